Source: an optimization exercise on an open RTL-to-GDS flow (aim: small area, a short achievable clock period and few clock cycles per item). Production flows keep margins and buffers that such runs may drop.
In this exercise RTL edits were held to simulation tests only and were not proved equivalent to the original.
Runs are listed by start time; runs that overlapped did not see each other's results, and the first one shown may already differ from the original design.
Not every run is shown, and edits may drop behaviour that the tests do not exercise.
No activity file was given, so power comes from the tool's default toggle rates.

### design/flow/run.sh
#!/bin/bash
# synth_recipe.tcl (not shown) runs the flow's synth.tcl, then flattens the netlist and writes it again
# the make line also repeats each setting of config.mk as NAME=value (left out here)
make -C /OpenROAD-flow-scripts/flow DESIGN_CONFIG=/design/flow/config.mk WORK_HOME=/design/flow/orfs CLKGATE_MAP_FILE= SYNTH_SCRIPT=/design/flow/synth_recipe.tcl finish
### design/flow/config.mk
export PLATFORM = sky130hd
export DESIGN_NAME = full_conn
export DESIGN_NICKNAME = full_conn
export VERILOG_FILES = /design/flow/design.v
export SDC_FILE = /design/flow/constraint.sdc
export NUM_CORES = 4
export LEC_CHECK = 0
export CAP_MARGIN = 20
export CORE_MARGIN = 2
export CORE_UTILIZATION = 45
export SLEW_MARGIN = 20
### design/flow/constraint.sdc
create_clock -name core_clock -period 15.0 [get_ports {clk}]
set_input_delay 3.0000 -clock core_clock [delete_from_list [all_inputs] [get_ports {clk}]]
set_output_delay 3.0000 -clock core_clock [all_outputs]
set_load 0.01 [all_outputs]
### design/flow/design.v
module full_conn
#
(
  parameter DATA_WIDTH = 32,
  parameter ADDR_WIDTH = 18
)
(
  input clk,
  input srstn,
  input enable,
  input dram_valid,
  input [DATA_WIDTH - 1:0] data_in,
  output [DATA_WIDTH - 1:0] data_out,
  output reg [ADDR_WIDTH - 1:0] addr_in,
  output [ADDR_WIDTH - 1:0] addr_out,
  output dram_en_wr,
  output dram_en_rd,
  output wire done
);
localparam [2:0] S_IDLE = 3'd0, S_B2 = 3'd1, S_BIAS = 3'd2, S_LOOP = 3'd3,
                 S_PAD = 3'd4, S_L2 = 3'd5, S_TAIL = 3'd6;
localparam [2:0] R_NONE = 3'd0, R_B2 = 3'd1, R_B1 = 3'd2, R_X = 3'd3,
                 R_W1 = 3'd4, R_W2 = 3'd5, R_W2H = 3'd6;
reg [2:0] st, st_n;
reg [3:0] c9, c9_n;      
reg [3:0] c10, c10_n;    
reg [2:0] wn, wn_n;      
reg [3:0] blk, blk_n;    
reg [2:0] xx, xy;        
reg [3:0] xz;
reg [15:0] wptr;         
reg [15:0] w2p;          
reg [2:0] nx;            
reg rd_en;
reg wr_en;
reg [3:0] wj;
reg done_r;
wire lasti = ~(|{xz, xy, xx});    
always @(*) begin
  st_n = st; c9_n = c9; c10_n = c10; wn_n = wn; blk_n = blk;
  nx = R_NONE;
  case (st)
    S_IDLE: if (enable) begin st_n = S_B2; c10_n = 4'd0; blk_n = 4'd0; nx = R_B2; end
    S_B2:
      if (c10 == 4'd9) begin st_n = S_BIAS; c9_n = 4'd0; nx = R_B1; end
      else begin c10_n = c10 + 4'd1; nx = R_B2; end
    S_BIAS:
      if (c9 == 4'd7) begin st_n = S_LOOP; c9_n = 4'd8; nx = R_X; end
      else begin c9_n = c9 + 4'd1; nx = R_B1; end
    S_LOOP:
      if (c9 == 4'd8) begin c9_n = 4'd0; nx = R_W1; end
      else if (c9 == 4'd7) begin
        if (lasti) begin st_n = S_PAD; c9_n = 4'd0; end
        else begin c9_n = 4'd8; nx = R_X; end
      end
      else begin c9_n = c9 + 4'd1; nx = R_W1; end
    S_PAD:
      if (c9 == 4'd1) begin st_n = S_L2; c10_n = 4'd0; wn_n = 3'd0; nx = R_W2H; end
      else c9_n = 4'd1;
    S_L2:
      if (c10 == 4'd9) begin
        c10_n = 4'd0;
        if (wn == 3'd7) begin
          if (blk == 4'd14) begin st_n = S_TAIL; c10_n = 4'd14; end
          else begin st_n = S_BIAS; blk_n = blk + 4'd1; c9_n = 4'd0; nx = R_B1; end
        end
        else begin wn_n = wn + 3'd1; nx = R_W2H; end
      end
      else begin c10_n = c10 + 4'd1; nx = R_W2; end
    S_TAIL:
      if (c10 == 4'd9) st_n = S_IDLE;
      else c10_n = c10 + 4'd1;
    default: st_n = S_IDLE;
  endcase
end
wire relu_en = (st == S_TAIL) & ~(c10[3] & c10[2]);
always @(posedge clk) begin
  if (~srstn) st <= S_IDLE;
  else st <= st_n;
  c9 <= c9_n;
  c10 <= c10_n;
  wn <= wn_n;
  blk <= blk_n;
end
always @(posedge clk) begin
  if (st == S_IDLE) begin
    xx <= 3'd0; xy <= 3'd0; xz <= 4'd0;
  end
  else if (nx == R_X) begin
    if (xx == 3'd4) begin
      xx <= 3'd0;
      if (xy == 3'd4) begin
        xy <= 3'd0;
        xz <= xz + 4'd1;
      end
      else xy <= xy + 3'd1;
    end
    else xx <= xx + 3'd1;
  end
end
always @(posedge clk) begin
  if (st == S_IDLE) wptr <= 16'd0;
  else if (nx == R_W1)
    wptr <= wptr + ((c9_n[2:0] != 3'd7) ? 16'd400 : (lasti ? 16'd1 : 16'd62737));
end
always @(posedge clk) begin
  if (st == S_IDLE) w2p <= 16'd50000;
  else if (nx == R_W2 || nx == R_W2H)
    w2p <= w2p + ((c10_n == 4'd9) ? 16'd64457 : 16'd120);
end
always @(posedge clk) begin
  case (nx)
    R_B2: addr_in <= {2'b00, 12'd3200, c10_n};
    R_B1: addr_in <= {2'b00, 9'd375, blk_n, c9_n[2:0]};
    R_X:  addr_in <= {2'b01, 2'b00, xz, 2'b00, xy, 2'b00, xx};
    R_W1: addr_in <= {2'b00, wptr};
    default: addr_in <= {2'b00, w2p};
  endcase
end
reg tg_x1, tg_x2, tg_b1_1, tg_b1_2, tg_b2_1, tg_b2_2, tg_h, tg_h1;
reg tg_w1_1, tg_w1_2, tg_w1_3, tg_w1_4;
reg tg_w2_1, tg_w2_2, tg_w2_3, tg_w2_4;
reg tg_x, tg_b1, tg_b2, tg_w1, tg_w2;
always @(posedge clk) begin
  if (~srstn) begin
    rd_en <= 1'b0;
    tg_x <= 1'b0; tg_b1 <= 1'b0; tg_b2 <= 1'b0; tg_w1 <= 1'b0; tg_w2 <= 1'b0; tg_h <= 1'b0;
    tg_x1 <= 1'b0; tg_x2 <= 1'b0; tg_b1_1 <= 1'b0; tg_b1_2 <= 1'b0;
    tg_b2_1 <= 1'b0; tg_b2_2 <= 1'b0; tg_h1 <= 1'b0;
    tg_w1_1 <= 1'b0; tg_w1_2 <= 1'b0; tg_w1_3 <= 1'b0; tg_w1_4 <= 1'b0;
    tg_w2_1 <= 1'b0; tg_w2_2 <= 1'b0; tg_w2_3 <= 1'b0; tg_w2_4 <= 1'b0;
    wr_en <= 1'b0;
    done_r <= 1'b0;
  end
  else begin
    rd_en <= (nx != R_NONE);
    tg_x <= (nx == R_X);
    tg_b1 <= (nx == R_B1);
    tg_b2 <= (nx == R_B2);
    tg_w1 <= (nx == R_W1);
    tg_w2 <= (nx == R_W2) | (nx == R_W2H);
    tg_h <= (nx == R_W2H);
    tg_x1 <= tg_x; tg_x2 <= tg_x1;
    tg_b1_1 <= tg_b1; tg_b1_2 <= tg_b1_1;
    tg_b2_1 <= tg_b2; tg_b2_2 <= tg_b2_1;
    tg_h1 <= tg_h;
    tg_w1_1 <= tg_w1; tg_w1_2 <= tg_w1_1; tg_w1_3 <= tg_w1_2; tg_w1_4 <= tg_w1_3;
    tg_w2_1 <= tg_w2; tg_w2_2 <= tg_w2_1; tg_w2_3 <= tg_w2_2; tg_w2_4 <= tg_w2_3;
    wr_en <= relu_en;
    done_r <= (st == S_TAIL) & (c10 == 4'd8);
  end
end
always @(posedge clk) wj <= c10;
assign dram_en_rd = rd_en;
assign dram_en_wr = wr_en;
assign done = done_r;
assign addr_out = {1'b1, 13'd0, wj};
reg [31:0] d;
always @(posedge clk) d <= data_in;
reg [31:0] kr0, kr1, kr2, kr3, kr4, kr5, kr6, kr7, kr8;
reg [31:0] yr0, yr1, yr2, yr3, yr4, yr5, yr6, yr7, yr8, yr9;
wire [31:0] opsrc = tg_x2 ? d : (kr6 & {32{~kr6[31]}});
wire [32:0] opx = {opsrc, 1'b0};
reg [15:0] b_one, b_two, b_neg;
integer bi;
always @(posedge clk) begin
  if (tg_x2 | tg_h1) begin
    for (bi = 0; bi < 16; bi = bi + 1) begin
      b_one[bi] <= opx[2*bi+1] ^ opx[2*bi];
      b_two[bi] <= (opx[2*bi+2] & ~opx[2*bi+1] & ~opx[2*bi]) | (~opx[2*bi+2] & opx[2*bi+1] & opx[2*bi]);
      b_neg[bi] <= opx[2*bi+2];
    end
  end
end
wire [31:0] a = d;
wire [31:0] t_r1, t_r2;
wire pp_0_0;
assign pp_0_0 = (b_one[0] & a[0]) ^ b_neg[0];
wire pp_0_1;
assign pp_0_1 = ((b_one[0] & a[1]) | (b_two[0] & a[0])) ^ b_neg[0];
wire pp_0_2;
assign pp_0_2 = ((b_one[0] & a[2]) | (b_two[0] & a[1])) ^ b_neg[0];
wire pp_0_3;
assign pp_0_3 = ((b_one[0] & a[3]) | (b_two[0] & a[2])) ^ b_neg[0];
wire pp_0_4;
assign pp_0_4 = ((b_one[0] & a[4]) | (b_two[0] & a[3])) ^ b_neg[0];
wire pp_0_5;
assign pp_0_5 = ((b_one[0] & a[5]) | (b_two[0] & a[4])) ^ b_neg[0];
wire pp_0_6;
assign pp_0_6 = ((b_one[0] & a[6]) | (b_two[0] & a[5])) ^ b_neg[0];
wire pp_0_7;
assign pp_0_7 = ((b_one[0] & a[7]) | (b_two[0] & a[6])) ^ b_neg[0];
wire pp_0_8;
assign pp_0_8 = ((b_one[0] & a[8]) | (b_two[0] & a[7])) ^ b_neg[0];
wire pp_0_9;
assign pp_0_9 = ((b_one[0] & a[9]) | (b_two[0] & a[8])) ^ b_neg[0];
wire pp_0_10;
assign pp_0_10 = ((b_one[0] & a[10]) | (b_two[0] & a[9])) ^ b_neg[0];
wire pp_0_11;
assign pp_0_11 = ((b_one[0] & a[11]) | (b_two[0] & a[10])) ^ b_neg[0];
wire pp_0_12;
assign pp_0_12 = ((b_one[0] & a[12]) | (b_two[0] & a[11])) ^ b_neg[0];
wire pp_0_13;
assign pp_0_13 = ((b_one[0] & a[13]) | (b_two[0] & a[12])) ^ b_neg[0];
wire pp_0_14;
assign pp_0_14 = ((b_one[0] & a[14]) | (b_two[0] & a[13])) ^ b_neg[0];
wire pp_0_15;
assign pp_0_15 = ((b_one[0] & a[15]) | (b_two[0] & a[14])) ^ b_neg[0];
wire pp_0_16;
assign pp_0_16 = ((b_one[0] & a[16]) | (b_two[0] & a[15])) ^ b_neg[0];
wire pp_0_17;
assign pp_0_17 = ((b_one[0] & a[17]) | (b_two[0] & a[16])) ^ b_neg[0];
wire pp_0_18;
assign pp_0_18 = ((b_one[0] & a[18]) | (b_two[0] & a[17])) ^ b_neg[0];
wire pp_0_19;
assign pp_0_19 = ((b_one[0] & a[19]) | (b_two[0] & a[18])) ^ b_neg[0];
wire pp_0_20;
assign pp_0_20 = ((b_one[0] & a[20]) | (b_two[0] & a[19])) ^ b_neg[0];
wire pp_0_21;
assign pp_0_21 = ((b_one[0] & a[21]) | (b_two[0] & a[20])) ^ b_neg[0];
wire pp_0_22;
assign pp_0_22 = ((b_one[0] & a[22]) | (b_two[0] & a[21])) ^ b_neg[0];
wire pp_0_23;
assign pp_0_23 = ((b_one[0] & a[23]) | (b_two[0] & a[22])) ^ b_neg[0];
wire pp_0_24;
assign pp_0_24 = ((b_one[0] & a[24]) | (b_two[0] & a[23])) ^ b_neg[0];
wire pp_0_25;
assign pp_0_25 = ((b_one[0] & a[25]) | (b_two[0] & a[24])) ^ b_neg[0];
wire pp_0_26;
assign pp_0_26 = ((b_one[0] & a[26]) | (b_two[0] & a[25])) ^ b_neg[0];
wire pp_0_27;
assign pp_0_27 = ((b_one[0] & a[27]) | (b_two[0] & a[26])) ^ b_neg[0];
wire pp_0_28;
assign pp_0_28 = ((b_one[0] & a[28]) | (b_two[0] & a[27])) ^ b_neg[0];
wire pp_0_29;
assign pp_0_29 = ((b_one[0] & a[29]) | (b_two[0] & a[28])) ^ b_neg[0];
wire pp_0_30;
assign pp_0_30 = ((b_one[0] & a[30]) | (b_two[0] & a[29])) ^ b_neg[0];
wire pp_0_31;
assign pp_0_31 = ((b_one[0] & a[31]) | (b_two[0] & a[30])) ^ b_neg[0];
wire pp_1_0;
assign pp_1_0 = (b_one[1] & a[0]) ^ b_neg[1];
wire pp_1_1;
assign pp_1_1 = ((b_one[1] & a[1]) | (b_two[1] & a[0])) ^ b_neg[1];
wire pp_1_2;
assign pp_1_2 = ((b_one[1] & a[2]) | (b_two[1] & a[1])) ^ b_neg[1];
wire pp_1_3;
assign pp_1_3 = ((b_one[1] & a[3]) | (b_two[1] & a[2])) ^ b_neg[1];
wire pp_1_4;
assign pp_1_4 = ((b_one[1] & a[4]) | (b_two[1] & a[3])) ^ b_neg[1];
wire pp_1_5;
assign pp_1_5 = ((b_one[1] & a[5]) | (b_two[1] & a[4])) ^ b_neg[1];
wire pp_1_6;
assign pp_1_6 = ((b_one[1] & a[6]) | (b_two[1] & a[5])) ^ b_neg[1];
wire pp_1_7;
assign pp_1_7 = ((b_one[1] & a[7]) | (b_two[1] & a[6])) ^ b_neg[1];
wire pp_1_8;
assign pp_1_8 = ((b_one[1] & a[8]) | (b_two[1] & a[7])) ^ b_neg[1];
wire pp_1_9;
assign pp_1_9 = ((b_one[1] & a[9]) | (b_two[1] & a[8])) ^ b_neg[1];
wire pp_1_10;
assign pp_1_10 = ((b_one[1] & a[10]) | (b_two[1] & a[9])) ^ b_neg[1];
wire pp_1_11;
assign pp_1_11 = ((b_one[1] & a[11]) | (b_two[1] & a[10])) ^ b_neg[1];
wire pp_1_12;
assign pp_1_12 = ((b_one[1] & a[12]) | (b_two[1] & a[11])) ^ b_neg[1];
wire pp_1_13;
assign pp_1_13 = ((b_one[1] & a[13]) | (b_two[1] & a[12])) ^ b_neg[1];
wire pp_1_14;
assign pp_1_14 = ((b_one[1] & a[14]) | (b_two[1] & a[13])) ^ b_neg[1];
wire pp_1_15;
assign pp_1_15 = ((b_one[1] & a[15]) | (b_two[1] & a[14])) ^ b_neg[1];
wire pp_1_16;
assign pp_1_16 = ((b_one[1] & a[16]) | (b_two[1] & a[15])) ^ b_neg[1];
wire pp_1_17;
assign pp_1_17 = ((b_one[1] & a[17]) | (b_two[1] & a[16])) ^ b_neg[1];
wire pp_1_18;
assign pp_1_18 = ((b_one[1] & a[18]) | (b_two[1] & a[17])) ^ b_neg[1];
wire pp_1_19;
assign pp_1_19 = ((b_one[1] & a[19]) | (b_two[1] & a[18])) ^ b_neg[1];
wire pp_1_20;
assign pp_1_20 = ((b_one[1] & a[20]) | (b_two[1] & a[19])) ^ b_neg[1];
wire pp_1_21;
assign pp_1_21 = ((b_one[1] & a[21]) | (b_two[1] & a[20])) ^ b_neg[1];
wire pp_1_22;
assign pp_1_22 = ((b_one[1] & a[22]) | (b_two[1] & a[21])) ^ b_neg[1];
wire pp_1_23;
assign pp_1_23 = ((b_one[1] & a[23]) | (b_two[1] & a[22])) ^ b_neg[1];
wire pp_1_24;
assign pp_1_24 = ((b_one[1] & a[24]) | (b_two[1] & a[23])) ^ b_neg[1];
wire pp_1_25;
assign pp_1_25 = ((b_one[1] & a[25]) | (b_two[1] & a[24])) ^ b_neg[1];
wire pp_1_26;
assign pp_1_26 = ((b_one[1] & a[26]) | (b_two[1] & a[25])) ^ b_neg[1];
wire pp_1_27;
assign pp_1_27 = ((b_one[1] & a[27]) | (b_two[1] & a[26])) ^ b_neg[1];
wire pp_1_28;
assign pp_1_28 = ((b_one[1] & a[28]) | (b_two[1] & a[27])) ^ b_neg[1];
wire pp_1_29;
assign pp_1_29 = ((b_one[1] & a[29]) | (b_two[1] & a[28])) ^ b_neg[1];
wire pp_2_0;
assign pp_2_0 = (b_one[2] & a[0]) ^ b_neg[2];
wire pp_2_1;
assign pp_2_1 = ((b_one[2] & a[1]) | (b_two[2] & a[0])) ^ b_neg[2];
wire pp_2_2;
assign pp_2_2 = ((b_one[2] & a[2]) | (b_two[2] & a[1])) ^ b_neg[2];
wire pp_2_3;
assign pp_2_3 = ((b_one[2] & a[3]) | (b_two[2] & a[2])) ^ b_neg[2];
wire pp_2_4;
assign pp_2_4 = ((b_one[2] & a[4]) | (b_two[2] & a[3])) ^ b_neg[2];
wire pp_2_5;
assign pp_2_5 = ((b_one[2] & a[5]) | (b_two[2] & a[4])) ^ b_neg[2];
wire pp_2_6;
assign pp_2_6 = ((b_one[2] & a[6]) | (b_two[2] & a[5])) ^ b_neg[2];
wire pp_2_7;
assign pp_2_7 = ((b_one[2] & a[7]) | (b_two[2] & a[6])) ^ b_neg[2];
wire pp_2_8;
assign pp_2_8 = ((b_one[2] & a[8]) | (b_two[2] & a[7])) ^ b_neg[2];
wire pp_2_9;
assign pp_2_9 = ((b_one[2] & a[9]) | (b_two[2] & a[8])) ^ b_neg[2];
wire pp_2_10;
assign pp_2_10 = ((b_one[2] & a[10]) | (b_two[2] & a[9])) ^ b_neg[2];
wire pp_2_11;
assign pp_2_11 = ((b_one[2] & a[11]) | (b_two[2] & a[10])) ^ b_neg[2];
wire pp_2_12;
assign pp_2_12 = ((b_one[2] & a[12]) | (b_two[2] & a[11])) ^ b_neg[2];
wire pp_2_13;
assign pp_2_13 = ((b_one[2] & a[13]) | (b_two[2] & a[12])) ^ b_neg[2];
wire pp_2_14;
assign pp_2_14 = ((b_one[2] & a[14]) | (b_two[2] & a[13])) ^ b_neg[2];
wire pp_2_15;
assign pp_2_15 = ((b_one[2] & a[15]) | (b_two[2] & a[14])) ^ b_neg[2];
wire pp_2_16;
assign pp_2_16 = ((b_one[2] & a[16]) | (b_two[2] & a[15])) ^ b_neg[2];
wire pp_2_17;
assign pp_2_17 = ((b_one[2] & a[17]) | (b_two[2] & a[16])) ^ b_neg[2];
wire pp_2_18;
assign pp_2_18 = ((b_one[2] & a[18]) | (b_two[2] & a[17])) ^ b_neg[2];
wire pp_2_19;
assign pp_2_19 = ((b_one[2] & a[19]) | (b_two[2] & a[18])) ^ b_neg[2];
wire pp_2_20;
assign pp_2_20 = ((b_one[2] & a[20]) | (b_two[2] & a[19])) ^ b_neg[2];
wire pp_2_21;
assign pp_2_21 = ((b_one[2] & a[21]) | (b_two[2] & a[20])) ^ b_neg[2];
wire pp_2_22;
assign pp_2_22 = ((b_one[2] & a[22]) | (b_two[2] & a[21])) ^ b_neg[2];
wire pp_2_23;
assign pp_2_23 = ((b_one[2] & a[23]) | (b_two[2] & a[22])) ^ b_neg[2];
wire pp_2_24;
assign pp_2_24 = ((b_one[2] & a[24]) | (b_two[2] & a[23])) ^ b_neg[2];
wire pp_2_25;
assign pp_2_25 = ((b_one[2] & a[25]) | (b_two[2] & a[24])) ^ b_neg[2];
wire pp_2_26;
assign pp_2_26 = ((b_one[2] & a[26]) | (b_two[2] & a[25])) ^ b_neg[2];
wire pp_2_27;
assign pp_2_27 = ((b_one[2] & a[27]) | (b_two[2] & a[26])) ^ b_neg[2];
wire pp_3_0;
assign pp_3_0 = (b_one[3] & a[0]) ^ b_neg[3];
wire pp_3_1;
assign pp_3_1 = ((b_one[3] & a[1]) | (b_two[3] & a[0])) ^ b_neg[3];
wire pp_3_2;
assign pp_3_2 = ((b_one[3] & a[2]) | (b_two[3] & a[1])) ^ b_neg[3];
wire pp_3_3;
assign pp_3_3 = ((b_one[3] & a[3]) | (b_two[3] & a[2])) ^ b_neg[3];
wire pp_3_4;
assign pp_3_4 = ((b_one[3] & a[4]) | (b_two[3] & a[3])) ^ b_neg[3];
wire pp_3_5;
assign pp_3_5 = ((b_one[3] & a[5]) | (b_two[3] & a[4])) ^ b_neg[3];
wire pp_3_6;
assign pp_3_6 = ((b_one[3] & a[6]) | (b_two[3] & a[5])) ^ b_neg[3];
wire pp_3_7;
assign pp_3_7 = ((b_one[3] & a[7]) | (b_two[3] & a[6])) ^ b_neg[3];
wire pp_3_8;
assign pp_3_8 = ((b_one[3] & a[8]) | (b_two[3] & a[7])) ^ b_neg[3];
wire pp_3_9;
assign pp_3_9 = ((b_one[3] & a[9]) | (b_two[3] & a[8])) ^ b_neg[3];
wire pp_3_10;
assign pp_3_10 = ((b_one[3] & a[10]) | (b_two[3] & a[9])) ^ b_neg[3];
wire pp_3_11;
assign pp_3_11 = ((b_one[3] & a[11]) | (b_two[3] & a[10])) ^ b_neg[3];
wire pp_3_12;
assign pp_3_12 = ((b_one[3] & a[12]) | (b_two[3] & a[11])) ^ b_neg[3];
wire pp_3_13;
assign pp_3_13 = ((b_one[3] & a[13]) | (b_two[3] & a[12])) ^ b_neg[3];
wire pp_3_14;
assign pp_3_14 = ((b_one[3] & a[14]) | (b_two[3] & a[13])) ^ b_neg[3];
wire pp_3_15;
assign pp_3_15 = ((b_one[3] & a[15]) | (b_two[3] & a[14])) ^ b_neg[3];
wire pp_3_16;
assign pp_3_16 = ((b_one[3] & a[16]) | (b_two[3] & a[15])) ^ b_neg[3];
wire pp_3_17;
assign pp_3_17 = ((b_one[3] & a[17]) | (b_two[3] & a[16])) ^ b_neg[3];
wire pp_3_18;
assign pp_3_18 = ((b_one[3] & a[18]) | (b_two[3] & a[17])) ^ b_neg[3];
wire pp_3_19;
assign pp_3_19 = ((b_one[3] & a[19]) | (b_two[3] & a[18])) ^ b_neg[3];
wire pp_3_20;
assign pp_3_20 = ((b_one[3] & a[20]) | (b_two[3] & a[19])) ^ b_neg[3];
wire pp_3_21;
assign pp_3_21 = ((b_one[3] & a[21]) | (b_two[3] & a[20])) ^ b_neg[3];
wire pp_3_22;
assign pp_3_22 = ((b_one[3] & a[22]) | (b_two[3] & a[21])) ^ b_neg[3];
wire pp_3_23;
assign pp_3_23 = ((b_one[3] & a[23]) | (b_two[3] & a[22])) ^ b_neg[3];
wire pp_3_24;
assign pp_3_24 = ((b_one[3] & a[24]) | (b_two[3] & a[23])) ^ b_neg[3];
wire pp_3_25;
assign pp_3_25 = ((b_one[3] & a[25]) | (b_two[3] & a[24])) ^ b_neg[3];
wire pp_4_0;
assign pp_4_0 = (b_one[4] & a[0]) ^ b_neg[4];
wire pp_4_1;
assign pp_4_1 = ((b_one[4] & a[1]) | (b_two[4] & a[0])) ^ b_neg[4];
wire pp_4_2;
assign pp_4_2 = ((b_one[4] & a[2]) | (b_two[4] & a[1])) ^ b_neg[4];
wire pp_4_3;
assign pp_4_3 = ((b_one[4] & a[3]) | (b_two[4] & a[2])) ^ b_neg[4];
wire pp_4_4;
assign pp_4_4 = ((b_one[4] & a[4]) | (b_two[4] & a[3])) ^ b_neg[4];
wire pp_4_5;
assign pp_4_5 = ((b_one[4] & a[5]) | (b_two[4] & a[4])) ^ b_neg[4];
wire pp_4_6;
assign pp_4_6 = ((b_one[4] & a[6]) | (b_two[4] & a[5])) ^ b_neg[4];
wire pp_4_7;
assign pp_4_7 = ((b_one[4] & a[7]) | (b_two[4] & a[6])) ^ b_neg[4];
wire pp_4_8;
assign pp_4_8 = ((b_one[4] & a[8]) | (b_two[4] & a[7])) ^ b_neg[4];
wire pp_4_9;
assign pp_4_9 = ((b_one[4] & a[9]) | (b_two[4] & a[8])) ^ b_neg[4];
wire pp_4_10;
assign pp_4_10 = ((b_one[4] & a[10]) | (b_two[4] & a[9])) ^ b_neg[4];
wire pp_4_11;
assign pp_4_11 = ((b_one[4] & a[11]) | (b_two[4] & a[10])) ^ b_neg[4];
wire pp_4_12;
assign pp_4_12 = ((b_one[4] & a[12]) | (b_two[4] & a[11])) ^ b_neg[4];
wire pp_4_13;
assign pp_4_13 = ((b_one[4] & a[13]) | (b_two[4] & a[12])) ^ b_neg[4];
wire pp_4_14;
assign pp_4_14 = ((b_one[4] & a[14]) | (b_two[4] & a[13])) ^ b_neg[4];
wire pp_4_15;
assign pp_4_15 = ((b_one[4] & a[15]) | (b_two[4] & a[14])) ^ b_neg[4];
wire pp_4_16;
assign pp_4_16 = ((b_one[4] & a[16]) | (b_two[4] & a[15])) ^ b_neg[4];
wire pp_4_17;
assign pp_4_17 = ((b_one[4] & a[17]) | (b_two[4] & a[16])) ^ b_neg[4];
wire pp_4_18;
assign pp_4_18 = ((b_one[4] & a[18]) | (b_two[4] & a[17])) ^ b_neg[4];
wire pp_4_19;
assign pp_4_19 = ((b_one[4] & a[19]) | (b_two[4] & a[18])) ^ b_neg[4];
wire pp_4_20;
assign pp_4_20 = ((b_one[4] & a[20]) | (b_two[4] & a[19])) ^ b_neg[4];
wire pp_4_21;
assign pp_4_21 = ((b_one[4] & a[21]) | (b_two[4] & a[20])) ^ b_neg[4];
wire pp_4_22;
assign pp_4_22 = ((b_one[4] & a[22]) | (b_two[4] & a[21])) ^ b_neg[4];
wire pp_4_23;
assign pp_4_23 = ((b_one[4] & a[23]) | (b_two[4] & a[22])) ^ b_neg[4];
wire pp_5_0;
assign pp_5_0 = (b_one[5] & a[0]) ^ b_neg[5];
wire pp_5_1;
assign pp_5_1 = ((b_one[5] & a[1]) | (b_two[5] & a[0])) ^ b_neg[5];
wire pp_5_2;
assign pp_5_2 = ((b_one[5] & a[2]) | (b_two[5] & a[1])) ^ b_neg[5];
wire pp_5_3;
assign pp_5_3 = ((b_one[5] & a[3]) | (b_two[5] & a[2])) ^ b_neg[5];
wire pp_5_4;
assign pp_5_4 = ((b_one[5] & a[4]) | (b_two[5] & a[3])) ^ b_neg[5];
wire pp_5_5;
assign pp_5_5 = ((b_one[5] & a[5]) | (b_two[5] & a[4])) ^ b_neg[5];
wire pp_5_6;
assign pp_5_6 = ((b_one[5] & a[6]) | (b_two[5] & a[5])) ^ b_neg[5];
wire pp_5_7;
assign pp_5_7 = ((b_one[5] & a[7]) | (b_two[5] & a[6])) ^ b_neg[5];
wire pp_5_8;
assign pp_5_8 = ((b_one[5] & a[8]) | (b_two[5] & a[7])) ^ b_neg[5];
wire pp_5_9;
assign pp_5_9 = ((b_one[5] & a[9]) | (b_two[5] & a[8])) ^ b_neg[5];
wire pp_5_10;
assign pp_5_10 = ((b_one[5] & a[10]) | (b_two[5] & a[9])) ^ b_neg[5];
wire pp_5_11;
assign pp_5_11 = ((b_one[5] & a[11]) | (b_two[5] & a[10])) ^ b_neg[5];
wire pp_5_12;
assign pp_5_12 = ((b_one[5] & a[12]) | (b_two[5] & a[11])) ^ b_neg[5];
wire pp_5_13;
assign pp_5_13 = ((b_one[5] & a[13]) | (b_two[5] & a[12])) ^ b_neg[5];
wire pp_5_14;
assign pp_5_14 = ((b_one[5] & a[14]) | (b_two[5] & a[13])) ^ b_neg[5];
wire pp_5_15;
assign pp_5_15 = ((b_one[5] & a[15]) | (b_two[5] & a[14])) ^ b_neg[5];
wire pp_5_16;
assign pp_5_16 = ((b_one[5] & a[16]) | (b_two[5] & a[15])) ^ b_neg[5];
wire pp_5_17;
assign pp_5_17 = ((b_one[5] & a[17]) | (b_two[5] & a[16])) ^ b_neg[5];
wire pp_5_18;
assign pp_5_18 = ((b_one[5] & a[18]) | (b_two[5] & a[17])) ^ b_neg[5];
wire pp_5_19;
assign pp_5_19 = ((b_one[5] & a[19]) | (b_two[5] & a[18])) ^ b_neg[5];
wire pp_5_20;
assign pp_5_20 = ((b_one[5] & a[20]) | (b_two[5] & a[19])) ^ b_neg[5];
wire pp_5_21;
assign pp_5_21 = ((b_one[5] & a[21]) | (b_two[5] & a[20])) ^ b_neg[5];
wire pp_6_0;
assign pp_6_0 = (b_one[6] & a[0]) ^ b_neg[6];
wire pp_6_1;
assign pp_6_1 = ((b_one[6] & a[1]) | (b_two[6] & a[0])) ^ b_neg[6];
wire pp_6_2;
assign pp_6_2 = ((b_one[6] & a[2]) | (b_two[6] & a[1])) ^ b_neg[6];
wire pp_6_3;
assign pp_6_3 = ((b_one[6] & a[3]) | (b_two[6] & a[2])) ^ b_neg[6];
wire pp_6_4;
assign pp_6_4 = ((b_one[6] & a[4]) | (b_two[6] & a[3])) ^ b_neg[6];
wire pp_6_5;
assign pp_6_5 = ((b_one[6] & a[5]) | (b_two[6] & a[4])) ^ b_neg[6];
wire pp_6_6;
assign pp_6_6 = ((b_one[6] & a[6]) | (b_two[6] & a[5])) ^ b_neg[6];
wire pp_6_7;
assign pp_6_7 = ((b_one[6] & a[7]) | (b_two[6] & a[6])) ^ b_neg[6];
wire pp_6_8;
assign pp_6_8 = ((b_one[6] & a[8]) | (b_two[6] & a[7])) ^ b_neg[6];
wire pp_6_9;
assign pp_6_9 = ((b_one[6] & a[9]) | (b_two[6] & a[8])) ^ b_neg[6];
wire pp_6_10;
assign pp_6_10 = ((b_one[6] & a[10]) | (b_two[6] & a[9])) ^ b_neg[6];
wire pp_6_11;
assign pp_6_11 = ((b_one[6] & a[11]) | (b_two[6] & a[10])) ^ b_neg[6];
wire pp_6_12;
assign pp_6_12 = ((b_one[6] & a[12]) | (b_two[6] & a[11])) ^ b_neg[6];
wire pp_6_13;
assign pp_6_13 = ((b_one[6] & a[13]) | (b_two[6] & a[12])) ^ b_neg[6];
wire pp_6_14;
assign pp_6_14 = ((b_one[6] & a[14]) | (b_two[6] & a[13])) ^ b_neg[6];
wire pp_6_15;
assign pp_6_15 = ((b_one[6] & a[15]) | (b_two[6] & a[14])) ^ b_neg[6];
wire pp_6_16;
assign pp_6_16 = ((b_one[6] & a[16]) | (b_two[6] & a[15])) ^ b_neg[6];
wire pp_6_17;
assign pp_6_17 = ((b_one[6] & a[17]) | (b_two[6] & a[16])) ^ b_neg[6];
wire pp_6_18;
assign pp_6_18 = ((b_one[6] & a[18]) | (b_two[6] & a[17])) ^ b_neg[6];
wire pp_6_19;
assign pp_6_19 = ((b_one[6] & a[19]) | (b_two[6] & a[18])) ^ b_neg[6];
wire pp_7_0;
assign pp_7_0 = (b_one[7] & a[0]) ^ b_neg[7];
wire pp_7_1;
assign pp_7_1 = ((b_one[7] & a[1]) | (b_two[7] & a[0])) ^ b_neg[7];
wire pp_7_2;
assign pp_7_2 = ((b_one[7] & a[2]) | (b_two[7] & a[1])) ^ b_neg[7];
wire pp_7_3;
assign pp_7_3 = ((b_one[7] & a[3]) | (b_two[7] & a[2])) ^ b_neg[7];
wire pp_7_4;
assign pp_7_4 = ((b_one[7] & a[4]) | (b_two[7] & a[3])) ^ b_neg[7];
wire pp_7_5;
assign pp_7_5 = ((b_one[7] & a[5]) | (b_two[7] & a[4])) ^ b_neg[7];
wire pp_7_6;
assign pp_7_6 = ((b_one[7] & a[6]) | (b_two[7] & a[5])) ^ b_neg[7];
wire pp_7_7;
assign pp_7_7 = ((b_one[7] & a[7]) | (b_two[7] & a[6])) ^ b_neg[7];
wire pp_7_8;
assign pp_7_8 = ((b_one[7] & a[8]) | (b_two[7] & a[7])) ^ b_neg[7];
wire pp_7_9;
assign pp_7_9 = ((b_one[7] & a[9]) | (b_two[7] & a[8])) ^ b_neg[7];
wire pp_7_10;
assign pp_7_10 = ((b_one[7] & a[10]) | (b_two[7] & a[9])) ^ b_neg[7];
wire pp_7_11;
assign pp_7_11 = ((b_one[7] & a[11]) | (b_two[7] & a[10])) ^ b_neg[7];
wire pp_7_12;
assign pp_7_12 = ((b_one[7] & a[12]) | (b_two[7] & a[11])) ^ b_neg[7];
wire pp_7_13;
assign pp_7_13 = ((b_one[7] & a[13]) | (b_two[7] & a[12])) ^ b_neg[7];
wire pp_7_14;
assign pp_7_14 = ((b_one[7] & a[14]) | (b_two[7] & a[13])) ^ b_neg[7];
wire pp_7_15;
assign pp_7_15 = ((b_one[7] & a[15]) | (b_two[7] & a[14])) ^ b_neg[7];
wire pp_7_16;
assign pp_7_16 = ((b_one[7] & a[16]) | (b_two[7] & a[15])) ^ b_neg[7];
wire pp_7_17;
assign pp_7_17 = ((b_one[7] & a[17]) | (b_two[7] & a[16])) ^ b_neg[7];
wire pp_8_0;
assign pp_8_0 = (b_one[8] & a[0]) ^ b_neg[8];
wire pp_8_1;
assign pp_8_1 = ((b_one[8] & a[1]) | (b_two[8] & a[0])) ^ b_neg[8];
wire pp_8_2;
assign pp_8_2 = ((b_one[8] & a[2]) | (b_two[8] & a[1])) ^ b_neg[8];
wire pp_8_3;
assign pp_8_3 = ((b_one[8] & a[3]) | (b_two[8] & a[2])) ^ b_neg[8];
wire pp_8_4;
assign pp_8_4 = ((b_one[8] & a[4]) | (b_two[8] & a[3])) ^ b_neg[8];
wire pp_8_5;
assign pp_8_5 = ((b_one[8] & a[5]) | (b_two[8] & a[4])) ^ b_neg[8];
wire pp_8_6;
assign pp_8_6 = ((b_one[8] & a[6]) | (b_two[8] & a[5])) ^ b_neg[8];
wire pp_8_7;
assign pp_8_7 = ((b_one[8] & a[7]) | (b_two[8] & a[6])) ^ b_neg[8];
wire pp_8_8;
assign pp_8_8 = ((b_one[8] & a[8]) | (b_two[8] & a[7])) ^ b_neg[8];
wire pp_8_9;
assign pp_8_9 = ((b_one[8] & a[9]) | (b_two[8] & a[8])) ^ b_neg[8];
wire pp_8_10;
assign pp_8_10 = ((b_one[8] & a[10]) | (b_two[8] & a[9])) ^ b_neg[8];
wire pp_8_11;
assign pp_8_11 = ((b_one[8] & a[11]) | (b_two[8] & a[10])) ^ b_neg[8];
wire pp_8_12;
assign pp_8_12 = ((b_one[8] & a[12]) | (b_two[8] & a[11])) ^ b_neg[8];
wire pp_8_13;
assign pp_8_13 = ((b_one[8] & a[13]) | (b_two[8] & a[12])) ^ b_neg[8];
wire pp_8_14;
assign pp_8_14 = ((b_one[8] & a[14]) | (b_two[8] & a[13])) ^ b_neg[8];
wire pp_8_15;
assign pp_8_15 = ((b_one[8] & a[15]) | (b_two[8] & a[14])) ^ b_neg[8];
wire pp_9_0;
assign pp_9_0 = (b_one[9] & a[0]) ^ b_neg[9];
wire pp_9_1;
assign pp_9_1 = ((b_one[9] & a[1]) | (b_two[9] & a[0])) ^ b_neg[9];
wire pp_9_2;
assign pp_9_2 = ((b_one[9] & a[2]) | (b_two[9] & a[1])) ^ b_neg[9];
wire pp_9_3;
assign pp_9_3 = ((b_one[9] & a[3]) | (b_two[9] & a[2])) ^ b_neg[9];
wire pp_9_4;
assign pp_9_4 = ((b_one[9] & a[4]) | (b_two[9] & a[3])) ^ b_neg[9];
wire pp_9_5;
assign pp_9_5 = ((b_one[9] & a[5]) | (b_two[9] & a[4])) ^ b_neg[9];
wire pp_9_6;
assign pp_9_6 = ((b_one[9] & a[6]) | (b_two[9] & a[5])) ^ b_neg[9];
wire pp_9_7;
assign pp_9_7 = ((b_one[9] & a[7]) | (b_two[9] & a[6])) ^ b_neg[9];
wire pp_9_8;
assign pp_9_8 = ((b_one[9] & a[8]) | (b_two[9] & a[7])) ^ b_neg[9];
wire pp_9_9;
assign pp_9_9 = ((b_one[9] & a[9]) | (b_two[9] & a[8])) ^ b_neg[9];
wire pp_9_10;
assign pp_9_10 = ((b_one[9] & a[10]) | (b_two[9] & a[9])) ^ b_neg[9];
wire pp_9_11;
assign pp_9_11 = ((b_one[9] & a[11]) | (b_two[9] & a[10])) ^ b_neg[9];
wire pp_9_12;
assign pp_9_12 = ((b_one[9] & a[12]) | (b_two[9] & a[11])) ^ b_neg[9];
wire pp_9_13;
assign pp_9_13 = ((b_one[9] & a[13]) | (b_two[9] & a[12])) ^ b_neg[9];
wire pp_10_0;
assign pp_10_0 = (b_one[10] & a[0]) ^ b_neg[10];
wire pp_10_1;
assign pp_10_1 = ((b_one[10] & a[1]) | (b_two[10] & a[0])) ^ b_neg[10];
wire pp_10_2;
assign pp_10_2 = ((b_one[10] & a[2]) | (b_two[10] & a[1])) ^ b_neg[10];
wire pp_10_3;
assign pp_10_3 = ((b_one[10] & a[3]) | (b_two[10] & a[2])) ^ b_neg[10];
wire pp_10_4;
assign pp_10_4 = ((b_one[10] & a[4]) | (b_two[10] & a[3])) ^ b_neg[10];
wire pp_10_5;
assign pp_10_5 = ((b_one[10] & a[5]) | (b_two[10] & a[4])) ^ b_neg[10];
wire pp_10_6;
assign pp_10_6 = ((b_one[10] & a[6]) | (b_two[10] & a[5])) ^ b_neg[10];
wire pp_10_7;
assign pp_10_7 = ((b_one[10] & a[7]) | (b_two[10] & a[6])) ^ b_neg[10];
wire pp_10_8;
assign pp_10_8 = ((b_one[10] & a[8]) | (b_two[10] & a[7])) ^ b_neg[10];
wire pp_10_9;
assign pp_10_9 = ((b_one[10] & a[9]) | (b_two[10] & a[8])) ^ b_neg[10];
wire pp_10_10;
assign pp_10_10 = ((b_one[10] & a[10]) | (b_two[10] & a[9])) ^ b_neg[10];
wire pp_10_11;
assign pp_10_11 = ((b_one[10] & a[11]) | (b_two[10] & a[10])) ^ b_neg[10];
wire pp_11_0;
assign pp_11_0 = (b_one[11] & a[0]) ^ b_neg[11];
wire pp_11_1;
assign pp_11_1 = ((b_one[11] & a[1]) | (b_two[11] & a[0])) ^ b_neg[11];
wire pp_11_2;
assign pp_11_2 = ((b_one[11] & a[2]) | (b_two[11] & a[1])) ^ b_neg[11];
wire pp_11_3;
assign pp_11_3 = ((b_one[11] & a[3]) | (b_two[11] & a[2])) ^ b_neg[11];
wire pp_11_4;
assign pp_11_4 = ((b_one[11] & a[4]) | (b_two[11] & a[3])) ^ b_neg[11];
wire pp_11_5;
assign pp_11_5 = ((b_one[11] & a[5]) | (b_two[11] & a[4])) ^ b_neg[11];
wire pp_11_6;
assign pp_11_6 = ((b_one[11] & a[6]) | (b_two[11] & a[5])) ^ b_neg[11];
wire pp_11_7;
assign pp_11_7 = ((b_one[11] & a[7]) | (b_two[11] & a[6])) ^ b_neg[11];
wire pp_11_8;
assign pp_11_8 = ((b_one[11] & a[8]) | (b_two[11] & a[7])) ^ b_neg[11];
wire pp_11_9;
assign pp_11_9 = ((b_one[11] & a[9]) | (b_two[11] & a[8])) ^ b_neg[11];
wire pp_12_0;
assign pp_12_0 = (b_one[12] & a[0]) ^ b_neg[12];
wire pp_12_1;
assign pp_12_1 = ((b_one[12] & a[1]) | (b_two[12] & a[0])) ^ b_neg[12];
wire pp_12_2;
assign pp_12_2 = ((b_one[12] & a[2]) | (b_two[12] & a[1])) ^ b_neg[12];
wire pp_12_3;
assign pp_12_3 = ((b_one[12] & a[3]) | (b_two[12] & a[2])) ^ b_neg[12];
wire pp_12_4;
assign pp_12_4 = ((b_one[12] & a[4]) | (b_two[12] & a[3])) ^ b_neg[12];
wire pp_12_5;
assign pp_12_5 = ((b_one[12] & a[5]) | (b_two[12] & a[4])) ^ b_neg[12];
wire pp_12_6;
assign pp_12_6 = ((b_one[12] & a[6]) | (b_two[12] & a[5])) ^ b_neg[12];
wire pp_12_7;
assign pp_12_7 = ((b_one[12] & a[7]) | (b_two[12] & a[6])) ^ b_neg[12];
wire pp_13_0;
assign pp_13_0 = (b_one[13] & a[0]) ^ b_neg[13];
wire pp_13_1;
assign pp_13_1 = ((b_one[13] & a[1]) | (b_two[13] & a[0])) ^ b_neg[13];
wire pp_13_2;
assign pp_13_2 = ((b_one[13] & a[2]) | (b_two[13] & a[1])) ^ b_neg[13];
wire pp_13_3;
assign pp_13_3 = ((b_one[13] & a[3]) | (b_two[13] & a[2])) ^ b_neg[13];
wire pp_13_4;
assign pp_13_4 = ((b_one[13] & a[4]) | (b_two[13] & a[3])) ^ b_neg[13];
wire pp_13_5;
assign pp_13_5 = ((b_one[13] & a[5]) | (b_two[13] & a[4])) ^ b_neg[13];
wire pp_14_0;
assign pp_14_0 = (b_one[14] & a[0]) ^ b_neg[14];
wire pp_14_1;
assign pp_14_1 = ((b_one[14] & a[1]) | (b_two[14] & a[0])) ^ b_neg[14];
wire pp_14_2;
assign pp_14_2 = ((b_one[14] & a[2]) | (b_two[14] & a[1])) ^ b_neg[14];
wire pp_14_3;
assign pp_14_3 = ((b_one[14] & a[3]) | (b_two[14] & a[2])) ^ b_neg[14];
wire pp_15_0;
assign pp_15_0 = (b_one[15] & a[0]) ^ b_neg[15];
wire pp_15_1;
assign pp_15_1 = ((b_one[15] & a[1]) | (b_two[15] & a[0])) ^ b_neg[15];
wire hs1, hc2;
assign hs1 = b_neg[1] ^ pp_0_2;
assign hc2 = b_neg[1] & pp_0_2;
wire hs3, hc4;
assign hs3 = pp_0_3 ^ pp_1_1;
assign hc4 = pp_0_3 & pp_1_1;
wire fs5, fc6;
assign fs5 = b_neg[2] ^ pp_0_4 ^ pp_1_2;
assign fc6 = (b_neg[2] & pp_0_4) | (pp_1_2 & (b_neg[2] ^ pp_0_4));
wire hs7, hc8;
assign hs7 = pp_2_0 ^ hc4;
assign hc8 = pp_2_0 & hc4;
wire fs9, fc10;
assign fs9 = pp_0_5 ^ pp_1_3 ^ pp_2_1;
assign fc10 = (pp_0_5 & pp_1_3) | (pp_2_1 & (pp_0_5 ^ pp_1_3));
wire hs11, hc12;
assign hs11 = fc6 ^ hc8;
assign hc12 = fc6 & hc8;
wire fs13, fc14;
assign fs13 = b_neg[3] ^ pp_0_6 ^ pp_1_4;
assign fc14 = (b_neg[3] & pp_0_6) | (pp_1_4 & (b_neg[3] ^ pp_0_6));
wire fs15, fc16;
assign fs15 = pp_2_2 ^ pp_3_0 ^ fc10;
assign fc16 = (pp_2_2 & pp_3_0) | (fc10 & (pp_2_2 ^ pp_3_0));
wire hs17, hc18;
assign hs17 = fs13 ^ hc12;
assign hc18 = fs13 & hc12;
wire fs19, fc20;
assign fs19 = pp_0_7 ^ pp_1_5 ^ pp_2_3;
assign fc20 = (pp_0_7 & pp_1_5) | (pp_2_3 & (pp_0_7 ^ pp_1_5));
wire fs21, fc22;
assign fs21 = pp_3_1 ^ fc14 ^ fs19;
assign fc22 = (pp_3_1 & fc14) | (fs19 & (pp_3_1 ^ fc14));
wire hs23, hc24;
assign hs23 = fc16 ^ hc18;
assign hc24 = fc16 & hc18;
wire fs25, fc26;
assign fs25 = b_neg[4] ^ pp_0_8 ^ pp_1_6;
assign fc26 = (b_neg[4] & pp_0_8) | (pp_1_6 & (b_neg[4] ^ pp_0_8));
wire fs27, fc28;
assign fs27 = pp_2_4 ^ pp_3_2 ^ pp_4_0;
assign fc28 = (pp_2_4 & pp_3_2) | (pp_4_0 & (pp_2_4 ^ pp_3_2));
wire fs29, fc30;
assign fs29 = fc20 ^ fs25 ^ fs27;
assign fc30 = (fc20 & fs25) | (fs27 & (fc20 ^ fs25));
wire hs31, hc32;
assign hs31 = fc22 ^ fs29;
assign hc32 = fc22 & fs29;
wire fs33, fc34;
assign fs33 = pp_0_9 ^ pp_1_7 ^ pp_2_5;
assign fc34 = (pp_0_9 & pp_1_7) | (pp_2_5 & (pp_0_9 ^ pp_1_7));
wire fs35, fc36;
assign fs35 = pp_3_3 ^ pp_4_1 ^ fc26;
assign fc36 = (pp_3_3 & pp_4_1) | (fc26 & (pp_3_3 ^ pp_4_1));
wire fs37, fc38;
assign fs37 = fc28 ^ fs33 ^ fc30;
assign fc38 = (fc28 & fs33) | (fc30 & (fc28 ^ fs33));
wire hs39, hc40;
assign hs39 = fs35 ^ hc32;
assign hc40 = fs35 & hc32;
wire fs41, fc42;
assign fs41 = b_neg[5] ^ pp_0_10 ^ pp_1_8;
assign fc42 = (b_neg[5] & pp_0_10) | (pp_1_8 & (b_neg[5] ^ pp_0_10));
wire fs43, fc44;
assign fs43 = pp_2_6 ^ pp_3_4 ^ pp_4_2;
assign fc44 = (pp_2_6 & pp_3_4) | (pp_4_2 & (pp_2_6 ^ pp_3_4));
wire fs45, fc46;
assign fs45 = pp_5_0 ^ fc34 ^ fs41;
assign fc46 = (pp_5_0 & fc34) | (fs41 & (pp_5_0 ^ fc34));
wire fs47, fc48;
assign fs47 = fs43 ^ fc36 ^ fs45;
assign fc48 = (fs43 & fc36) | (fs45 & (fs43 ^ fc36));
wire hs49, hc50;
assign hs49 = fc38 ^ hc40;
assign hc50 = fc38 & hc40;
wire fs51, fc52;
assign fs51 = pp_0_11 ^ pp_1_9 ^ pp_2_7;
assign fc52 = (pp_0_11 & pp_1_9) | (pp_2_7 & (pp_0_11 ^ pp_1_9));
wire fs53, fc54;
assign fs53 = pp_3_5 ^ pp_4_3 ^ pp_5_1;
assign fc54 = (pp_3_5 & pp_4_3) | (pp_5_1 & (pp_3_5 ^ pp_4_3));
wire fs55, fc56;
assign fs55 = fc42 ^ fc44 ^ fs51;
assign fc56 = (fc42 & fc44) | (fs51 & (fc42 ^ fc44));
wire fs57, fc58;
assign fs57 = fs53 ^ fc46 ^ fs55;
assign fc58 = (fs53 & fc46) | (fs55 & (fs53 ^ fc46));
wire hs59, hc60;
assign hs59 = fc48 ^ fs57;
assign hc60 = fc48 & fs57;
wire fs61, fc62;
assign fs61 = b_neg[6] ^ pp_0_12 ^ pp_1_10;
assign fc62 = (b_neg[6] & pp_0_12) | (pp_1_10 & (b_neg[6] ^ pp_0_12));
wire fs63, fc64;
assign fs63 = pp_2_8 ^ pp_3_6 ^ pp_4_4;
assign fc64 = (pp_2_8 & pp_3_6) | (pp_4_4 & (pp_2_8 ^ pp_3_6));
wire fs65, fc66;
assign fs65 = pp_5_2 ^ pp_6_0 ^ fc52;
assign fc66 = (pp_5_2 & pp_6_0) | (fc52 & (pp_5_2 ^ pp_6_0));
wire fs67, fc68;
assign fs67 = fc54 ^ fs61 ^ fs63;
assign fc68 = (fc54 & fs61) | (fs63 & (fc54 ^ fs61));
wire fs69, fc70;
assign fs69 = fc56 ^ fs65 ^ fs67;
assign fc70 = (fc56 & fs65) | (fs67 & (fc56 ^ fs65));
wire hs71, hc72;
assign hs71 = fc58 ^ fs69;
assign hc72 = fc58 & fs69;
wire fs73, fc74;
assign fs73 = pp_0_13 ^ pp_1_11 ^ pp_2_9;
assign fc74 = (pp_0_13 & pp_1_11) | (pp_2_9 & (pp_0_13 ^ pp_1_11));
wire fs75, fc76;
assign fs75 = pp_3_7 ^ pp_4_5 ^ pp_5_3;
assign fc76 = (pp_3_7 & pp_4_5) | (pp_5_3 & (pp_3_7 ^ pp_4_5));
wire fs77, fc78;
assign fs77 = pp_6_1 ^ fc62 ^ fc64;
assign fc78 = (pp_6_1 & fc62) | (fc64 & (pp_6_1 ^ fc62));
wire fs79, fc80;
assign fs79 = fs73 ^ fs75 ^ fc66;
assign fc80 = (fs73 & fs75) | (fc66 & (fs73 ^ fs75));
wire fs81, fc82;
assign fs81 = fc68 ^ fs77 ^ fc70;
assign fc82 = (fc68 & fs77) | (fc70 & (fc68 ^ fs77));
wire hs83, hc84;
assign hs83 = fs79 ^ hc72;
assign hc84 = fs79 & hc72;
wire fs85, fc86;
assign fs85 = b_neg[7] ^ pp_0_14 ^ pp_1_12;
assign fc86 = (b_neg[7] & pp_0_14) | (pp_1_12 & (b_neg[7] ^ pp_0_14));
wire fs87, fc88;
assign fs87 = pp_2_10 ^ pp_3_8 ^ pp_4_6;
assign fc88 = (pp_2_10 & pp_3_8) | (pp_4_6 & (pp_2_10 ^ pp_3_8));
wire fs89, fc90;
assign fs89 = pp_5_4 ^ pp_6_2 ^ pp_7_0;
assign fc90 = (pp_5_4 & pp_6_2) | (pp_7_0 & (pp_5_4 ^ pp_6_2));
wire fs91, fc92;
assign fs91 = fc74 ^ fc76 ^ fs85;
assign fc92 = (fc74 & fc76) | (fs85 & (fc74 ^ fc76));
wire fs93, fc94;
assign fs93 = fs87 ^ fs89 ^ fc78;
assign fc94 = (fs87 & fs89) | (fc78 & (fs87 ^ fs89));
wire fs95, fc96;
assign fs95 = fs91 ^ fc80 ^ fs93;
assign fc96 = (fs91 & fc80) | (fs93 & (fs91 ^ fc80));
wire hs97, hc98;
assign hs97 = fc82 ^ hc84;
assign hc98 = fc82 & hc84;
wire fs99, fc100;
assign fs99 = pp_0_15 ^ pp_1_13 ^ pp_2_11;
assign fc100 = (pp_0_15 & pp_1_13) | (pp_2_11 & (pp_0_15 ^ pp_1_13));
wire fs101, fc102;
assign fs101 = pp_3_9 ^ pp_4_7 ^ pp_5_5;
assign fc102 = (pp_3_9 & pp_4_7) | (pp_5_5 & (pp_3_9 ^ pp_4_7));
wire fs103, fc104;
assign fs103 = pp_6_3 ^ pp_7_1 ^ fc86;
assign fc104 = (pp_6_3 & pp_7_1) | (fc86 & (pp_6_3 ^ pp_7_1));
wire fs105, fc106;
assign fs105 = fc88 ^ fc90 ^ fs99;
assign fc106 = (fc88 & fc90) | (fs99 & (fc88 ^ fc90));
wire fs107, fc108;
assign fs107 = fs101 ^ fc92 ^ fs103;
assign fc108 = (fs101 & fc92) | (fs103 & (fs101 ^ fc92));
wire fs109, fc110;
assign fs109 = fs105 ^ fc94 ^ fs107;
assign fc110 = (fs105 & fc94) | (fs107 & (fs105 ^ fc94));
wire hs111, hc112;
assign hs111 = fc96 ^ fs109;
assign hc112 = fc96 & fs109;
wire fs113, fc114;
assign fs113 = b_neg[8] ^ pp_0_16 ^ pp_1_14;
assign fc114 = (b_neg[8] & pp_0_16) | (pp_1_14 & (b_neg[8] ^ pp_0_16));
wire fs115, fc116;
assign fs115 = pp_2_12 ^ pp_3_10 ^ pp_4_8;
assign fc116 = (pp_2_12 & pp_3_10) | (pp_4_8 & (pp_2_12 ^ pp_3_10));
wire fs117, fc118;
assign fs117 = pp_5_6 ^ pp_6_4 ^ pp_7_2;
assign fc118 = (pp_5_6 & pp_6_4) | (pp_7_2 & (pp_5_6 ^ pp_6_4));
wire fs119, fc120;
assign fs119 = pp_8_0 ^ fc100 ^ fc102;
assign fc120 = (pp_8_0 & fc100) | (fc102 & (pp_8_0 ^ fc100));
wire fs121, fc122;
assign fs121 = fs113 ^ fs115 ^ fs117;
assign fc122 = (fs113 & fs115) | (fs117 & (fs113 ^ fs115));
wire fs123, fc124;
assign fs123 = fc104 ^ fc106 ^ fs119;
assign fc124 = (fc104 & fc106) | (fs119 & (fc104 ^ fc106));
wire fs125, fc126;
assign fs125 = fs121 ^ fc108 ^ fs123;
assign fc126 = (fs121 & fc108) | (fs123 & (fs121 ^ fc108));
wire hs127, hc128;
assign hs127 = fc110 ^ fs125;
assign hc128 = fc110 & fs125;
wire fs129, fc130;
assign fs129 = pp_0_17 ^ pp_1_15 ^ pp_2_13;
assign fc130 = (pp_0_17 & pp_1_15) | (pp_2_13 & (pp_0_17 ^ pp_1_15));
wire fs131, fc132;
assign fs131 = pp_3_11 ^ pp_4_9 ^ pp_5_7;
assign fc132 = (pp_3_11 & pp_4_9) | (pp_5_7 & (pp_3_11 ^ pp_4_9));
wire fs133, fc134;
assign fs133 = pp_6_5 ^ pp_7_3 ^ pp_8_1;
assign fc134 = (pp_6_5 & pp_7_3) | (pp_8_1 & (pp_6_5 ^ pp_7_3));
wire fs135, fc136;
assign fs135 = fc114 ^ fc116 ^ fc118;
assign fc136 = (fc114 & fc116) | (fc118 & (fc114 ^ fc116));
wire fs137, fc138;
assign fs137 = fs129 ^ fs131 ^ fs133;
assign fc138 = (fs129 & fs131) | (fs133 & (fs129 ^ fs131));
wire fs139, fc140;
assign fs139 = fc120 ^ fc122 ^ fs135;
assign fc140 = (fc120 & fc122) | (fs135 & (fc120 ^ fc122));
wire fs141, fc142;
assign fs141 = fs137 ^ fc124 ^ fs139;
assign fc142 = (fs137 & fc124) | (fs139 & (fs137 ^ fc124));
wire hs143, hc144;
assign hs143 = fc126 ^ fs141;
assign hc144 = fc126 & fs141;
wire fs145, fc146;
assign fs145 = b_neg[9] ^ pp_0_18 ^ pp_1_16;
assign fc146 = (b_neg[9] & pp_0_18) | (pp_1_16 & (b_neg[9] ^ pp_0_18));
wire fs147, fc148;
assign fs147 = pp_2_14 ^ pp_3_12 ^ pp_4_10;
assign fc148 = (pp_2_14 & pp_3_12) | (pp_4_10 & (pp_2_14 ^ pp_3_12));
wire fs149, fc150;
assign fs149 = pp_5_8 ^ pp_6_6 ^ pp_7_4;
assign fc150 = (pp_5_8 & pp_6_6) | (pp_7_4 & (pp_5_8 ^ pp_6_6));
wire fs151, fc152;
assign fs151 = pp_8_2 ^ pp_9_0 ^ fc130;
assign fc152 = (pp_8_2 & pp_9_0) | (fc130 & (pp_8_2 ^ pp_9_0));
wire fs153, fc154;
assign fs153 = fc132 ^ fc134 ^ fs145;
assign fc154 = (fc132 & fc134) | (fs145 & (fc132 ^ fc134));
wire fs155, fc156;
assign fs155 = fs147 ^ fs149 ^ fc136;
assign fc156 = (fs147 & fs149) | (fc136 & (fs147 ^ fs149));
wire fs157, fc158;
assign fs157 = fc138 ^ fs151 ^ fs153;
assign fc158 = (fc138 & fs151) | (fs153 & (fc138 ^ fs151));
wire fs159, fc160;
assign fs159 = fc140 ^ fs155 ^ fs157;
assign fc160 = (fc140 & fs155) | (fs157 & (fc140 ^ fs155));
wire hs161, hc162;
assign hs161 = fc142 ^ fs159;
assign hc162 = fc142 & fs159;
wire fs163, fc164;
assign fs163 = pp_0_19 ^ pp_1_17 ^ pp_2_15;
assign fc164 = (pp_0_19 & pp_1_17) | (pp_2_15 & (pp_0_19 ^ pp_1_17));
wire fs165, fc166;
assign fs165 = pp_3_13 ^ pp_4_11 ^ pp_5_9;
assign fc166 = (pp_3_13 & pp_4_11) | (pp_5_9 & (pp_3_13 ^ pp_4_11));
wire fs167, fc168;
assign fs167 = pp_6_7 ^ pp_7_5 ^ pp_8_3;
assign fc168 = (pp_6_7 & pp_7_5) | (pp_8_3 & (pp_6_7 ^ pp_7_5));
wire fs169, fc170;
assign fs169 = pp_9_1 ^ fc146 ^ fc148;
assign fc170 = (pp_9_1 & fc146) | (fc148 & (pp_9_1 ^ fc146));
wire fs171, fc172;
assign fs171 = fc150 ^ fs163 ^ fs165;
assign fc172 = (fc150 & fs163) | (fs165 & (fc150 ^ fs163));
wire fs173, fc174;
assign fs173 = fs167 ^ fc152 ^ fc154;
assign fc174 = (fs167 & fc152) | (fc154 & (fs167 ^ fc152));
wire fs175, fc176;
assign fs175 = fs169 ^ fs171 ^ fc156;
assign fc176 = (fs169 & fs171) | (fc156 & (fs169 ^ fs171));
wire fs177, fc178;
assign fs177 = fc158 ^ fs173 ^ fc160;
assign fc178 = (fc158 & fs173) | (fc160 & (fc158 ^ fs173));
wire hs179, hc180;
assign hs179 = fs175 ^ hc162;
assign hc180 = fs175 & hc162;
wire fs181, fc182;
assign fs181 = b_neg[10] ^ pp_0_20 ^ pp_1_18;
assign fc182 = (b_neg[10] & pp_0_20) | (pp_1_18 & (b_neg[10] ^ pp_0_20));
wire fs183, fc184;
assign fs183 = pp_2_16 ^ pp_3_14 ^ pp_4_12;
assign fc184 = (pp_2_16 & pp_3_14) | (pp_4_12 & (pp_2_16 ^ pp_3_14));
wire fs185, fc186;
assign fs185 = pp_5_10 ^ pp_6_8 ^ pp_7_6;
assign fc186 = (pp_5_10 & pp_6_8) | (pp_7_6 & (pp_5_10 ^ pp_6_8));
wire fs187, fc188;
assign fs187 = pp_8_4 ^ pp_9_2 ^ pp_10_0;
assign fc188 = (pp_8_4 & pp_9_2) | (pp_10_0 & (pp_8_4 ^ pp_9_2));
wire fs189, fc190;
assign fs189 = fc164 ^ fc166 ^ fc168;
assign fc190 = (fc164 & fc166) | (fc168 & (fc164 ^ fc166));
wire fs191, fc192;
assign fs191 = fs181 ^ fs183 ^ fs185;
assign fc192 = (fs181 & fs183) | (fs185 & (fs181 ^ fs183));
wire fs193, fc194;
assign fs193 = fs187 ^ fc170 ^ fc172;
assign fc194 = (fs187 & fc170) | (fc172 & (fs187 ^ fc170));
wire fs195, fc196;
assign fs195 = fs189 ^ fs191 ^ fc174;
assign fc196 = (fs189 & fs191) | (fc174 & (fs189 ^ fs191));
wire fs197, fc198;
assign fs197 = fs193 ^ fc176 ^ fs195;
assign fc198 = (fs193 & fc176) | (fs195 & (fs193 ^ fc176));
wire hs199, hc200;
assign hs199 = fc178 ^ hc180;
assign hc200 = fc178 & hc180;
wire fs201, fc202;
assign fs201 = pp_0_21 ^ pp_1_19 ^ pp_2_17;
assign fc202 = (pp_0_21 & pp_1_19) | (pp_2_17 & (pp_0_21 ^ pp_1_19));
wire fs203, fc204;
assign fs203 = pp_3_15 ^ pp_4_13 ^ pp_5_11;
assign fc204 = (pp_3_15 & pp_4_13) | (pp_5_11 & (pp_3_15 ^ pp_4_13));
wire fs205, fc206;
assign fs205 = pp_6_9 ^ pp_7_7 ^ pp_8_5;
assign fc206 = (pp_6_9 & pp_7_7) | (pp_8_5 & (pp_6_9 ^ pp_7_7));
wire fs207, fc208;
assign fs207 = pp_9_3 ^ pp_10_1 ^ fc182;
assign fc208 = (pp_9_3 & pp_10_1) | (fc182 & (pp_9_3 ^ pp_10_1));
wire fs209, fc210;
assign fs209 = fc184 ^ fc186 ^ fc188;
assign fc210 = (fc184 & fc186) | (fc188 & (fc184 ^ fc186));
wire fs211, fc212;
assign fs211 = fs201 ^ fs203 ^ fs205;
assign fc212 = (fs201 & fs203) | (fs205 & (fs201 ^ fs203));
wire fs213, fc214;
assign fs213 = fc190 ^ fc192 ^ fs207;
assign fc214 = (fc190 & fc192) | (fs207 & (fc190 ^ fc192));
wire fs215, fc216;
assign fs215 = fs209 ^ fs211 ^ fc194;
assign fc216 = (fs209 & fs211) | (fc194 & (fs209 ^ fs211));
wire fs217, fc218;
assign fs217 = fs213 ^ fc196 ^ fs215;
assign fc218 = (fs213 & fc196) | (fs215 & (fs213 ^ fc196));
wire hs219, hc220;
assign hs219 = fc198 ^ fs217;
assign hc220 = fc198 & fs217;
wire fs221, fc222;
assign fs221 = b_neg[11] ^ pp_0_22 ^ pp_1_20;
assign fc222 = (b_neg[11] & pp_0_22) | (pp_1_20 & (b_neg[11] ^ pp_0_22));
wire fs223, fc224;
assign fs223 = pp_2_18 ^ pp_3_16 ^ pp_4_14;
assign fc224 = (pp_2_18 & pp_3_16) | (pp_4_14 & (pp_2_18 ^ pp_3_16));
wire fs225, fc226;
assign fs225 = pp_5_12 ^ pp_6_10 ^ pp_7_8;
assign fc226 = (pp_5_12 & pp_6_10) | (pp_7_8 & (pp_5_12 ^ pp_6_10));
wire fs227, fc228;
assign fs227 = pp_8_6 ^ pp_9_4 ^ pp_10_2;
assign fc228 = (pp_8_6 & pp_9_4) | (pp_10_2 & (pp_8_6 ^ pp_9_4));
wire fs229, fc230;
assign fs229 = pp_11_0 ^ fc202 ^ fc204;
assign fc230 = (pp_11_0 & fc202) | (fc204 & (pp_11_0 ^ fc202));
wire fs231, fc232;
assign fs231 = fc206 ^ fs221 ^ fs223;
assign fc232 = (fc206 & fs221) | (fs223 & (fc206 ^ fs221));
wire fs233, fc234;
assign fs233 = fs225 ^ fs227 ^ fc208;
assign fc234 = (fs225 & fs227) | (fc208 & (fs225 ^ fs227));
wire fs235, fc236;
assign fs235 = fc210 ^ fc212 ^ fs229;
assign fc236 = (fc210 & fc212) | (fs229 & (fc210 ^ fc212));
wire fs237, fc238;
assign fs237 = fs231 ^ fc214 ^ fs233;
assign fc238 = (fs231 & fc214) | (fs233 & (fs231 ^ fc214));
wire fs239, fc240;
assign fs239 = fs235 ^ fc216 ^ fs237;
assign fc240 = (fs235 & fc216) | (fs237 & (fs235 ^ fc216));
wire hs241, hc242;
assign hs241 = fc218 ^ fs239;
assign hc242 = fc218 & fs239;
wire fs243, fc244;
assign fs243 = pp_0_23 ^ pp_1_21 ^ pp_2_19;
assign fc244 = (pp_0_23 & pp_1_21) | (pp_2_19 & (pp_0_23 ^ pp_1_21));
wire fs245, fc246;
assign fs245 = pp_3_17 ^ pp_4_15 ^ pp_5_13;
assign fc246 = (pp_3_17 & pp_4_15) | (pp_5_13 & (pp_3_17 ^ pp_4_15));
wire fs247, fc248;
assign fs247 = pp_6_11 ^ pp_7_9 ^ pp_8_7;
assign fc248 = (pp_6_11 & pp_7_9) | (pp_8_7 & (pp_6_11 ^ pp_7_9));
wire fs249, fc250;
assign fs249 = pp_9_5 ^ pp_10_3 ^ pp_11_1;
assign fc250 = (pp_9_5 & pp_10_3) | (pp_11_1 & (pp_9_5 ^ pp_10_3));
wire fs251, fc252;
assign fs251 = fc222 ^ fc224 ^ fc226;
assign fc252 = (fc222 & fc224) | (fc226 & (fc222 ^ fc224));
wire fs253, fc254;
assign fs253 = fc228 ^ fs243 ^ fs245;
assign fc254 = (fc228 & fs243) | (fs245 & (fc228 ^ fs243));
wire fs255, fc256;
assign fs255 = fs247 ^ fs249 ^ fc230;
assign fc256 = (fs247 & fs249) | (fc230 & (fs247 ^ fs249));
wire fs257, fc258;
assign fs257 = fc232 ^ fs251 ^ fs253;
assign fc258 = (fc232 & fs251) | (fs253 & (fc232 ^ fs251));
wire fs259, fc260;
assign fs259 = fc234 ^ fc236 ^ fs255;
assign fc260 = (fc234 & fc236) | (fs255 & (fc234 ^ fc236));
wire fs261, fc262;
assign fs261 = fs257 ^ fc238 ^ fs259;
assign fc262 = (fs257 & fc238) | (fs259 & (fs257 ^ fc238));
wire hs263, hc264;
assign hs263 = fc240 ^ fs261;
assign hc264 = fc240 & fs261;
wire fs265, fc266;
assign fs265 = b_neg[12] ^ pp_0_24 ^ pp_1_22;
assign fc266 = (b_neg[12] & pp_0_24) | (pp_1_22 & (b_neg[12] ^ pp_0_24));
wire fs267, fc268;
assign fs267 = pp_2_20 ^ pp_3_18 ^ pp_4_16;
assign fc268 = (pp_2_20 & pp_3_18) | (pp_4_16 & (pp_2_20 ^ pp_3_18));
wire fs269, fc270;
assign fs269 = pp_5_14 ^ pp_6_12 ^ pp_7_10;
assign fc270 = (pp_5_14 & pp_6_12) | (pp_7_10 & (pp_5_14 ^ pp_6_12));
wire fs271, fc272;
assign fs271 = pp_8_8 ^ pp_9_6 ^ pp_10_4;
assign fc272 = (pp_8_8 & pp_9_6) | (pp_10_4 & (pp_8_8 ^ pp_9_6));
wire fs273, fc274;
assign fs273 = pp_11_2 ^ pp_12_0 ^ fc244;
assign fc274 = (pp_11_2 & pp_12_0) | (fc244 & (pp_11_2 ^ pp_12_0));
wire fs275, fc276;
assign fs275 = fc246 ^ fc248 ^ fc250;
assign fc276 = (fc246 & fc248) | (fc250 & (fc246 ^ fc248));
wire fs277, fc278;
assign fs277 = fs265 ^ fs267 ^ fs269;
assign fc278 = (fs265 & fs267) | (fs269 & (fs265 ^ fs267));
wire fs279, fc280;
assign fs279 = fs271 ^ fc252 ^ fc254;
assign fc280 = (fs271 & fc252) | (fc254 & (fs271 ^ fc252));
wire fs281, fc282;
assign fs281 = fs273 ^ fs275 ^ fs277;
assign fc282 = (fs273 & fs275) | (fs277 & (fs273 ^ fs275));
wire fs283, fc284;
assign fs283 = fc256 ^ fc258 ^ fs279;
assign fc284 = (fc256 & fc258) | (fs279 & (fc256 ^ fc258));
wire fs285, fc286;
assign fs285 = fs281 ^ fc260 ^ fs283;
assign fc286 = (fs281 & fc260) | (fs283 & (fs281 ^ fc260));
wire hs287, hc288;
assign hs287 = fc262 ^ fs285;
assign hc288 = fc262 & fs285;
wire fs289, fc290;
assign fs289 = pp_0_25 ^ pp_1_23 ^ pp_2_21;
assign fc290 = (pp_0_25 & pp_1_23) | (pp_2_21 & (pp_0_25 ^ pp_1_23));
wire fs291, fc292;
assign fs291 = pp_3_19 ^ pp_4_17 ^ pp_5_15;
assign fc292 = (pp_3_19 & pp_4_17) | (pp_5_15 & (pp_3_19 ^ pp_4_17));
wire fs293, fc294;
assign fs293 = pp_6_13 ^ pp_7_11 ^ pp_8_9;
assign fc294 = (pp_6_13 & pp_7_11) | (pp_8_9 & (pp_6_13 ^ pp_7_11));
wire fs295, fc296;
assign fs295 = pp_9_7 ^ pp_10_5 ^ pp_11_3;
assign fc296 = (pp_9_7 & pp_10_5) | (pp_11_3 & (pp_9_7 ^ pp_10_5));
wire fs297, fc298;
assign fs297 = pp_12_1 ^ fc266 ^ fc268;
assign fc298 = (pp_12_1 & fc266) | (fc268 & (pp_12_1 ^ fc266));
wire fs299, fc300;
assign fs299 = fc270 ^ fc272 ^ fs289;
assign fc300 = (fc270 & fc272) | (fs289 & (fc270 ^ fc272));
wire fs301, fc302;
assign fs301 = fs291 ^ fs293 ^ fs295;
assign fc302 = (fs291 & fs293) | (fs295 & (fs291 ^ fs293));
wire fs303, fc304;
assign fs303 = fc274 ^ fc276 ^ fc278;
assign fc304 = (fc274 & fc276) | (fc278 & (fc274 ^ fc276));
wire fs305, fc306;
assign fs305 = fs297 ^ fs299 ^ fs301;
assign fc306 = (fs297 & fs299) | (fs301 & (fs297 ^ fs299));
wire fs307, fc308;
assign fs307 = fc280 ^ fc282 ^ fs303;
assign fc308 = (fc280 & fc282) | (fs303 & (fc280 ^ fc282));
wire fs309, fc310;
assign fs309 = fs305 ^ fc284 ^ fs307;
assign fc310 = (fs305 & fc284) | (fs307 & (fs305 ^ fc284));
wire hs311, hc312;
assign hs311 = fc286 ^ fs309;
assign hc312 = fc286 & fs309;
wire fs313, fc314;
assign fs313 = b_neg[13] ^ pp_0_26 ^ pp_1_24;
assign fc314 = (b_neg[13] & pp_0_26) | (pp_1_24 & (b_neg[13] ^ pp_0_26));
wire fs315, fc316;
assign fs315 = pp_2_22 ^ pp_3_20 ^ pp_4_18;
assign fc316 = (pp_2_22 & pp_3_20) | (pp_4_18 & (pp_2_22 ^ pp_3_20));
wire fs317, fc318;
assign fs317 = pp_5_16 ^ pp_6_14 ^ pp_7_12;
assign fc318 = (pp_5_16 & pp_6_14) | (pp_7_12 & (pp_5_16 ^ pp_6_14));
wire fs319, fc320;
assign fs319 = pp_8_10 ^ pp_9_8 ^ pp_10_6;
assign fc320 = (pp_8_10 & pp_9_8) | (pp_10_6 & (pp_8_10 ^ pp_9_8));
wire fs321, fc322;
assign fs321 = pp_11_4 ^ pp_12_2 ^ pp_13_0;
assign fc322 = (pp_11_4 & pp_12_2) | (pp_13_0 & (pp_11_4 ^ pp_12_2));
wire fs323, fc324;
assign fs323 = fc290 ^ fc292 ^ fc294;
assign fc324 = (fc290 & fc292) | (fc294 & (fc290 ^ fc292));
wire fs325, fc326;
assign fs325 = fc296 ^ fs313 ^ fs315;
assign fc326 = (fc296 & fs313) | (fs315 & (fc296 ^ fs313));
wire fs327, fc328;
assign fs327 = fs317 ^ fs319 ^ fs321;
assign fc328 = (fs317 & fs319) | (fs321 & (fs317 ^ fs319));
wire fs329, fc330;
assign fs329 = fc298 ^ fc300 ^ fc302;
assign fc330 = (fc298 & fc300) | (fc302 & (fc298 ^ fc300));
wire fs331, fc332;
assign fs331 = fs323 ^ fs325 ^ fs327;
assign fc332 = (fs323 & fs325) | (fs327 & (fs323 ^ fs325));
wire fs333, fc334;
assign fs333 = fc304 ^ fc306 ^ fs329;
assign fc334 = (fc304 & fc306) | (fs329 & (fc304 ^ fc306));
wire fs335, fc336;
assign fs335 = fs331 ^ fc308 ^ fs333;
assign fc336 = (fs331 & fc308) | (fs333 & (fs331 ^ fc308));
wire hs337, hc338;
assign hs337 = fc310 ^ fs335;
assign hc338 = fc310 & fs335;
wire fs339, fc340;
assign fs339 = pp_0_27 ^ pp_1_25 ^ pp_2_23;
assign fc340 = (pp_0_27 & pp_1_25) | (pp_2_23 & (pp_0_27 ^ pp_1_25));
wire fs341, fc342;
assign fs341 = pp_3_21 ^ pp_4_19 ^ pp_5_17;
assign fc342 = (pp_3_21 & pp_4_19) | (pp_5_17 & (pp_3_21 ^ pp_4_19));
wire fs343, fc344;
assign fs343 = pp_6_15 ^ pp_7_13 ^ pp_8_11;
assign fc344 = (pp_6_15 & pp_7_13) | (pp_8_11 & (pp_6_15 ^ pp_7_13));
wire fs345, fc346;
assign fs345 = pp_9_9 ^ pp_10_7 ^ pp_11_5;
assign fc346 = (pp_9_9 & pp_10_7) | (pp_11_5 & (pp_9_9 ^ pp_10_7));
wire fs347, fc348;
assign fs347 = pp_12_3 ^ pp_13_1 ^ fc314;
assign fc348 = (pp_12_3 & pp_13_1) | (fc314 & (pp_12_3 ^ pp_13_1));
wire fs349, fc350;
assign fs349 = fc316 ^ fc318 ^ fc320;
assign fc350 = (fc316 & fc318) | (fc320 & (fc316 ^ fc318));
wire fs351, fc352;
assign fs351 = fc322 ^ fs339 ^ fs341;
assign fc352 = (fc322 & fs339) | (fs341 & (fc322 ^ fs339));
wire fs353, fc354;
assign fs353 = fs343 ^ fs345 ^ fc324;
assign fc354 = (fs343 & fs345) | (fc324 & (fs343 ^ fs345));
wire fs355, fc356;
assign fs355 = fc326 ^ fc328 ^ fs347;
assign fc356 = (fc326 & fc328) | (fs347 & (fc326 ^ fc328));
wire fs357, fc358;
assign fs357 = fs349 ^ fs351 ^ fc330;
assign fc358 = (fs349 & fs351) | (fc330 & (fs349 ^ fs351));
wire fs359, fc360;
assign fs359 = fc332 ^ fs353 ^ fs355;
assign fc360 = (fc332 & fs353) | (fs355 & (fc332 ^ fs353));
wire fs361, fc362;
assign fs361 = fc334 ^ fs357 ^ fs359;
assign fc362 = (fc334 & fs357) | (fs359 & (fc334 ^ fs357));
wire hs363, hc364;
assign hs363 = fc336 ^ fs361;
assign hc364 = fc336 & fs361;
wire fs365, fc366;
assign fs365 = b_neg[14] ^ pp_0_28 ^ pp_1_26;
assign fc366 = (b_neg[14] & pp_0_28) | (pp_1_26 & (b_neg[14] ^ pp_0_28));
wire fs367, fc368;
assign fs367 = pp_2_24 ^ pp_3_22 ^ pp_4_20;
assign fc368 = (pp_2_24 & pp_3_22) | (pp_4_20 & (pp_2_24 ^ pp_3_22));
wire fs369, fc370;
assign fs369 = pp_5_18 ^ pp_6_16 ^ pp_7_14;
assign fc370 = (pp_5_18 & pp_6_16) | (pp_7_14 & (pp_5_18 ^ pp_6_16));
wire fs371, fc372;
assign fs371 = pp_8_12 ^ pp_9_10 ^ pp_10_8;
assign fc372 = (pp_8_12 & pp_9_10) | (pp_10_8 & (pp_8_12 ^ pp_9_10));
wire fs373, fc374;
assign fs373 = pp_11_6 ^ pp_12_4 ^ pp_13_2;
assign fc374 = (pp_11_6 & pp_12_4) | (pp_13_2 & (pp_11_6 ^ pp_12_4));
wire fs375, fc376;
assign fs375 = pp_14_0 ^ fc340 ^ fc342;
assign fc376 = (pp_14_0 & fc340) | (fc342 & (pp_14_0 ^ fc340));
wire fs377, fc378;
assign fs377 = fc344 ^ fc346 ^ fs365;
assign fc378 = (fc344 & fc346) | (fs365 & (fc344 ^ fc346));
wire fs379, fc380;
assign fs379 = fs367 ^ fs369 ^ fs371;
assign fc380 = (fs367 & fs369) | (fs371 & (fs367 ^ fs369));
wire fs381, fc382;
assign fs381 = fs373 ^ fc348 ^ fc350;
assign fc382 = (fs373 & fc348) | (fc350 & (fs373 ^ fc348));
wire fs383, fc384;
assign fs383 = fc352 ^ fs375 ^ fs377;
assign fc384 = (fc352 & fs375) | (fs377 & (fc352 ^ fs375));
wire fs385, fc386;
assign fs385 = fs379 ^ fc354 ^ fc356;
assign fc386 = (fs379 & fc354) | (fc356 & (fs379 ^ fc354));
wire fs387, fc388;
assign fs387 = fs381 ^ fs383 ^ fc358;
assign fc388 = (fs381 & fs383) | (fc358 & (fs381 ^ fs383));
wire fs389, fc390;
assign fs389 = fc360 ^ fs385 ^ fc362;
assign fc390 = (fc360 & fs385) | (fc362 & (fc360 ^ fs385));
wire hs391, hc392;
assign hs391 = fs387 ^ hc364;
assign hc392 = fs387 & hc364;
wire fs393, fc394;
assign fs393 = pp_0_29 ^ pp_1_27 ^ pp_2_25;
assign fc394 = (pp_0_29 & pp_1_27) | (pp_2_25 & (pp_0_29 ^ pp_1_27));
wire fs395, fc396;
assign fs395 = pp_3_23 ^ pp_4_21 ^ pp_5_19;
assign fc396 = (pp_3_23 & pp_4_21) | (pp_5_19 & (pp_3_23 ^ pp_4_21));
wire fs397, fc398;
assign fs397 = pp_6_17 ^ pp_7_15 ^ pp_8_13;
assign fc398 = (pp_6_17 & pp_7_15) | (pp_8_13 & (pp_6_17 ^ pp_7_15));
wire fs399, fc400;
assign fs399 = pp_9_11 ^ pp_10_9 ^ pp_11_7;
assign fc400 = (pp_9_11 & pp_10_9) | (pp_11_7 & (pp_9_11 ^ pp_10_9));
wire fs401, fc402;
assign fs401 = pp_12_5 ^ pp_13_3 ^ pp_14_1;
assign fc402 = (pp_12_5 & pp_13_3) | (pp_14_1 & (pp_12_5 ^ pp_13_3));
wire fs403, fc404;
assign fs403 = fc366 ^ fc368 ^ fc370;
assign fc404 = (fc366 & fc368) | (fc370 & (fc366 ^ fc368));
wire fs405, fc406;
assign fs405 = fc372 ^ fc374 ^ fs393;
assign fc406 = (fc372 & fc374) | (fs393 & (fc372 ^ fc374));
wire fs407, fc408;
assign fs407 = fs395 ^ fs397 ^ fs399;
assign fc408 = (fs395 & fs397) | (fs399 & (fs395 ^ fs397));
wire fs409, fc410;
assign fs409 = fs401 ^ fc376 ^ fc378;
assign fc410 = (fs401 & fc376) | (fc378 & (fs401 ^ fc376));
wire fs411, fc412;
assign fs411 = fc380 ^ fs403 ^ fs405;
assign fc412 = (fc380 & fs403) | (fs405 & (fc380 ^ fs403));
wire fs413, fc414;
assign fs413 = fs407 ^ fc382 ^ fc384;
assign fc414 = (fs407 & fc382) | (fc384 & (fs407 ^ fc382));
wire fs415, fc416;
assign fs415 = fs409 ^ fs411 ^ fc386;
assign fc416 = (fs409 & fs411) | (fc386 & (fs409 ^ fs411));
wire fs417, fc418;
assign fs417 = fs413 ^ fc388 ^ fs415;
assign fc418 = (fs413 & fc388) | (fs415 & (fs413 ^ fc388));
wire hs419, hc420;
assign hs419 = fc390 ^ hc392;
assign hc420 = fc390 & hc392;
wire fs421, fc422;
assign fs421 = b_neg[15] ^ pp_0_30 ^ pp_1_28;
assign fc422 = (b_neg[15] & pp_0_30) | (pp_1_28 & (b_neg[15] ^ pp_0_30));
wire fs423, fc424;
assign fs423 = pp_2_26 ^ pp_3_24 ^ pp_4_22;
assign fc424 = (pp_2_26 & pp_3_24) | (pp_4_22 & (pp_2_26 ^ pp_3_24));
wire fs425, fc426;
assign fs425 = pp_5_20 ^ pp_6_18 ^ pp_7_16;
assign fc426 = (pp_5_20 & pp_6_18) | (pp_7_16 & (pp_5_20 ^ pp_6_18));
wire fs427, fc428;
assign fs427 = pp_8_14 ^ pp_9_12 ^ pp_10_10;
assign fc428 = (pp_8_14 & pp_9_12) | (pp_10_10 & (pp_8_14 ^ pp_9_12));
wire fs429, fc430;
assign fs429 = pp_11_8 ^ pp_12_6 ^ pp_13_4;
assign fc430 = (pp_11_8 & pp_12_6) | (pp_13_4 & (pp_11_8 ^ pp_12_6));
wire fs431, fc432;
assign fs431 = pp_14_2 ^ pp_15_0 ^ fc394;
assign fc432 = (pp_14_2 & pp_15_0) | (fc394 & (pp_14_2 ^ pp_15_0));
wire fs433, fc434;
assign fs433 = fc396 ^ fc398 ^ fc400;
assign fc434 = (fc396 & fc398) | (fc400 & (fc396 ^ fc398));
wire fs435, fc436;
assign fs435 = fc402 ^ fs421 ^ fs423;
assign fc436 = (fc402 & fs421) | (fs423 & (fc402 ^ fs421));
wire fs437, fc438;
assign fs437 = fs425 ^ fs427 ^ fs429;
assign fc438 = (fs425 & fs427) | (fs429 & (fs425 ^ fs427));
wire fs439, fc440;
assign fs439 = fc404 ^ fc406 ^ fc408;
assign fc440 = (fc404 & fc406) | (fc408 & (fc404 ^ fc406));
wire fs441, fc442;
assign fs441 = fs431 ^ fs433 ^ fs435;
assign fc442 = (fs431 & fs433) | (fs435 & (fs431 ^ fs433));
wire fs443, fc444;
assign fs443 = fs437 ^ fc410 ^ fc412;
assign fc444 = (fs437 & fc410) | (fc412 & (fs437 ^ fc410));
wire fs445, fc446;
assign fs445 = fs439 ^ fs441 ^ fc414;
assign fc446 = (fs439 & fs441) | (fc414 & (fs439 ^ fs441));
wire fs447, fc448;
assign fs447 = fs443 ^ fc416 ^ fs445;
assign fc448 = (fs443 & fc416) | (fs445 & (fs443 ^ fc416));
wire hs449, hc450;
assign hs449 = fc418 ^ fs447;
assign hc450 = fc418 & fs447;
wire x451;
assign x451 = pp_0_31 ^ pp_1_29 ^ pp_2_27;
wire x452;
assign x452 = pp_3_25 ^ pp_4_23 ^ pp_5_21;
wire x453;
assign x453 = pp_6_19 ^ pp_7_17 ^ pp_8_15;
wire x454;
assign x454 = pp_9_13 ^ pp_10_11 ^ pp_11_9;
wire x455;
assign x455 = pp_12_7 ^ pp_13_5 ^ pp_14_3;
wire x456;
assign x456 = pp_15_1 ^ fc422 ^ fc424;
wire x457;
assign x457 = fc426 ^ fc428 ^ fc430;
wire x458;
assign x458 = x451 ^ x452 ^ x453;
wire x459;
assign x459 = x454 ^ x455 ^ fc432;
wire x460;
assign x460 = fc434 ^ fc436 ^ fc438;
wire x461;
assign x461 = x456 ^ x457 ^ x458;
wire x462;
assign x462 = fc440 ^ fc442 ^ x459;
wire x463;
assign x463 = x460 ^ x461 ^ fc444;
wire x464;
assign x464 = x462 ^ fc446 ^ x463;
wire x465;
assign x465 = fc448 ^ x464 ^ hc450;
assign t_r1 = {x465, hc420, fs417, fs389, hc338, hc312, hc288, hc264, hc242, hc220, hc200, fs197, fs177, hc144, hc128, hc112, hc98, fs95, fs81, hc60, hc50, fs47, fs37, hc24, fs21, fs15, fs9, fs5, hc2, pp_1_0, pp_0_1, pp_0_0};
assign t_r2 = {1'b0, hs449, hs419, hs391, hs363, hs337, hs311, hs287, hs263, hs241, hs219, hs199, hs179, hs161, hs143, hs127, hs111, hs97, hs83, hs71, hs59, hs49, hs39, hs31, hs23, hs17, hs11, hs7, hs3, hs1, 1'b0, b_neg[0]};
reg [31:0] r1, r2;
always @(posedge clk) begin
  r1 <= t_r1;
  r2 <= t_r2;
end
wire [31:0] psum = r1 + r2;
reg [15:0] p;
always @(posedge clk) p <= psum[31:16];
wire [31:0] pext = {{16{p[15]}}, p};
always @(posedge clk) begin
  kr0 <= kr8 + (pext & {32{tg_w1_4}});
  kr1 <= kr0; kr2 <= kr1; kr3 <= kr2; kr4 <= kr3; kr5 <= kr4; kr6 <= kr5;
  kr7 <= tg_b1_2 ? d : kr6;
  kr8 <= kr7;
end
always @(posedge clk) begin
  yr0 <= yr9 + (pext & {32{tg_w2_4}});
  yr1 <= yr0; yr2 <= yr1; yr3 <= yr2; yr4 <= yr3; yr5 <= yr4; yr6 <= yr5; yr7 <= yr6;
  yr8 <= tg_b2_2 ? d : (relu_en ? (yr7 & {32{~yr7[31]}}) : yr7);
  yr9 <= yr8;
end
assign data_out = yr8;
endmodule
==> flow_summary.yaml, run 1 <==
yosys:
  ys.warnings.count: 1
  async_flop_share_pct: 0
  yosys.area.top_type_share_pct: 44.5
  synth_flop_cell: "dfxtp_1"
  syn_area_mm2: 0.0369
  synth_edf_count: 52
  synthCells: 3264
  avgSynthCellArea_um2: 11.3
  synth_cell_types: 80
  ys_seq_area_share_pct: 48.7
  synth_top_area_cell: "dfxtp_1"
  synth_area_leaders: "dfxtp_1, fa_1, ha_1"
  synth-seq-cells: 871
cts:
  cts_buffer_depth: 3
  cts_htree_levels: 3
  clkLatencyLatePin_ps: 670
  cts_tree: "built"
  postCtsResizedCells: 0
  hold_buffers: 0
  clkTransAtPathRegs_ps: 60
  cts_buffers: 86
  cts_sinks: 871
  root_buffer: "clkbuf_16"
  cts_setup_buffers: 0
worst_setup_path:
  cp.required_ps: 15510
  r2r_start: "b_neg[8]$_DFFE_PP_"
  regToRegSetupSlack_ps: 9060
  endpoint_kind: "flip-flop"
  cp-start-kind: "input pin"
  crit_end: "w2p[14]$_SDFFE_PP1P_"
  arrival_ps: 7590
  critPathMaxFanout: 8
  startpoint: "enable"
  r2r-end: "r1[31]$_DFF_P_"
  reg2regPathDepth: 16
  worstSetupPathType: "in -> reg"
power:
  p_per_area_mw_per_mm2: 173
  vdd_drop_max_uv: 114
  leakage_uw: 0.0174
routing:
  viasPerCell: 5.48
  drt-total-wl_mm: 93.5
  drtIter0Drc: 1961
  dr.pass1.iters: 6
  drc: 0
  num_vias: 24300
  wl_per_cell_um: 21.1
  drtAntennaViolNets: 0
sta:
  worstMarginPinSlew_ps: 1030
  min_period_ps: 7080
  rsz0062_at_grt: "no"
  fin_setup_tns_ps: 0
  slew_violations: 0
  max_freq_mhz: 141
  hold_viol: 0
  max_slew_margin_pct: 31.2
  worst_clock_skew_ps: 62.0
  setup_viol: 0
  post-route-period-util_pct: 47.2
floorplan:
  die_y_um: 290
  core_mm2: 0.0808
  io_pins: 107
  initial_core_util_pct: 45.6
  rows: 104
  die_area_mm2: 0.0842
  die_w_um: 290
cells_and_area:
  fillCellCount: 7005
  area_delta_synth_final_pct: 13.2
  drive_above_1_share_pct: 7.33
  regArea_mm2: 0.0180
  stdcell_area_mm2: 0.0417
  num-nets-final: 3694
  multi_input_area_mm2: 0.0174
placement:
  portBuffers: 90
  globalplace.congestion: 0.896
  placed_cell_area_mm2: 0.0387
  post-dp-hpwl_mm: 61.6
global_route:
  grt_overflow_total: 0
  antenna_found_initial: 3
  grt_pass1_wl_mm: 146
  grt_max_degree: 65
  grtUsageTotal_pct: 22.1
  grt_pass1_vias: 25500
run:
  cap_violations: 0
status:
  status: "finished clean"
hold_path:
  min_path_type: "reg -> reg"
-- layout by cell type (no fill, tap or decap), drive strengths merged, types with 12 or more instances in the layout --
| cell type | instances |
|---|---|
| a211oi | 16 |
| a221o | 13 |
| o211ai | 13 |
| nor3b | 32 |
| o21bai | 12 |
| ha | 158 |
| mux2 | 32 |
| buf | 59 |
| o21ai | 89 |
| o21a | 17 |
| nor2 | 100 |
| dfxtp | 819 |
| nor2b | 21 |
| xor2 | 204 |
| inv | 177 |
| nand2 | 133 |
| nand4 | 13 |
| edfxtp | 52 |
| clkdlybuf4s50 | 90 |
| xnor2 | 207 |
| clkinv | 25 |
| clkbuf | 115 |
| nand2b | 14 |
| and2 | 54 |
| nand3 | 31 |
| a22oi | 260 |
| nor3 | 24 |
| fa | 198 |
| a21oi | 151 |
| and3 | 17 |
| a21o | 44 |
| a22o | 34 |
| conb | 15 |
| or3 | 22 |
-- per-stage QoR --
stage	setup WS [ps]	std cells	hold WS [ps]	util, %	power, uW
2_1_floorplan	8900	3277	310	-	4310
5_1_grt	7660	4429	289	51.6	7630
6_report	7920	4430	283	51.6	7210
3_5_place_dp	7250	4274	312	47.9	5040
3_3_place_gp	7340	4274	310	47.9	4990
4_1_cts	7950	4429	276	51.6	7280
-- worst min-delay path by stage --
stage | from | endpoint | slack [ps] | cells after the start
6_report | kr5[18]$_DFF_P_ | kr6[18]$_DFF_P_ | 280 | 0
5_1_grt | kr5[18]$_DFF_P_ | kr6[18]$_DFF_P_ | 290 | 0
4_1_cts | kr5[18]$_DFF_P_ | kr6[18]$_DFF_P_ | 280 | 0
3_5_place_dp | kr7[19]$_DFF_P_ | kr8[19]$_DFF_P_ | 310 | 0
3_3_place_gp | kr2[29]$_DFF_P_ | kr3[29]$_DFF_P_ | 310 | 0
2_1_floorplan | kr0[0]$_DFF_P_ | kr1[0]$_DFF_P_ | 310 | 0
-- area by class of cell --
cell class | instances | area share (%)
Sequential cell | 871 | 43.1
Multi-Input combinational cell | 2021 | 41.8
Clock buffer | 115 | 5.81
Timing Repair Buffer | 149 | 3.22
Tap cell | 1060 | 3.18
Inverter | 173 | 1.56
Clock inverter | 40 | 1.33
Antenna cell | 1 | 0.00600
-- cells in the mapped netlist (all sizes together), types with 6 or more instances --
library cell,count
edfxtp,52
nand3b,6
inv,170
buf,65
nand2,133
xnor2,207
fa,198
nor2b,21
mux2,32
ha,158
a211oi,16
mux2i,11
nand2b,14
a22o,34
nor3b,32
o21bai,12
a22oi,260
o211ai,13
or3,22
o21ai,89
nor2,100
nand4,13
a221o,13
o21a,17
and2,54
a31oi,11
a21o,44
a41oi,6
xor2,204
dfxtp,819
clkbuf,147
and3,17
a21oi,151
nand3,31
nor3,24
-- metal layers --
metal | track usage, % | up-vias | part of all wire (%)
met2 | 37.6 | 916 | 48
li1 | - | 11200 | -
met1 | 27.9 | 11900 | 42
met3 | 3.82 | 221 | 6.6
met4 | 8.31 | 2 | 3.6
met5 | 0 | - | 0.017
-- critical path: stages --
cell	delay, ps
clkdlybuf4s50_1	610
nor2_1	100
a21oi_1	160
o22ai_1	160
a221o_1	510
nand4bb_1	330
inv_1	280
ha_1	300
ha_1	210
a21oi_1	220
o21ai_0	160
a211o_1	320
a21oi_1	220
nor2b_1	100
o41ai_1	410
o21ai_0	210
xnor2_1	190
o21ai_0	90
-- cells by family after synthesis --
kind of cell | after synthesis | share of synthesized area [%]
multiplexers | 43 | 1.28
XOR/XNOR | 411 | 9.77
adder cells (fa/ha/maj) | 356 | 16.1
AO/OA/AOI/OAI | 715 | 13.3
other | 2 | 0.0204
flip-flops | 871 | 48.7
buffers and inverters | 385 | 4.12
AND/OR/NAND/NOR | 481 | 6.63
-- power by group --
part / switching (uW) / total, uW / internal [uW] / leakage, uW
Sequential: 171 / 2950 / 2780 / 0.00716
Combinational: 1140 / 2040 / 899 / 0.00877
Clock: 938 / 2220 / 1280 / 0.00144
Total: 2250 / 7210 / 4960 / 0.0174
Testbench counts, summed over its fixed seeds: cycles 664,480, items 12.
==> run 2: changes to the inputs <==
==> design/flow/design.v (replaced) <==
module full_conn
#
(
  parameter DATA_WIDTH = 32,
  parameter ADDR_WIDTH = 18
)
(
  input clk,
  input srstn,
  input enable,
  input dram_valid,
  input [DATA_WIDTH - 1:0] data_in,
  output [DATA_WIDTH - 1:0] data_out,
  output reg [ADDR_WIDTH - 1:0] addr_in,
  output [ADDR_WIDTH - 1:0] addr_out,
  output dram_en_wr,
  output dram_en_rd,
  output wire done
);
localparam [2:0] S_IDLE = 3'd0, S_B2 = 3'd1, S_BIAS = 3'd2, S_LOOP = 3'd3,
                 S_PAD = 3'd4, S_L2 = 3'd5, S_TAIL = 3'd6;
localparam [2:0] R_NONE = 3'd0, R_B2 = 3'd1, R_B1 = 3'd2, R_X = 3'd3,
                 R_W1 = 3'd4, R_W2 = 3'd5, R_W2H = 3'd6;
reg [2:0] st, st_n;
reg [2:0] ty, ty_n;
reg [3:0] c9, c9_n;      
reg [3:0] c10, c10_n;    
reg [2:0] wn, wn_n;      
reg [3:0] blk, blk_n;    
reg [2:0] xx, xy;        
reg [3:0] xz;
reg [15:0] wptr;         
reg [15:0] w2p;          
reg rd_en;
reg wr_en;
reg [3:0] wj;
reg done_r;
wire lasti = ~(|{xz, xy, xx});    
always @(*) begin
  st_n = st; c9_n = c9; c10_n = c10; wn_n = wn; blk_n = blk;
  ty_n = R_NONE;
  case (st)
    S_IDLE: if (enable) begin st_n = S_B2; c10_n = 4'd0; ty_n = R_B2; end
    S_B2:
      if (c10 == 4'd9) begin st_n = S_BIAS; c9_n = 4'd0; ty_n = R_B1; end
      else begin c10_n = c10 + 4'd1; ty_n = R_B2; end
    S_BIAS:
      if (c9 == 4'd7) begin st_n = S_LOOP; c9_n = 4'd8; ty_n = R_X; end
      else begin c9_n = c9 + 4'd1; ty_n = R_B1; end
    S_LOOP:
      if (c9 == 4'd8) begin c9_n = 4'd0; ty_n = R_W1; end
      else if (c9 == 4'd7) begin
        if (lasti) begin st_n = S_PAD; c9_n = 4'd0; end
        else begin c9_n = 4'd8; ty_n = R_X; end
      end
      else begin c9_n = c9 + 4'd1; ty_n = R_W1; end
    S_PAD:
      if (c9 == 4'd1) begin st_n = S_L2; c10_n = 4'd0; wn_n = 3'd0; ty_n = R_W2H; end
      else c9_n = 4'd1;
    S_L2:
      if (c10 == 4'd9) begin
        c10_n = 4'd0;
        if (wn == 3'd7) begin
          if (blk == 4'd14) begin st_n = S_TAIL; c10_n = 4'd13; end
          else begin st_n = S_BIAS; blk_n = blk + 4'd1; c9_n = 4'd0; ty_n = R_B1; end
        end
        else begin wn_n = wn + 3'd1; ty_n = R_W2H; end
      end
      else begin c10_n = c10 + 4'd1; ty_n = R_W2; end
    S_TAIL:
      if (c10 == 4'd9) st_n = S_IDLE;
      else c10_n = c10 + 4'd1;
    default: st_n = S_IDLE;
  endcase
end
wire relu_en = (st == S_TAIL) & ~(c10[3] & c10[2]);
always @(posedge clk) begin
  if (~srstn) begin
    st <= S_IDLE;
    ty <= R_NONE;
  end
  else begin
    st <= st_n;
    ty <= ty_n;
  end
  c9 <= c9_n;
  c10 <= c10_n;
  wn <= wn_n;
  if (st == S_IDLE) blk <= 4'd0;
  else blk <= blk_n;
end
always @(posedge clk) begin
  if (st == S_IDLE) begin
    xx <= 3'd0; xy <= 3'd0; xz <= 4'd0;
  end
  else if (ty == R_X) begin
    if (xx == 3'd4) begin
      xx <= 3'd0;
      if (xy == 3'd4) begin
        xy <= 3'd0;
        xz <= xz + 4'd1;
      end
      else xy <= xy + 3'd1;
    end
    else xx <= xx + 3'd1;
  end
end
always @(posedge clk) begin
  if (st == S_IDLE) wptr <= 16'd0;
  else if (ty == R_W1)
    wptr <= wptr + ((c9[2:0] != 3'd7) ? 16'd400 : (lasti ? 16'd1 : 16'd62737));
end
always @(posedge clk) begin
  if (st == S_IDLE) w2p <= 16'd50000;
  else if (ty == R_W2 || ty == R_W2H)
    w2p <= w2p + ((c10 == 4'd9) ? 16'd64457 : 16'd120);
end
always @(posedge clk) begin
  case (ty)
    R_B2: addr_in <= {2'b00, 12'd3200, c10};
    R_B1: addr_in <= {2'b00, 9'd375, blk, c9[2:0]};
    R_X:  addr_in <= {2'b01, 2'b00, xz, 2'b00, xy, 2'b00, xx};
    R_W1: addr_in <= {2'b00, wptr};
    default: addr_in <= {2'b00, w2p};
  endcase
end
reg tg_x1, tg_x2, tg_b1_1, tg_b1_2, tg_b2_1, tg_b2_2, tg_h, tg_h1;
reg tg_w1_1, tg_w1_2, tg_w1_3;
reg tg_w2_1, tg_w2_2, tg_w2_3;
reg tg_x, tg_b1, tg_b2, tg_w1, tg_w2;
always @(posedge clk) begin
  if (~srstn) begin
    rd_en <= 1'b0;
    tg_x <= 1'b0; tg_b1 <= 1'b0; tg_b2 <= 1'b0; tg_w1 <= 1'b0; tg_w2 <= 1'b0; tg_h <= 1'b0;
    tg_x1 <= 1'b0; tg_x2 <= 1'b0; tg_b1_1 <= 1'b0; tg_b1_2 <= 1'b0;
    tg_b2_1 <= 1'b0; tg_b2_2 <= 1'b0; tg_h1 <= 1'b0;
    tg_w1_1 <= 1'b0; tg_w1_2 <= 1'b0; tg_w1_3 <= 1'b0;
    tg_w2_1 <= 1'b0; tg_w2_2 <= 1'b0; tg_w2_3 <= 1'b0;
    wr_en <= 1'b0;
    done_r <= 1'b0;
  end
  else begin
    rd_en <= (ty != R_NONE);
    tg_x <= (ty == R_X);
    tg_b1 <= (ty == R_B1);
    tg_b2 <= (ty == R_B2);
    tg_w1 <= (ty == R_W1);
    tg_w2 <= (ty == R_W2) | (ty == R_W2H);
    tg_h <= (ty == R_W2H);
    tg_x1 <= tg_x; tg_x2 <= tg_x1;
    tg_b1_1 <= tg_b1; tg_b1_2 <= tg_b1_1;
    tg_b2_1 <= tg_b2; tg_b2_2 <= tg_b2_1;
    tg_h1 <= tg_h;
    tg_w1_1 <= tg_w1; tg_w1_2 <= tg_w1_1; tg_w1_3 <= tg_w1_2;
    tg_w2_1 <= tg_w2; tg_w2_2 <= tg_w2_1; tg_w2_3 <= tg_w2_2;
    wr_en <= relu_en;
    done_r <= (st == S_TAIL) & (c10 == 4'd8);
  end
end
always @(posedge clk) wj <= c10;
assign dram_en_rd = rd_en;
assign dram_en_wr = wr_en;
assign done = done_r;
assign addr_out = {1'b1, 13'd0, wj};
reg [31:0] d;
always @(posedge clk) d <= data_in;
reg [31:0] kr0, kr1, kr2, kr3, kr4, kr5, kr6, kr7, kr8;
reg [31:0] yr0, yr1, yr2, yr3, yr4, yr5, yr6, yr7, yr8, yr9;
wire [31:0] opsrc = tg_x2 ? d : (kr7 & {32{~kr7[31]}});
wire [32:0] opx = {opsrc, 1'b0};
reg [15:0] b_one, b_two, b_neg;
integer bi;
always @(posedge clk) begin
  if (tg_x2 | tg_h1) begin
    for (bi = 0; bi < 16; bi = bi + 1) begin
      b_one[bi] <= opx[2*bi+1] ^ opx[2*bi];
      b_two[bi] <= (opx[2*bi+2] & ~opx[2*bi+1] & ~opx[2*bi]) | (~opx[2*bi+2] & opx[2*bi+1] & opx[2*bi]);
      b_neg[bi] <= opx[2*bi+2];
    end
  end
end
wire [31:0] a = d;
wire [31:0] t_r1, t_r2;
wire pp_0_0;
assign pp_0_0 = (b_one[0] & a[0]) ^ b_neg[0];
wire pp_0_1;
assign pp_0_1 = ((b_one[0] & a[1]) | (b_two[0] & a[0])) ^ b_neg[0];
wire pp_0_2;
assign pp_0_2 = ((b_one[0] & a[2]) | (b_two[0] & a[1])) ^ b_neg[0];
wire pp_0_3;
assign pp_0_3 = ((b_one[0] & a[3]) | (b_two[0] & a[2])) ^ b_neg[0];
wire pp_0_4;
assign pp_0_4 = ((b_one[0] & a[4]) | (b_two[0] & a[3])) ^ b_neg[0];
wire pp_0_5;
assign pp_0_5 = ((b_one[0] & a[5]) | (b_two[0] & a[4])) ^ b_neg[0];
wire pp_0_6;
assign pp_0_6 = ((b_one[0] & a[6]) | (b_two[0] & a[5])) ^ b_neg[0];
wire pp_0_7;
assign pp_0_7 = ((b_one[0] & a[7]) | (b_two[0] & a[6])) ^ b_neg[0];
wire pp_0_8;
assign pp_0_8 = ((b_one[0] & a[8]) | (b_two[0] & a[7])) ^ b_neg[0];
wire pp_0_9;
assign pp_0_9 = ((b_one[0] & a[9]) | (b_two[0] & a[8])) ^ b_neg[0];
wire pp_0_10;
assign pp_0_10 = ((b_one[0] & a[10]) | (b_two[0] & a[9])) ^ b_neg[0];
wire pp_0_11;
assign pp_0_11 = ((b_one[0] & a[11]) | (b_two[0] & a[10])) ^ b_neg[0];
wire pp_0_12;
assign pp_0_12 = ((b_one[0] & a[12]) | (b_two[0] & a[11])) ^ b_neg[0];
wire pp_0_13;
assign pp_0_13 = ((b_one[0] & a[13]) | (b_two[0] & a[12])) ^ b_neg[0];
wire pp_0_14;
assign pp_0_14 = ((b_one[0] & a[14]) | (b_two[0] & a[13])) ^ b_neg[0];
wire pp_0_15;
assign pp_0_15 = ((b_one[0] & a[15]) | (b_two[0] & a[14])) ^ b_neg[0];
wire pp_0_16;
assign pp_0_16 = ((b_one[0] & a[16]) | (b_two[0] & a[15])) ^ b_neg[0];
wire pp_0_17;
assign pp_0_17 = ((b_one[0] & a[17]) | (b_two[0] & a[16])) ^ b_neg[0];
wire pp_0_18;
assign pp_0_18 = ((b_one[0] & a[18]) | (b_two[0] & a[17])) ^ b_neg[0];
wire pp_0_19;
assign pp_0_19 = ((b_one[0] & a[19]) | (b_two[0] & a[18])) ^ b_neg[0];
wire pp_0_20;
assign pp_0_20 = ((b_one[0] & a[20]) | (b_two[0] & a[19])) ^ b_neg[0];
wire pp_0_21;
assign pp_0_21 = ((b_one[0] & a[21]) | (b_two[0] & a[20])) ^ b_neg[0];
wire pp_0_22;
assign pp_0_22 = ((b_one[0] & a[22]) | (b_two[0] & a[21])) ^ b_neg[0];
wire pp_0_23;
assign pp_0_23 = ((b_one[0] & a[23]) | (b_two[0] & a[22])) ^ b_neg[0];
wire pp_0_24;
assign pp_0_24 = ((b_one[0] & a[24]) | (b_two[0] & a[23])) ^ b_neg[0];
wire pp_0_25;
assign pp_0_25 = ((b_one[0] & a[25]) | (b_two[0] & a[24])) ^ b_neg[0];
wire pp_0_26;
assign pp_0_26 = ((b_one[0] & a[26]) | (b_two[0] & a[25])) ^ b_neg[0];
wire pp_0_27;
assign pp_0_27 = ((b_one[0] & a[27]) | (b_two[0] & a[26])) ^ b_neg[0];
wire pp_0_28;
assign pp_0_28 = ((b_one[0] & a[28]) | (b_two[0] & a[27])) ^ b_neg[0];
wire pp_0_29;
assign pp_0_29 = ((b_one[0] & a[29]) | (b_two[0] & a[28])) ^ b_neg[0];
wire pp_0_30;
assign pp_0_30 = ((b_one[0] & a[30]) | (b_two[0] & a[29])) ^ b_neg[0];
wire pp_0_31;
assign pp_0_31 = ((b_one[0] & a[31]) | (b_two[0] & a[30])) ^ b_neg[0];
wire pp_1_0;
assign pp_1_0 = (b_one[1] & a[0]) ^ b_neg[1];
wire pp_1_1;
assign pp_1_1 = ((b_one[1] & a[1]) | (b_two[1] & a[0])) ^ b_neg[1];
wire pp_1_2;
assign pp_1_2 = ((b_one[1] & a[2]) | (b_two[1] & a[1])) ^ b_neg[1];
wire pp_1_3;
assign pp_1_3 = ((b_one[1] & a[3]) | (b_two[1] & a[2])) ^ b_neg[1];
wire pp_1_4;
assign pp_1_4 = ((b_one[1] & a[4]) | (b_two[1] & a[3])) ^ b_neg[1];
wire pp_1_5;
assign pp_1_5 = ((b_one[1] & a[5]) | (b_two[1] & a[4])) ^ b_neg[1];
wire pp_1_6;
assign pp_1_6 = ((b_one[1] & a[6]) | (b_two[1] & a[5])) ^ b_neg[1];
wire pp_1_7;
assign pp_1_7 = ((b_one[1] & a[7]) | (b_two[1] & a[6])) ^ b_neg[1];
wire pp_1_8;
assign pp_1_8 = ((b_one[1] & a[8]) | (b_two[1] & a[7])) ^ b_neg[1];
wire pp_1_9;
assign pp_1_9 = ((b_one[1] & a[9]) | (b_two[1] & a[8])) ^ b_neg[1];
wire pp_1_10;
assign pp_1_10 = ((b_one[1] & a[10]) | (b_two[1] & a[9])) ^ b_neg[1];
wire pp_1_11;
assign pp_1_11 = ((b_one[1] & a[11]) | (b_two[1] & a[10])) ^ b_neg[1];
wire pp_1_12;
assign pp_1_12 = ((b_one[1] & a[12]) | (b_two[1] & a[11])) ^ b_neg[1];
wire pp_1_13;
assign pp_1_13 = ((b_one[1] & a[13]) | (b_two[1] & a[12])) ^ b_neg[1];
wire pp_1_14;
assign pp_1_14 = ((b_one[1] & a[14]) | (b_two[1] & a[13])) ^ b_neg[1];
wire pp_1_15;
assign pp_1_15 = ((b_one[1] & a[15]) | (b_two[1] & a[14])) ^ b_neg[1];
wire pp_1_16;
assign pp_1_16 = ((b_one[1] & a[16]) | (b_two[1] & a[15])) ^ b_neg[1];
wire pp_1_17;
assign pp_1_17 = ((b_one[1] & a[17]) | (b_two[1] & a[16])) ^ b_neg[1];
wire pp_1_18;
assign pp_1_18 = ((b_one[1] & a[18]) | (b_two[1] & a[17])) ^ b_neg[1];
wire pp_1_19;
assign pp_1_19 = ((b_one[1] & a[19]) | (b_two[1] & a[18])) ^ b_neg[1];
wire pp_1_20;
assign pp_1_20 = ((b_one[1] & a[20]) | (b_two[1] & a[19])) ^ b_neg[1];
wire pp_1_21;
assign pp_1_21 = ((b_one[1] & a[21]) | (b_two[1] & a[20])) ^ b_neg[1];
wire pp_1_22;
assign pp_1_22 = ((b_one[1] & a[22]) | (b_two[1] & a[21])) ^ b_neg[1];
wire pp_1_23;
assign pp_1_23 = ((b_one[1] & a[23]) | (b_two[1] & a[22])) ^ b_neg[1];
wire pp_1_24;
assign pp_1_24 = ((b_one[1] & a[24]) | (b_two[1] & a[23])) ^ b_neg[1];
wire pp_1_25;
assign pp_1_25 = ((b_one[1] & a[25]) | (b_two[1] & a[24])) ^ b_neg[1];
wire pp_1_26;
assign pp_1_26 = ((b_one[1] & a[26]) | (b_two[1] & a[25])) ^ b_neg[1];
wire pp_1_27;
assign pp_1_27 = ((b_one[1] & a[27]) | (b_two[1] & a[26])) ^ b_neg[1];
wire pp_1_28;
assign pp_1_28 = ((b_one[1] & a[28]) | (b_two[1] & a[27])) ^ b_neg[1];
wire pp_1_29;
assign pp_1_29 = ((b_one[1] & a[29]) | (b_two[1] & a[28])) ^ b_neg[1];
wire pp_2_0;
assign pp_2_0 = (b_one[2] & a[0]) ^ b_neg[2];
wire pp_2_1;
assign pp_2_1 = ((b_one[2] & a[1]) | (b_two[2] & a[0])) ^ b_neg[2];
wire pp_2_2;
assign pp_2_2 = ((b_one[2] & a[2]) | (b_two[2] & a[1])) ^ b_neg[2];
wire pp_2_3;
assign pp_2_3 = ((b_one[2] & a[3]) | (b_two[2] & a[2])) ^ b_neg[2];
wire pp_2_4;
assign pp_2_4 = ((b_one[2] & a[4]) | (b_two[2] & a[3])) ^ b_neg[2];
wire pp_2_5;
assign pp_2_5 = ((b_one[2] & a[5]) | (b_two[2] & a[4])) ^ b_neg[2];
wire pp_2_6;
assign pp_2_6 = ((b_one[2] & a[6]) | (b_two[2] & a[5])) ^ b_neg[2];
wire pp_2_7;
assign pp_2_7 = ((b_one[2] & a[7]) | (b_two[2] & a[6])) ^ b_neg[2];
wire pp_2_8;
assign pp_2_8 = ((b_one[2] & a[8]) | (b_two[2] & a[7])) ^ b_neg[2];
wire pp_2_9;
assign pp_2_9 = ((b_one[2] & a[9]) | (b_two[2] & a[8])) ^ b_neg[2];
wire pp_2_10;
assign pp_2_10 = ((b_one[2] & a[10]) | (b_two[2] & a[9])) ^ b_neg[2];
wire pp_2_11;
assign pp_2_11 = ((b_one[2] & a[11]) | (b_two[2] & a[10])) ^ b_neg[2];
wire pp_2_12;
assign pp_2_12 = ((b_one[2] & a[12]) | (b_two[2] & a[11])) ^ b_neg[2];
wire pp_2_13;
assign pp_2_13 = ((b_one[2] & a[13]) | (b_two[2] & a[12])) ^ b_neg[2];
wire pp_2_14;
assign pp_2_14 = ((b_one[2] & a[14]) | (b_two[2] & a[13])) ^ b_neg[2];
wire pp_2_15;
assign pp_2_15 = ((b_one[2] & a[15]) | (b_two[2] & a[14])) ^ b_neg[2];
wire pp_2_16;
assign pp_2_16 = ((b_one[2] & a[16]) | (b_two[2] & a[15])) ^ b_neg[2];
wire pp_2_17;
assign pp_2_17 = ((b_one[2] & a[17]) | (b_two[2] & a[16])) ^ b_neg[2];
wire pp_2_18;
assign pp_2_18 = ((b_one[2] & a[18]) | (b_two[2] & a[17])) ^ b_neg[2];
wire pp_2_19;
assign pp_2_19 = ((b_one[2] & a[19]) | (b_two[2] & a[18])) ^ b_neg[2];
wire pp_2_20;
assign pp_2_20 = ((b_one[2] & a[20]) | (b_two[2] & a[19])) ^ b_neg[2];
wire pp_2_21;
assign pp_2_21 = ((b_one[2] & a[21]) | (b_two[2] & a[20])) ^ b_neg[2];
wire pp_2_22;
assign pp_2_22 = ((b_one[2] & a[22]) | (b_two[2] & a[21])) ^ b_neg[2];
wire pp_2_23;
assign pp_2_23 = ((b_one[2] & a[23]) | (b_two[2] & a[22])) ^ b_neg[2];
wire pp_2_24;
assign pp_2_24 = ((b_one[2] & a[24]) | (b_two[2] & a[23])) ^ b_neg[2];
wire pp_2_25;
assign pp_2_25 = ((b_one[2] & a[25]) | (b_two[2] & a[24])) ^ b_neg[2];
wire pp_2_26;
assign pp_2_26 = ((b_one[2] & a[26]) | (b_two[2] & a[25])) ^ b_neg[2];
wire pp_2_27;
assign pp_2_27 = ((b_one[2] & a[27]) | (b_two[2] & a[26])) ^ b_neg[2];
wire pp_3_0;
assign pp_3_0 = (b_one[3] & a[0]) ^ b_neg[3];
wire pp_3_1;
assign pp_3_1 = ((b_one[3] & a[1]) | (b_two[3] & a[0])) ^ b_neg[3];
wire pp_3_2;
assign pp_3_2 = ((b_one[3] & a[2]) | (b_two[3] & a[1])) ^ b_neg[3];
wire pp_3_3;
assign pp_3_3 = ((b_one[3] & a[3]) | (b_two[3] & a[2])) ^ b_neg[3];
wire pp_3_4;
assign pp_3_4 = ((b_one[3] & a[4]) | (b_two[3] & a[3])) ^ b_neg[3];
wire pp_3_5;
assign pp_3_5 = ((b_one[3] & a[5]) | (b_two[3] & a[4])) ^ b_neg[3];
wire pp_3_6;
assign pp_3_6 = ((b_one[3] & a[6]) | (b_two[3] & a[5])) ^ b_neg[3];
wire pp_3_7;
assign pp_3_7 = ((b_one[3] & a[7]) | (b_two[3] & a[6])) ^ b_neg[3];
wire pp_3_8;
assign pp_3_8 = ((b_one[3] & a[8]) | (b_two[3] & a[7])) ^ b_neg[3];
wire pp_3_9;
assign pp_3_9 = ((b_one[3] & a[9]) | (b_two[3] & a[8])) ^ b_neg[3];
wire pp_3_10;
assign pp_3_10 = ((b_one[3] & a[10]) | (b_two[3] & a[9])) ^ b_neg[3];
wire pp_3_11;
assign pp_3_11 = ((b_one[3] & a[11]) | (b_two[3] & a[10])) ^ b_neg[3];
wire pp_3_12;
assign pp_3_12 = ((b_one[3] & a[12]) | (b_two[3] & a[11])) ^ b_neg[3];
wire pp_3_13;
assign pp_3_13 = ((b_one[3] & a[13]) | (b_two[3] & a[12])) ^ b_neg[3];
wire pp_3_14;
assign pp_3_14 = ((b_one[3] & a[14]) | (b_two[3] & a[13])) ^ b_neg[3];
wire pp_3_15;
assign pp_3_15 = ((b_one[3] & a[15]) | (b_two[3] & a[14])) ^ b_neg[3];
wire pp_3_16;
assign pp_3_16 = ((b_one[3] & a[16]) | (b_two[3] & a[15])) ^ b_neg[3];
wire pp_3_17;
assign pp_3_17 = ((b_one[3] & a[17]) | (b_two[3] & a[16])) ^ b_neg[3];
wire pp_3_18;
assign pp_3_18 = ((b_one[3] & a[18]) | (b_two[3] & a[17])) ^ b_neg[3];
wire pp_3_19;
assign pp_3_19 = ((b_one[3] & a[19]) | (b_two[3] & a[18])) ^ b_neg[3];
wire pp_3_20;
assign pp_3_20 = ((b_one[3] & a[20]) | (b_two[3] & a[19])) ^ b_neg[3];
wire pp_3_21;
assign pp_3_21 = ((b_one[3] & a[21]) | (b_two[3] & a[20])) ^ b_neg[3];
wire pp_3_22;
assign pp_3_22 = ((b_one[3] & a[22]) | (b_two[3] & a[21])) ^ b_neg[3];
wire pp_3_23;
assign pp_3_23 = ((b_one[3] & a[23]) | (b_two[3] & a[22])) ^ b_neg[3];
wire pp_3_24;
assign pp_3_24 = ((b_one[3] & a[24]) | (b_two[3] & a[23])) ^ b_neg[3];
wire pp_3_25;
assign pp_3_25 = ((b_one[3] & a[25]) | (b_two[3] & a[24])) ^ b_neg[3];
wire pp_4_0;
assign pp_4_0 = (b_one[4] & a[0]) ^ b_neg[4];
wire pp_4_1;
assign pp_4_1 = ((b_one[4] & a[1]) | (b_two[4] & a[0])) ^ b_neg[4];
wire pp_4_2;
assign pp_4_2 = ((b_one[4] & a[2]) | (b_two[4] & a[1])) ^ b_neg[4];
wire pp_4_3;
assign pp_4_3 = ((b_one[4] & a[3]) | (b_two[4] & a[2])) ^ b_neg[4];
wire pp_4_4;
assign pp_4_4 = ((b_one[4] & a[4]) | (b_two[4] & a[3])) ^ b_neg[4];
wire pp_4_5;
assign pp_4_5 = ((b_one[4] & a[5]) | (b_two[4] & a[4])) ^ b_neg[4];
wire pp_4_6;
assign pp_4_6 = ((b_one[4] & a[6]) | (b_two[4] & a[5])) ^ b_neg[4];
wire pp_4_7;
assign pp_4_7 = ((b_one[4] & a[7]) | (b_two[4] & a[6])) ^ b_neg[4];
wire pp_4_8;
assign pp_4_8 = ((b_one[4] & a[8]) | (b_two[4] & a[7])) ^ b_neg[4];
wire pp_4_9;
assign pp_4_9 = ((b_one[4] & a[9]) | (b_two[4] & a[8])) ^ b_neg[4];
wire pp_4_10;
assign pp_4_10 = ((b_one[4] & a[10]) | (b_two[4] & a[9])) ^ b_neg[4];
wire pp_4_11;
assign pp_4_11 = ((b_one[4] & a[11]) | (b_two[4] & a[10])) ^ b_neg[4];
wire pp_4_12;
assign pp_4_12 = ((b_one[4] & a[12]) | (b_two[4] & a[11])) ^ b_neg[4];
wire pp_4_13;
assign pp_4_13 = ((b_one[4] & a[13]) | (b_two[4] & a[12])) ^ b_neg[4];
wire pp_4_14;
assign pp_4_14 = ((b_one[4] & a[14]) | (b_two[4] & a[13])) ^ b_neg[4];
wire pp_4_15;
assign pp_4_15 = ((b_one[4] & a[15]) | (b_two[4] & a[14])) ^ b_neg[4];
wire pp_4_16;
assign pp_4_16 = ((b_one[4] & a[16]) | (b_two[4] & a[15])) ^ b_neg[4];
wire pp_4_17;
assign pp_4_17 = ((b_one[4] & a[17]) | (b_two[4] & a[16])) ^ b_neg[4];
wire pp_4_18;
assign pp_4_18 = ((b_one[4] & a[18]) | (b_two[4] & a[17])) ^ b_neg[4];
wire pp_4_19;
assign pp_4_19 = ((b_one[4] & a[19]) | (b_two[4] & a[18])) ^ b_neg[4];
wire pp_4_20;
assign pp_4_20 = ((b_one[4] & a[20]) | (b_two[4] & a[19])) ^ b_neg[4];
wire pp_4_21;
assign pp_4_21 = ((b_one[4] & a[21]) | (b_two[4] & a[20])) ^ b_neg[4];
wire pp_4_22;
assign pp_4_22 = ((b_one[4] & a[22]) | (b_two[4] & a[21])) ^ b_neg[4];
wire pp_4_23;
assign pp_4_23 = ((b_one[4] & a[23]) | (b_two[4] & a[22])) ^ b_neg[4];
wire pp_5_0;
assign pp_5_0 = (b_one[5] & a[0]) ^ b_neg[5];
wire pp_5_1;
assign pp_5_1 = ((b_one[5] & a[1]) | (b_two[5] & a[0])) ^ b_neg[5];
wire pp_5_2;
assign pp_5_2 = ((b_one[5] & a[2]) | (b_two[5] & a[1])) ^ b_neg[5];
wire pp_5_3;
assign pp_5_3 = ((b_one[5] & a[3]) | (b_two[5] & a[2])) ^ b_neg[5];
wire pp_5_4;
assign pp_5_4 = ((b_one[5] & a[4]) | (b_two[5] & a[3])) ^ b_neg[5];
wire pp_5_5;
assign pp_5_5 = ((b_one[5] & a[5]) | (b_two[5] & a[4])) ^ b_neg[5];
wire pp_5_6;
assign pp_5_6 = ((b_one[5] & a[6]) | (b_two[5] & a[5])) ^ b_neg[5];
wire pp_5_7;
assign pp_5_7 = ((b_one[5] & a[7]) | (b_two[5] & a[6])) ^ b_neg[5];
wire pp_5_8;
assign pp_5_8 = ((b_one[5] & a[8]) | (b_two[5] & a[7])) ^ b_neg[5];
wire pp_5_9;
assign pp_5_9 = ((b_one[5] & a[9]) | (b_two[5] & a[8])) ^ b_neg[5];
wire pp_5_10;
assign pp_5_10 = ((b_one[5] & a[10]) | (b_two[5] & a[9])) ^ b_neg[5];
wire pp_5_11;
assign pp_5_11 = ((b_one[5] & a[11]) | (b_two[5] & a[10])) ^ b_neg[5];
wire pp_5_12;
assign pp_5_12 = ((b_one[5] & a[12]) | (b_two[5] & a[11])) ^ b_neg[5];
wire pp_5_13;
assign pp_5_13 = ((b_one[5] & a[13]) | (b_two[5] & a[12])) ^ b_neg[5];
wire pp_5_14;
assign pp_5_14 = ((b_one[5] & a[14]) | (b_two[5] & a[13])) ^ b_neg[5];
wire pp_5_15;
assign pp_5_15 = ((b_one[5] & a[15]) | (b_two[5] & a[14])) ^ b_neg[5];
wire pp_5_16;
assign pp_5_16 = ((b_one[5] & a[16]) | (b_two[5] & a[15])) ^ b_neg[5];
wire pp_5_17;
assign pp_5_17 = ((b_one[5] & a[17]) | (b_two[5] & a[16])) ^ b_neg[5];
wire pp_5_18;
assign pp_5_18 = ((b_one[5] & a[18]) | (b_two[5] & a[17])) ^ b_neg[5];
wire pp_5_19;
assign pp_5_19 = ((b_one[5] & a[19]) | (b_two[5] & a[18])) ^ b_neg[5];
wire pp_5_20;
assign pp_5_20 = ((b_one[5] & a[20]) | (b_two[5] & a[19])) ^ b_neg[5];
wire pp_5_21;
assign pp_5_21 = ((b_one[5] & a[21]) | (b_two[5] & a[20])) ^ b_neg[5];
wire pp_6_0;
assign pp_6_0 = (b_one[6] & a[0]) ^ b_neg[6];
wire pp_6_1;
assign pp_6_1 = ((b_one[6] & a[1]) | (b_two[6] & a[0])) ^ b_neg[6];
wire pp_6_2;
assign pp_6_2 = ((b_one[6] & a[2]) | (b_two[6] & a[1])) ^ b_neg[6];
wire pp_6_3;
assign pp_6_3 = ((b_one[6] & a[3]) | (b_two[6] & a[2])) ^ b_neg[6];
wire pp_6_4;
assign pp_6_4 = ((b_one[6] & a[4]) | (b_two[6] & a[3])) ^ b_neg[6];
wire pp_6_5;
assign pp_6_5 = ((b_one[6] & a[5]) | (b_two[6] & a[4])) ^ b_neg[6];
wire pp_6_6;
assign pp_6_6 = ((b_one[6] & a[6]) | (b_two[6] & a[5])) ^ b_neg[6];
wire pp_6_7;
assign pp_6_7 = ((b_one[6] & a[7]) | (b_two[6] & a[6])) ^ b_neg[6];
wire pp_6_8;
assign pp_6_8 = ((b_one[6] & a[8]) | (b_two[6] & a[7])) ^ b_neg[6];
wire pp_6_9;
assign pp_6_9 = ((b_one[6] & a[9]) | (b_two[6] & a[8])) ^ b_neg[6];
wire pp_6_10;
assign pp_6_10 = ((b_one[6] & a[10]) | (b_two[6] & a[9])) ^ b_neg[6];
wire pp_6_11;
assign pp_6_11 = ((b_one[6] & a[11]) | (b_two[6] & a[10])) ^ b_neg[6];
wire pp_6_12;
assign pp_6_12 = ((b_one[6] & a[12]) | (b_two[6] & a[11])) ^ b_neg[6];
wire pp_6_13;
assign pp_6_13 = ((b_one[6] & a[13]) | (b_two[6] & a[12])) ^ b_neg[6];
wire pp_6_14;
assign pp_6_14 = ((b_one[6] & a[14]) | (b_two[6] & a[13])) ^ b_neg[6];
wire pp_6_15;
assign pp_6_15 = ((b_one[6] & a[15]) | (b_two[6] & a[14])) ^ b_neg[6];
wire pp_6_16;
assign pp_6_16 = ((b_one[6] & a[16]) | (b_two[6] & a[15])) ^ b_neg[6];
wire pp_6_17;
assign pp_6_17 = ((b_one[6] & a[17]) | (b_two[6] & a[16])) ^ b_neg[6];
wire pp_6_18;
assign pp_6_18 = ((b_one[6] & a[18]) | (b_two[6] & a[17])) ^ b_neg[6];
wire pp_6_19;
assign pp_6_19 = ((b_one[6] & a[19]) | (b_two[6] & a[18])) ^ b_neg[6];
wire pp_7_0;
assign pp_7_0 = (b_one[7] & a[0]) ^ b_neg[7];
wire pp_7_1;
assign pp_7_1 = ((b_one[7] & a[1]) | (b_two[7] & a[0])) ^ b_neg[7];
wire pp_7_2;
assign pp_7_2 = ((b_one[7] & a[2]) | (b_two[7] & a[1])) ^ b_neg[7];
wire pp_7_3;
assign pp_7_3 = ((b_one[7] & a[3]) | (b_two[7] & a[2])) ^ b_neg[7];
wire pp_7_4;
assign pp_7_4 = ((b_one[7] & a[4]) | (b_two[7] & a[3])) ^ b_neg[7];
wire pp_7_5;
assign pp_7_5 = ((b_one[7] & a[5]) | (b_two[7] & a[4])) ^ b_neg[7];
wire pp_7_6;
assign pp_7_6 = ((b_one[7] & a[6]) | (b_two[7] & a[5])) ^ b_neg[7];
wire pp_7_7;
assign pp_7_7 = ((b_one[7] & a[7]) | (b_two[7] & a[6])) ^ b_neg[7];
wire pp_7_8;
assign pp_7_8 = ((b_one[7] & a[8]) | (b_two[7] & a[7])) ^ b_neg[7];
wire pp_7_9;
assign pp_7_9 = ((b_one[7] & a[9]) | (b_two[7] & a[8])) ^ b_neg[7];
wire pp_7_10;
assign pp_7_10 = ((b_one[7] & a[10]) | (b_two[7] & a[9])) ^ b_neg[7];
wire pp_7_11;
assign pp_7_11 = ((b_one[7] & a[11]) | (b_two[7] & a[10])) ^ b_neg[7];
wire pp_7_12;
assign pp_7_12 = ((b_one[7] & a[12]) | (b_two[7] & a[11])) ^ b_neg[7];
wire pp_7_13;
assign pp_7_13 = ((b_one[7] & a[13]) | (b_two[7] & a[12])) ^ b_neg[7];
wire pp_7_14;
assign pp_7_14 = ((b_one[7] & a[14]) | (b_two[7] & a[13])) ^ b_neg[7];
wire pp_7_15;
assign pp_7_15 = ((b_one[7] & a[15]) | (b_two[7] & a[14])) ^ b_neg[7];
wire pp_7_16;
assign pp_7_16 = ((b_one[7] & a[16]) | (b_two[7] & a[15])) ^ b_neg[7];
wire pp_7_17;
assign pp_7_17 = ((b_one[7] & a[17]) | (b_two[7] & a[16])) ^ b_neg[7];
wire pp_8_0;
assign pp_8_0 = (b_one[8] & a[0]) ^ b_neg[8];
wire pp_8_1;
assign pp_8_1 = ((b_one[8] & a[1]) | (b_two[8] & a[0])) ^ b_neg[8];
wire pp_8_2;
assign pp_8_2 = ((b_one[8] & a[2]) | (b_two[8] & a[1])) ^ b_neg[8];
wire pp_8_3;
assign pp_8_3 = ((b_one[8] & a[3]) | (b_two[8] & a[2])) ^ b_neg[8];
wire pp_8_4;
assign pp_8_4 = ((b_one[8] & a[4]) | (b_two[8] & a[3])) ^ b_neg[8];
wire pp_8_5;
assign pp_8_5 = ((b_one[8] & a[5]) | (b_two[8] & a[4])) ^ b_neg[8];
wire pp_8_6;
assign pp_8_6 = ((b_one[8] & a[6]) | (b_two[8] & a[5])) ^ b_neg[8];
wire pp_8_7;
assign pp_8_7 = ((b_one[8] & a[7]) | (b_two[8] & a[6])) ^ b_neg[8];
wire pp_8_8;
assign pp_8_8 = ((b_one[8] & a[8]) | (b_two[8] & a[7])) ^ b_neg[8];
wire pp_8_9;
assign pp_8_9 = ((b_one[8] & a[9]) | (b_two[8] & a[8])) ^ b_neg[8];
wire pp_8_10;
assign pp_8_10 = ((b_one[8] & a[10]) | (b_two[8] & a[9])) ^ b_neg[8];
wire pp_8_11;
assign pp_8_11 = ((b_one[8] & a[11]) | (b_two[8] & a[10])) ^ b_neg[8];
wire pp_8_12;
assign pp_8_12 = ((b_one[8] & a[12]) | (b_two[8] & a[11])) ^ b_neg[8];
wire pp_8_13;
assign pp_8_13 = ((b_one[8] & a[13]) | (b_two[8] & a[12])) ^ b_neg[8];
wire pp_8_14;
assign pp_8_14 = ((b_one[8] & a[14]) | (b_two[8] & a[13])) ^ b_neg[8];
wire pp_8_15;
assign pp_8_15 = ((b_one[8] & a[15]) | (b_two[8] & a[14])) ^ b_neg[8];
wire pp_9_0;
assign pp_9_0 = (b_one[9] & a[0]) ^ b_neg[9];
wire pp_9_1;
assign pp_9_1 = ((b_one[9] & a[1]) | (b_two[9] & a[0])) ^ b_neg[9];
wire pp_9_2;
assign pp_9_2 = ((b_one[9] & a[2]) | (b_two[9] & a[1])) ^ b_neg[9];
wire pp_9_3;
assign pp_9_3 = ((b_one[9] & a[3]) | (b_two[9] & a[2])) ^ b_neg[9];
wire pp_9_4;
assign pp_9_4 = ((b_one[9] & a[4]) | (b_two[9] & a[3])) ^ b_neg[9];
wire pp_9_5;
assign pp_9_5 = ((b_one[9] & a[5]) | (b_two[9] & a[4])) ^ b_neg[9];
wire pp_9_6;
assign pp_9_6 = ((b_one[9] & a[6]) | (b_two[9] & a[5])) ^ b_neg[9];
wire pp_9_7;
assign pp_9_7 = ((b_one[9] & a[7]) | (b_two[9] & a[6])) ^ b_neg[9];
wire pp_9_8;
assign pp_9_8 = ((b_one[9] & a[8]) | (b_two[9] & a[7])) ^ b_neg[9];
wire pp_9_9;
assign pp_9_9 = ((b_one[9] & a[9]) | (b_two[9] & a[8])) ^ b_neg[9];
wire pp_9_10;
assign pp_9_10 = ((b_one[9] & a[10]) | (b_two[9] & a[9])) ^ b_neg[9];
wire pp_9_11;
assign pp_9_11 = ((b_one[9] & a[11]) | (b_two[9] & a[10])) ^ b_neg[9];
wire pp_9_12;
assign pp_9_12 = ((b_one[9] & a[12]) | (b_two[9] & a[11])) ^ b_neg[9];
wire pp_9_13;
assign pp_9_13 = ((b_one[9] & a[13]) | (b_two[9] & a[12])) ^ b_neg[9];
wire pp_10_0;
assign pp_10_0 = (b_one[10] & a[0]) ^ b_neg[10];
wire pp_10_1;
assign pp_10_1 = ((b_one[10] & a[1]) | (b_two[10] & a[0])) ^ b_neg[10];
wire pp_10_2;
assign pp_10_2 = ((b_one[10] & a[2]) | (b_two[10] & a[1])) ^ b_neg[10];
wire pp_10_3;
assign pp_10_3 = ((b_one[10] & a[3]) | (b_two[10] & a[2])) ^ b_neg[10];
wire pp_10_4;
assign pp_10_4 = ((b_one[10] & a[4]) | (b_two[10] & a[3])) ^ b_neg[10];
wire pp_10_5;
assign pp_10_5 = ((b_one[10] & a[5]) | (b_two[10] & a[4])) ^ b_neg[10];
wire pp_10_6;
assign pp_10_6 = ((b_one[10] & a[6]) | (b_two[10] & a[5])) ^ b_neg[10];
wire pp_10_7;
assign pp_10_7 = ((b_one[10] & a[7]) | (b_two[10] & a[6])) ^ b_neg[10];
wire pp_10_8;
assign pp_10_8 = ((b_one[10] & a[8]) | (b_two[10] & a[7])) ^ b_neg[10];
wire pp_10_9;
assign pp_10_9 = ((b_one[10] & a[9]) | (b_two[10] & a[8])) ^ b_neg[10];
wire pp_10_10;
assign pp_10_10 = ((b_one[10] & a[10]) | (b_two[10] & a[9])) ^ b_neg[10];
wire pp_10_11;
assign pp_10_11 = ((b_one[10] & a[11]) | (b_two[10] & a[10])) ^ b_neg[10];
wire pp_11_0;
assign pp_11_0 = (b_one[11] & a[0]) ^ b_neg[11];
wire pp_11_1;
assign pp_11_1 = ((b_one[11] & a[1]) | (b_two[11] & a[0])) ^ b_neg[11];
wire pp_11_2;
assign pp_11_2 = ((b_one[11] & a[2]) | (b_two[11] & a[1])) ^ b_neg[11];
wire pp_11_3;
assign pp_11_3 = ((b_one[11] & a[3]) | (b_two[11] & a[2])) ^ b_neg[11];
wire pp_11_4;
assign pp_11_4 = ((b_one[11] & a[4]) | (b_two[11] & a[3])) ^ b_neg[11];
wire pp_11_5;
assign pp_11_5 = ((b_one[11] & a[5]) | (b_two[11] & a[4])) ^ b_neg[11];
wire pp_11_6;
assign pp_11_6 = ((b_one[11] & a[6]) | (b_two[11] & a[5])) ^ b_neg[11];
wire pp_11_7;
assign pp_11_7 = ((b_one[11] & a[7]) | (b_two[11] & a[6])) ^ b_neg[11];
wire pp_11_8;
assign pp_11_8 = ((b_one[11] & a[8]) | (b_two[11] & a[7])) ^ b_neg[11];
wire pp_11_9;
assign pp_11_9 = ((b_one[11] & a[9]) | (b_two[11] & a[8])) ^ b_neg[11];
wire pp_12_0;
assign pp_12_0 = (b_one[12] & a[0]) ^ b_neg[12];
wire pp_12_1;
assign pp_12_1 = ((b_one[12] & a[1]) | (b_two[12] & a[0])) ^ b_neg[12];
wire pp_12_2;
assign pp_12_2 = ((b_one[12] & a[2]) | (b_two[12] & a[1])) ^ b_neg[12];
wire pp_12_3;
assign pp_12_3 = ((b_one[12] & a[3]) | (b_two[12] & a[2])) ^ b_neg[12];
wire pp_12_4;
assign pp_12_4 = ((b_one[12] & a[4]) | (b_two[12] & a[3])) ^ b_neg[12];
wire pp_12_5;
assign pp_12_5 = ((b_one[12] & a[5]) | (b_two[12] & a[4])) ^ b_neg[12];
wire pp_12_6;
assign pp_12_6 = ((b_one[12] & a[6]) | (b_two[12] & a[5])) ^ b_neg[12];
wire pp_12_7;
assign pp_12_7 = ((b_one[12] & a[7]) | (b_two[12] & a[6])) ^ b_neg[12];
wire pp_13_0;
assign pp_13_0 = (b_one[13] & a[0]) ^ b_neg[13];
wire pp_13_1;
assign pp_13_1 = ((b_one[13] & a[1]) | (b_two[13] & a[0])) ^ b_neg[13];
wire pp_13_2;
assign pp_13_2 = ((b_one[13] & a[2]) | (b_two[13] & a[1])) ^ b_neg[13];
wire pp_13_3;
assign pp_13_3 = ((b_one[13] & a[3]) | (b_two[13] & a[2])) ^ b_neg[13];
wire pp_13_4;
assign pp_13_4 = ((b_one[13] & a[4]) | (b_two[13] & a[3])) ^ b_neg[13];
wire pp_13_5;
assign pp_13_5 = ((b_one[13] & a[5]) | (b_two[13] & a[4])) ^ b_neg[13];
wire pp_14_0;
assign pp_14_0 = (b_one[14] & a[0]) ^ b_neg[14];
wire pp_14_1;
assign pp_14_1 = ((b_one[14] & a[1]) | (b_two[14] & a[0])) ^ b_neg[14];
wire pp_14_2;
assign pp_14_2 = ((b_one[14] & a[2]) | (b_two[14] & a[1])) ^ b_neg[14];
wire pp_14_3;
assign pp_14_3 = ((b_one[14] & a[3]) | (b_two[14] & a[2])) ^ b_neg[14];
wire pp_15_0;
assign pp_15_0 = (b_one[15] & a[0]) ^ b_neg[15];
wire pp_15_1;
assign pp_15_1 = ((b_one[15] & a[1]) | (b_two[15] & a[0])) ^ b_neg[15];
wire hs1;
assign hs1 = b_neg[12] ^ pp_0_24;
wire hc2;
assign hc2 = b_neg[12] & pp_0_24;
wire hs3;
assign hs3 = pp_0_25 ^ pp_1_23;
wire hc4;
assign hc4 = pp_0_25 & pp_1_23;
wire fs5;
assign fs5 = b_neg[13] ^ pp_0_26 ^ pp_1_24;
wire fc6;
assign fc6 = (b_neg[13] & pp_0_26) | (pp_1_24 & (b_neg[13] ^ pp_0_26));
wire hs7;
assign hs7 = pp_2_22 ^ pp_3_20;
wire hc8;
assign hc8 = pp_2_22 & pp_3_20;
wire fs9;
assign fs9 = pp_0_27 ^ pp_1_25 ^ pp_2_23;
wire fc10;
assign fc10 = (pp_0_27 & pp_1_25) | (pp_2_23 & (pp_0_27 ^ pp_1_25));
wire hs11;
assign hs11 = pp_3_21 ^ pp_4_19;
wire hc12;
assign hc12 = pp_3_21 & pp_4_19;
wire fs13;
assign fs13 = b_neg[14] ^ pp_0_28 ^ pp_1_26;
wire fc14;
assign fc14 = (b_neg[14] & pp_0_28) | (pp_1_26 & (b_neg[14] ^ pp_0_28));
wire fs15;
assign fs15 = pp_2_24 ^ pp_3_22 ^ pp_4_20;
wire fc16;
assign fc16 = (pp_2_24 & pp_3_22) | (pp_4_20 & (pp_2_24 ^ pp_3_22));
wire hs17;
assign hs17 = pp_5_18 ^ pp_6_16;
wire hc18;
assign hc18 = pp_5_18 & pp_6_16;
wire fs19;
assign fs19 = pp_0_29 ^ pp_1_27 ^ pp_2_25;
wire fc20;
assign fc20 = (pp_0_29 & pp_1_27) | (pp_2_25 & (pp_0_29 ^ pp_1_27));
wire fs21;
assign fs21 = pp_3_23 ^ pp_4_21 ^ pp_5_19;
wire fc22;
assign fc22 = (pp_3_23 & pp_4_21) | (pp_5_19 & (pp_3_23 ^ pp_4_21));
wire hs23;
assign hs23 = pp_6_17 ^ pp_7_15;
wire hc24;
assign hc24 = pp_6_17 & pp_7_15;
wire fs25;
assign fs25 = b_neg[15] ^ pp_0_30 ^ pp_1_28;
wire fc26;
assign fc26 = (b_neg[15] & pp_0_30) | (pp_1_28 & (b_neg[15] ^ pp_0_30));
wire fs27;
assign fs27 = pp_2_26 ^ pp_3_24 ^ pp_4_22;
wire fc28;
assign fc28 = (pp_2_26 & pp_3_24) | (pp_4_22 & (pp_2_26 ^ pp_3_24));
wire fs29;
assign fs29 = pp_5_20 ^ pp_6_18 ^ pp_7_16;
wire fc30;
assign fc30 = (pp_5_20 & pp_6_18) | (pp_7_16 & (pp_5_20 ^ pp_6_18));
wire hs31;
assign hs31 = pp_8_14 ^ pp_9_12;
wire hc32;
assign hc32 = pp_8_14 & pp_9_12;
wire fs33;
assign fs33 = pp_0_31 ^ pp_1_29 ^ pp_2_27;
wire fs34;
assign fs34 = pp_3_25 ^ pp_4_23 ^ pp_5_21;
wire fs35;
assign fs35 = pp_6_19 ^ pp_7_17 ^ pp_8_15;
wire hs36;
assign hs36 = pp_9_13 ^ pp_10_11;
wire hs37;
assign hs37 = b_neg[8] ^ pp_0_16;
wire hc38;
assign hc38 = b_neg[8] & pp_0_16;
wire hs39;
assign hs39 = pp_0_17 ^ pp_1_15;
wire hc40;
assign hc40 = pp_0_17 & pp_1_15;
wire fs41;
assign fs41 = b_neg[9] ^ pp_0_18 ^ pp_1_16;
wire fc42;
assign fc42 = (b_neg[9] & pp_0_18) | (pp_1_16 & (b_neg[9] ^ pp_0_18));
wire hs43;
assign hs43 = pp_2_14 ^ pp_3_12;
wire hc44;
assign hc44 = pp_2_14 & pp_3_12;
wire fs45;
assign fs45 = pp_0_19 ^ pp_1_17 ^ pp_2_15;
wire fc46;
assign fc46 = (pp_0_19 & pp_1_17) | (pp_2_15 & (pp_0_19 ^ pp_1_17));
wire hs47;
assign hs47 = pp_3_13 ^ pp_4_11;
wire hc48;
assign hc48 = pp_3_13 & pp_4_11;
wire fs49;
assign fs49 = b_neg[10] ^ pp_0_20 ^ pp_1_18;
wire fc50;
assign fc50 = (b_neg[10] & pp_0_20) | (pp_1_18 & (b_neg[10] ^ pp_0_20));
wire fs51;
assign fs51 = pp_2_16 ^ pp_3_14 ^ pp_4_12;
wire fc52;
assign fc52 = (pp_2_16 & pp_3_14) | (pp_4_12 & (pp_2_16 ^ pp_3_14));
wire hs53;
assign hs53 = pp_5_10 ^ pp_6_8;
wire hc54;
assign hc54 = pp_5_10 & pp_6_8;
wire fs55;
assign fs55 = pp_0_21 ^ pp_1_19 ^ pp_2_17;
wire fc56;
assign fc56 = (pp_0_21 & pp_1_19) | (pp_2_17 & (pp_0_21 ^ pp_1_19));
wire fs57;
assign fs57 = pp_3_15 ^ pp_4_13 ^ pp_5_11;
wire fc58;
assign fc58 = (pp_3_15 & pp_4_13) | (pp_5_11 & (pp_3_15 ^ pp_4_13));
wire hs59;
assign hs59 = pp_6_9 ^ pp_7_7;
wire hc60;
assign hc60 = pp_6_9 & pp_7_7;
wire fs61;
assign fs61 = b_neg[11] ^ pp_0_22 ^ pp_1_20;
wire fc62;
assign fc62 = (b_neg[11] & pp_0_22) | (pp_1_20 & (b_neg[11] ^ pp_0_22));
wire fs63;
assign fs63 = pp_2_18 ^ pp_3_16 ^ pp_4_14;
wire fc64;
assign fc64 = (pp_2_18 & pp_3_16) | (pp_4_14 & (pp_2_18 ^ pp_3_16));
wire fs65;
assign fs65 = pp_5_12 ^ pp_6_10 ^ pp_7_8;
wire fc66;
assign fc66 = (pp_5_12 & pp_6_10) | (pp_7_8 & (pp_5_12 ^ pp_6_10));
wire hs67;
assign hs67 = pp_8_6 ^ pp_9_4;
wire hc68;
assign hc68 = pp_8_6 & pp_9_4;
wire fs69;
assign fs69 = pp_0_23 ^ pp_1_21 ^ pp_2_19;
wire fc70;
assign fc70 = (pp_0_23 & pp_1_21) | (pp_2_19 & (pp_0_23 ^ pp_1_21));
wire fs71;
assign fs71 = pp_3_17 ^ pp_4_15 ^ pp_5_13;
wire fc72;
assign fc72 = (pp_3_17 & pp_4_15) | (pp_5_13 & (pp_3_17 ^ pp_4_15));
wire fs73;
assign fs73 = pp_6_11 ^ pp_7_9 ^ pp_8_7;
wire fc74;
assign fc74 = (pp_6_11 & pp_7_9) | (pp_8_7 & (pp_6_11 ^ pp_7_9));
wire hs75;
assign hs75 = pp_9_5 ^ pp_10_3;
wire hc76;
assign hc76 = pp_9_5 & pp_10_3;
wire fs77;
assign fs77 = pp_1_22 ^ pp_2_20 ^ pp_3_18;
wire fc78;
assign fc78 = (pp_1_22 & pp_2_20) | (pp_3_18 & (pp_1_22 ^ pp_2_20));
wire fs79;
assign fs79 = pp_4_16 ^ pp_5_14 ^ pp_6_12;
wire fc80;
assign fc80 = (pp_4_16 & pp_5_14) | (pp_6_12 & (pp_4_16 ^ pp_5_14));
wire fs81;
assign fs81 = pp_7_10 ^ pp_8_8 ^ pp_9_6;
wire fc82;
assign fc82 = (pp_7_10 & pp_8_8) | (pp_9_6 & (pp_7_10 ^ pp_8_8));
wire fs83;
assign fs83 = pp_10_4 ^ pp_11_2 ^ pp_12_0;
wire fc84;
assign fc84 = (pp_10_4 & pp_11_2) | (pp_12_0 & (pp_10_4 ^ pp_11_2));
wire fs85;
assign fs85 = pp_2_21 ^ pp_3_19 ^ pp_4_17;
wire fc86;
assign fc86 = (pp_2_21 & pp_3_19) | (pp_4_17 & (pp_2_21 ^ pp_3_19));
wire fs87;
assign fs87 = pp_5_15 ^ pp_6_13 ^ pp_7_11;
wire fc88;
assign fc88 = (pp_5_15 & pp_6_13) | (pp_7_11 & (pp_5_15 ^ pp_6_13));
wire fs89;
assign fs89 = pp_8_9 ^ pp_9_7 ^ pp_10_5;
wire fc90;
assign fc90 = (pp_8_9 & pp_9_7) | (pp_10_5 & (pp_8_9 ^ pp_9_7));
wire fs91;
assign fs91 = pp_11_3 ^ pp_12_1 ^ hs3;
wire fc92;
assign fc92 = (pp_11_3 & pp_12_1) | (hs3 & (pp_11_3 ^ pp_12_1));
wire fs93;
assign fs93 = pp_4_18 ^ pp_5_16 ^ pp_6_14;
wire fc94;
assign fc94 = (pp_4_18 & pp_5_16) | (pp_6_14 & (pp_4_18 ^ pp_5_16));
wire fs95;
assign fs95 = pp_7_12 ^ pp_8_10 ^ pp_9_8;
wire fc96;
assign fc96 = (pp_7_12 & pp_8_10) | (pp_9_8 & (pp_7_12 ^ pp_8_10));
wire fs97;
assign fs97 = pp_10_6 ^ pp_11_4 ^ pp_12_2;
wire fc98;
assign fc98 = (pp_10_6 & pp_11_4) | (pp_12_2 & (pp_10_6 ^ pp_11_4));
wire fs99;
assign fs99 = pp_13_0 ^ hs7 ^ hc4;
wire fc100;
assign fc100 = (pp_13_0 & hs7) | (hc4 & (pp_13_0 ^ hs7));
wire fs101;
assign fs101 = pp_5_17 ^ pp_6_15 ^ pp_7_13;
wire fc102;
assign fc102 = (pp_5_17 & pp_6_15) | (pp_7_13 & (pp_5_17 ^ pp_6_15));
wire fs103;
assign fs103 = pp_8_11 ^ pp_9_9 ^ pp_10_7;
wire fc104;
assign fc104 = (pp_8_11 & pp_9_9) | (pp_10_7 & (pp_8_11 ^ pp_9_9));
wire fs105;
assign fs105 = pp_11_5 ^ pp_12_3 ^ pp_13_1;
wire fc106;
assign fc106 = (pp_11_5 & pp_12_3) | (pp_13_1 & (pp_11_5 ^ pp_12_3));
wire fs107;
assign fs107 = hs11 ^ hc8 ^ fs9;
wire fc108;
assign fc108 = (hs11 & hc8) | (fs9 & (hs11 ^ hc8));
wire fs109;
assign fs109 = pp_7_14 ^ pp_8_12 ^ pp_9_10;
wire fc110;
assign fc110 = (pp_7_14 & pp_8_12) | (pp_9_10 & (pp_7_14 ^ pp_8_12));
wire fs111;
assign fs111 = pp_10_8 ^ pp_11_6 ^ pp_12_4;
wire fc112;
assign fc112 = (pp_10_8 & pp_11_6) | (pp_12_4 & (pp_10_8 ^ pp_11_6));
wire fs113;
assign fs113 = pp_13_2 ^ pp_14_0 ^ hs17;
wire fc114;
assign fc114 = (pp_13_2 & pp_14_0) | (hs17 & (pp_13_2 ^ pp_14_0));
wire fs115;
assign fs115 = hc12 ^ fs13 ^ fs15;
wire fc116;
assign fc116 = (hc12 & fs13) | (fs15 & (hc12 ^ fs13));
wire fs117;
assign fs117 = pp_8_13 ^ pp_9_11 ^ pp_10_9;
wire fc118;
assign fc118 = (pp_8_13 & pp_9_11) | (pp_10_9 & (pp_8_13 ^ pp_9_11));
wire fs119;
assign fs119 = pp_11_7 ^ pp_12_5 ^ pp_13_3;
wire fc120;
assign fc120 = (pp_11_7 & pp_12_5) | (pp_13_3 & (pp_11_7 ^ pp_12_5));
wire fs121;
assign fs121 = pp_14_1 ^ hs23 ^ hc18;
wire fc122;
assign fc122 = (pp_14_1 & hs23) | (hc18 & (pp_14_1 ^ hs23));
wire fs123;
assign fs123 = fs19 ^ fs21 ^ fc14;
wire fc124;
assign fc124 = (fs19 & fs21) | (fc14 & (fs19 ^ fs21));
wire fs125;
assign fs125 = pp_10_10 ^ pp_11_8 ^ pp_12_6;
wire fc126;
assign fc126 = (pp_10_10 & pp_11_8) | (pp_12_6 & (pp_10_10 ^ pp_11_8));
wire fs127;
assign fs127 = pp_13_4 ^ pp_14_2 ^ pp_15_0;
wire fc128;
assign fc128 = (pp_13_4 & pp_14_2) | (pp_15_0 & (pp_13_4 ^ pp_14_2));
wire fs129;
assign fs129 = hs31 ^ hc24 ^ fs25;
wire fc130;
assign fc130 = (hs31 & hc24) | (fs25 & (hs31 ^ hc24));
wire fs131;
assign fs131 = fs27 ^ fs29 ^ fc20;
wire fc132;
assign fc132 = (fs27 & fs29) | (fc20 & (fs27 ^ fs29));
wire fs133;
assign fs133 = pp_11_9 ^ pp_12_7 ^ pp_13_5;
wire fs134;
assign fs134 = pp_14_3 ^ pp_15_1 ^ hs36;
wire fs135;
assign fs135 = hc32 ^ fs33 ^ fs34;
wire fs136;
assign fs136 = fs35 ^ fc26 ^ fc28;
wire hs137;
assign hs137 = b_neg[5] ^ pp_0_10;
wire hc138;
assign hc138 = b_neg[5] & pp_0_10;
wire hs139;
assign hs139 = pp_0_11 ^ pp_1_9;
wire hc140;
assign hc140 = pp_0_11 & pp_1_9;
wire fs141;
assign fs141 = b_neg[6] ^ pp_0_12 ^ pp_1_10;
wire fc142;
assign fc142 = (b_neg[6] & pp_0_12) | (pp_1_10 & (b_neg[6] ^ pp_0_12));
wire hs143;
assign hs143 = pp_2_8 ^ pp_3_6;
wire hc144;
assign hc144 = pp_2_8 & pp_3_6;
wire fs145;
assign fs145 = pp_0_13 ^ pp_1_11 ^ pp_2_9;
wire fc146;
assign fc146 = (pp_0_13 & pp_1_11) | (pp_2_9 & (pp_0_13 ^ pp_1_11));
wire hs147;
assign hs147 = pp_3_7 ^ pp_4_5;
wire hc148;
assign hc148 = pp_3_7 & pp_4_5;
wire fs149;
assign fs149 = b_neg[7] ^ pp_0_14 ^ pp_1_12;
wire fc150;
assign fc150 = (b_neg[7] & pp_0_14) | (pp_1_12 & (b_neg[7] ^ pp_0_14));
wire fs151;
assign fs151 = pp_2_10 ^ pp_3_8 ^ pp_4_6;
wire fc152;
assign fc152 = (pp_2_10 & pp_3_8) | (pp_4_6 & (pp_2_10 ^ pp_3_8));
wire hs153;
assign hs153 = pp_5_4 ^ pp_6_2;
wire hc154;
assign hc154 = pp_5_4 & pp_6_2;
wire fs155;
assign fs155 = pp_0_15 ^ pp_1_13 ^ pp_2_11;
wire fc156;
assign fc156 = (pp_0_15 & pp_1_13) | (pp_2_11 & (pp_0_15 ^ pp_1_13));
wire fs157;
assign fs157 = pp_3_9 ^ pp_4_7 ^ pp_5_5;
wire fc158;
assign fc158 = (pp_3_9 & pp_4_7) | (pp_5_5 & (pp_3_9 ^ pp_4_7));
wire hs159;
assign hs159 = pp_6_3 ^ pp_7_1;
wire hc160;
assign hc160 = pp_6_3 & pp_7_1;
wire fs161;
assign fs161 = pp_1_14 ^ pp_2_12 ^ pp_3_10;
wire fc162;
assign fc162 = (pp_1_14 & pp_2_12) | (pp_3_10 & (pp_1_14 ^ pp_2_12));
wire fs163;
assign fs163 = pp_4_8 ^ pp_5_6 ^ pp_6_4;
wire fc164;
assign fc164 = (pp_4_8 & pp_5_6) | (pp_6_4 & (pp_4_8 ^ pp_5_6));
wire fs165;
assign fs165 = pp_7_2 ^ pp_8_0 ^ hs37;
wire fc166;
assign fc166 = (pp_7_2 & pp_8_0) | (hs37 & (pp_7_2 ^ pp_8_0));
wire fs167;
assign fs167 = pp_2_13 ^ pp_3_11 ^ pp_4_9;
wire fc168;
assign fc168 = (pp_2_13 & pp_3_11) | (pp_4_9 & (pp_2_13 ^ pp_3_11));
wire fs169;
assign fs169 = pp_5_7 ^ pp_6_5 ^ pp_7_3;
wire fc170;
assign fc170 = (pp_5_7 & pp_6_5) | (pp_7_3 & (pp_5_7 ^ pp_6_5));
wire fs171;
assign fs171 = pp_8_1 ^ hs39 ^ hc38;
wire fc172;
assign fc172 = (pp_8_1 & hs39) | (hc38 & (pp_8_1 ^ hs39));
wire fs173;
assign fs173 = pp_4_10 ^ pp_5_8 ^ pp_6_6;
wire fc174;
assign fc174 = (pp_4_10 & pp_5_8) | (pp_6_6 & (pp_4_10 ^ pp_5_8));
wire fs175;
assign fs175 = pp_7_4 ^ pp_8_2 ^ pp_9_0;
wire fc176;
assign fc176 = (pp_7_4 & pp_8_2) | (pp_9_0 & (pp_7_4 ^ pp_8_2));
wire fs177;
assign fs177 = hs43 ^ hc40 ^ fs41;
wire fc178;
assign fc178 = (hs43 & hc40) | (fs41 & (hs43 ^ hc40));
wire fs179;
assign fs179 = pp_5_9 ^ pp_6_7 ^ pp_7_5;
wire fc180;
assign fc180 = (pp_5_9 & pp_6_7) | (pp_7_5 & (pp_5_9 ^ pp_6_7));
wire fs181;
assign fs181 = pp_8_3 ^ pp_9_1 ^ hs47;
wire fc182;
assign fc182 = (pp_8_3 & pp_9_1) | (hs47 & (pp_8_3 ^ pp_9_1));
wire fs183;
assign fs183 = hc44 ^ fs45 ^ fc42;
wire fc184;
assign fc184 = (hc44 & fs45) | (fc42 & (hc44 ^ fs45));
wire fs185;
assign fs185 = pp_7_6 ^ pp_8_4 ^ pp_9_2;
wire fc186;
assign fc186 = (pp_7_6 & pp_8_4) | (pp_9_2 & (pp_7_6 ^ pp_8_4));
wire fs187;
assign fs187 = pp_10_0 ^ hs53 ^ hc48;
wire fc188;
assign fc188 = (pp_10_0 & hs53) | (hc48 & (pp_10_0 ^ hs53));
wire fs189;
assign fs189 = fs49 ^ fs51 ^ fc46;
wire fc190;
assign fc190 = (fs49 & fs51) | (fc46 & (fs49 ^ fs51));
wire fs191;
assign fs191 = pp_8_5 ^ pp_9_3 ^ pp_10_1;
wire fc192;
assign fc192 = (pp_8_5 & pp_9_3) | (pp_10_1 & (pp_8_5 ^ pp_9_3));
wire fs193;
assign fs193 = hs59 ^ hc54 ^ fs55;
wire fc194;
assign fc194 = (hs59 & hc54) | (fs55 & (hs59 ^ hc54));
wire fs195;
assign fs195 = fs57 ^ fc50 ^ fc52;
wire fc196;
assign fc196 = (fs57 & fc50) | (fc52 & (fs57 ^ fc50));
wire fs197;
assign fs197 = pp_10_2 ^ pp_11_0 ^ hs67;
wire fc198;
assign fc198 = (pp_10_2 & pp_11_0) | (hs67 & (pp_10_2 ^ pp_11_0));
wire fs199;
assign fs199 = hc60 ^ fs61 ^ fs63;
wire fc200;
assign fc200 = (hc60 & fs61) | (fs63 & (hc60 ^ fs61));
wire fs201;
assign fs201 = fs65 ^ fc56 ^ fc58;
wire fc202;
assign fc202 = (fs65 & fc56) | (fc58 & (fs65 ^ fc56));
wire fs203;
assign fs203 = pp_11_1 ^ hs75 ^ hc68;
wire fc204;
assign fc204 = (pp_11_1 & hs75) | (hc68 & (pp_11_1 ^ hs75));
wire fs205;
assign fs205 = fs69 ^ fs71 ^ fs73;
wire fc206;
assign fc206 = (fs69 & fs71) | (fs73 & (fs69 ^ fs71));
wire fs207;
assign fs207 = fc62 ^ fc64 ^ fc66;
wire fc208;
assign fc208 = (fc62 & fc64) | (fc66 & (fc62 ^ fc64));
wire fs209;
assign fs209 = hs1 ^ hc76 ^ fs77;
wire fc210;
assign fc210 = (hs1 & hc76) | (fs77 & (hs1 ^ hc76));
wire fs211;
assign fs211 = fs79 ^ fs81 ^ fs83;
wire fc212;
assign fc212 = (fs79 & fs81) | (fs83 & (fs79 ^ fs81));
wire fs213;
assign fs213 = fc70 ^ fc72 ^ fc74;
wire fc214;
assign fc214 = (fc70 & fc72) | (fc74 & (fc70 ^ fc72));
wire fs215;
assign fs215 = hc2 ^ fs85 ^ fs87;
wire fc216;
assign fc216 = (hc2 & fs85) | (fs87 & (hc2 ^ fs85));
wire fs217;
assign fs217 = fs89 ^ fc78 ^ fc80;
wire fc218;
assign fc218 = (fs89 & fc78) | (fc80 & (fs89 ^ fc78));
wire fs219;
assign fs219 = fc82 ^ fc84 ^ fs91;
wire fc220;
assign fc220 = (fc82 & fc84) | (fs91 & (fc82 ^ fc84));
wire fs221;
assign fs221 = fs93 ^ fs95 ^ fs97;
wire fc222;
assign fc222 = (fs93 & fs95) | (fs97 & (fs93 ^ fs95));
wire fs223;
assign fs223 = fs5 ^ fc86 ^ fc88;
wire fc224;
assign fc224 = (fs5 & fc86) | (fc88 & (fs5 ^ fc86));
wire fs225;
assign fs225 = fc90 ^ fs99 ^ fc92;
wire fc226;
assign fc226 = (fc90 & fs99) | (fc92 & (fc90 ^ fs99));
wire fs227;
assign fs227 = fs101 ^ fs103 ^ fs105;
wire fc228;
assign fc228 = (fs101 & fs103) | (fs105 & (fs101 ^ fs103));
wire fs229;
assign fs229 = fc6 ^ fc94 ^ fc96;
wire fc230;
assign fc230 = (fc6 & fc94) | (fc96 & (fc6 ^ fc94));
wire fs231;
assign fs231 = fc98 ^ fc100 ^ fs107;
wire fc232;
assign fc232 = (fc98 & fc100) | (fs107 & (fc98 ^ fc100));
wire fs233;
assign fs233 = fs109 ^ fs111 ^ fc10;
wire fc234;
assign fc234 = (fs109 & fs111) | (fc10 & (fs109 ^ fs111));
wire fs235;
assign fs235 = fc102 ^ fc104 ^ fc106;
wire fc236;
assign fc236 = (fc102 & fc104) | (fc106 & (fc102 ^ fc104));
wire fs237;
assign fs237 = fs113 ^ fs115 ^ fc108;
wire fc238;
assign fc238 = (fs113 & fs115) | (fc108 & (fs113 ^ fs115));
wire fs239;
assign fs239 = fs117 ^ fs119 ^ fc16;
wire fc240;
assign fc240 = (fs117 & fs119) | (fc16 & (fs117 ^ fs119));
wire fs241;
assign fs241 = fc110 ^ fc112 ^ fs121;
wire fc242;
assign fc242 = (fc110 & fc112) | (fs121 & (fc110 ^ fc112));
wire fs243;
assign fs243 = fc114 ^ fs123 ^ fc116;
wire fc244;
assign fc244 = (fc114 & fs123) | (fc116 & (fc114 ^ fs123));
wire fs245;
assign fs245 = fs125 ^ fs127 ^ fc22;
wire fc246;
assign fc246 = (fs125 & fs127) | (fc22 & (fs125 ^ fs127));
wire fs247;
assign fs247 = fc118 ^ fc120 ^ fc122;
wire fc248;
assign fc248 = (fc118 & fc120) | (fc122 & (fc118 ^ fc120));
wire fs249;
assign fs249 = fs129 ^ fs131 ^ fc124;
wire fc250;
assign fc250 = (fs129 & fs131) | (fc124 & (fs129 ^ fs131));
wire fs251;
assign fs251 = fs133 ^ fc30 ^ fc126;
wire fs252;
assign fs252 = fc128 ^ fs134 ^ fs135;
wire fs253;
assign fs253 = fs136 ^ fc130 ^ fc132;
wire hs254;
assign hs254 = b_neg[3] ^ pp_0_6;
wire hc255;
assign hc255 = b_neg[3] & pp_0_6;
wire hs256;
assign hs256 = pp_0_7 ^ pp_1_5;
wire hc257;
assign hc257 = pp_0_7 & pp_1_5;
wire fs258;
assign fs258 = b_neg[4] ^ pp_0_8 ^ pp_1_6;
wire fc259;
assign fc259 = (b_neg[4] & pp_0_8) | (pp_1_6 & (b_neg[4] ^ pp_0_8));
wire hs260;
assign hs260 = pp_2_4 ^ pp_3_2;
wire hc261;
assign hc261 = pp_2_4 & pp_3_2;
wire fs262;
assign fs262 = pp_0_9 ^ pp_1_7 ^ pp_2_5;
wire fc263;
assign fc263 = (pp_0_9 & pp_1_7) | (pp_2_5 & (pp_0_9 ^ pp_1_7));
wire hs264;
assign hs264 = pp_3_3 ^ pp_4_1;
wire hc265;
assign hc265 = pp_3_3 & pp_4_1;
wire fs266;
assign fs266 = pp_1_8 ^ pp_2_6 ^ pp_3_4;
wire fc267;
assign fc267 = (pp_1_8 & pp_2_6) | (pp_3_4 & (pp_1_8 ^ pp_2_6));
wire fs268;
assign fs268 = pp_4_2 ^ pp_5_0 ^ hs137;
wire fc269;
assign fc269 = (pp_4_2 & pp_5_0) | (hs137 & (pp_4_2 ^ pp_5_0));
wire fs270;
assign fs270 = pp_2_7 ^ pp_3_5 ^ pp_4_3;
wire fc271;
assign fc271 = (pp_2_7 & pp_3_5) | (pp_4_3 & (pp_2_7 ^ pp_3_5));
wire fs272;
assign fs272 = pp_5_1 ^ hs139 ^ hc138;
wire fc273;
assign fc273 = (pp_5_1 & hs139) | (hc138 & (pp_5_1 ^ hs139));
wire fs274;
assign fs274 = pp_4_4 ^ pp_5_2 ^ pp_6_0;
wire fc275;
assign fc275 = (pp_4_4 & pp_5_2) | (pp_6_0 & (pp_4_4 ^ pp_5_2));
wire fs276;
assign fs276 = hs143 ^ hc140 ^ fs141;
wire fc277;
assign fc277 = (hs143 & hc140) | (fs141 & (hs143 ^ hc140));
wire fs278;
assign fs278 = pp_5_3 ^ pp_6_1 ^ hs147;
wire fc279;
assign fc279 = (pp_5_3 & pp_6_1) | (hs147 & (pp_5_3 ^ pp_6_1));
wire fs280;
assign fs280 = hc144 ^ fs145 ^ fc142;
wire fc281;
assign fc281 = (hc144 & fs145) | (fc142 & (hc144 ^ fs145));
wire fs282;
assign fs282 = pp_7_0 ^ hs153 ^ hc148;
wire fc283;
assign fc283 = (pp_7_0 & hs153) | (hc148 & (pp_7_0 ^ hs153));
wire fs284;
assign fs284 = fs149 ^ fs151 ^ fc146;
wire fc285;
assign fc285 = (fs149 & fs151) | (fc146 & (fs149 ^ fs151));
wire fs286;
assign fs286 = hs159 ^ hc154 ^ fs155;
wire fc287;
assign fc287 = (hs159 & hc154) | (fs155 & (hs159 ^ hc154));
wire fs288;
assign fs288 = fs157 ^ fc150 ^ fc152;
wire fc289;
assign fc289 = (fs157 & fc150) | (fc152 & (fs157 ^ fc150));
wire fs290;
assign fs290 = hc160 ^ fs161 ^ fs163;
wire fc291;
assign fc291 = (hc160 & fs161) | (fs163 & (hc160 ^ fs161));
wire fs292;
assign fs292 = fc156 ^ fc158 ^ fs165;
wire fc293;
assign fc293 = (fc156 & fc158) | (fs165 & (fc156 ^ fc158));
wire fs294;
assign fs294 = fs167 ^ fs169 ^ fc162;
wire fc295;
assign fc295 = (fs167 & fs169) | (fc162 & (fs167 ^ fs169));
wire fs296;
assign fs296 = fc164 ^ fs171 ^ fc166;
wire fc297;
assign fc297 = (fc164 & fs171) | (fc166 & (fc164 ^ fs171));
wire fs298;
assign fs298 = fs173 ^ fs175 ^ fc168;
wire fc299;
assign fc299 = (fs173 & fs175) | (fc168 & (fs173 ^ fs175));
wire fs300;
assign fs300 = fc170 ^ fc172 ^ fs177;
wire fc301;
assign fc301 = (fc170 & fc172) | (fs177 & (fc170 ^ fc172));
wire fs302;
assign fs302 = fs179 ^ fc174 ^ fc176;
wire fc303;
assign fc303 = (fs179 & fc174) | (fc176 & (fs179 ^ fc174));
wire fs304;
assign fs304 = fs181 ^ fs183 ^ fc178;
wire fc305;
assign fc305 = (fs181 & fs183) | (fc178 & (fs181 ^ fs183));
wire fs306;
assign fs306 = fs185 ^ fc180 ^ fs187;
wire fc307;
assign fc307 = (fs185 & fc180) | (fs187 & (fs185 ^ fc180));
wire fs308;
assign fs308 = fc182 ^ fs189 ^ fc184;
wire fc309;
assign fc309 = (fc182 & fs189) | (fc184 & (fc182 ^ fs189));
wire fs310;
assign fs310 = fs191 ^ fc186 ^ fc188;
wire fc311;
assign fc311 = (fs191 & fc186) | (fc188 & (fs191 ^ fc186));
wire fs312;
assign fs312 = fs193 ^ fs195 ^ fc190;
wire fc313;
assign fc313 = (fs193 & fs195) | (fc190 & (fs193 ^ fs195));
wire fs314;
assign fs314 = fc192 ^ fs197 ^ fs199;
wire fc315;
assign fc315 = (fc192 & fs197) | (fs199 & (fc192 ^ fs197));
wire fs316;
assign fs316 = fs201 ^ fc194 ^ fc196;
wire fc317;
assign fc317 = (fs201 & fc194) | (fc196 & (fs201 ^ fc194));
wire fs318;
assign fs318 = fs203 ^ fc198 ^ fs205;
wire fc319;
assign fc319 = (fs203 & fc198) | (fs205 & (fs203 ^ fc198));
wire fs320;
assign fs320 = fs207 ^ fc200 ^ fc202;
wire fc321;
assign fc321 = (fs207 & fc200) | (fc202 & (fs207 ^ fc200));
wire fs322;
assign fs322 = fc204 ^ fs209 ^ fs211;
wire fc323;
assign fc323 = (fc204 & fs209) | (fs211 & (fc204 ^ fs209));
wire fs324;
assign fs324 = fs213 ^ fc206 ^ fc208;
wire fc325;
assign fc325 = (fs213 & fc206) | (fc208 & (fs213 ^ fc206));
wire fs326;
assign fs326 = fs215 ^ fs217 ^ fc210;
wire fc327;
assign fc327 = (fs215 & fs217) | (fc210 & (fs215 ^ fs217));
wire fs328;
assign fs328 = fc212 ^ fc214 ^ fs219;
wire fc329;
assign fc329 = (fc212 & fc214) | (fs219 & (fc212 ^ fc214));
wire fs330;
assign fs330 = fs221 ^ fs223 ^ fc216;
wire fc331;
assign fc331 = (fs221 & fs223) | (fc216 & (fs221 ^ fs223));
wire fs332;
assign fs332 = fc218 ^ fs225 ^ fc220;
wire fc333;
assign fc333 = (fc218 & fs225) | (fc220 & (fc218 ^ fs225));
wire fs334;
assign fs334 = fs227 ^ fs229 ^ fc222;
wire fc335;
assign fc335 = (fs227 & fs229) | (fc222 & (fs227 ^ fs229));
wire fs336;
assign fs336 = fc224 ^ fc226 ^ fs231;
wire fc337;
assign fc337 = (fc224 & fc226) | (fs231 & (fc224 ^ fc226));
wire fs338;
assign fs338 = fs233 ^ fs235 ^ fc228;
wire fc339;
assign fc339 = (fs233 & fs235) | (fc228 & (fs233 ^ fs235));
wire fs340;
assign fs340 = fc230 ^ fs237 ^ fc232;
wire fc341;
assign fc341 = (fc230 & fs237) | (fc232 & (fc230 ^ fs237));
wire fs342;
assign fs342 = fs239 ^ fc234 ^ fc236;
wire fc343;
assign fc343 = (fs239 & fc234) | (fc236 & (fs239 ^ fc234));
wire fs344;
assign fs344 = fs241 ^ fs243 ^ fc238;
wire fc345;
assign fc345 = (fs241 & fs243) | (fc238 & (fs241 ^ fs243));
wire fs346;
assign fs346 = fs245 ^ fc240 ^ fs247;
wire fc347;
assign fc347 = (fs245 & fc240) | (fs247 & (fs245 ^ fc240));
wire fs348;
assign fs348 = fc242 ^ fs249 ^ fc244;
wire fc349;
assign fc349 = (fc242 & fs249) | (fc244 & (fc242 ^ fs249));
wire fs350;
assign fs350 = fs251 ^ fc246 ^ fc248;
wire fs351;
assign fs351 = fs252 ^ fs253 ^ fc250;
wire hs352;
assign hs352 = b_neg[2] ^ pp_0_4;
wire hc353;
assign hc353 = b_neg[2] & pp_0_4;
wire hs354;
assign hs354 = pp_0_5 ^ pp_1_3;
wire hc355;
assign hc355 = pp_0_5 & pp_1_3;
wire fs356;
assign fs356 = pp_1_4 ^ pp_2_2 ^ pp_3_0;
wire fc357;
assign fc357 = (pp_1_4 & pp_2_2) | (pp_3_0 & (pp_1_4 ^ pp_2_2));
wire fs358;
assign fs358 = pp_2_3 ^ pp_3_1 ^ hs256;
wire fc359;
assign fc359 = (pp_2_3 & pp_3_1) | (hs256 & (pp_2_3 ^ pp_3_1));
wire fs360;
assign fs360 = pp_4_0 ^ hs260 ^ hc257;
wire fc361;
assign fc361 = (pp_4_0 & hs260) | (hc257 & (pp_4_0 ^ hs260));
wire fs362;
assign fs362 = hs264 ^ hc261 ^ fs262;
wire fc363;
assign fc363 = (hs264 & hc261) | (fs262 & (hs264 ^ hc261));
wire fs364;
assign fs364 = hc265 ^ fs266 ^ fc263;
wire fc365;
assign fc365 = (hc265 & fs266) | (fc263 & (hc265 ^ fs266));
wire fs366;
assign fs366 = fs270 ^ fc267 ^ fs272;
wire fc367;
assign fc367 = (fs270 & fc267) | (fs272 & (fs270 ^ fc267));
wire fs368;
assign fs368 = fs274 ^ fc271 ^ fc273;
wire fc369;
assign fc369 = (fs274 & fc271) | (fc273 & (fs274 ^ fc271));
wire fs370;
assign fs370 = fc275 ^ fs278 ^ fs280;
wire fc371;
assign fc371 = (fc275 & fs278) | (fs280 & (fc275 ^ fs278));
wire fs372;
assign fs372 = fs282 ^ fc279 ^ fs284;
wire fc373;
assign fc373 = (fs282 & fc279) | (fs284 & (fs282 ^ fc279));
wire fs374;
assign fs374 = fc283 ^ fs286 ^ fs288;
wire fc375;
assign fc375 = (fc283 & fs286) | (fs288 & (fc283 ^ fs286));
wire fs376;
assign fs376 = fs290 ^ fc287 ^ fc289;
wire fc377;
assign fc377 = (fs290 & fc287) | (fc289 & (fs290 ^ fc287));
wire fs378;
assign fs378 = fs294 ^ fc291 ^ fs296;
wire fc379;
assign fc379 = (fs294 & fc291) | (fs296 & (fs294 ^ fc291));
wire fs380;
assign fs380 = fs298 ^ fc295 ^ fc297;
wire fc381;
assign fc381 = (fs298 & fc295) | (fc297 & (fs298 ^ fc295));
wire fs382;
assign fs382 = fs302 ^ fc299 ^ fs304;
wire fc383;
assign fc383 = (fs302 & fc299) | (fs304 & (fs302 ^ fc299));
wire fs384;
assign fs384 = fc303 ^ fs306 ^ fs308;
wire fc385;
assign fc385 = (fc303 & fs306) | (fs308 & (fc303 ^ fs306));
wire fs386;
assign fs386 = fs310 ^ fc307 ^ fs312;
wire fc387;
assign fc387 = (fs310 & fc307) | (fs312 & (fs310 ^ fc307));
wire fs388;
assign fs388 = fc311 ^ fs314 ^ fs316;
wire fc389;
assign fc389 = (fc311 & fs314) | (fs316 & (fc311 ^ fs314));
wire fs390;
assign fs390 = fs318 ^ fs320 ^ fc315;
wire fc391;
assign fc391 = (fs318 & fs320) | (fc315 & (fs318 ^ fs320));
wire fs392;
assign fs392 = fs322 ^ fs324 ^ fc319;
wire fc393;
assign fc393 = (fs322 & fs324) | (fc319 & (fs322 ^ fs324));
wire fs394;
assign fs394 = fs326 ^ fc323 ^ fc325;
wire fc395;
assign fc395 = (fs326 & fc323) | (fc325 & (fs326 ^ fc323));
wire fs396;
assign fs396 = fs330 ^ fc327 ^ fs332;
wire fc397;
assign fc397 = (fs330 & fc327) | (fs332 & (fs330 ^ fc327));
wire fs398;
assign fs398 = fs334 ^ fc331 ^ fc333;
wire fc399;
assign fc399 = (fs334 & fc331) | (fc333 & (fs334 ^ fc331));
wire fs400;
assign fs400 = fs338 ^ fc335 ^ fs340;
wire fc401;
assign fc401 = (fs338 & fc335) | (fs340 & (fs338 ^ fc335));
wire fs402;
assign fs402 = fs342 ^ fc339 ^ fs344;
wire fc403;
assign fc403 = (fs342 & fc339) | (fs344 & (fs342 ^ fc339));
wire fs404;
assign fs404 = fc343 ^ fs346 ^ fs348;
wire fc405;
assign fc405 = (fc343 & fs346) | (fs348 & (fc343 ^ fs346));
wire fs406;
assign fs406 = fs350 ^ fc347 ^ fs351;
wire hs407;
assign hs407 = b_neg[1] ^ pp_0_2;
wire hc408;
assign hc408 = b_neg[1] & pp_0_2;
wire hs409;
assign hs409 = pp_0_3 ^ pp_1_1;
wire hc410;
assign hc410 = pp_0_3 & pp_1_1;
wire fs411;
assign fs411 = pp_1_2 ^ pp_2_0 ^ hs352;
wire fc412;
assign fc412 = (pp_1_2 & pp_2_0) | (hs352 & (pp_1_2 ^ pp_2_0));
wire fs413;
assign fs413 = pp_2_1 ^ hs354 ^ hc353;
wire fc414;
assign fc414 = (pp_2_1 & hs354) | (hc353 & (pp_2_1 ^ hs354));
wire fs415;
assign fs415 = hs254 ^ hc355 ^ fs356;
wire fc416;
assign fc416 = (hs254 & hc355) | (fs356 & (hs254 ^ hc355));
wire fs417;
assign fs417 = hc255 ^ fc357 ^ fs358;
wire fc418;
assign fc418 = (hc255 & fc357) | (fs358 & (hc255 ^ fc357));
wire fs419;
assign fs419 = fs258 ^ fs360 ^ fc359;
wire fc420;
assign fc420 = (fs258 & fs360) | (fc359 & (fs258 ^ fs360));
wire fs421;
assign fs421 = fc259 ^ fc361 ^ fs362;
wire fc422;
assign fc422 = (fc259 & fc361) | (fs362 & (fc259 ^ fc361));
wire fs423;
assign fs423 = fs268 ^ fs364 ^ fc363;
wire fc424;
assign fc424 = (fs268 & fs364) | (fc363 & (fs268 ^ fs364));
wire fs425;
assign fs425 = fc269 ^ fc365 ^ fs366;
wire fc426;
assign fc426 = (fc269 & fc365) | (fs366 & (fc269 ^ fc365));
wire fs427;
assign fs427 = fs276 ^ fs368 ^ fc367;
wire fc428;
assign fc428 = (fs276 & fs368) | (fc367 & (fs276 ^ fs368));
wire fs429;
assign fs429 = fc277 ^ fc369 ^ fs370;
wire fc430;
assign fc430 = (fc277 & fc369) | (fs370 & (fc277 ^ fc369));
wire fs431;
assign fs431 = fc281 ^ fs372 ^ fc371;
wire fc432;
assign fc432 = (fc281 & fs372) | (fc371 & (fc281 ^ fs372));
wire fs433;
assign fs433 = fc285 ^ fs374 ^ fc373;
wire fc434;
assign fc434 = (fc285 & fs374) | (fc373 & (fc285 ^ fs374));
wire fs435;
assign fs435 = fs292 ^ fs376 ^ fc375;
wire fc436;
assign fc436 = (fs292 & fs376) | (fc375 & (fs292 ^ fs376));
wire fs437;
assign fs437 = fc293 ^ fc377 ^ fs378;
wire fc438;
assign fc438 = (fc293 & fc377) | (fs378 & (fc293 ^ fc377));
wire fs439;
assign fs439 = fs300 ^ fs380 ^ fc379;
wire fc440;
assign fc440 = (fs300 & fs380) | (fc379 & (fs300 ^ fs380));
wire fs441;
assign fs441 = fc301 ^ fc381 ^ fs382;
wire fc442;
assign fc442 = (fc301 & fc381) | (fs382 & (fc301 ^ fc381));
wire fs443;
assign fs443 = fc305 ^ fs384 ^ fc383;
wire fc444;
assign fc444 = (fc305 & fs384) | (fc383 & (fc305 ^ fs384));
wire fs445;
assign fs445 = fc309 ^ fs386 ^ fc385;
wire fc446;
assign fc446 = (fc309 & fs386) | (fc385 & (fc309 ^ fs386));
wire fs447;
assign fs447 = fc313 ^ fs388 ^ fc387;
wire fc448;
assign fc448 = (fc313 & fs388) | (fc387 & (fc313 ^ fs388));
wire fs449;
assign fs449 = fc317 ^ fs390 ^ fc389;
wire fc450;
assign fc450 = (fc317 & fs390) | (fc389 & (fc317 ^ fs390));
wire fs451;
assign fs451 = fc321 ^ fs392 ^ fc391;
wire fc452;
assign fc452 = (fc321 & fs392) | (fc391 & (fc321 ^ fs392));
wire fs453;
assign fs453 = fs328 ^ fs394 ^ fc393;
wire fc454;
assign fc454 = (fs328 & fs394) | (fc393 & (fs328 ^ fs394));
wire fs455;
assign fs455 = fc329 ^ fc395 ^ fs396;
wire fc456;
assign fc456 = (fc329 & fc395) | (fs396 & (fc329 ^ fc395));
wire fs457;
assign fs457 = fs336 ^ fs398 ^ fc397;
wire fc458;
assign fc458 = (fs336 & fs398) | (fc397 & (fs336 ^ fs398));
wire fs459;
assign fs459 = fc337 ^ fc399 ^ fs400;
wire fc460;
assign fc460 = (fc337 & fc399) | (fs400 & (fc337 ^ fc399));
wire fs461;
assign fs461 = fc341 ^ fs402 ^ fc401;
wire fc462;
assign fc462 = (fc341 & fs402) | (fc401 & (fc341 ^ fs402));
wire fs463;
assign fs463 = fc345 ^ fs404 ^ fc403;
wire fc464;
assign fc464 = (fc345 & fs404) | (fc403 & (fc345 ^ fs404));
wire fs465;
assign fs465 = fc349 ^ fs406 ^ fc405;
assign t_r1 = {fs465, fs463, fs461, fs459, fs457, fs455, fs453, fs451, fs449, fs447, fs445, fs443, fs441, fs439, fs437, fs435, fs433, fs431, fs429, fs427, fs425, fs423, fs421, fs419, fs417, fs415, fs413, fs411, hs409, hs407, pp_0_1, b_neg[0]};
assign t_r2 = {fc464, fc462, fc460, fc458, fc456, fc454, fc452, fc450, fc448, fc446, fc444, fc442, fc440, fc438, fc436, fc434, fc432, fc430, fc428, fc426, fc424, fc422, fc420, fc418, fc416, fc414, fc412, hc410, hc408, pp_1_0, 1'b0, pp_0_0};
reg [31:0] r1, r2;
always @(posedge clk) begin
  r1 <= t_r1;
  r2 <= t_r2;
end
wire [31:0] psum = r1 + r2;
wire [31:0] pext = {{16{psum[31]}}, psum[31:16]};
always @(posedge clk) begin
  kr0 <= kr8 + (pext & {32{tg_w1_3}});
  kr1 <= kr0; kr2 <= kr1; kr3 <= kr2; kr4 <= kr3; kr5 <= kr4; kr6 <= kr5; kr7 <= kr6;
  kr8 <= tg_b1_2 ? d : kr7;
end
always @(posedge clk) begin
  yr0 <= yr9 + (pext & {32{tg_w2_3}});
  yr1 <= yr0; yr2 <= yr1; yr3 <= yr2; yr4 <= yr3; yr5 <= yr4; yr6 <= yr5; yr7 <= yr6; yr8 <= yr7;
  yr9 <= tg_b2_2 ? d : (relu_en ? (yr8 & {32{~yr8[31]}}) : yr8);
end
assign data_out = yr9;
endmodule
--- a/design/flow/config.mk
+++ b/design/flow/config.mk
@@ -5,6 +5,7 @@
 export SDC_FILE = /design/flow/constraint.sdc
 export NUM_CORES = 4
 export LEC_CHECK = 0
+export ABC_CLOCK_PERIOD_IN_PS = 4000
 export CAP_MARGIN = 20
 export CORE_MARGIN = 2
 export CORE_UTILIZATION = 45
==> run 2 against run 1 <==
Synthesized area fell by 0.12%. Core utilization rose by 0.079 points. Global-route usage fell by 0.35 points. Register-to-register slack barely moved. Critical endpoint is now yr0[28]$_DFF_P_. Largest power group unchanged. Highest routed layer is now met4.
==> flow_summary.yaml, run 2 <==
floorplan:
  die_w_um: 290
  die_y_um: 290
  initial_core_util_pct: 45.6
  core_mm2: 0.0808
  rows: 104
  die_area_mm2: 0.0841
  io_pins: 107
global_route:
  antenna_found_initial: 1
  grt_overflow_total: 0
  grtUsageTotal_pct: 21.7
  grt_max_degree: 65
  grt_pass1_wl_mm: 144
  grt_pass1_vias: 25600
sta:
  max_freq_mhz: 169
  hold_viol: 0
  rsz0062_at_grt: "no"
  post-route-period-util_pct: 39.5
  max_slew_margin_pct: 32.9
  worstMarginPinSlew_ps: 1000
  hold_slack_ps: 298
  slew_violations: 0
  min_period_ps: 5930
  worst_clock_skew_ps: 52.9
  fin_setup_tns_ps: 0
  setup_viol: 0
yosys:
  synth_flop_cell: "dfxtp_1"
  synth_top_area_cell: "dfxtp_1"
  synth-xor-area-share_pct: 10.0
  synth_top_family_by_area: "adder cells"
  avgSynthCellArea_um2: 11.2
  synth_compound_area_share_pct: 13.0
  yosys-mux-area-fraction_pct: 1.37
  ys_top_cells_by_count: "dfxtp_1, a22oi_1, xor2_1, inv_1"
  synthSimpleGateAreaFrac_pct: 6.64
  ys.warnings.count: 1
  ys_seq_area_share_pct: 48.2
  synth_area_leaders: "dfxtp_1, fa_1, ha_1"
  async_flop_share_pct: 0
  synthCells: 3300
  synthAdderAreaFrac_pct: 16.2
  synth_cell_types: 75
  synth_edf_count: 59
  syn_area_mm2: 0.0368
  synth_most_common_cell: "dfxtp_1"
  yosys.area.top_type_share_pct: 43.4
  synth-seq-cells: 857
worst_setup_path:
  startpoint: "r1[20]$_DFF_P_"
  cp.required_ps: 15560
  critPathMaxFanout: 6
  endpoint_kind: "flip-flop"
  cp-start-kind: "flip-flop"
  r2r-end: "yr0[28]$_DFF_P_"
  r2r_start: "r1[20]$_DFF_P_"
  arrival_ps: 6490
  worstSetupPathType: "reg -> reg"
  regToRegSetupSlack_ps: 9070
  crit_end: "yr0[28]$_DFF_P_"
  reg2regPathDepth: 20
cells_and_area:
  num-nets-final: 3731
  drive_above_1_share_pct: 7.86
  final_cell_count_no_fill: 4469
  regArea_mm2: 0.0177
  final_cell_mix: "dfxtp_1, a22oi_1, xor2_1, inv_1"
  multi_input_area_mm2: 0.0175
  fillCellCount: 7042
  area_delta_synth_final_pct: 13.5
  final_common_cell: "dfxtp_1"
cts:
  cts_sinks: 857
  cts_setup_buffers: 0
  cts_tree: "built"
  hold_buffers: 0
  cts_buffer_depth: 3
  postCtsResizedCells: 0
  cts_buffers: 85
  clkTransAtPathRegs_ps: 60
  clkLatencyLatePin_ps: 680
  cts_htree_levels: 3
  root_buffer: "clkbuf_16"
run:
  cap_violations: 0
routing:
  viasPerCell: 5.44
  drc: 0
  num_vias: 24300
  dr.pass1.iters: 5
  drt-total-wl_mm: 91.2
  wl_per_cell_um: 20.4
  drtAntennaViolNets: 0
  drtIter0Drc: 1622
placement:
  globalplace.congestion: 0.851
  portBuffers: 90
  post-dp-hpwl_mm: 60.5
  place_inst: 4311
hold_path:
  min_path_type: "reg -> reg"
status:
  status: "finished clean"
power:
  vdd_drop_max_uv: 141
  p_total_uw: 6520
  p_per_area_mw_per_mm2: 156
  leakage_uw: 0.0174
## run 2: cell count changes in the layout (fill, tap and decap cells not counted), moves of 8 or more
cell	delta
a21o_1	-13
a221o_1	-12
and2_1	-8
dfxtp_1	-20
inv_1	+46
nand2_1	+10
nor4_1	+9
xnor2_1	-9
xor2_1	+19
## run 2: metal layers
layer  global-route usage (%)  wire length [um]
met5                        0                 0
met1                     28.3             39200
met2                     36.4             43700
met3                     3.81              5580
met4                     7.57              2710
## run 2: where the power goes
part	switching, uW	internal [uW]
clock	943	1290
combinational	912	637
sequential	128	2610
## run 2: layout make-up
class	count	share of cell area, %
tap	1060	3.18
clock inverter	44	1.48
inverter	217	1.95
antenna	1	0.00599
timing repair buffer	152	3.27
clock buffer	113	5.83
multi-input combinational	2025	41.8
sequential	857	42.5
## run 2: worst max-delay path, cell delays in order (launching register included)
cell and delay, ps:
dfxtp_1 300, ha_1 400, o21a_1 140, o21ai_0 520, a2bb2o_4 270, a41oi_2 410, o221ai_2 230, or2_1 280
xor2_1 170, and2_1 180, ha_1 390, o21a_1 170, o211ai_1 130, nor4_1 490, o211ai_1 280, o211ai_1 430
and3_1 330, o21ai_0 210, o211ai_1 270, a21oi_1 110, xnor2_1 140
## run 2: worst min-delay path by stage
stage	end	from	slack [ps]	cells past startpoint
after CTS	kr4[22]$_DFF_P_	kr3[22]$_DFF_P_	300	0
after detailed placement	kr1[16]$_DFF_P_	kr0[16]$_DFF_P_	310	0
after floorplan	kr1[0]$_DFF_P_	kr0[0]$_DFF_P_	310	0
after global placement	yr1[2]$_DFF_P_	yr0[2]$_DFF_P_	310	0
after global routing	kr2[30]$_DFF_P_	kr1[30]$_DFF_P_	300	0
final	kr2[30]$_DFF_P_	kr1[30]$_DFF_P_	300	0
## run 2: kinds of logic (layout without fill, tap and decap cells)
family	after synthesis	after routing
AO/OA/AOI/OAI	696	696
buffers and inverters	431	526
other	2	16
flip-flops	857	857
AND/OR/NAND/NOR	490	490
adder cells (fa/ha/maj)	357	357
multiplexers	46	46
XOR/XNOR	421	421
## run 2: stage by stage
| step | setup slack [ps] | cell area [um^2] | utilization (%) |
|---|---|---|---|
| final | 9070 | 41800 | 51.7 |
| after CTS | 9110 | 41800 | 51.7 |
| after detailed placement | 9080 | 38700 | 47.9 |
| after global routing | 8650 | 41800 | 51.7 |
| after floorplan | 10030 | 36900 | - |
| after global placement | 9190 | 38700 | 47.9 |
Testbench counts for the RTL of run 2, summed over its fixed seeds: cycles 664,492, items 12.

-- static timing again, ports no longer ideal --
The flow's constraints put no driver on any port. The routed layouts listed below were extracted and timed again, unchanged, in two steps.
Step 1: set_driving_cell puts a clkbuf_16 on clk and a buf_2 on each other input, an assumption about the parent block.
Step 2, shift: input delay + t, output delay - t, t = (earliest + latest rising clock arrival at the registers) / 2. This alone moves slack from input paths to output paths.
Three values: no drivers, after step 1, after step 2; two values: the first two.
run | shift t [ns] | setup WS [ns] | worst data-port slew with drivers (ns)
run 1 | 0.705 | 7.923 / 7.949 / 7.245 | 0.09
run 2 | 0.717 | 9.068 / 9.068 / 9.068 | 0.04
After both steps every run listed still meets setup and hold. The setup slack of run 1, which loses most, moves by +0.026 ns with the drivers and by -0.678 ns with both steps.
